From an optimization exercise on the open Yosys and OpenROAD flow, aimed at small area; shortcuts taken in it are not production practice. RTL that was checked went through simulation tests only; none was proved equivalent to the original. The runs stand in the order in which they began. Some may have run side by side, so a run need not build on the results above it, and the first need not be the original design. Not every run is shown, and edits may drop behaviour that the tests do not exercise. Function not checked in run 1: the RTL went through the layout flow alone. Power is estimated from default activity; no workload was simulated.

<file path="design/flow/design.v">
module counter(out,clk,clr);
input clk,clr;
output reg[3:0] out;
always @(posedge clk) begin
    if(clr)out<=4'b0000;
    else out<=out+1;
end
endmodule
module Processing_Element(A,B,Aout,Bout,clk,clr,read,write);
parameter N=16;
input[N-1:0] A,B;
output reg[N-1:0] Aout,Bout;
reg[N-1:0] Acc;
input clk,clr,read,write;
always @(posedge clk)begin
    if(clr & ~read & ~write)begin
        Acc<=0;
        Aout<=0;
        Bout<=0;
    end
    else if(~clr & read & ~write)begin
      Bout<=Acc;
    end
    else if(~clr & ~read & write )begin
      Bout<=B;
    end
    else begin
        Acc<=Acc+A*B;
        Aout<=A;
        Bout<=B;
    end
end
endmodule
module PE_layer(A0,B0,B1,B2,B3,B4,A0_out,B0_out,B1_out,B2_out,B3_out,B4_out,clk,clr,read,write);
parameter N=16;
parameter M=5;
input[N-1:0] A0,B0,B1,B2,B3,B4;
output[N-1:0] A0_out,B0_out,B1_out,B2_out,B3_out,B4_out;
input clk;
input[M-1:0] clr,read,write;
wire[N-1:0] A0_temp0,A0_temp1,A0_temp2,A0_temp3;
Processing_Element PE0(A0,B0,A0_temp0,B0_out,clk,clr[0],read[0],write[0]);
Processing_Element PE1(A0_temp0,B1,A0_temp1,B1_out,clk,clr[1],read[1],write[1]);
Processing_Element PE2(A0_temp1,B2,A0_temp2,B2_out,clk,clr[2],read[2],write[2]);
Processing_Element PE3(A0_temp2,B3,A0_temp3,B3_out,clk,clr[3],read[3],write[3]);
Processing_Element PE4(A0_temp3,B4,A0_out,B4_out,clk,clr[4],read[4],write[4]);
endmodule
module Systolic_Array(A0,A1,A2,A3,A4,B0,B1,B2,B3,B4,A0_out,A1_out,A2_out,A3_out,A4_out,B0_out,B1_out,B2_out,B3_out,B4_out,clk,clr,clr_C,read,write);
parameter N=16;
parameter M=25;
input[N-1:0] A0,A1,A2,A3,A4,B0,B1,B2,B3,B4;
output[N-1:0] A0_out,A1_out,A2_out,A3_out,A4_out,B0_out,B1_out,B2_out,B3_out,B4_out;
input clk,clr_C;
input[M-1:0] clr,read,write;
wire[3:0] cout;
wire[N-1:0] B0_temp0,B1_temp0,B2_temp0,B3_temp0,B4_temp0;
wire[N-1:0] B0_temp1,B1_temp1,B2_temp1,B3_temp1,B4_temp1;
wire[N-1:0] B0_temp2,B1_temp2,B2_temp2,B3_temp2,B4_temp2;
wire[N-1:0] B0_temp3,B1_temp3,B2_temp3,B3_temp3,B4_temp3;
counter C0(cout,clk,clr_C);
PE_layer PE_layer0(A0,B0,B1,B2,B3,B4,A0_out,B0_temp0,B1_temp0,B2_temp0,B3_temp0,B4_temp0,clk,clr[4:0],read[4:0],write[4:0]);
PE_layer PE_layer1(A1,B0_temp0,B1_temp0,B2_temp0,B3_temp0,B4_temp0,A1_out,B0_temp1,B1_temp1,B2_temp1,B3_temp1,B4_temp1,clk,clr[9:5],read[9:5],write[9:5]);
PE_layer PE_layer2(A2,B0_temp1,B1_temp1,B2_temp1,B3_temp1,B4_temp1,A2_out,B0_temp2,B1_temp2,B2_temp2,B3_temp2,B4_temp2,clk,clr[14:10],read[14:10],write[14:10]);
PE_layer PE_layer3(A3,B0_temp2,B1_temp2,B2_temp2,B3_temp2,B4_temp2,A3_out,B0_temp3,B1_temp3,B2_temp3,B3_temp3,B4_temp3,clk,clr[19:15],read[19:15],write[19:15]);
PE_layer PE_layer4(A4,B0_temp3,B1_temp3,B2_temp3,B3_temp3,B4_temp3,A4_out,B0_out,B1_out,B2_out,B3_out,B4_out,clk,clr[24:20],read[24:20],write[24:20]);
endmodule
module Controller(init,C,read,write,clr,clr_C,clk);
input init,clk;
input[3:0] C;
output reg[24:0] read,write,clr;
output reg clr_C;
reg[1:0] state;
parameter Sinit=2'b00,S1=2'b01,S2=2'b10,S3=2'b11;
always @(posedge clk) begin
    case (state)
        Sinit:state<=init?S1:Sinit;
        S1:state<=(C==4'b1101)?S2:S1;
        S2:state<=S3;
        S3:state<=(C==4'b0110)?Sinit:S3;
    endcase
end
always @(state) begin
    case(state)
    Sinit:begin read<=25'b0;write<=25'b0;clr={25{1'b1}};clr_C=1'b1; end
    S1:begin read<=25'b0;write<=25'b0;clr=25'b0;clr_C=1'b0; end
    S2:begin read<={25{1'b1}};write<=25'b0;clr=25'b0;clr_C=1'b1; end
    S3:begin read<=25'b0;write<={25{1'b1}};clr=25'b0;clr_C=1'b0; end
    endcase
end
endmodule
module Systolic_Array_Controller(init,read,write,clr,clr_C,clk);
input init,clk;
output[24:0] read,write,clr;
output clr_C;
wire[3:0] C;
Controller C1(init,C,read,write,clr,clr_C,clk);
counter co(C,clk,clr_C);
endmodule
module Systolic_Array_with_Controller(init,clk,A0,A1,A2,A3,A4,B0,B1,B2,B3,B4,A0_out,A1_out,A2_out,A3_out,A4_out,B0_out,B1_out,B2_out,B3_out,B4_out);
parameter N=16;
parameter M=25;
input[N-1:0] A0,A1,A2,A3,A4,B0,B1,B2,B3,B4;
output[N-1:0] A0_out,A1_out,A2_out,A3_out,A4_out,B0_out,B1_out,B2_out,B3_out,B4_out;
input init,clk;
wire[24:0] read,write,clr;
wire clr_C;
Systolic_Array_Controller SAC(init,read,write,clr,clr_C,clk);
Systolic_Array SA(A0,A1,A2,A3,A4,B0,B1,B2,B3,B4,A0_out,A1_out,A2_out,A3_out,A4_out,B0_out,B1_out,B2_out,B3_out,B4_out,clk,clr,clr_C,read,write);
endmodule
</file>
<file path="design/flow/run.sh">
#!/bin/bash
# synth_recipe.tcl (not shown) runs the flow's synth.tcl, then flattens the netlist and writes it again
# the make line also repeats each setting of config.mk as NAME=value (left out here)
make -C /OpenROAD-flow-scripts/flow DESIGN_CONFIG=/design/flow/config.mk WORK_HOME=/design/flow/orfs CLKGATE_MAP_FILE= SYNTH_SCRIPT=/design/flow/synth_recipe.tcl finish
</file>
<file path="design/flow/config.mk">
export PLATFORM = sky130hd
export DESIGN_NAME = Systolic_Array_with_Controller
export DESIGN_NICKNAME = Systolic_Array_with_Controller
export VERILOG_FILES = /design/flow/design.v
export SDC_FILE = /design/flow/constraint.sdc
export NUM_CORES = 4
export LEC_CHECK = 0
export CAP_MARGIN = 20
export CORE_MARGIN = 2
export CORE_UTILIZATION = 40
export SLEW_MARGIN = 20
</file>
<file path="design/flow/constraint.sdc">
create_clock -name core_clock -period 10.0 [get_ports {clk}]
set_input_delay 2.0000 -clock core_clock [delete_from_list [all_inputs] [get_ports {clk}]]
set_output_delay 2.0000 -clock core_clock [all_outputs]
set_load 0.01 [all_outputs]
</file>
==> qor.json, run 1 <==
{
  "die": {
    "floorplan.initialDensity_pct": 40.2,
    "die_height_um": 613,
    "fp.coreArea_um2": 369000,
    "dieArea_um2": 376000,
    "fp.dieW_um": 613,
    "io_pins": 322,
    "core.rowCount": 223
  },
  "clock_tree": {
    "tritoncts": "yes",
    "cts_buffer_depth": 4,
    "cts.clk_slew.worst_paths_ns": 0.06,
    "clk_latency_ns": 0.92,
    "postCtsResizedCells": 0,
    "cts_buffers": 160,
    "ctsHoldBuffers": 0,
    "cts.htree.levels": 4,
    "clock_sink_count": 1206,
    "postCtsSetupBuffers": 0,
    "clk_root_buffer_cell": "sky130_fd_sc_hd__clkbuf_16"
  },
  "worst_setup_path": {
    "crit_path_max_fo": 16,
    "timing.rr.start": "SA.PE_layer2.PE2.Bout[1]$_SDFF_PP0_",
    "cp_data_required_time_ns": 10.69,
    "endpoint_kind": "flip-flop",
    "worstSetupStartpointType": "primary input",
    "critPathKind": "primary input to flip-flop",
    "setup.worst_path.start": "B4[1]",
    "timing.critical_path.arrival_ns": 7.68,
    "setup.reg_to_reg.worst_slack_ns": 4.09
  },
  "timing": {
    "fin_worst_hold_slack_ns": 0.442,
    "final_max_slew_viol_count": 0,
    "slew_headroom_pct": 32.9,
    "rsz_0062_raised_after_global_routing": "false",
    "finalSetupTns_ns": 0,
    "worstMarginPinSlew_ns": 1.01,
    "setup-violations-final": 0,
    "final_period_minus_worst_setup_slack_ns": 6.99,
    "worst_slack_ns": 3.01,
    "final.period_utilization_pct": 69.9,
    "setup_skew_after_layout_ns": 0.0871,
    "final_hold_viol_count": 0,
    "max_clock_freq_ghz": 0.143
  },
  "cells_and_area": {
    "commonest_cells_after_routing_fill_and_taps_aside": "4047 x sky130_fd_sc_hd__nand2_1, 3940 x sky130_fd_sc_hd__inv_1, 2350 x sky130_fd_sc_hd__fa_1",
    "layout-drive-gt1-share_pct": 1.90,
    "most_frequent_standard_cell_in_the_layout_excluding_fill_and_tap_cells": "sky130_fd_sc_hd__nand2_1",
    "final_nets": 21461,
    "area_added_between_synthesis_and_finish_pct": 8.37,
    "finish.cell_count_without_fillers": 22728
  },
  "place": {
    "dpl_worst_slack_ns": 2.17,
    "portBuffers": 321,
    "placedCellCount": 22434,
    "dp.final_hpwl_um": 299000,
    "finalWeightedCongestion": 0.863
  },
  "yosys": {
    "synthesis.area_per_instance_um2": 8.28,
    "area_of_the_mapped_netlist_um2": 148000,
    "syn-instance-count": 17933,
    "synth-edff-count": 0,
    "synth_cell_type_count": 48,
    "netlist_top_cells_area": "sky130_fd_sc_hd__fa_1 32%, sky130_fd_sc_hd__dfxtp_1 16%, sky130_fd_sc_hd__ha_1 11%",
    "synth_top_cell_by_area": "sky130_fd_sc_hd__fa_1",
    "asyncSetResetFlopFracSynth_pct": 0,
    "synth_sequential_area_ratio_pct": 16.3,
    "synth_nets": 21748,
    "share_of_the_synthesized_area_in_the_top_cell_type_pct": 31.7,
    "yosys_register_bits": 1206,
    "synth_top_flop_cell": "sky130_fd_sc_hd__dfxtp_1",
    "synth.yosys.warnings": 3
  },
  "global_route": {
    "grt.overflow.total": 0,
    "first_global_vias": 115005,
    "grtUsageTotal_pct": 21.4,
    "largest_net_degree_at_the_start_of_global_routing": 195,
    "antenna_found_initial": 10,
    "grt_pass1_wl_um": 640000
  },
  "route": {
    "drt-vias-per-instance": 4.83,
    "drt-wirelength-per-cell_um": 17.4,
    "drt_iter0_markers": 5728,
    "drc": 0,
    "drt_first_pass_iters": 6,
    "vias": 109796,
    "routed_wl_um": 395000,
    "detail-route-antenna-nets": 0
  },
  "hold_path": {
    "timing.hold.worst.start": "SA.PE_layer0.PE3.Acc[6]$_SDFFE_PP0P_",
    "holdCritPathClass": "flip-flop to flip-flop"
  },
  "status": {
    "outcome": "no timing/DRC/antenna violations"
  },
  "run": {
    "cap_violations": 0
  }
}
[synth_stat cells (all sizes together) (3+ instances only)]
library cell	number
a2111oi	24
a211o	3
a211oi	28
a21boi	46
a21o	74
a21oi	76
a311oi	8
a31oi	3
a41o	11
and2	1319
and3	5
buf	32
clkbuf	796
dfxtp	1206
fa	2350
ha	1303
inv	3940
nand2	4047
nand2b	31
nand3	37
nand3b	9
nand4	4
nor2	116
nor2b	30
nor3	56
nor4	13
o2111ai	3
o211ai	7
o21a	81
o21ai	1138
o21bai	45
o31a	20
o31ai	63
o41ai	3
or2	9
or3	3
xnor2	746
xor2	238
[critical path: stages]
cell and delay (ns):
sky130_fd_sc_hd__clkdlybuf4s50_1 0.74, sky130_fd_sc_hd__and2_1 0.35, sky130_fd_sc_hd__fa_1 0.53, sky130_fd_sc_hd__inv_1 0.05
sky130_fd_sc_hd__fa_1 0.55, sky130_fd_sc_hd__fa_1 0.45, sky130_fd_sc_hd__fa_1 0.54, sky130_fd_sc_hd__inv_1 0.05
sky130_fd_sc_hd__fa_1 0.47, sky130_fd_sc_hd__inv_1 0.05, sky130_fd_sc_hd__fa_1 0.47, sky130_fd_sc_hd__inv_1 0.04
sky130_fd_sc_hd__ha_1 0.32, sky130_fd_sc_hd__a21oi_1 0.37, sky130_fd_sc_hd__o21ai_0 0.15, sky130_fd_sc_hd__a211oi_1 0.26
sky130_fd_sc_hd__xor2_1 0.18, sky130_fd_sc_hd__o21ai_1 0.08
[cell families (layout without fill, tap and decap cells)]
kind of cell,count (synthesis),count (layout),share of synthesized area (%)
multiplexers,2,2,0.0135
XOR/XNOR,984,984,5.80
buffers and inverters,4768,4605,12.1
AND/OR/NAND/NOR,5681,5681,16.9
other,0,8,0
flip-flops,1206,1206,16.3
AO/OA/AOI/OAI,1639,1639,6.34
adder cells (fa/ha/maj),3653,3653,42.7
[worst paths after layout]
kind         cells after the start                                    end
max                             18  SA.PE_layer0.PE4.Acc[14]$_SDFFE_PP0P_
min reg2reg                      2    SA.PE_layer0.PE3.Bout[6]$_SDFF_PP0_
max reg2reg                     17  SA.PE_layer3.PE2.Acc[15]$_SDFFE_PP0P_
min                              2    SA.PE_layer0.PE3.Bout[6]$_SDFF_PP0_
[final cells by class]
type	instances	area, um^2
clock buffers	202	4450
repair buffers	379	3720
well taps	4950	6190
multi-input cells	11959	106000
diodes	8	20.0
fillers	36807	208000
inverters	3940	14800
clock inverters	84	1140
flip-flops and latches	1206	24200
[routing by layer]
| metal | vias to the layer above | GRT usage (%) | share of wire [%] |
|---|---|---|---|
| met4 | 10 | 5.61 | 2.7 |
| met2 | 2377 | 36.0 | 47 |
| met5 | - | 0 | 0.016 |
| met1 | 54625 | 29.1 | 45 |
| met3 | 579 | 2.46 | 4.6 |
| li1 | 52205 | - | - |
[metrics by stage]
stage          utilization (%)  area (um^2)
2_1_floorplan                -       148000
3_3_place_gp              42.1       155000
3_5_place_dp              42.1       155000
4_1_cts                   43.6       161000
5_1_grt                   43.6       161000
6_report                  43.6       161000
Power of run 1 is left out: the tool's default activity adds up to more than one toggle a clock period on the data nets, which glitch-free logic cannot reach.
==> run 2, diff against run 1 <==
==> design/flow/design.v (replaced) <==
module Systolic_Array_with_Controller(init,clk,A0,A1,A2,A3,A4,B0,B1,B2,B3,B4,
  A0_out,A1_out,A2_out,A3_out,A4_out,B0_out,B1_out,B2_out,B3_out,B4_out);
parameter N=16;
input [N-1:0] A0,A1,A2,A3,A4,B0,B1,B2,B3,B4;
output [N-1:0] A0_out,A1_out,A2_out,A3_out,A4_out,B0_out,B1_out,B2_out,B3_out,B4_out;
input init,clk;
reg [4:0] k;
always @(posedge clk) begin
  if (k == 5'd31) k <= init ? 5'd0 : 5'd31;
  else if (k >= 5'd21) k <= 5'd31;
  else k <= k + 5'd1;
end
wire [4:0] v;
assign v[0] = (k >= 5'd1) & (k <= 5'd14);
assign v[1] = (k >= 5'd2) & (k <= 5'd14);
assign v[2] = (k >= 5'd3) & (k <= 5'd14);
assign v[3] = (k >= 5'd4) & (k <= 5'd14);
assign v[4] = (k >= 5'd5) & (k <= 5'd14);
wire sh   = (k >= 5'd15) & (k <= 5'd17);    
wire ra_s = (k == 5'd14);                    
wire ra_3 = (k >= 5'd15) & (k <= 5'd18);    
wire rb   = ((k >= 5'd4) & (k <= 5'd13)) | ((k >= 5'd19) & (k <= 5'd21));
wire oa   = (k >= 5'd4) & (k <= 5'd13);     
wire oh   = (k >= 5'd14) & (k <= 5'd21);    
wire [5*N-1:0] Ain = {A4,A3,A2,A1,A0};
wire [5*N-1:0] Bin = {B4,B3,B2,B1,B0};
reg  [20*N-1:0] as;     
reg  [20*N-1:0] bs;     
reg  [5*N-1:0]  ao;
reg  [5*N-1:0]  bo;
reg  [25*N-1:0] acc;    
wire [25*N-1:0] sum;
genvar i, j;
generate
  for (i = 0; i < 5; i = i + 1) begin : row
    always @(posedge clk) begin
      as[(i*4+0)*N +: N] <= Ain[i*N +: N];
      as[(i*4+1)*N +: N] <= as[(i*4+0)*N +: N];
      as[(i*4+2)*N +: N] <= as[(i*4+1)*N +: N];
      as[(i*4+3)*N +: N] <= as[(i*4+2)*N +: N];
      ao[i*N +: N] <= ({N{oa}} & as[(i*4+3)*N +: N]) | ({N{oh}} & ao[i*N +: N]);
    end
  end
  for (j = 0; j < 5; j = j + 1) begin : col
    always @(posedge clk) begin
      bs[(0*5+j)*N +: N] <= Bin[j*N +: N];
      bs[(1*5+j)*N +: N] <= bs[(0*5+j)*N +: N];
      bs[(2*5+j)*N +: N] <= bs[(1*5+j)*N +: N];
      bs[(3*5+j)*N +: N] <= bs[(2*5+j)*N +: N];
      bo[j*N +: N] <= ({N{ra_s}} & sum[(4*5+j)*N +: N]) | ({N{ra_3}} & acc[(3*5+j)*N +: N])
                    | ({N{rb}} & bs[(3*5+j)*N +: N]);
    end
  end
  for (i = 0; i < 5; i = i + 1) begin : pr
    for (j = 0; j < 5; j = j + 1) begin : pc
      wire [N-1:0] a_op;
      wire [N-1:0] b_op;
      if (j < 4) begin : ai
        assign a_op = as[(i*4+j)*N +: N];
      end else begin : ao4
        assign a_op = ao[i*N +: N];
      end
      if (i < 4) begin : bi
        assign b_op = bs[(i*5+j)*N +: N];
      end else begin : bo4
        assign b_op = bo[j*N +: N];
      end
      wire en = v[(i > j) ? i : j];
      mac16 m (.a(a_op), .b(b_op), .c(acc[(i*5+j)*N +: N]), .y(sum[(i*5+j)*N +: N]));
      if (i >= 1 && i <= 3) begin : mid
        always @(posedge clk)
          acc[(i*5+j)*N +: N] <= ({N{en}} & sum[(i*5+j)*N +: N]) | ({N{sh}} & acc[((i-1)*5+j)*N +: N]);
      end else begin : rim
        always @(posedge clk)
          acc[(i*5+j)*N +: N] <= {N{en}} & sum[(i*5+j)*N +: N];
      end
    end
  end
endgenerate
assign {A4_out,A3_out,A2_out,A1_out,A0_out} = ao;
assign {B4_out,B3_out,B2_out,B1_out,B0_out} = bo;
endmodule
module mac16(input [15:0] a, input [15:0] b, input [15:0] c, output [15:0] y);
  wire n1 = a[0] & b[0];
  wire n2 = a[1] & b[0];
  wire n3 = a[2] & b[0];
  wire n4 = a[3] & b[0];
  wire n5 = a[4] & b[0];
  wire n6 = a[5] & b[0];
  wire n7 = a[6] & b[0];
  wire n8 = a[7] & b[0];
  wire n9 = a[8] & b[0];
  wire n10 = a[9] & b[0];
  wire n11 = a[10] & b[0];
  wire n12 = a[11] & b[0];
  wire n13 = a[12] & b[0];
  wire n14 = a[13] & b[0];
  wire n15 = a[14] & b[0];
  wire n16 = a[15] & b[0];
  wire n17 = a[0] & b[1];
  wire n18 = a[1] & b[1];
  wire n19 = a[2] & b[1];
  wire n20 = a[3] & b[1];
  wire n21 = a[4] & b[1];
  wire n22 = a[5] & b[1];
  wire n23 = a[6] & b[1];
  wire n24 = a[7] & b[1];
  wire n25 = a[8] & b[1];
  wire n26 = a[9] & b[1];
  wire n27 = a[10] & b[1];
  wire n28 = a[11] & b[1];
  wire n29 = a[12] & b[1];
  wire n30 = a[13] & b[1];
  wire n31 = a[14] & b[1];
  wire n32 = a[0] & b[2];
  wire n33 = a[1] & b[2];
  wire n34 = a[2] & b[2];
  wire n35 = a[3] & b[2];
  wire n36 = a[4] & b[2];
  wire n37 = a[5] & b[2];
  wire n38 = a[6] & b[2];
  wire n39 = a[7] & b[2];
  wire n40 = a[8] & b[2];
  wire n41 = a[9] & b[2];
  wire n42 = a[10] & b[2];
  wire n43 = a[11] & b[2];
  wire n44 = a[12] & b[2];
  wire n45 = a[13] & b[2];
  wire n46 = a[0] & b[3];
  wire n47 = a[1] & b[3];
  wire n48 = a[2] & b[3];
  wire n49 = a[3] & b[3];
  wire n50 = a[4] & b[3];
  wire n51 = a[5] & b[3];
  wire n52 = a[6] & b[3];
  wire n53 = a[7] & b[3];
  wire n54 = a[8] & b[3];
  wire n55 = a[9] & b[3];
  wire n56 = a[10] & b[3];
  wire n57 = a[11] & b[3];
  wire n58 = a[12] & b[3];
  wire n59 = a[0] & b[4];
  wire n60 = a[1] & b[4];
  wire n61 = a[2] & b[4];
  wire n62 = a[3] & b[4];
  wire n63 = a[4] & b[4];
  wire n64 = a[5] & b[4];
  wire n65 = a[6] & b[4];
  wire n66 = a[7] & b[4];
  wire n67 = a[8] & b[4];
  wire n68 = a[9] & b[4];
  wire n69 = a[10] & b[4];
  wire n70 = a[11] & b[4];
  wire n71 = a[0] & b[5];
  wire n72 = a[1] & b[5];
  wire n73 = a[2] & b[5];
  wire n74 = a[3] & b[5];
  wire n75 = a[4] & b[5];
  wire n76 = a[5] & b[5];
  wire n77 = a[6] & b[5];
  wire n78 = a[7] & b[5];
  wire n79 = a[8] & b[5];
  wire n80 = a[9] & b[5];
  wire n81 = a[10] & b[5];
  wire n82 = a[0] & b[6];
  wire n83 = a[1] & b[6];
  wire n84 = a[2] & b[6];
  wire n85 = a[3] & b[6];
  wire n86 = a[4] & b[6];
  wire n87 = a[5] & b[6];
  wire n88 = a[6] & b[6];
  wire n89 = a[7] & b[6];
  wire n90 = a[8] & b[6];
  wire n91 = a[9] & b[6];
  wire n92 = a[0] & b[7];
  wire n93 = a[1] & b[7];
  wire n94 = a[2] & b[7];
  wire n95 = a[3] & b[7];
  wire n96 = a[4] & b[7];
  wire n97 = a[5] & b[7];
  wire n98 = a[6] & b[7];
  wire n99 = a[7] & b[7];
  wire n100 = a[8] & b[7];
  wire n101 = a[0] & b[8];
  wire n102 = a[1] & b[8];
  wire n103 = a[2] & b[8];
  wire n104 = a[3] & b[8];
  wire n105 = a[4] & b[8];
  wire n106 = a[5] & b[8];
  wire n107 = a[6] & b[8];
  wire n108 = a[7] & b[8];
  wire n109 = a[0] & b[9];
  wire n110 = a[1] & b[9];
  wire n111 = a[2] & b[9];
  wire n112 = a[3] & b[9];
  wire n113 = a[4] & b[9];
  wire n114 = a[5] & b[9];
  wire n115 = a[6] & b[9];
  wire n116 = a[0] & b[10];
  wire n117 = a[1] & b[10];
  wire n118 = a[2] & b[10];
  wire n119 = a[3] & b[10];
  wire n120 = a[4] & b[10];
  wire n121 = a[5] & b[10];
  wire n122 = a[0] & b[11];
  wire n123 = a[1] & b[11];
  wire n124 = a[2] & b[11];
  wire n125 = a[3] & b[11];
  wire n126 = a[4] & b[11];
  wire n127 = a[0] & b[12];
  wire n128 = a[1] & b[12];
  wire n129 = a[2] & b[12];
  wire n130 = a[3] & b[12];
  wire n131 = a[0] & b[13];
  wire n132 = a[1] & b[13];
  wire n133 = a[2] & b[13];
  wire n134 = a[0] & b[14];
  wire n135 = a[1] & b[14];
  wire n136 = a[0] & b[15];
  wire n137 = n13 ^ n28;
  wire n138 = n13 & n28;
  wire n139 = n14 ^ n29 ^ n43;
  wire n140 = (n14 & n29) | (n14 & n43) | (n29 & n43);
  wire n141 = n56 ^ n68;
  wire n142 = n56 & n68;
  wire n143 = n15 ^ n30 ^ n44;
  wire n144 = (n15 & n30) | (n15 & n44) | (n30 & n44);
  wire n145 = n57 ^ n69 ^ n80;
  wire n146 = (n57 & n69) | (n57 & n80) | (n69 & n80);
  wire n147 = n90 ^ n99;
  wire n148 = n90 & n99;
  wire n149 = n16 ^ n31 ^ n45;
  wire n150 = n58 ^ n70 ^ n81;
  wire n151 = n91 ^ n100 ^ n108;
  wire n152 = n115 ^ n121;
  wire n153 = n9 ^ n24;
  wire n154 = n9 & n24;
  wire n155 = n10 ^ n25 ^ n39;
  wire n156 = (n10 & n25) | (n10 & n39) | (n25 & n39);
  wire n157 = n52 ^ n64;
  wire n158 = n52 & n64;
  wire n159 = n11 ^ n26 ^ n40;
  wire n160 = (n11 & n26) | (n11 & n40) | (n26 & n40);
  wire n161 = n53 ^ n65 ^ n76;
  wire n162 = (n53 & n65) | (n53 & n76) | (n65 & n76);
  wire n163 = n86 ^ n95;
  wire n164 = n86 & n95;
  wire n165 = n12 ^ n27 ^ n41;
  wire n166 = (n12 & n27) | (n12 & n41) | (n27 & n41);
  wire n167 = n54 ^ n66 ^ n77;
  wire n168 = (n54 & n66) | (n54 & n77) | (n66 & n77);
  wire n169 = n87 ^ n96 ^ n104;
  wire n170 = (n87 & n96) | (n87 & n104) | (n96 & n104);
  wire n171 = n111 ^ n117;
  wire n172 = n111 & n117;
  wire n173 = n42 ^ n55 ^ n67;
  wire n174 = (n42 & n55) | (n42 & n67) | (n55 & n67);
  wire n175 = n78 ^ n88 ^ n97;
  wire n176 = (n78 & n88) | (n78 & n97) | (n88 & n97);
  wire n177 = n105 ^ n112 ^ n118;
  wire n178 = (n105 & n112) | (n105 & n118) | (n112 & n118);
  wire n179 = n123 ^ n127 ^ c[12];
  wire n180 = (n123 & n127) | (n123 & c[12]) | (n127 & c[12]);
  wire n181 = n79 ^ n89 ^ n98;
  wire n182 = (n79 & n89) | (n79 & n98) | (n89 & n98);
  wire n183 = n106 ^ n113 ^ n119;
  wire n184 = (n106 & n113) | (n106 & n119) | (n113 & n119);
  wire n185 = n124 ^ n128 ^ n131;
  wire n186 = (n124 & n128) | (n124 & n131) | (n128 & n131);
  wire n187 = c[13] ^ n139 ^ n141;
  wire n188 = (c[13] & n139) | (c[13] & n141) | (n139 & n141);
  wire n189 = n107 ^ n114 ^ n120;
  wire n190 = (n107 & n114) | (n107 & n120) | (n114 & n120);
  wire n191 = n125 ^ n129 ^ n132;
  wire n192 = (n125 & n129) | (n125 & n132) | (n129 & n132);
  wire n193 = n134 ^ c[14] ^ n143;
  wire n194 = (n134 & c[14]) | (n134 & n143) | (c[14] & n143);
  wire n195 = n145 ^ n147 ^ n140;
  wire n196 = (n145 & n147) | (n145 & n140) | (n147 & n140);
  wire n197 = n126 ^ n130 ^ n133;
  wire n198 = n135 ^ n136 ^ c[15];
  wire n199 = n149 ^ n150 ^ n151;
  wire n200 = n152 ^ n144 ^ n146;
  wire n201 = n6 ^ n21;
  wire n202 = n6 & n21;
  wire n203 = n7 ^ n22 ^ n36;
  wire n204 = (n7 & n22) | (n7 & n36) | (n22 & n36);
  wire n205 = n49 ^ n61;
  wire n206 = n49 & n61;
  wire n207 = n8 ^ n23 ^ n37;
  wire n208 = (n8 & n23) | (n8 & n37) | (n23 & n37);
  wire n209 = n50 ^ n62 ^ n73;
  wire n210 = (n50 & n62) | (n50 & n73) | (n62 & n73);
  wire n211 = n83 ^ n92;
  wire n212 = n83 & n92;
  wire n213 = n38 ^ n51 ^ n63;
  wire n214 = (n38 & n51) | (n38 & n63) | (n51 & n63);
  wire n215 = n74 ^ n84 ^ n93;
  wire n216 = (n74 & n84) | (n74 & n93) | (n84 & n93);
  wire n217 = n101 ^ c[8] ^ n153;
  wire n218 = (n101 & c[8]) | (n101 & n153) | (c[8] & n153);
  wire n219 = n75 ^ n85 ^ n94;
  wire n220 = (n75 & n85) | (n75 & n94) | (n85 & n94);
  wire n221 = n102 ^ n109 ^ c[9];
  wire n222 = (n102 & n109) | (n102 & c[9]) | (n109 & c[9]);
  wire n223 = n155 ^ n157 ^ n154;
  wire n224 = (n155 & n157) | (n155 & n154) | (n157 & n154);
  wire n225 = n103 ^ n110 ^ n116;
  wire n226 = (n103 & n110) | (n103 & n116) | (n110 & n116);
  wire n227 = c[10] ^ n159 ^ n161;
  wire n228 = (c[10] & n159) | (c[10] & n161) | (n159 & n161);
  wire n229 = n163 ^ n156 ^ n158;
  wire n230 = (n163 & n156) | (n163 & n158) | (n156 & n158);
  wire n231 = n122 ^ c[11] ^ n165;
  wire n232 = (n122 & c[11]) | (n122 & n165) | (c[11] & n165);
  wire n233 = n167 ^ n169 ^ n171;
  wire n234 = (n167 & n169) | (n167 & n171) | (n169 & n171);
  wire n235 = n160 ^ n162 ^ n164;
  wire n236 = (n160 & n162) | (n160 & n164) | (n162 & n164);
  wire n237 = n137 ^ n173 ^ n175;
  wire n238 = (n137 & n173) | (n137 & n175) | (n173 & n175);
  wire n239 = n177 ^ n179 ^ n166;
  wire n240 = (n177 & n179) | (n177 & n166) | (n179 & n166);
  wire n241 = n168 ^ n170 ^ n172;
  wire n242 = (n168 & n170) | (n168 & n172) | (n170 & n172);
  wire n243 = n138 ^ n181 ^ n183;
  wire n244 = (n138 & n181) | (n138 & n183) | (n181 & n183);
  wire n245 = n185 ^ n187 ^ n174;
  wire n246 = (n185 & n187) | (n185 & n174) | (n187 & n174);
  wire n247 = n176 ^ n178 ^ n180;
  wire n248 = (n176 & n178) | (n176 & n180) | (n178 & n180);
  wire n249 = n142 ^ n189 ^ n191;
  wire n250 = (n142 & n189) | (n142 & n191) | (n189 & n191);
  wire n251 = n193 ^ n195 ^ n182;
  wire n252 = (n193 & n195) | (n193 & n182) | (n195 & n182);
  wire n253 = n184 ^ n186 ^ n188;
  wire n254 = (n184 & n186) | (n184 & n188) | (n186 & n188);
  wire n255 = n148 ^ n197 ^ n198;
  wire n256 = n199 ^ n200 ^ n190;
  wire n257 = n192 ^ n194 ^ n196;
  wire n258 = n4 ^ n19;
  wire n259 = n4 & n19;
  wire n260 = n5 ^ n20 ^ n34;
  wire n261 = (n5 & n20) | (n5 & n34) | (n20 & n34);
  wire n262 = n47 ^ n59;
  wire n263 = n47 & n59;
  wire n264 = n35 ^ n48 ^ n60;
  wire n265 = (n35 & n48) | (n35 & n60) | (n48 & n60);
  wire n266 = n71 ^ c[5] ^ n201;
  wire n267 = (n71 & c[5]) | (n71 & n201) | (c[5] & n201);
  wire n268 = n72 ^ n82 ^ c[6];
  wire n269 = (n72 & n82) | (n72 & c[6]) | (n82 & c[6]);
  wire n270 = n203 ^ n205 ^ n202;
  wire n271 = (n203 & n205) | (n203 & n202) | (n205 & n202);
  wire n272 = c[7] ^ n207 ^ n209;
  wire n273 = (c[7] & n207) | (c[7] & n209) | (n207 & n209);
  wire n274 = n211 ^ n204 ^ n206;
  wire n275 = (n211 & n204) | (n211 & n206) | (n204 & n206);
  wire n276 = n213 ^ n215 ^ n217;
  wire n277 = (n213 & n215) | (n213 & n217) | (n215 & n217);
  wire n278 = n208 ^ n210 ^ n212;
  wire n279 = (n208 & n210) | (n208 & n212) | (n210 & n212);
  wire n280 = n219 ^ n221 ^ n223;
  wire n281 = (n219 & n221) | (n219 & n223) | (n221 & n223);
  wire n282 = n214 ^ n216 ^ n218;
  wire n283 = (n214 & n216) | (n214 & n218) | (n216 & n218);
  wire n284 = n225 ^ n227 ^ n229;
  wire n285 = (n225 & n227) | (n225 & n229) | (n227 & n229);
  wire n286 = n220 ^ n222 ^ n224;
  wire n287 = (n220 & n222) | (n220 & n224) | (n222 & n224);
  wire n288 = n231 ^ n233 ^ n235;
  wire n289 = (n231 & n233) | (n231 & n235) | (n233 & n235);
  wire n290 = n226 ^ n228 ^ n230;
  wire n291 = (n226 & n228) | (n226 & n230) | (n228 & n230);
  wire n292 = n237 ^ n239 ^ n241;
  wire n293 = (n237 & n239) | (n237 & n241) | (n239 & n241);
  wire n294 = n232 ^ n234 ^ n236;
  wire n295 = (n232 & n234) | (n232 & n236) | (n234 & n236);
  wire n296 = n243 ^ n245 ^ n247;
  wire n297 = (n243 & n245) | (n243 & n247) | (n245 & n247);
  wire n298 = n238 ^ n240 ^ n242;
  wire n299 = (n238 & n240) | (n238 & n242) | (n240 & n242);
  wire n300 = n249 ^ n251 ^ n253;
  wire n301 = (n249 & n251) | (n249 & n253) | (n251 & n253);
  wire n302 = n244 ^ n246 ^ n248;
  wire n303 = (n244 & n246) | (n244 & n248) | (n246 & n248);
  wire n304 = n255 ^ n256 ^ n257;
  wire n305 = n250 ^ n252 ^ n254;
  wire n306 = n3 ^ n18;
  wire n307 = n3 & n18;
  wire n308 = n33 ^ n46 ^ c[3];
  wire n309 = (n33 & n46) | (n33 & c[3]) | (n46 & c[3]);
  wire n310 = c[4] ^ n260 ^ n262;
  wire n311 = (c[4] & n260) | (c[4] & n262) | (n260 & n262);
  wire n312 = n264 ^ n266 ^ n261;
  wire n313 = (n264 & n266) | (n264 & n261) | (n266 & n261);
  wire n314 = n268 ^ n270 ^ n265;
  wire n315 = (n268 & n270) | (n268 & n265) | (n270 & n265);
  wire n316 = n272 ^ n274 ^ n269;
  wire n317 = (n272 & n274) | (n272 & n269) | (n274 & n269);
  wire n318 = n276 ^ n278 ^ n273;
  wire n319 = (n276 & n278) | (n276 & n273) | (n278 & n273);
  wire n320 = n280 ^ n282 ^ n277;
  wire n321 = (n280 & n282) | (n280 & n277) | (n282 & n277);
  wire n322 = n284 ^ n286 ^ n281;
  wire n323 = (n284 & n286) | (n284 & n281) | (n286 & n281);
  wire n324 = n288 ^ n290 ^ n285;
  wire n325 = (n288 & n290) | (n288 & n285) | (n290 & n285);
  wire n326 = n292 ^ n294 ^ n289;
  wire n327 = (n292 & n294) | (n292 & n289) | (n294 & n289);
  wire n328 = n296 ^ n298 ^ n293;
  wire n329 = (n296 & n298) | (n296 & n293) | (n298 & n293);
  wire n330 = n300 ^ n302 ^ n297;
  wire n331 = (n300 & n302) | (n300 & n297) | (n302 & n297);
  wire n332 = n304 ^ n305 ^ n301;
  wire n333 = n2 ^ n17;
  wire n334 = n2 & n17;
  wire n335 = n32 ^ c[2] ^ n306;
  wire n336 = (n32 & c[2]) | (n32 & n306) | (c[2] & n306);
  wire n337 = n258 ^ n308 ^ n307;
  wire n338 = (n258 & n308) | (n258 & n307) | (n308 & n307);
  wire n339 = n259 ^ n310 ^ n309;
  wire n340 = (n259 & n310) | (n259 & n309) | (n310 & n309);
  wire n341 = n263 ^ n312 ^ n311;
  wire n342 = (n263 & n312) | (n263 & n311) | (n312 & n311);
  wire n343 = n267 ^ n314 ^ n313;
  wire n344 = (n267 & n314) | (n267 & n313) | (n314 & n313);
  wire n345 = n271 ^ n316 ^ n315;
  wire n346 = (n271 & n316) | (n271 & n315) | (n316 & n315);
  wire n347 = n275 ^ n318 ^ n317;
  wire n348 = (n275 & n318) | (n275 & n317) | (n318 & n317);
  wire n349 = n279 ^ n320 ^ n319;
  wire n350 = (n279 & n320) | (n279 & n319) | (n320 & n319);
  wire n351 = n283 ^ n322 ^ n321;
  wire n352 = (n283 & n322) | (n283 & n321) | (n322 & n321);
  wire n353 = n287 ^ n324 ^ n323;
  wire n354 = (n287 & n324) | (n287 & n323) | (n324 & n323);
  wire n355 = n291 ^ n326 ^ n325;
  wire n356 = (n291 & n326) | (n291 & n325) | (n326 & n325);
  wire n357 = n295 ^ n328 ^ n327;
  wire n358 = (n295 & n328) | (n295 & n327) | (n328 & n327);
  wire n359 = n299 ^ n330 ^ n329;
  wire n360 = (n299 & n330) | (n299 & n329) | (n330 & n329);
  wire n361 = n303 ^ n332 ^ n331;
  wire n362 = n1 ^ c[0];
  wire n363 = n1 & c[0];
  wire n364 = c[1] ^ n333 ^ n363;
  wire n365 = (c[1] & n333) | (c[1] & n363) | (n333 & n363);
  wire n366 = n335 ^ n334 ^ n365;
  wire n367 = (n335 & n334) | (n335 & n365) | (n334 & n365);
  wire n368 = n337 ^ n336 ^ n367;
  wire n369 = (n337 & n336) | (n337 & n367) | (n336 & n367);
  wire n370 = n339 ^ n338 ^ n369;
  wire n371 = (n339 & n338) | (n339 & n369) | (n338 & n369);
  wire n372 = n341 ^ n340 ^ n371;
  wire n373 = (n341 & n340) | (n341 & n371) | (n340 & n371);
  wire n374 = n343 ^ n342 ^ n373;
  wire n375 = (n343 & n342) | (n343 & n373) | (n342 & n373);
  wire n376 = n345 ^ n344 ^ n375;
  wire n377 = (n345 & n344) | (n345 & n375) | (n344 & n375);
  wire n378 = n347 ^ n346 ^ n377;
  wire n379 = (n347 & n346) | (n347 & n377) | (n346 & n377);
  wire n380 = n349 ^ n348 ^ n379;
  wire n381 = (n349 & n348) | (n349 & n379) | (n348 & n379);
  wire n382 = n351 ^ n350 ^ n381;
  wire n383 = (n351 & n350) | (n351 & n381) | (n350 & n381);
  wire n384 = n353 ^ n352 ^ n383;
  wire n385 = (n353 & n352) | (n353 & n383) | (n352 & n383);
  wire n386 = n355 ^ n354 ^ n385;
  wire n387 = (n355 & n354) | (n355 & n385) | (n354 & n385);
  wire n388 = n357 ^ n356 ^ n387;
  wire n389 = (n357 & n356) | (n357 & n387) | (n356 & n387);
  wire n390 = n359 ^ n358 ^ n389;
  wire n391 = (n359 & n358) | (n359 & n389) | (n358 & n389);
  wire n392 = n361 ^ n360 ^ n391;
  assign y = {n392, n390, n388, n386, n384, n382, n380, n378, n376, n374, n372, n370, n368, n366, n364, n362};
endmodule
==> qor.json, run 2 <==
{
  "status": {
    "outcome": "no timing/DRC/antenna violations"
  },
  "global_route": {
    "largest_net_degree_at_the_start_of_global_routing": 125,
    "grtUsageTotal_pct": 23.6,
    "grt_pass1_wl_um": 558000,
    "first_global_vias": 87585,
    "grt.overflow.total": 0,
    "antenna_found_initial": 18
  },
  "yosys": {
    "synth_sequential_area_ratio_pct": 19.6,
    "post_synth_most_frequent_cells": "2625 x sky130_fd_sc_hd__fa_1, 2532 x sky130_fd_sc_hd__inv_1, 2314 x sky130_fd_sc_hd__and2_1, 1205 x sky130_fd_sc_hd__dfxtp_1, 1187 x sky130_fd_sc_hd__nand2_1",
    "asyncSetResetFlopFracSynth_pct": 0,
    "synth_nets": 15184,
    "share_of_the_synthesized_area_in_the_top_cell_type_pct": 42.8,
    "synth_top_flop_cell": "sky130_fd_sc_hd__dfxtp_1",
    "netlist_top_cells_area": "sky130_fd_sc_hd__fa_1 43%, sky130_fd_sc_hd__dfxtp_1 20%, sky130_fd_sc_hd__and2_1 12%",
    "synth.most_common_cell": "sky130_fd_sc_hd__fa_1",
    "area_of_the_mapped_netlist_um2": 123000,
    "synthesis.area_per_instance_um2": 10.2,
    "syn-instance-count": 12017,
    "synth-edff-count": 0,
    "synth_top_cell_by_area": "sky130_fd_sc_hd__fa_1",
    "synth.yosys.warnings": 1,
    "yosys_register_bits": 1205,
    "synth_cell_type_count": 34
  },
  "clock_tree": {
    "postCtsSetupBuffers": 0,
    "clock_sink_count": 1205,
    "postCtsResizedCells": 0,
    "clk_root_buffer_cell": "sky130_fd_sc_hd__clkbuf_16",
    "clk_latency_ns": 0.85,
    "cts.clk_slew.worst_paths_ns": 0.07,
    "cts.htree.levels": 4,
    "cts_buffers": 154,
    "tritoncts": "yes",
    "cts_buffer_depth": 4,
    "ctsHoldBuffers": 0
  },
  "worst_setup_path": {
    "critPathKind": "flip-flop to flip-flop",
    "setup.reg_to_reg.worst_slack_ns": 1.23,
    "endpoint_kind": "flip-flop",
    "worstReg2RegEnd": "bo[47]$_DFF_P_",
    "r2r_cells": 25,
    "cp_data_required_time_ns": 10.78,
    "worstSetupStartpointType": "flip-flop",
    "timing.critical_path.arrival_ns": 9.55,
    "timing.rr.start": "as[289]$_DFF_P_",
    "crit_path_max_fo": 16
  },
  "place": {
    "dp.final_hpwl_um": 274000,
    "placed_area_um2": 131000,
    "portBuffers": 321,
    "finalWeightedCongestion": 0.907,
    "placedCellCount": 16168
  },
  "die": {
    "fp.coreArea_um2": 306000,
    "die_height_um": 558,
    "fp.dieW_um": 558,
    "core.rowCount": 203,
    "floorplan.initialDensity_pct": 40.2,
    "dieArea_um2": 312000,
    "io_pins": 322
  },
  "route": {
    "drc": 0,
    "drt_iter0_markers": 5948,
    "drt-wirelength-per-cell_um": 21.7,
    "drt_first_pass_iters": 8,
    "dr.max_layer_used": "met5",
    "drt-vias-per-instance": 4.89,
    "wl_met3_um": 24200,
    "met2WireLength_um": 164000,
    "vias": 80464,
    "detail-route-antenna-nets": 0,
    "m1WireLength_um": 160000,
    "routed_wl_um": 357000
  },
  "timing": {
    "fin_worst_hold_slack_ns": 0.378,
    "finalSetupTns_ns": 0,
    "max_clock_freq_ghz": 0.114,
    "worstMarginPinSlew_ns": 1.13,
    "slew_headroom_pct": 24.7,
    "final_hold_viol_count": 0,
    "setup_skew_after_layout_ns": 0.0478,
    "final_max_slew_viol_count": 0,
    "final.period_utilization_pct": 87.7,
    "rsz_0062_raised_after_global_routing": "false",
    "final_period_minus_worst_setup_slack_ns": 8.77,
    "setup-violations-final": 0
  },
  "cells_and_area": {
    "biggestRegsByFlops": "acc (400), as (320), bs (320)",
    "number_of_flip_flops_under_the_largest_register_name": 400,
    "final_nets": 15392,
    "most_frequent_standard_cell_in_the_layout_excluding_fill_and_tap_cells": "sky130_fd_sc_hd__fa_1",
    "final_area_um2": 136000,
    "layout-drive-gt1-share_pct": 3.82,
    "finish.cell_count_without_fillers": 16454,
    "registers.top_by_ff_count": "acc",
    "area_added_between_synthesis_and_finish_pct": 10.9,
    "commonest_cells_after_routing_fill_and_taps_aside": "2625 x sky130_fd_sc_hd__fa_1, 2532 x sky130_fd_sc_hd__inv_1, 2314 x sky130_fd_sc_hd__and2_1"
  },
  "power_and_ir_drop": {
    "total_leakage_power_nw": 58.8,
    "power_per_cell_area_nw_per_um2": 278,
    "vdd_drop_max_uv": 183
  },
  "hold_path": {
    "holdCritPathClass": "flip-flop to flip-flop",
    "timing.hold.worst.start": "as[143]$_DFF_P_",
    "holdPathStages": 0,
    "holdPathEnd": "as[159]$_DFF_P_"
  },
  "run": {
    "cap_violations": 0
  }
}
## run 2: report_power, final
group	switching, mW	total, mW	internal (mW)
Clock	2.43	5.94	3.51
Sequential	1.60	7.18	5.58
Combinational	13.0	24.7	11.7
Total	17.1	37.9	20.8
## run 2: logic make-up after synthesis
| logic type | Yosys count | share of synthesized area, % |
|---|---|---|
| compound gates | 435 | 2.93 |
| fa+ha+maj | 3005 | 46.6 |
| buf+inv | 2994 | 9.20 |
| flops | 1205 | 19.6 |
| xor+xnor | 751 | 5.63 |
| simple gates | 3627 | 16.0 |
## run 2: routing by layer
metal	GRT usage, %	up-vias
met5	0.293	-
met4	5.34	8
met3	3.50	485
met2	37.5	2562
met1	34.1	42221
li1	-	35188
## run 2: worst max-delay path: stages (launching register included)
cell and delay (ns):
sky130_fd_sc_hd__dfxtp_1 0.69, sky130_fd_sc_hd__and2_1 0.22, sky130_fd_sc_hd__ha_1 0.13, sky130_fd_sc_hd__inv_1 0.05, sky130_fd_sc_hd__fa_1 0.50, sky130_fd_sc_hd__inv_1 0.05, sky130_fd_sc_hd__fa_1 0.39, sky130_fd_sc_hd__fa_1 0.46
sky130_fd_sc_hd__fa_1 0.46, sky130_fd_sc_hd__fa_1 0.46, sky130_fd_sc_hd__fa_1 0.47, sky130_fd_sc_hd__fa_1 0.46, sky130_fd_sc_hd__fa_1 0.47, sky130_fd_sc_hd__fa_1 0.47, sky130_fd_sc_hd__fa_1 0.48, sky130_fd_sc_hd__fa_1 0.48
sky130_fd_sc_hd__fa_1 0.55, sky130_fd_sc_hd__fa_1 0.45, sky130_fd_sc_hd__inv_1 0.09, sky130_fd_sc_hd__fa_1 0.19, sky130_fd_sc_hd__xor2_1 0.17, sky130_fd_sc_hd__xnor2_1 0.15, sky130_fd_sc_hd__xnor2_1 0.10, sky130_fd_sc_hd__xnor2_1 0.24
sky130_fd_sc_hd__xnor3_1 0.37, sky130_fd_sc_hd__o21ai_0 0.15
## run 2: per-stage QoR
step                total power [mW]  worst slack, ns  util (%)
CTS                             38.4             1.13      44.6
floorplan                       24.5             1.75         -
detailed placement              32.1             1.16      42.8
global placement                31.9             1.33      42.8
global route                    41.8            0.806      44.6
finish                          37.9             1.23      44.6
## run 2: layout make-up
class                           instances  area [um^2]
Antenna cell                            9         22.5
Clock buffer                          195         4300
Clock inverter                         81          995
Fill cell                           29195       169000
Inverter                             2533         9510
Multi-Input combinational cell       7818        87600
Sequential cell                      1205        24100
Tap cell                             4100         5130
Timing Repair Buffer                  513         4690
## run 2: worst max-delay path by stage
| stage | cells past startpoint | endpoint | startpoint |
|---|---|---|---|
| 2_1_floorplan | 26 | bo[15]$_DFF_P_ | bo[0]$_DFF_P_ |
| 3_3_place_gp | 25 | acc[15]$_DFF_P_ | bs[0]$_DFF_P_ |
| 3_5_place_dp | 25 | bo[47]$_DFF_P_ | as[289]$_DFF_P_ |
| 4_1_cts | 25 | bo[47]$_DFF_P_ | as[289]$_DFF_P_ |
| 5_1_grt | 25 | bo[47]$_DFF_P_ | as[289]$_DFF_P_ |
| 6_report | 25 | bo[47]$_DFF_P_ | as[289]$_DFF_P_ |
==> run 3, diff against run 2 <==
==> design/flow/flow/run.sh (new file) <==
#!/bin/bash
# Standard ORFS layout, with one extra step between synthesis and floorplan: polopt.py
# re-chooses the polarity of full adders and simple gates in the synthesized netlist to
# drop needless inverters (registers untouched).  Each tool's output goes to its own log.
set -euo pipefail
W=$(pwd)
R=$W/orfs/results/${FLOW_PLATFORM}/Systolic_Array_with_Controller/base
bash standard.sh synth > "$W/log_synth.txt" 2>&1
cp "$R/1_2_yosys.v" "$W/1_2_yosys.standard.v"
python3 "$W/flow/polopt.py" "$W/1_2_yosys.standard.v" "$R/1_2_yosys.v" > "$W/log_polopt.txt" 2>&1
touch "$R/1_2_yosys.v"
bash standard.sh finish > "$W/log_layout.txt" 2>&1
==> design/flow/flow/polopt.py (new file) <==
#!/usr/bin/env python3
"""Polarity optimisation of a Yosys-written sky130hd gate netlist.

Full adders are self-dual: FA(~a,~b,~c) = (~sum, ~cout).  Yosys' extract_fa picks each
adder's polarity on its own, which leaves inverters between adders.  This pass chooses, for
every fa_1, whether it works on true or complemented signals; re-types 2-input AND/OR-type
gates (and2 nand2 or2 nor2 and2b nor2b nand2b or2b), xor/xnor gates and half adders so that
they take their inputs at whatever polarity is at hand and give the output polarity that is
wanted; and drops the inverters this makes needless.  Registers and all other cells are kept.

usage: polopt.py in.v out.v
"""
import re
import sys
import math
import random
from collections import defaultdict

OUTPINS = {"X", "Y", "Q", "Q_N", "SUM", "COUT", "HI", "LO"}
INV = 3.7536
A_AND = 6.256
A_NAND = 3.7536
A_XOR = 8.7584
A_HA = 12.5120

cell_re = re.compile(r"^\s*(sky130_fd_sc_hd__\w+)\s+(\S+)\s*\((.*?)\);", re.S | re.M)
pin_re = re.compile(r"\.(\w+)\(\s*((?:\\\S+)|[^()\s]+(?:\s*\[[^\]]*\])?)\s*\)")

# 2-input and-type gates: (pin1, pin2, out, inv1, inv2, invout): out = (p1^i1 & p2^i2) ^ io
ANDTYPE = {
    "and2_1": ("A", "B", "X", 0, 0, 0),
    "nand2_1": ("A", "B", "Y", 0, 0, 1),
    "or2_1": ("A", "B", "X", 1, 1, 1),
    "nor2_1": ("A", "B", "Y", 1, 1, 0),
    "and2b_1": ("A_N", "B", "X", 1, 0, 0),
    "nor2b_1": ("A", "B_N", "Y", 1, 0, 0),
    "nand2b_1": ("A_N", "B", "Y", 1, 0, 1),
    "or2b_1": ("B_N", "A", "X", 1, 0, 1),
}


def and_cell(i1, i2, io):
    """cheapest cell for out = (x1^i1 & x2^i2) ^ io: (type, cost, pins for x1, x2, out)"""
    if (i1, i2) == (0, 0):
        return ("nand2_1", A_NAND, "A", "B", "Y") if io else ("and2_1", A_AND, "A", "B", "X")
    if (i1, i2) == (1, 1):
        return ("or2_1", A_AND, "A", "B", "X") if io else ("nor2_1", A_NAND, "A", "B", "Y")
    if (i1, i2) == (1, 0):
        return ("nand2b_1", A_AND, "A_N", "B", "Y") if io else ("nor2b_1", A_AND, "A", "B_N", "Y")
    return ("nand2b_1", A_AND, "B", "A_N", "Y") if io else ("nor2b_1", A_AND, "B_N", "A", "Y")


def main(inp, outp):
    text = open(inp).read()
    first = text.index("sky130_fd_sc_hd__")
    first = text.rfind("\n", 0, first) + 1
    endm = text.rindex("endmodule")
    header, body, footer = text[:first], text[first:endm], text[endm:]
    cells = []
    pos = 0
    rest = []
    for m in cell_re.finditer(body):
        gap = body[pos:m.start()]
        if gap.strip():
            rest.append(gap)
        pos = m.end()
        typ = m.group(1)[len("sky130_fd_sc_hd__"):]
        pins = [(p, n.strip()) for p, n in pin_re.findall(m.group(3))]
        cells.append([typ, m.group(2), pins])
    if body[pos:].strip():
        rest.append(body[pos:])
    for r in rest:
        print("polopt: warning: unparsed text kept:", r.strip()[:200], file=sys.stderr)

    ports = set()
    for m in re.finditer(r"^\s*(input|output)\s+(\[[^\]]*\])?\s*(\S+);", header, re.M):
        name = m.group(3)
        if m.group(2):
            hi, lo = [int(x) for x in m.group(2)[1:-1].split(":")]
            for b in range(min(hi, lo), max(hi, lo) + 1):
                ports.add(f"{name}[{b}]")
        else:
            ports.add(name)

    driver = {}
    for ci, (typ, name, pins) in enumerate(cells):
        for p, n in pins:
            if p in OUTPINS:
                driver[n] = (ci, p)

    inv = set()
    for ci, (typ, name, pins) in enumerate(cells):
        if typ in ("inv_1", "inv_2", "clkinv_1") and dict(pins)["Y"] not in ports:
            inv.add(ci)

    def root(n):
        par = 0
        while n in driver and driver[n][0] in inv:
            n = dict(cells[driver[n][0]][2])["A"]
            par ^= 1
        return n, par

    # kinds: FA (var = flip), AND (var = out flip), XOR (var = out flip), HA (vars on sum/cout)
    kind = {}
    for ci, (typ, name, pins) in enumerate(cells):
        if ci in inv:
            continue
        if typ == "fa_1":
            kind[ci] = "fa"
        elif typ in ANDTYPE:
            kind[ci] = "and"
        elif typ in ("xor2_1", "xnor2_1"):
            kind[ci] = "xor"
        elif typ == "ha_1":
            kind[ci] = "ha"
    # a cell that drives a port keeps its output polarity (the port net keeps its name)
    fixedout = set()
    for n in ports:
        if n in driver and driver[n][0] in kind:
            fixedout.add(driver[n][0])

    # output-net variable: provided polarity of each root net relative to its original signal
    prov = defaultdict(int)
    # per-cell data
    ins = {}      # ci -> list of (pin, root, par)
    for ci, (typ, name, pins) in enumerate(cells):
        if ci in inv:
            continue
        ins[ci] = [(p,) + root(n) for p, n in pins if p not in OUTPINS]
    outs = {ci: [(p, n) for p, n in cells[ci][2] if p in OUTPINS] for ci in ins}

    # consumers of each root: (ci, pin, par); ci None for a port
    cons = defaultdict(list)
    for ci in ins:
        for p, r, par in ins[ci]:
            cons[r].append((ci, p, par))
    for n in ports:
        if n in driver:
            r, par = root(n)
            if r != n or True:
                cons[r].append((None, None, par))

    fa_flip = {ci: 0 for ci, k in kind.items() if k == "fa"}

    def need(ci, par):
        if ci is None:
            return par
        k = kind.get(ci)
        if k == "fa":
            return par ^ fa_flip[ci]
        if k in ("and", "xor", "ha"):
            return None
        return par

    def root_cost(r):
        pv = prov[r]
        for ci, p, par in cons[r]:
            q = need(ci, par)
            if q is not None and q != pv:
                return INV
        return 0.0

    def in_inv(ci, p, r, par):
        # inversion a cell input must apply, relative to the cell's original input net
        return par ^ prov[r]

    def cell_cost(ci):
        k = kind.get(ci)
        typ = cells[ci][0]
        if k == "and":
            p1, p2, po, i1, i2, io = ANDTYPE[typ]
            d = {p: (r, par) for p, r, par in ins[ci]}
            (r1, a1), (r2, a2) = d[p1], d[p2]
            out_n = dict(outs[ci])[po]
            return and_cell(i1 ^ a1 ^ prov[r1], i2 ^ a2 ^ prov[r2], io ^ prov[out_n])[1]
        if k == "ha":
            d = {p: (r, par) for p, r, par in ins[ci]}
            o = dict(outs[ci])
            a = d["A"][1] ^ prov[d["A"][0]]
            b = d["B"][1] ^ prov[d["B"][0]]
            if a == 0 and b == 0 and prov[o["COUT"]] == 0 and prov[o["SUM"]] == 0:
                return A_HA
            return A_XOR + and_cell(a, b, prov[o["COUT"]])[1]
        return 0.0

    # variables: list of (name, cells whose output polarity flips together)
    var_out = {}   # var id -> list of output root nets
    var_kind = {}
    for ci, k in kind.items():
        if ci in fixedout:
            continue
        if k == "fa":
            var_out[("fa", ci)] = [n for p, n in outs[ci]]
            var_kind[("fa", ci)] = ci
        elif k in ("and", "xor"):
            var_out[("o", ci)] = [n for p, n in outs[ci]]
        elif k == "ha":
            for p, n in outs[ci]:
                var_out[("o", ci, p)] = [n]

    def affected(v):
        rs = set(var_out[v])
        cs = set()
        if v[0] == "fa":
            ci = v[1]
            rs |= {r for p, r, par in ins[ci]}
        for r in var_out[v]:
            for ci, p, par in cons[r]:
                if ci is not None and kind.get(ci) in ("and", "ha"):
                    cs.add(ci)
        return rs, cs

    aff = {v: affected(v) for v in var_out}

    def local(v):
        rs, cs = aff[v]
        c = sum(root_cost(r) for r in rs) + sum(cell_cost(ci) for ci in cs)
        if v[0] == "o":
            c += cell_cost(v[1])
        return c

    def flip(v):
        for n in var_out[v]:
            prov[n] ^= 1
        if v[0] == "fa":
            fa_flip[v[1]] ^= 1

    def total():
        return sum(root_cost(r) for r in list(cons.keys())) + sum(cell_cost(ci) for ci in kind)

    start = total()
    vars_ = list(var_out.keys())
    rnd = random.Random(1)
    # neighbours for compound moves: vars whose outputs feed an FA
    feeders = defaultdict(list)
    for v in vars_:
        if v[0] == "fa":
            for p, r, par in ins[v[1]]:
                for w in (("o", driver[r][0]) if r in driver else None,
                          ("fa", driver[r][0]) if r in driver else None,
                          ("o", driver[r][0], driver[r][1]) if r in driver else None):
                    if w in var_out:
                        feeders[v].append(w)
    T = 2.0
    cur = start
    for it in range(60):
        rnd.shuffle(vars_)
        changed = 0
        for v in vars_:
            grp = [v]
            before = local(v)
            flip(v)
            after = local(v)
            d = after - before
            # compound: also re-choose the feeders of a flipped FA
            if v[0] == "fa":
                for w in feeders[v]:
                    b2 = local(w)
                    flip(w)
                    a2 = local(w)
                    if a2 < b2 - 1e-9:
                        d += a2 - b2
                        grp.append(w)
                    else:
                        flip(w)
            if d < -1e-9 or (T > 0.05 and rnd.random() < math.exp(-d / T) and d > 0):
                cur += d
                changed += 1
            else:
                for w in reversed(grp):
                    flip(w)
        T *= 0.85
        if T < 0.05 and changed == 0:
            break
    # final greedy polish
    for _ in range(10):
        ch = 0
        for v in vars_:
            b = local(v)
            flip(v)
            if local(v) < b - 1e-9:
                ch += 1
            else:
                flip(v)
        if not ch:
            break
    end = total()
    print(f"polopt: polarity-dependent area {start:.1f} -> {end:.1f}", file=sys.stderr)

    # rebuild
    newwires = []
    invnet = {}
    out_cells = []

    def comp(r):
        if r not in invnet:
            nm = f"_polinv{len(invnet)}_"
            invnet[r] = nm
            newwires.append(nm)
            out_cells.append(("inv_1", f"_polinvc{len(invnet)}_", [("A", r), ("Y", nm)]))
        return invnet[r]

    def pick(r, want):
        return r if prov[r] == want else comp(r)

    for ci, (typ, name, pins) in enumerate(cells):
        if ci in inv:
            continue
        k = kind.get(ci)
        o = dict(outs[ci])
        d = {p: (r, par) for p, r, par in ins[ci]}
        if k == "and":
            p1, p2, po, i1, i2, io = ANDTYPE[typ]
            (r1, a1), (r2, a2) = d[p1], d[p2]
            t, c, q1, q2, qo = and_cell(i1 ^ a1 ^ prov[r1], i2 ^ a2 ^ prov[r2], io ^ prov[o[po]])
            out_cells.append((t, name, [(q1, r1), (q2, r2), (qo, o[po])]))
            continue
        if k == "xor":
            (ra, aa), (rb, ab) = d["A"], d["B"]
            po = "X" if "X" in o else "Y"
            x = (1 if typ.startswith("xnor") else 0) ^ aa ^ prov[ra] ^ ab ^ prov[rb] ^ prov[o[po]]
            out_cells.append(("xnor2_1", name, [("A", ra), ("B", rb), ("Y", o[po])]) if x else
                             ("xor2_1", name, [("A", ra), ("B", rb), ("X", o[po])]))
            continue
        if k == "ha":
            (ra, aa), (rb, ab) = d["A"], d["B"]
            a = aa ^ prov[ra]
            b = ab ^ prov[rb]
            if a == 0 and b == 0 and prov[o["COUT"]] == 0 and prov[o["SUM"]] == 0:
                out_cells.append(("ha_1", name, [("A", ra), ("B", rb), ("COUT", o["COUT"]), ("SUM", o["SUM"])]))
            else:
                x = a ^ b ^ prov[o["SUM"]]
                out_cells.append(("xnor2_1", name + "_s", [("A", ra), ("B", rb), ("Y", o["SUM"])]) if x else
                                 ("xor2_1", name + "_s", [("A", ra), ("B", rb), ("X", o["SUM"])]))
                t, c, q1, q2, qo = and_cell(a, b, prov[o["COUT"]])
                out_cells.append((t, name + "_c", [(q1, ra), (q2, rb), (qo, o["COUT"])]))
            continue
        newpins = []
        for p, n in pins:
            if p in OUTPINS:
                newpins.append((p, n))
            else:
                r, par = root(n)
                newpins.append((p, pick(r, need(ci, par))))
        out_cells.append((typ, name, newpins))
    # ports driven through absorbed inverters keep their polarity via root consumers: a port
    # net that was the output of an absorbed inverter must still be driven
    for n in ports:
        if n in driver and driver[n][0] in inv:
            raise SystemExit("polopt: port driven by absorbed inverter")

    lines = [header.rstrip("\n") + "\n"]
    for w in newwires:
        lines.append(f"  wire {w};\n")
    for typ, name, pins in out_cells:
        conn = ",\n".join(f"    .{p}({n}{' ' if n.startswith(chr(92)) else ''})" for p, n in pins)
        lines.append(f"  sky130_fd_sc_hd__{typ} {name} (\n{conn}\n  );\n")
    for r in rest:
        lines.append(r)
    lines.append(footer)
    open(outp, "w").write("".join(lines))
    cnt = defaultdict(int)
    for typ, _, _ in out_cells:
        cnt[typ] += 1
    print("polopt: " + " ".join(f"{k} {v}" for k, v in sorted(cnt.items()) if v > 50), file=sys.stderr)


if __name__ == "__main__":
    main(sys.argv[1], sys.argv[2])
==> design/flow/standard.sh (new file) <==
#!/bin/bash
# synth_recipe.tcl (not shown) runs the flow's synth.tcl, then flattens the netlist and writes it again
# the make line also repeats each setting of config.mk as NAME=value (left out here)
make -C /OpenROAD-flow-scripts/flow DESIGN_CONFIG=/design/flow/config.mk WORK_HOME=/design/flow/orfs CLKGATE_MAP_FILE= SYNTH_SCRIPT=/design/flow/synth_recipe.tcl "${@:-finish}"
removed: design/flow/run.sh
==> qor.json, run 3 <==
{
  "status": {
    "outcome": "no timing/DRC/antenna violations"
  },
  "timing": {
    "finalSetupTns_ns": 0,
    "setup-violations-final": 0,
    "setup_skew_after_layout_ns": 0.0527,
    "final_max_slew_viol_count": 0,
    "final_period_minus_worst_setup_slack_ns": 8.44,
    "slew_headroom_pct": 34.3,
    "final_hold_viol_count": 0,
    "max_clock_freq_ghz": 0.119,
    "rsz_0062_raised_after_global_routing": "false",
    "worstMarginPinSlew_ns": 0.985,
    "final.period_utilization_pct": 84.4
  },
  "hold_path": {
    "holdPathEnd": "bs[95]$_DFF_P_",
    "timing.hold.worst.start": "bs[15]$_DFF_P_",
    "holdPathStages": 0,
    "holdCritPathClass": "flip-flop to flip-flop"
  },
  "global_route": {
    "grt.overflow.total": 0,
    "grtUsageTotal_pct": 24.4,
    "largest_net_degree_at_the_start_of_global_routing": 137,
    "first_global_vias": 86588,
    "antenna_found_initial": 24,
    "grt_pass1_wl_um": 533000
  },
  "clock_tree": {
    "cts_buffer_depth": 4,
    "clk_root_buffer_cell": "sky130_fd_sc_hd__clkbuf_16",
    "ctsHoldBuffers": 0,
    "tritoncts": "yes",
    "cts_buffers": 153,
    "postCtsSetupBuffers": 0,
    "clk_latency_ns": 0.86,
    "postCtsResizedCells": 0,
    "clock_sink_count": 1205,
    "cts.htree.levels": 4,
    "cts.clk_slew.worst_paths_ns": 0.06
  },
  "cells_and_area": {
    "biggestRegsByFlops": "acc (400), as (320), bs (320)",
    "multi_input_comb_area_um2": 83600,
    "ff_latch_area_um2": 24100,
    "fraction_of_the_core_area_covered_by_cells_at_the_end_of_the_flow_pct": 44.4,
    "area_added_between_synthesis_and_finish_pct": 10.8,
    "number_of_flip_flops_under_the_largest_register_name": 400,
    "fillerInstances": 25882,
    "layout-drive-gt1-share_pct": 3.44,
    "commonest_cells_after_routing_fill_and_taps_aside": "2993 x sky130_fd_sc_hd__nand2_1, 2625 x sky130_fd_sc_hd__fa_1, 1205 x sky130_fd_sc_hd__dfxtp_1",
    "final_area_um2": 124000,
    "most_frequent_standard_cell_in_the_layout_excluding_fill_and_tap_cells": "sky130_fd_sc_hd__nand2_1",
    "finish.cell_count_without_fillers": 14336,
    "registers.top_by_ff_count": "acc",
    "final_nets": 13388
  },
  "worst_setup_path": {
    "worstReg2RegEnd": "acc[15]$_DFF_P_",
    "r2r_cells": 23,
    "slowest_delay_ns": 0.66,
    "cp_data_required_time_ns": 10.73,
    "timing.critical_path.arrival_ns": 9.17,
    "crit_path_frequent_cell": "sky130_fd_sc_hd__fa_1",
    "timing.critical_path.cells": "nand2_1 > xnor2_1 > fa_1 > fa_1 > inv_1 > fa_1 > fa_1 > inv_1 > fa_1 > fa_1 > fa_1 > fa_1 > fa_1 > fa_1 > fa_1 > fa_1 > fa_1 > xor2_1 > xnor2_1 > xnor2_1 > xnor2_1 > xnor3_1 > and2_1",
    "setup.reg_to_reg.worst_slack_ns": 1.56,
    "endpoint_kind": "flip-flop",
    "timing.rr.start": "bs[1]$_DFF_P_",
    "worstSetupStartpointType": "flip-flop",
    "worst_path_max_delay_cell": "sky130_fd_sc_hd__dfxtp_1",
    "crit_path_max_fo": 16,
    "critPathKind": "flip-flop to flip-flop"
  },
  "route": {
    "routed_wl_um": 339000,
    "drt_first_pass_iters": 8,
    "detail-route-antenna-nets": 0,
    "drt-vias-per-instance": 5.33,
    "vias": 76455,
    "drc": 0,
    "drt_iter0_markers": 6728,
    "drt-wirelength-per-cell_um": 23.6
  },
  "power_and_ir_drop": {
    "total_leakage_power_nw": 43.4,
    "power_per_cell_area_nw_per_um2": 302,
    "vdd_drop_max_uv": 181
  },
  "place": {
    "placed_area_um2": 119000,
    "dp.final_hpwl_um": 255000,
    "portBuffers": 321,
    "placedCellCount": 14063,
    "finalWeightedCongestion": 0.909
  },
  "run": {
    "cap_violations": 0
  },
  "die": {
    "fp.coreArea_um2": 279000,
    "core.rowCount": 194,
    "dieArea_um2": 284000,
    "fp.dieW_um": 533,
    "floorplan.initialDensity_pct": 40.1,
    "io_pins": 322,
    "die_height_um": 533
  },
  "yosys": {
    "synthesis.area_per_instance_um2": 10.8,
    "syn-instance-count": 10382,
    "synth.yosys.warnings": 1,
    "area_of_the_mapped_netlist_um2": 112000,
    "synth_nets": 13276
  }
}
-- run 3: cell types whose count changed in the layout (fill, tap and decap cells not counted), sizes merged, moves of 49 or more --
cell,before,now
and2,2314,634
buf,192,97
ha,380,107
inv,2545,638
nand2,1187,2994
nor2,35,84
or2,2,58
xnor2,592,788
xor2,134,210
-- run 3: per-layer routing --
metal / up-vias / part of all wire, % / GRT usage (%)
met3: 790 / 9.3 / 5.32
met5: - / 0.061 / 0
li1: 31750 / - / -
met4: 32 / 3.5 / 8.06
met1: 40213 / 41 / 33.6
met2: 3670 / 46 / 38.3
-- run 3: worst max-delay path by stage --
stage | from | end | slack, ns
6_report | bs[1]$_DFF_P_ | acc[15]$_DFF_P_ | 1.56
5_1_grt | bs[0]$_DFF_P_ | acc[15]$_DFF_P_ | 1.12
4_1_cts | bs[1]$_DFF_P_ | acc[15]$_DFF_P_ | 1.48
3_5_place_dp | bs[1]$_DFF_P_ | acc[15]$_DFF_P_ | 1.47
3_3_place_gp | bs[1]$_DFF_P_ | acc[15]$_DFF_P_ | 1.51
2_1_floorplan | bs[1]$_DFF_P_ | acc[15]$_DFF_P_ | 2.03
-- run 3: power by group --
| group | total (mW) | leakage (nW) | internal [mW] | switching [mW] |
|---|---|---|---|---|
| sequential | 7.36 | 10.0 | 5.59 | 1.78 |
| clock | 5.74 | 2.49 | 3.41 | 2.33 |
| combinational | 24.3 | 30.9 | 11.8 | 12.5 |
-- run 3: cell type report --
| type | instances | area share [%] |
|---|---|---|
| Antenna cell | 6 | 0.0121 |
| Inverter | 626 | 1.90 |
| Clock buffer | 194 | 3.46 |
| Tap cell | 3724 | 3.76 |
| Clock inverter | 73 | 0.695 |
| Multi-Input combinational cell | 8090 | 67.5 |
| Sequential cell | 1205 | 19.5 |
| Timing Repair Buffer | 418 | 3.19 |
-- run 3: worst max-delay path: cells and delay by family (launching register included) --
family	cells	cell delay, ns
xor+xnor	6	1.35
fa+ha+maj	13	5.86
buf+inv	2	0.12
flops	1	0.66
simple gates	2	0.31
-- run 3: metrics by stage --
step,power [mW],setup WS (ns),hold WS (ns)
floorplan,24.6,2.03,0.326
global placement,31.4,1.51,0.366
detailed placement,31.7,1.47,0.372
CTS,37.9,1.48,0.373
global route,41.1,1.12,0.373
finish,37.5,1.56,0.363
==> run 4, diff against run 3 <==
==> design/flow/run.sh (new file) <==
#!/bin/bash
# synth_recipe.tcl (not shown) runs the flow's synth.tcl, then flattens the netlist and writes it again
# the make line also repeats each setting of config.mk as NAME=value (left out here)
make -C /OpenROAD-flow-scripts/flow DESIGN_CONFIG=/design/flow/config.mk WORK_HOME=/design/flow/orfs CLKGATE_MAP_FILE= SYNTH_SCRIPT=/design/flow/synth_recipe.tcl finish
--- a/design/flow/config.mk
+++ b/design/flow/config.mk
@@ -8,4 +8,5 @@
 export CAP_MARGIN = 20
 export CORE_MARGIN = 2
 export CORE_UTILIZATION = 40
+export CTS_BUF_LIST = sky130_fd_sc_hd__clkbuf_4
 export SLEW_MARGIN = 20
removed: design/flow/flow/run.sh
removed: design/flow/flow/polopt.py
removed: design/flow/standard.sh
==> qor.json, run 4 <==
{
  "cells_and_area": {
    "ff_latch_area_um2": 24100,
    "area_added_between_synthesis_and_finish_pct": 10.4,
    "number_of_flip_flops_under_the_largest_register_name": 400,
    "commonest_cells_after_routing_fill_and_taps_aside": "2625 x sky130_fd_sc_hd__fa_1, 2532 x sky130_fd_sc_hd__inv_1, 2314 x sky130_fd_sc_hd__and2_1",
    "final_nets": 15594,
    "layout-drive-gt1-share_pct": 5.98,
    "fillerInstances": 29512,
    "finish.cell_count_without_fillers": 16821,
    "most_frequent_standard_cell_in_the_layout_excluding_fill_and_tap_cells": "sky130_fd_sc_hd__fa_1",
    "biggestRegsByFlops": "acc (400), as (320), bs (320)",
    "registers.top_by_ff_count": "acc",
    "multi_input_comb_area_um2": 87600
  },
  "clock_tree": {
    "postCtsResizedCells": 0,
    "clk_root_buffer_cell": "sky130_fd_sc_hd__clkbuf_4",
    "postCtsSetupBuffers": 0,
    "cts.clk_slew.worst_paths_ns": 0.07,
    "ctsHoldBuffers": 0,
    "cts_buffer_depth": 4,
    "clock_sink_count": 1205,
    "tritoncts": "yes",
    "cts.htree.levels": 5,
    "cts_buffers": 356,
    "clk_latency_ns": 1.36
  },
  "die": {
    "floorplan.initialDensity_pct": 40.2,
    "core.rowCount": 203,
    "io_pins": 322,
    "dieArea_um2": 312000,
    "die_height_um": 558,
    "fp.dieW_um": 558,
    "fp.coreArea_um2": 306000
  },
  "global_route": {
    "first_global_vias": 89216,
    "grtUsageTotal_pct": 23.7,
    "largest_net_degree_at_the_start_of_global_routing": 125,
    "grt.overflow.total": 0,
    "grt_pass1_wl_um": 560000,
    "antenna_found_initial": 27
  },
  "worst_setup_path": {
    "endpoint_kind": "flip-flop",
    "worstSetupStartpointType": "flip-flop",
    "crit_path_max_fo": 15,
    "timing.critical_path.arrival_ns": 9.96,
    "timing.rr.start": "bo[66]$_DFF_P_",
    "setup.reg_to_reg.worst_slack_ns": 1.25,
    "worstReg2RegEnd": "bo[79]$_DFF_P_",
    "critPathKind": "flip-flop to flip-flop",
    "cp_data_required_time_ns": 11.21,
    "r2r_cells": 25
  },
  "power_and_ir_drop": {
    "vdd_drop_max_uv": 184,
    "power_per_cell_area_nw_per_um2": 272,
    "fin_total_pwr_mw": 36.8,
    "total_leakage_power_nw": 58.9
  },
  "yosys": {
    "synthesis.area_per_instance_um2": 10.2,
    "synth-edff-count": 0,
    "synth_top_cell_by_area": "sky130_fd_sc_hd__fa_1",
    "synth_top_flop_cell": "sky130_fd_sc_hd__dfxtp_1",
    "syn-instance-count": 12017,
    "synth_nets": 15184,
    "synth_cell_type_count": 34,
    "yosys_register_bits": 1205,
    "synth_sequential_area_ratio_pct": 19.6,
    "asyncSetResetFlopFracSynth_pct": 0,
    "netlist_top_cells_area": "sky130_fd_sc_hd__fa_1 43%, sky130_fd_sc_hd__dfxtp_1 20%, sky130_fd_sc_hd__and2_1 12%",
    "synth.most_common_cell": "sky130_fd_sc_hd__fa_1",
    "share_of_the_synthesized_area_in_the_top_cell_type_pct": 42.8,
    "post_synth_most_frequent_cells": "2625 x sky130_fd_sc_hd__fa_1, 2532 x sky130_fd_sc_hd__inv_1, 2314 x sky130_fd_sc_hd__and2_1, 1205 x sky130_fd_sc_hd__dfxtp_1, 1187 x sky130_fd_sc_hd__nand2_1",
    "area_of_the_mapped_netlist_um2": 123000,
    "synth.yosys.warnings": 1
  },
  "hold_path": {
    "holdCritPathClass": "flip-flop to flip-flop",
    "timing.hold.worst.start": "as[303]$_DFF_P_",
    "holdPathStages": 0,
    "holdPathEnd": "as[319]$_DFF_P_"
  },
  "route": {
    "drt_iter0_markers": 5762,
    "detail-route-antenna-nets": 0,
    "drt-wirelength-per-cell_um": 21.3,
    "vias": 81951,
    "drc": 0,
    "drt_first_pass_iters": 9,
    "drt-vias-per-instance": 4.87,
    "routed_wl_um": 358000
  },
  "status": {
    "outcome": "no timing/DRC/antenna violations"
  },
  "timing": {
    "setup_skew_after_layout_ns": 0.112,
    "final_max_slew_viol_count": 0,
    "worst_slack_ns": 1.25,
    "final_period_minus_worst_setup_slack_ns": 8.75,
    "max_clock_freq_ghz": 0.114,
    "worstMarginPinSlew_ns": 1.14,
    "setup-violations-final": 0,
    "fin_worst_hold_slack_ns": 0.325,
    "final.period_utilization_pct": 87.5,
    "rsz_0062_raised_after_global_routing": "false",
    "slew_headroom_pct": 24.0,
    "finalSetupTns_ns": 0,
    "final_hold_viol_count": 0
  },
  "place": {
    "dpl_worst_slack_ns": 1.16,
    "finalWeightedCongestion": 0.907,
    "placedCellCount": 16168,
    "portBuffers": 321,
    "dp.final_hpwl_um": 274000
  },
  "run": {
    "cap_violations": 0
  }
}
run 4: metrics by stage:
step	utilization (%)	instance area [um^2]
detailed placement	42.8	131000
CTS	44.3	136000
global route	44.3	136000
global placement	42.8	131000
floorplan	-	123000
finish	44.4	136000
run 4: area by class of cell:
cell class | instances | area share [%]
multi-input cells | 7818 | 64.6
inverters | 2533 | 7.01
diodes | 14 | 0.0258
well taps | 4100 | 3.78
flip-flops and latches | 1205 | 17.8
repair buffers | 513 | 3.46
clock buffers | 480 | 2.66
clock inverters | 158 | 0.731
run 4: where the power goes:
group | switching (mW) | internal (mW)
Sequential | 1.59 | 5.58
Clock | 2.45 | 2.49
Combinational | 13.0 | 11.7
run 4: worst max-delay path: stages (launching register included):
cell and delay [ns]:
sky130_fd_sc_hd__dfxtp_1 0.70, sky130_fd_sc_hd__nand2_1 0.17, sky130_fd_sc_hd__fa_1 0.57, sky130_fd_sc_hd__inv_1 0.07, sky130_fd_sc_hd__fa_1 0.49, sky130_fd_sc_hd__inv_1 0.06
sky130_fd_sc_hd__fa_1 0.49, sky130_fd_sc_hd__inv_1 0.05, sky130_fd_sc_hd__fa_1 0.39, sky130_fd_sc_hd__fa_1 0.47, sky130_fd_sc_hd__fa_1 0.49, sky130_fd_sc_hd__fa_1 0.47
sky130_fd_sc_hd__fa_1 0.47, sky130_fd_sc_hd__fa_1 0.46, sky130_fd_sc_hd__fa_1 0.47, sky130_fd_sc_hd__fa_1 0.48, sky130_fd_sc_hd__fa_1 0.48, sky130_fd_sc_hd__fa_1 0.42
sky130_fd_sc_hd__inv_1 0.08, sky130_fd_sc_hd__fa_1 0.18, sky130_fd_sc_hd__xor2_1 0.18, sky130_fd_sc_hd__xnor2_1 0.11, sky130_fd_sc_hd__xnor2_1 0.21, sky130_fd_sc_hd__xnor2_1 0.17
sky130_fd_sc_hd__xnor3_1 0.36, sky130_fd_sc_hd__o21ai_0 0.15
run 4: worst max path at each step:
| stage | from | end | cells past startpoint |
|---|---|---|---|
| after floorplan | bo[0]$_DFF_P_ | bo[15]$_DFF_P_ | 26 |
| after global placement | bs[0]$_DFF_P_ | acc[15]$_DFF_P_ | 25 |
| after detailed placement | as[289]$_DFF_P_ | bo[47]$_DFF_P_ | 25 |
| after CTS | bo[66]$_DFF_P_ | bo[79]$_DFF_P_ | 25 |
| after global routing | bo[66]$_DFF_P_ | bo[79]$_DFF_P_ | 25 |
| final | bo[66]$_DFF_P_ | bo[79]$_DFF_P_ | 25 |
run 4: layer usage:
layer	share of wire, %	track usage, %	vias to the layer above
li1	-	-	35800
met1	44	33.8	42694
met2	46	37.5	2845
met3	7.3	4.09	590
met4	2.4	5.71	22
met5	0.075	0.293	-
run 4: cells by family after synthesis:
family / Yosys count / synth area share [%]
AND/OR/NAND/NOR: 3627 / 16.0
adder cells (fa/ha/maj): 3005 / 46.6
buffers and inverters: 2994 / 9.20
flip-flops: 1205 / 19.6
XOR/XNOR: 751 / 5.63
AO/OA/AOI/OAI: 435 / 2.93
==> run 5, diff against run 4 <==
--- a/design/flow/design.v
+++ b/design/flow/design.v
@@ -28,7 +28,8 @@
 reg  [20*N-1:0] bs;     
 reg  [5*N-1:0]  ao;
 reg  [5*N-1:0]  bo;
-reg  [25*N-1:0] acc;    
+reg  [25*N-1:0] accn;   
+wire [25*N-1:0] acc = ~accn;
 wire [25*N-1:0] sum;
 genvar i, j;
 generate
@@ -69,10 +70,10 @@
       mac16 m (.a(a_op), .b(b_op), .c(acc[(i*5+j)*N +: N]), .y(sum[(i*5+j)*N +: N]));
       if (i >= 1 && i <= 3) begin : mid
         always @(posedge clk)
-          acc[(i*5+j)*N +: N] <= ({N{en}} & sum[(i*5+j)*N +: N]) | ({N{sh}} & acc[((i-1)*5+j)*N +: N]);
+          accn[(i*5+j)*N +: N] <= ~(({N{en}} & sum[(i*5+j)*N +: N]) | ({N{sh}} & acc[((i-1)*5+j)*N +: N]));
       end else begin : rim
         always @(posedge clk)
-          acc[(i*5+j)*N +: N] <= {N{en}} & sum[(i*5+j)*N +: N];
+          accn[(i*5+j)*N +: N] <= ~({N{en}} & sum[(i*5+j)*N +: N]);
       end
     end
   end
==> design/flow/flow/run.sh (new file) <==
#!/bin/bash
# Standard ORFS layout with these changes:
#  - between synthesis and floorplan, three rounds of: polopt.py re-chooses the polarity of
#    full adders and simple gates to drop needless inverters, then remap.ys re-maps the logic
#    around the adders and flip-flops with ABC (registers untouched);
#  - port buffers are buf_1 cells;
#  - the clock tree uses clkbuf_8 with sink clusters of 12 and no dummy loads.
# Each tool's output goes to a log file of its own in this folder.
set -euo pipefail
W=$(pwd)
R=$W/orfs/results/${FLOW_PLATFORM}/Systolic_Array_with_Controller/base
LIB=$FLOW_HOME/platforms/${FLOW_PLATFORM}/lib/sky130_fd_sc_hd__tt_025C_1v80.lib
YOSYS=$FLOW_HOME/../tools/install/yosys/bin/yosys
export BUFFER_PORTS_ARGS="-buffer_cell sky130_fd_sc_hd__buf_1"
export CTS_ARGS="-sink_clustering_enable -repair_clock_nets -dont_use_dummy_load -buf_list sky130_fd_sc_hd__clkbuf_8 -sink_clustering_size 12 -sink_clustering_max_diameter 60"
bash standard.sh synth > "$W/log_synth.txt" 2>&1
cp "$R/1_2_yosys.v" "$W/net_0.v"
for i in 1 2 3; do
  python3 "$W/flow/polopt.py" "$W/net_$((i-1)).v" "$W/net_${i}_polopt.v" > "$W/log_polopt_$i.txt" 2>&1
  sed -e "s#LIB#$LIB#g" -e "s#IN#$W/net_${i}_polopt.v#" -e "s#OUT#$W/net_$i.v#" \
      -e "s#TOP#$FLOW_TOP#g" "$W/flow/remap.ys" > "$W/remap_$i.ys"
  "$YOSYS" -s "$W/remap_$i.ys" > "$W/log_remap_$i.txt" 2>&1
done
cp "$W/net_3.v" "$R/1_2_yosys.v"
touch "$R/1_2_yosys.v"
bash standard.sh finish > "$W/log_layout.txt" 2>&1
==> design/flow/flow/polopt.py (new file) <==
#!/usr/bin/env python3
"""Polarity optimisation of a Yosys-written sky130hd gate netlist.

Full adders are self-dual: FA(~a,~b,~c) = (~sum, ~cout).  Yosys' extract_fa picks each
adder's polarity on its own, which leaves inverters between adders.  This pass chooses, for
every fa_1, whether it works on true or complemented signals; re-types 2-input AND/OR-type
gates (and2 nand2 or2 nor2 and2b nor2b nand2b or2b), xor/xnor gates and half adders so that
they take their inputs at whatever polarity is at hand and give the output polarity that is
wanted; and drops the inverters this makes needless.  Registers and all other cells are kept.

usage: polopt.py in.v out.v
"""
import re
import sys
import math
import random
from collections import defaultdict

OUTPINS = {"X", "Y", "Q", "Q_N", "SUM", "COUT", "HI", "LO"}
INV = 3.7536
A_AND = 6.256
A_NAND = 3.7536
A_XOR = 8.7584
A_HA = 12.5120

cell_re = re.compile(r"^\s*(sky130_fd_sc_hd__\w+)\s+(\S+)\s*\((.*?)\);", re.S | re.M)
pin_re = re.compile(r"\.(\w+)\(\s*((?:\\\S+)|[^()\s]+(?:\s*\[[^\]]*\])?)\s*\)")

# 2-input and-type gates: (pin1, pin2, out, inv1, inv2, invout): out = (p1^i1 & p2^i2) ^ io
ANDTYPE = {
    "and2_1": ("A", "B", "X", 0, 0, 0),
    "nand2_1": ("A", "B", "Y", 0, 0, 1),
    "or2_1": ("A", "B", "X", 1, 1, 1),
    "nor2_1": ("A", "B", "Y", 1, 1, 0),
    "and2b_1": ("A_N", "B", "X", 1, 0, 0),
    "nor2b_1": ("A", "B_N", "Y", 1, 0, 0),
    "nand2b_1": ("A_N", "B", "Y", 1, 0, 1),
    "or2b_1": ("B_N", "A", "X", 1, 0, 1),
}


def and_cell(i1, i2, io):
    """cheapest cell for out = (x1^i1 & x2^i2) ^ io: (type, cost, pins for x1, x2, out)"""
    if (i1, i2) == (0, 0):
        return ("nand2_1", A_NAND, "A", "B", "Y") if io else ("and2_1", A_AND, "A", "B", "X")
    if (i1, i2) == (1, 1):
        return ("or2_1", A_AND, "A", "B", "X") if io else ("nor2_1", A_NAND, "A", "B", "Y")
    if (i1, i2) == (1, 0):
        return ("nand2b_1", A_AND, "A_N", "B", "Y") if io else ("nor2b_1", A_AND, "A", "B_N", "Y")
    return ("nand2b_1", A_AND, "B", "A_N", "Y") if io else ("nor2b_1", A_AND, "B_N", "A", "Y")


def main(inp, outp):
    text = open(inp).read()
    first = text.index("sky130_fd_sc_hd__")
    first = text.rfind("\n", 0, first) + 1
    endm = text.rindex("endmodule")
    header, body, footer = text[:first], text[first:endm], text[endm:]
    cells = []
    pos = 0
    rest = []
    for m in cell_re.finditer(body):
        gap = body[pos:m.start()]
        if gap.strip():
            rest.append(gap)
        pos = m.end()
        typ = m.group(1)[len("sky130_fd_sc_hd__"):]
        pins = [(p, n.strip()) for p, n in pin_re.findall(m.group(3))]
        cells.append([typ, m.group(2), pins])
    if body[pos:].strip():
        rest.append(body[pos:])
    for r in rest:
        if not re.fullmatch(r"(\s*assign\s[^;]*;)*\s*", r):
            raise SystemExit("polopt: cannot parse: " + r.strip()[:200])

    ports = set()
    for m in re.finditer(r"^\s*(input|output)\s+(\[[^\]]*\])?\s*(\S+);", header, re.M):
        name = m.group(3)
        if m.group(2):
            hi, lo = [int(x) for x in m.group(2)[1:-1].split(":")]
            for b in range(min(hi, lo), max(hi, lo) + 1):
                ports.add(f"{name}[{b}]")
        else:
            ports.add(name)

    # nets named in assign statements keep their polarity, like ports
    widths = {}
    for m in re.finditer(r"^\s*(?:wire|input|output|reg)\s+(?:\[(\d+):(\d+)\]\s*)?(\\\S+|[\w$]+)\s*;", header, re.M):
        if m.group(1) is not None:
            widths[m.group(3)] = (int(m.group(1)), int(m.group(2)))

    def expand(term):
        term = term.strip()
        m = re.match(r"^(\\\S+|[\w$]+)\s*\[(\d+):(\d+)\]$", term)
        if m:
            a, b = int(m.group(2)), int(m.group(3))
            return [f"{m.group(1)}[{i}]" for i in range(min(a, b), max(a, b) + 1)]
        m = re.match(r"^(\\\S+|[\w$]+)\s*\[(\d+)\]$", term)
        if m:
            return [f"{m.group(1)}[{m.group(2)}]"]
        if term in widths:
            a, b = widths[term]
            return [f"{term}[{i}]" for i in range(min(a, b), max(a, b) + 1)]
        return [term]

    for r in rest:
        for m in re.finditer(r"assign\s+(.*?)\s*=\s*(.*?);", r, re.S):
            for side in (m.group(1), m.group(2)):
                side = side.strip()
                if side.startswith("{"):
                    side = side[1:-1]
                for term in re.split(r",(?![^\[]*\])", side):
                    for n in expand(term):
                        ports.add(n)

    driver = {}
    for ci, (typ, name, pins) in enumerate(cells):
        for p, n in pins:
            if p in OUTPINS:
                driver[n] = (ci, p)

    inv = set()
    for ci, (typ, name, pins) in enumerate(cells):
        if typ in ("inv_1", "inv_2", "clkinv_1") and dict(pins)["Y"] not in ports:
            inv.add(ci)

    def root(n):
        par = 0
        while n in driver and driver[n][0] in inv:
            n = dict(cells[driver[n][0]][2])["A"]
            par ^= 1
        return n, par

    # kinds: FA (var = flip), AND (var = out flip), XOR (var = out flip), HA (vars on sum/cout)
    kind = {}
    for ci, (typ, name, pins) in enumerate(cells):
        if ci in inv:
            continue
        if typ == "fa_1":
            kind[ci] = "fa"
        elif typ in ANDTYPE:
            kind[ci] = "and"
        elif typ in ("xor2_1", "xnor2_1"):
            kind[ci] = "xor"
        elif typ == "ha_1":
            kind[ci] = "ha"
    # a cell that drives a port keeps its output polarity (the port net keeps its name)
    fixedout = set()
    for n in ports:
        if n in driver and driver[n][0] in kind:
            fixedout.add(driver[n][0])

    # output-net variable: provided polarity of each root net relative to its original signal
    prov = defaultdict(int)
    # per-cell data
    ins = {}      # ci -> list of (pin, root, par)
    for ci, (typ, name, pins) in enumerate(cells):
        if ci in inv:
            continue
        ins[ci] = [(p,) + root(n) for p, n in pins if p not in OUTPINS]
    outs = {ci: [(p, n) for p, n in cells[ci][2] if p in OUTPINS] for ci in ins}

    # consumers of each root: (ci, pin, par); ci None for a port
    cons = defaultdict(list)
    for ci in ins:
        for p, r, par in ins[ci]:
            cons[r].append((ci, p, par))
    for n in ports:
        if n in driver:
            r, par = root(n)
            if r != n or True:
                cons[r].append((None, None, par))

    fa_flip = {ci: 0 for ci, k in kind.items() if k == "fa"}

    def need(ci, par):
        if ci is None:
            return par
        k = kind.get(ci)
        if k == "fa":
            return par ^ fa_flip[ci]
        if k in ("and", "xor", "ha"):
            return None
        return par

    def root_cost(r):
        pv = prov[r]
        for ci, p, par in cons[r]:
            q = need(ci, par)
            if q is not None and q != pv:
                return INV
        return 0.0

    def in_inv(ci, p, r, par):
        # inversion a cell input must apply, relative to the cell's original input net
        return par ^ prov[r]

    def cell_cost(ci):
        k = kind.get(ci)
        typ = cells[ci][0]
        if k == "and":
            p1, p2, po, i1, i2, io = ANDTYPE[typ]
            d = {p: (r, par) for p, r, par in ins[ci]}
            (r1, a1), (r2, a2) = d[p1], d[p2]
            out_n = dict(outs[ci])[po]
            return and_cell(i1 ^ a1 ^ prov[r1], i2 ^ a2 ^ prov[r2], io ^ prov[out_n])[1]
        if k == "ha":
            d = {p: (r, par) for p, r, par in ins[ci]}
            o = dict(outs[ci])
            a = d["A"][1] ^ prov[d["A"][0]]
            b = d["B"][1] ^ prov[d["B"][0]]
            if a == 0 and b == 0 and prov[o["COUT"]] == 0 and prov[o["SUM"]] == 0:
                return A_HA
            return A_XOR + and_cell(a, b, prov[o["COUT"]])[1]
        return 0.0

    # variables: list of (name, cells whose output polarity flips together)
    var_out = {}   # var id -> list of output root nets
    var_kind = {}
    for ci, k in kind.items():
        if ci in fixedout:
            continue
        if k == "fa":
            var_out[("fa", ci)] = [n for p, n in outs[ci]]
            var_kind[("fa", ci)] = ci
        elif k in ("and", "xor"):
            var_out[("o", ci)] = [n for p, n in outs[ci]]
        elif k == "ha":
            for p, n in outs[ci]:
                var_out[("o", ci, p)] = [n]

    def affected(v):
        rs = set(var_out[v])
        cs = set()
        if v[0] == "fa":
            ci = v[1]
            rs |= {r for p, r, par in ins[ci]}
        for r in var_out[v]:
            for ci, p, par in cons[r]:
                if ci is not None and kind.get(ci) in ("and", "ha"):
                    cs.add(ci)
        return rs, cs

    aff = {v: affected(v) for v in var_out}

    def local(v):
        rs, cs = aff[v]
        c = sum(root_cost(r) for r in rs) + sum(cell_cost(ci) for ci in cs)
        if v[0] == "o":
            c += cell_cost(v[1])
        return c

    def flip(v):
        for n in var_out[v]:
            prov[n] ^= 1
        if v[0] == "fa":
            fa_flip[v[1]] ^= 1

    def total():
        return sum(root_cost(r) for r in list(cons.keys())) + sum(cell_cost(ci) for ci in kind)

    start = total()
    vars_ = list(var_out.keys())
    rnd = random.Random(1)
    # neighbours for compound moves: vars whose outputs feed an FA
    feeders = defaultdict(list)
    for v in vars_:
        if v[0] == "fa":
            for p, r, par in ins[v[1]]:
                for w in (("o", driver[r][0]) if r in driver else None,
                          ("fa", driver[r][0]) if r in driver else None,
                          ("o", driver[r][0], driver[r][1]) if r in driver else None):
                    if w in var_out:
                        feeders[v].append(w)
    T = 2.0
    cur = start
    for it in range(60):
        rnd.shuffle(vars_)
        changed = 0
        for v in vars_:
            grp = [v]
            before = local(v)
            flip(v)
            after = local(v)
            d = after - before
            # compound: also re-choose the feeders of a flipped FA
            if v[0] == "fa":
                for w in feeders[v]:
                    b2 = local(w)
                    flip(w)
                    a2 = local(w)
                    if a2 < b2 - 1e-9:
                        d += a2 - b2
                        grp.append(w)
                    else:
                        flip(w)
            if d < -1e-9 or (T > 0.05 and rnd.random() < math.exp(-d / T) and d > 0):
                cur += d
                changed += 1
            else:
                for w in reversed(grp):
                    flip(w)
        T *= 0.85
        if T < 0.05 and changed == 0:
            break
    # final greedy polish
    for _ in range(10):
        ch = 0
        for v in vars_:
            b = local(v)
            flip(v)
            if local(v) < b - 1e-9:
                ch += 1
            else:
                flip(v)
        if not ch:
            break
    end = total()
    print(f"polopt: polarity-dependent area {start:.1f} -> {end:.1f}", file=sys.stderr)

    # rebuild
    newwires = []
    invnet = {}
    out_cells = []

    def comp(r):
        if r not in invnet:
            nm = f"_polinv{len(invnet)}_"
            invnet[r] = nm
            newwires.append(nm)
            out_cells.append(("inv_1", f"_polinvc{len(invnet)}_", [("A", r), ("Y", nm)]))
        return invnet[r]

    def pick(r, want):
        return r if prov[r] == want else comp(r)

    for ci, (typ, name, pins) in enumerate(cells):
        if ci in inv:
            continue
        k = kind.get(ci)
        o = dict(outs[ci])
        d = {p: (r, par) for p, r, par in ins[ci]}
        if k == "and":
            p1, p2, po, i1, i2, io = ANDTYPE[typ]
            (r1, a1), (r2, a2) = d[p1], d[p2]
            t, c, q1, q2, qo = and_cell(i1 ^ a1 ^ prov[r1], i2 ^ a2 ^ prov[r2], io ^ prov[o[po]])
            out_cells.append((t, name, [(q1, r1), (q2, r2), (qo, o[po])]))
            continue
        if k == "xor":
            (ra, aa), (rb, ab) = d["A"], d["B"]
            po = "X" if "X" in o else "Y"
            x = (1 if typ.startswith("xnor") else 0) ^ aa ^ prov[ra] ^ ab ^ prov[rb] ^ prov[o[po]]
            out_cells.append(("xnor2_1", name, [("A", ra), ("B", rb), ("Y", o[po])]) if x else
                             ("xor2_1", name, [("A", ra), ("B", rb), ("X", o[po])]))
            continue
        if k == "ha":
            (ra, aa), (rb, ab) = d["A"], d["B"]
            a = aa ^ prov[ra]
            b = ab ^ prov[rb]
            if a == 0 and b == 0 and prov[o["COUT"]] == 0 and prov[o["SUM"]] == 0:
                out_cells.append(("ha_1", name, [("A", ra), ("B", rb), ("COUT", o["COUT"]), ("SUM", o["SUM"])]))
            else:
                x = a ^ b ^ prov[o["SUM"]]
                out_cells.append(("xnor2_1", name + "_s", [("A", ra), ("B", rb), ("Y", o["SUM"])]) if x else
                                 ("xor2_1", name + "_s", [("A", ra), ("B", rb), ("X", o["SUM"])]))
                t, c, q1, q2, qo = and_cell(a, b, prov[o["COUT"]])
                out_cells.append((t, name + "_c", [(q1, ra), (q2, rb), (qo, o["COUT"])]))
            continue
        newpins = []
        for p, n in pins:
            if p in OUTPINS:
                newpins.append((p, n))
            else:
                r, par = root(n)
                newpins.append((p, pick(r, need(ci, par))))
        out_cells.append((typ, name, newpins))
    # ports driven through absorbed inverters keep their polarity via root consumers: a port
    # net that was the output of an absorbed inverter must still be driven
    for n in ports:
        if n in driver and driver[n][0] in inv:
            raise SystemExit("polopt: port driven by absorbed inverter")

    lines = [header.rstrip("\n") + "\n"]
    for w in newwires:
        lines.append(f"  wire {w};\n")
    for typ, name, pins in out_cells:
        conn = ",\n".join(f"    .{p}({n}{' ' if n.startswith(chr(92)) else ''})" for p, n in pins)
        lines.append(f"  sky130_fd_sc_hd__{typ} {name} (\n{conn}\n  );\n")
    for r in rest:
        lines.append(r)
    lines.append(footer)
    open(outp, "w").write("".join(lines))
    cnt = defaultdict(int)
    for typ, _, _ in out_cells:
        cnt[typ] += 1
    print("polopt: " + " ".join(f"{k} {v}" for k, v in sorted(cnt.items()) if v > 50), file=sys.stderr)


if __name__ == "__main__":
    main(sys.argv[1], sys.argv[2])
==> design/flow/flow/remap.ys (new file) <==
# Re-map the logic around the full adders, half adders and flip-flops (kept as they are)
# after polopt.py has fixed the adders' polarities, so inverters fold into other gates.
read_liberty -ignore_miss_func LIB
read_verilog -sv IN
hierarchy -top TOP
setattr -mod -set keep_hierarchy 1 sky130_fd_sc_hd__fa_1 sky130_fd_sc_hd__ha_1 sky130_fd_sc_hd__dfxtp_1
flatten
rename -hide w:*.*
opt_clean -purge
abc -liberty LIB -dont_use *lpflow* -dont_use *probe* -dont_use *clk* -D 10000
opt_clean -purge
splitnets
opt_clean -purge
insbuf -buf sky130_fd_sc_hd__buf_1 A X
opt_clean -purge
select -module TOP
write_verilog -noattr -noexpr -selected OUT
==> design/flow/standard.sh (new file) <==
#!/bin/bash
# synth_recipe.tcl (not shown) runs the flow's synth.tcl, then flattens the netlist and writes it again
# the make line also repeats each setting of config.mk as NAME=value (left out here)
make -C /OpenROAD-flow-scripts/flow DESIGN_CONFIG=/design/flow/config.mk WORK_HOME=/design/flow/orfs CLKGATE_MAP_FILE= SYNTH_SCRIPT=/design/flow/synth_recipe.tcl "${@:-finish}"
--- a/design/flow/config.mk
+++ b/design/flow/config.mk
@@ -8,5 +8,4 @@
 export CAP_MARGIN = 20
 export CORE_MARGIN = 2
 export CORE_UTILIZATION = 40
-export CTS_BUF_LIST = sky130_fd_sc_hd__clkbuf_4
 export SLEW_MARGIN = 20
removed: design/flow/run.sh
==> qor.json, run 5 <==
{
  "status": {
    "outcome": "no timing/DRC/antenna violations"
  },
  "route": {
    "drc": 0,
    "routed_wl_um": 323000,
    "drt-vias-per-instance": 5.66,
    "drt-wirelength-per-cell_um": 24.0,
    "vias": 76103,
    "drt_first_pass_iters": 6,
    "detail-route-antenna-nets": 0,
    "drt_iter0_markers": 6117
  },
  "clock_tree": {
    "clk_latency_ns": 0.98,
    "ctsHoldBuffers": 0,
    "postCtsResizedCells": 0,
    "cts.clk_slew.worst_paths_ns": 0.08,
    "clock_sink_count": 1205,
    "clk_root_buffer_cell": "sky130_fd_sc_hd__clkbuf_8",
    "cts_buffer_depth": 4,
    "postCtsSetupBuffers": 0,
    "cts_buffers": 167,
    "tritoncts": "yes",
    "cts.htree.levels": 4
  },
  "die": {
    "fp.dieW_um": 519,
    "fp.coreArea_um2": 264000,
    "core.rowCount": 189,
    "die_height_um": 519,
    "io_pins": 322,
    "floorplan.initialDensity_pct": 40.1,
    "dieArea_um2": 269000
  },
  "yosys": {
    "area_of_the_mapped_netlist_um2": 106000,
    "synthesis.area_per_instance_um2": 11.4,
    "synth.yosys.warnings": 1,
    "syn-instance-count": 9275,
    "synth_nets": 12073
  },
  "place": {
    "placedCellCount": 13273,
    "finalWeightedCongestion": 0.925,
    "portBuffers": 321,
    "dp.final_hpwl_um": 247000
  },
  "worst_setup_path": {
    "cp_data_required_time_ns": 10.88,
    "critPathKind": "flip-flop to flip-flop",
    "endpoint_kind": "flip-flop",
    "timing.critical_path.arrival_ns": 9.98,
    "worstSetupStartpointType": "flip-flop",
    "setup.worst_path.start": "bs[144]$_DFF_P_",
    "timing.rr.start": "bs[144]$_DFF_P_",
    "crit_path_max_fo": 23
  },
  "timing": {
    "final_hold_viol_count": 0,
    "rsz_0062_raised_after_global_routing": "false",
    "setup_skew_after_layout_ns": 0.0931,
    "setup-violations-final": 0,
    "max_clock_freq_ghz": 0.110,
    "final.period_utilization_pct": 91.0,
    "slew_headroom_pct": 30.1,
    "final_period_minus_worst_setup_slack_ns": 9.10,
    "final_max_slew_viol_count": 0,
    "worstMarginPinSlew_ns": 1.05,
    "finalSetupTns_ns": 0
  },
  "hold_path": {
    "timing.hold.worst.start": "as[15]$_DFF_P_",
    "holdCritPathClass": "flip-flop to flip-flop"
  },
  "cells_and_area": {
    "final_nets": 12708,
    "multi_input_comb_area_um2": 81500,
    "biggestRegsByFlops": "accn (400), as (320), bs (320)",
    "most_frequent_standard_cell_in_the_layout_excluding_fill_and_tap_cells": "sky130_fd_sc_hd__nand2_1",
    "ff_latch_area_um2": 24100,
    "commonest_cells_after_routing_fill_and_taps_aside": "3136 x sky130_fd_sc_hd__nand2_1, 2625 x sky130_fd_sc_hd__fa_1, 1205 x sky130_fd_sc_hd__dfxtp_1",
    "finish.cell_count_without_fillers": 13447,
    "layout-drive-gt1-share_pct": 4.01,
    "registers.top_by_ff_count": "accn",
    "number_of_flip_flops_under_the_largest_register_name": 400,
    "area_added_between_synthesis_and_finish_pct": 8.89,
    "fillerInstances": 24830
  },
  "power_and_ir_drop": {
    "netSwitchingFraction_pct": 46.6,
    "power_per_cell_area_nw_per_um2": 321,
    "fin_total_pwr_mw": 37.1,
    "clock_power_share_pct": 9.0,
    "vdd_drop_max_uv": 264,
    "combPwrFrac_pct": 70.8,
    "p_sw_mw": 17.3,
    "part_of_the_power_in_registers_pct": 20.2,
    "total_leakage_power_nw": 35.4,
    "power.internal_mw": 19.8
  },
  "global_route": {
    "grt_pass1_wl_um": 515000,
    "grt.overflow.total": 0,
    "first_global_vias": 84516,
    "antenna_found_initial": 15,
    "largest_net_degree_at_the_start_of_global_routing": 130,
    "grtUsageTotal_pct": 24.6
  },
  "run": {
    "cap_violations": 0
  }
}
## run 5: cell count changes in the layout (fill, tap and decap cells not counted), sizes merged, moves of 199 or more
cell	before	now
nand2	1187	3138
inv	2547	59
clkbuf	480	167
o22a	0	199
clkdlybuf4s50	321	0
ha	380	11
nand4	0	325
buf	192	536
and2	2314	31
## run 5: layout make-up
class | count | area share [%]
multi-input combinational | 7941 | 70.6
sequential | 1205 | 20.9
tap | 3533 | 3.83
timing repair buffer | 536 | 2.47
clock buffer | 167 | 1.99
inverter | 59 | 0.192
antenna | 6 | 0.0130
## run 5: power by group through the flow
| stage | Combinational (mW) | Sequential (mW) | Clock, mW |
|---|---|---|---|
| 2_1_floorplan | 19.6 | 6.90 | 0 |
| 3_3_place_gp | 26.0 | 7.55 | 0 |
| 3_5_place_dp | 26.4 | 7.57 | 0 |
| 4_1_cts | 26.7 | 7.46 | 3.47 |
| 5_1_grt | 29.9 | 7.59 | 3.63 |
| 6_report | 26.3 | 7.49 | 3.33 |
## run 5: path summary, 6_finish.rpt
check                      endpoint  slack (ns)  depth (start not counted)
setup reg to reg  accn[159]$_DFF_P_        0.90                         23
setup / recovery  accn[159]$_DFF_P_        0.90                         23
hold reg to reg      as[31]$_DFF_P_        0.36                          0
hold / removal       as[31]$_DFF_P_        0.36                          0
## run 5: worst max-delay path, cell delays in order, from the launching register on
cell                      delay [ns]
sky130_fd_sc_hd__dfxtp_1        0.87
sky130_fd_sc_hd__nand2_1        0.17
sky130_fd_sc_hd__or2_0          0.29
sky130_fd_sc_hd__fa_1           0.44
sky130_fd_sc_hd__fa_1           0.48
sky130_fd_sc_hd__fa_1           0.48
sky130_fd_sc_hd__fa_1           0.48
sky130_fd_sc_hd__fa_1           0.48
sky130_fd_sc_hd__fa_1           0.48
sky130_fd_sc_hd__fa_1           0.46
sky130_fd_sc_hd__fa_1           0.47
sky130_fd_sc_hd__fa_1           0.46
sky130_fd_sc_hd__fa_1           0.46
sky130_fd_sc_hd__fa_1           0.48
sky130_fd_sc_hd__fa_1           0.47
sky130_fd_sc_hd__fa_1           0.46
sky130_fd_sc_hd__fa_1           0.44
sky130_fd_sc_hd__xnor2_1        0.23
sky130_fd_sc_hd__xnor2_1        0.17
sky130_fd_sc_hd__xnor2_1        0.16
sky130_fd_sc_hd__xnor2_1        0.16
sky130_fd_sc_hd__xnor2_1        0.11
sky130_fd_sc_hd__o21a_1         0.17
sky130_fd_sc_hd__a21oi_1        0.12
## run 5: per-stage QoR
stage / hold WS, ns / instance area [um^2] / util, % / worst slack (ns)
after floorplan: 0.331 / 106000 / - / 1.59
after global placement: 0.356 / 113000 / 42.8 / 1.09
after detailed placement: 0.361 / 113000 / 42.8 / 0.979
after CTS: 0.353 / 115000 / 43.7 / 0.905
after global routing: 0.350 / 115000 / 43.7 / 0.430
final: 0.365 / 115000 / 43.7 / 0.901
## run 5: layer usage
| layer | routed length (um) | GRT usage, % |
|---|---|---|
| met5 | 86 | 0 |
| met4 | 13800 | 9.29 |
| met3 | 26900 | 4.62 |
| met2 | 156000 | 40.2 |
| met1 | 126000 | 32.6 |
==> run 6, diff against run 5 <==
==> design/flow/flow/run.sh (replaced) <==
#!/bin/bash
# Standard ORFS layout with these changes:
#  - between synthesis and floorplan, polopt.py re-chooses the polarity of full adders and
#    simple gates in the synthesized netlist to drop needless inverters, and remap.ys then
#    re-maps the logic around the adders and flip-flops with ABC (registers untouched);
#  - port buffers are buf_1 cells;
#  - the clock tree uses clkbuf_8 with sink clusters of 12 and no dummy loads.
# Each tool's output goes to a log file of its own in this folder.
set -euo pipefail
W=$(pwd)
R=$W/orfs/results/${FLOW_PLATFORM}/Systolic_Array_with_Controller/base
LIB=$FLOW_HOME/platforms/${FLOW_PLATFORM}/lib/sky130_fd_sc_hd__tt_025C_1v80.lib
YOSYS=$FLOW_HOME/../tools/install/yosys/bin/yosys
export BUFFER_PORTS_ARGS="-buffer_cell sky130_fd_sc_hd__buf_1"
export CTS_ARGS="-sink_clustering_enable -repair_clock_nets -dont_use_dummy_load -buf_list sky130_fd_sc_hd__clkbuf_8 -sink_clustering_size 12 -sink_clustering_max_diameter 60"
bash standard.sh synth > "$W/log_synth.txt" 2>&1
cp "$R/1_2_yosys.v" "$W/1_2_yosys.standard.v"
python3 "$W/flow/polopt.py" "$W/1_2_yosys.standard.v" "$W/1_2_yosys.polopt.v" > "$W/log_polopt.txt" 2>&1
sed -e "s#LIB#$LIB#g" -e "s#IN#$W/1_2_yosys.polopt.v#" -e "s#OUT#$W/1_2_yosys.remap.v#" \
    -e "s#TOP#$FLOW_TOP#g" "$W/flow/remap.ys" > "$W/remap_run.ys"
"$YOSYS" -s "$W/remap_run.ys" > "$W/log_remap.txt" 2>&1
cp "$W/1_2_yosys.remap.v" "$R/1_2_yosys.v"
touch "$R/1_2_yosys.v"
bash standard.sh finish > "$W/log_layout.txt" 2>&1
==> qor.json, run 6 <==
{
  "cells_and_area": {
    "fillerInstances": 24692,
    "registers.top_by_ff_count": "accn",
    "final_nets": 12765,
    "most_frequent_standard_cell_in_the_layout_excluding_fill_and_tap_cells": "sky130_fd_sc_hd__nand2_1",
    "area_added_between_synthesis_and_finish_pct": 8.49,
    "biggestRegsByFlops": "accn (400), as (320), bs (320)",
    "commonest_cells_after_routing_fill_and_taps_aside": "3120 x sky130_fd_sc_hd__nand2_1, 2625 x sky130_fd_sc_hd__fa_1, 1205 x sky130_fd_sc_hd__dfxtp_1",
    "fraction_of_the_core_area_covered_by_cells_at_the_end_of_the_flow_pct": 43.6,
    "layout-drive-gt1-share_pct": 3.54,
    "number_of_flip_flops_under_the_largest_register_name": 400,
    "finish.cell_count_without_fillers": 13495
  },
  "yosys": {
    "syn-instance-count": 9369,
    "synth.yosys.warnings": 1,
    "area_of_the_mapped_netlist_um2": 106000,
    "synth_nets": 12175,
    "synthesis.area_per_instance_um2": 11.3
  },
  "power_and_ir_drop": {
    "power_per_cell_area_nw_per_um2": 255,
    "total_leakage_power_nw": 34.7,
    "vdd_drop_max_uv": 210
  },
  "route": {
    "drt_first_pass_iters": 6,
    "drt_iter0_markers": 6327,
    "detail-route-antenna-nets": 0,
    "vias": 76249,
    "drt-vias-per-instance": 5.65,
    "drt-wirelength-per-cell_um": 24.0,
    "routed_wl_um": 324000,
    "drc": 0
  },
  "status": {
    "outcome": "no timing/DRC/antenna violations"
  },
  "die": {
    "io_pins": 322,
    "core.rowCount": 189,
    "fp.coreArea_um2": 265000,
    "die_height_um": 519,
    "dieArea_um2": 270000,
    "floorplan.initialDensity_pct": 40.2,
    "fp.dieW_um": 519
  },
  "worst_setup_path": {
    "setup.worst_path.start": "as[240]$_DFF_P_",
    "timing.rr.start": "as[240]$_DFF_P_",
    "r2r_cells": 23,
    "critPathKind": "flip-flop to flip-flop",
    "worstSetupStartpointType": "flip-flop",
    "endpoint_kind": "flip-flop",
    "cp_data_required_time_ns": 10.87,
    "timing.critical_path.arrival_ns": 10.07,
    "worstReg2RegEnd": "accn[303]$_DFF_P_",
    "setup.reg_to_reg.worst_slack_ns": 0.80,
    "crit_path_max_fo": 20
  },
  "global_route": {
    "antenna_found_initial": 15,
    "largest_net_degree_at_the_start_of_global_routing": 149,
    "grtUsageTotal_pct": 24.5,
    "grt.overflow.total": 0,
    "first_global_vias": 84747,
    "grt_pass1_wl_um": 513000
  },
  "timing": {
    "final.period_utilization_pct": 92.0,
    "final_period_minus_worst_setup_slack_ns": 9.20,
    "worstMarginPinSlew_ns": 1.07,
    "setup-violations-final": 0,
    "final_hold_viol_count": 0,
    "rsz_0062_raised_after_global_routing": "false",
    "max_clock_freq_ghz": 0.109,
    "finalSetupTns_ns": 0,
    "final_max_slew_viol_count": 0,
    "slew_headroom_pct": 28.5,
    "setup_skew_after_layout_ns": 0.109
  },
  "clock_tree": {
    "cts_buffer_depth": 4,
    "clk_root_buffer_cell": "sky130_fd_sc_hd__clkbuf_8",
    "postCtsSetupBuffers": 0,
    "cts.clk_slew.worst_paths_ns": 0.10,
    "postCtsResizedCells": 0,
    "cts_buffers": 162,
    "clk_latency_ns": 1.00,
    "ctsHoldBuffers": 0,
    "tritoncts": "yes",
    "cts.htree.levels": 4,
    "clock_sink_count": 1205
  },
  "place": {
    "placedCellCount": 13328,
    "portBuffers": 321,
    "dp.final_hpwl_um": 245000,
    "finalWeightedCongestion": 0.902
  },
  "hold_path": {
    "holdPathStages": 0,
    "holdPathEnd": "as[31]$_DFF_P_",
    "timing.hold.worst.start": "as[15]$_DFF_P_",
    "holdCritPathClass": "flip-flop to flip-flop"
  },
  "run": {
    "cap_violations": 0
  }
}
run 6: where the power goes:
group | leakage [nW] | internal (mW) | switching (mW)
registers | 10.0 | 5.42 | 1.40
clock network | 1.16 | 1.43 | 1.82
logic | 23.6 | 9.29 | 9.99
run 6: per-stage QoR:
| stage | instance area [um^2] | power, mW | hold WS [ns] | worst slack [ns] |
|---|---|---|---|---|
| floorplan | 106000 | 20.7 | 0.331 | 1.58 |
| global placement | 113000 | 26.0 | 0.343 | 0.992 |
| detailed placement | 113000 | 26.3 | 0.344 | 0.915 |
| CTS | 115000 | 29.8 | 0.344 | 0.811 |
| global route | 115000 | 32.4 | 0.356 | 0.411 |
| finish | 115000 | 29.4 | 0.349 | 0.799 |
run 6: worst max path at each step:
| stage | cells past startpoint | slack (ns) | endpoint |
|---|---|---|---|
| floorplan | 23 | 1.58 | accn[303]$_DFF_P_ |
| global placement | 23 | 0.99 | accn[303]$_DFF_P_ |
| detailed placement | 23 | 0.92 | accn[303]$_DFF_P_ |
| CTS | 23 | 0.81 | accn[303]$_DFF_P_ |
| global route | 23 | 0.41 | accn[303]$_DFF_P_ |
| finish | 23 | 0.80 | accn[303]$_DFF_P_ |
run 6: critical path, cell delays in order (launching register included):
cell,delay (ns)
sky130_fd_sc_hd__dfxtp_1,0.91
sky130_fd_sc_hd__nand2_1,0.17
sky130_fd_sc_hd__or2_0,0.30
sky130_fd_sc_hd__fa_1,0.43
sky130_fd_sc_hd__fa_1,0.47
sky130_fd_sc_hd__fa_1,0.49
sky130_fd_sc_hd__fa_1,0.46
sky130_fd_sc_hd__fa_1,0.48
sky130_fd_sc_hd__fa_1,0.47
sky130_fd_sc_hd__fa_1,0.48
sky130_fd_sc_hd__fa_1,0.48
sky130_fd_sc_hd__fa_1,0.47
sky130_fd_sc_hd__fa_1,0.46
sky130_fd_sc_hd__fa_1,0.46
sky130_fd_sc_hd__fa_1,0.48
sky130_fd_sc_hd__fa_1,0.47
sky130_fd_sc_hd__fa_1,0.45
sky130_fd_sc_hd__xor2_1,0.19
sky130_fd_sc_hd__xnor2_1,0.19
sky130_fd_sc_hd__xnor2_1,0.16
sky130_fd_sc_hd__xnor2_1,0.16
sky130_fd_sc_hd__xnor2_1,0.12
sky130_fd_sc_hd__o21a_1,0.20
sky130_fd_sc_hd__a21oi_1,0.13
run 6: per-layer routing:
| layer | vias up | part of all wire (%) | track usage [%] |
|---|---|---|---|
| met2 | 4022 | 48 | 40.2 |
| met1 | 39854 | 39 | 32.2 |
| li1 | 31544 | - | - |
| met3 | 815 | 8.5 | 4.53 |
| met4 | 14 | 4.3 | 9.71 |
| met5 | - | 0.027 | 0 |
run 6: area by class of cell:
class | count | area (um^2) | share of cell area, %
Antenna cell | 5 | 12.5 | 0.0109
Clock buffer | 162 | 2230 | 1.93
Inverter | 120 | 450 | 0.391
Multi-Input combinational cell | 7974 | 81500 | 70.7
Sequential cell | 1205 | 24100 | 20.9
Tap cell | 3533 | 4420 | 3.83
Timing Repair Buffer | 496 | 2530 | 2.20
==> run 7, diff against run 6 <==
==> design/flow/design.v (replaced) <==
module Systolic_Array_with_Controller(init,clk,A0,A1,A2,A3,A4,B0,B1,B2,B3,B4,
  A0_out,A1_out,A2_out,A3_out,A4_out,B0_out,B1_out,B2_out,B3_out,B4_out);
parameter N=16;
input [N-1:0] A0,A1,A2,A3,A4,B0,B1,B2,B3,B4;
output [N-1:0] A0_out,A1_out,A2_out,A3_out,A4_out,B0_out,B1_out,B2_out,B3_out,B4_out;
input init,clk;
reg [4:0] k;
always @(posedge clk) begin
  if (k == 5'd31) k <= init ? 5'd0 : 5'd31;
  else if (k >= 5'd21) k <= 5'd31;
  else k <= k + 5'd1;
end
wire [4:0] v;
assign v[0] = (k >= 5'd1) & (k <= 5'd14);
assign v[1] = (k >= 5'd2) & (k <= 5'd14);
assign v[2] = (k >= 5'd3) & (k <= 5'd14);
assign v[3] = (k >= 5'd4) & (k <= 5'd14);
assign v[4] = (k >= 5'd5) & (k <= 5'd14);
wire sh   = (k >= 5'd15) & (k <= 5'd17);    
wire ra_s = (k == 5'd14);                    
wire ra_3 = (k >= 5'd15) & (k <= 5'd18);    
wire rb   = ((k >= 5'd4) & (k <= 5'd13)) | ((k >= 5'd19) & (k <= 5'd21));
wire oa   = (k >= 5'd4) & (k <= 5'd13);     
wire oh   = (k >= 5'd14) & (k <= 5'd21);    
wire [5*N-1:0] Ain = {A4,A3,A2,A1,A0};
wire [5*N-1:0] Bin = {B4,B3,B2,B1,B0};
reg  [20*N-1:0] as;     
reg  [20*N-1:0] bs;     
reg  [5*N-1:0]  ao;
reg  [5*N-1:0]  bo;
reg  [25*N-1:0] accn;   
wire [25*N-1:0] acc = ~accn;
wire [25*N-1:0] sum;
genvar i, j;
generate
  for (i = 0; i < 5; i = i + 1) begin : row
    always @(posedge clk) begin
      as[(i*4+0)*N +: N] <= Ain[i*N +: N];
      as[(i*4+1)*N +: N] <= as[(i*4+0)*N +: N];
      as[(i*4+2)*N +: N] <= as[(i*4+1)*N +: N];
      as[(i*4+3)*N +: N] <= as[(i*4+2)*N +: N];
      ao[i*N +: N] <= ({N{oa}} & as[(i*4+3)*N +: N]) | ({N{oh}} & ao[i*N +: N]);
    end
  end
  for (j = 0; j < 5; j = j + 1) begin : col
    always @(posedge clk) begin
      bs[(0*5+j)*N +: N] <= Bin[j*N +: N];
      bs[(1*5+j)*N +: N] <= bs[(0*5+j)*N +: N];
      bs[(2*5+j)*N +: N] <= bs[(1*5+j)*N +: N];
      bs[(3*5+j)*N +: N] <= bs[(2*5+j)*N +: N];
      bo[j*N +: N] <= ({N{ra_s}} & sum[(4*5+j)*N +: N]) | ({N{ra_3}} & acc[(3*5+j)*N +: N])
                    | ({N{rb}} & bs[(3*5+j)*N +: N]);
    end
  end
  for (i = 0; i < 5; i = i + 1) begin : pr
    for (j = 0; j < 5; j = j + 1) begin : pc
      wire [N-1:0] a_op;
      wire [N-1:0] b_op;
      if (j < 4) begin : ai
        assign a_op = as[(i*4+j)*N +: N];
      end else begin : ao4
        assign a_op = ao[i*N +: N];
      end
      if (i < 4) begin : bi
        assign b_op = bs[(i*5+j)*N +: N];
      end else begin : bo4
        assign b_op = bo[j*N +: N];
      end
      wire en = v[(i > j) ? i : j];
      mac16 m (.a(a_op), .b(b_op), .c(acc[(i*5+j)*N +: N]), .y(sum[(i*5+j)*N +: N]));
      if (i >= 1 && i <= 3) begin : mid
        always @(posedge clk)
          accn[(i*5+j)*N +: N] <= ~(({N{en}} & sum[(i*5+j)*N +: N]) | ({N{sh}} & acc[((i-1)*5+j)*N +: N]));
      end else begin : rim
        always @(posedge clk)
          accn[(i*5+j)*N +: N] <= ~({N{en}} & sum[(i*5+j)*N +: N]);
      end
    end
  end
endgenerate
assign {A4_out,A3_out,A2_out,A1_out,A0_out} = ao;
assign {B4_out,B3_out,B2_out,B1_out,B0_out} = bo;
endmodule
module mac_fa(input x, input y, input z, output s, output co);
  assign s = x ^ y ^ z;
  assign co = (x & y) | (x & z) | (y & z);
endmodule
module mac_ha(input x, input y, output s, output co);
  assign s = x ^ y;
  assign co = x & y;
endmodule
module mac_bsel(input a1, input a0, input one, input two, input neg, output p);
  assign p = ((a1 & one) | (a0 & two)) ^ neg;
endmodule
module mac16(input [15:0] a, input [15:0] b, input [15:0] c, output [15:0] y);
  wire n1 = b[0] ^ 1'b0;
  wire n2 = (b[1] & ~b[0] & ~1'b0) | (~b[1] & b[0] & 1'b0);
  wire n3;
  mac_bsel u1 (a[0], 1'b0, n1, n2, b[1], n3);
  wire n4;
  mac_bsel u2 (a[1], a[0], n1, n2, b[1], n4);
  wire n5;
  mac_bsel u3 (a[2], a[1], n1, n2, b[1], n5);
  wire n6;
  mac_bsel u4 (a[3], a[2], n1, n2, b[1], n6);
  wire n7;
  mac_bsel u5 (a[4], a[3], n1, n2, b[1], n7);
  wire n8;
  mac_bsel u6 (a[5], a[4], n1, n2, b[1], n8);
  wire n9;
  mac_bsel u7 (a[6], a[5], n1, n2, b[1], n9);
  wire n10;
  mac_bsel u8 (a[7], a[6], n1, n2, b[1], n10);
  wire n11;
  mac_bsel u9 (a[8], a[7], n1, n2, b[1], n11);
  wire n12;
  mac_bsel u10 (a[9], a[8], n1, n2, b[1], n12);
  wire n13;
  mac_bsel u11 (a[10], a[9], n1, n2, b[1], n13);
  wire n14;
  mac_bsel u12 (a[11], a[10], n1, n2, b[1], n14);
  wire n15;
  mac_bsel u13 (a[12], a[11], n1, n2, b[1], n15);
  wire n16;
  mac_bsel u14 (a[13], a[12], n1, n2, b[1], n16);
  wire n17;
  mac_bsel u15 (a[14], a[13], n1, n2, b[1], n17);
  wire n18;
  mac_bsel u16 (a[15], a[14], n1, n2, b[1], n18);
  wire n19 = b[2] ^ b[1];
  wire n20 = (b[3] & ~b[2] & ~b[1]) | (~b[3] & b[2] & b[1]);
  wire n21;
  mac_bsel u17 (a[0], 1'b0, n19, n20, b[3], n21);
  wire n22;
  mac_bsel u18 (a[1], a[0], n19, n20, b[3], n22);
  wire n23;
  mac_bsel u19 (a[2], a[1], n19, n20, b[3], n23);
  wire n24;
  mac_bsel u20 (a[3], a[2], n19, n20, b[3], n24);
  wire n25;
  mac_bsel u21 (a[4], a[3], n19, n20, b[3], n25);
  wire n26;
  mac_bsel u22 (a[5], a[4], n19, n20, b[3], n26);
  wire n27;
  mac_bsel u23 (a[6], a[5], n19, n20, b[3], n27);
  wire n28;
  mac_bsel u24 (a[7], a[6], n19, n20, b[3], n28);
  wire n29;
  mac_bsel u25 (a[8], a[7], n19, n20, b[3], n29);
  wire n30;
  mac_bsel u26 (a[9], a[8], n19, n20, b[3], n30);
  wire n31;
  mac_bsel u27 (a[10], a[9], n19, n20, b[3], n31);
  wire n32;
  mac_bsel u28 (a[11], a[10], n19, n20, b[3], n32);
  wire n33;
  mac_bsel u29 (a[12], a[11], n19, n20, b[3], n33);
  wire n34;
  mac_bsel u30 (a[13], a[12], n19, n20, b[3], n34);
  wire n35 = b[4] ^ b[3];
  wire n36 = (b[5] & ~b[4] & ~b[3]) | (~b[5] & b[4] & b[3]);
  wire n37;
  mac_bsel u31 (a[0], 1'b0, n35, n36, b[5], n37);
  wire n38;
  mac_bsel u32 (a[1], a[0], n35, n36, b[5], n38);
  wire n39;
  mac_bsel u33 (a[2], a[1], n35, n36, b[5], n39);
  wire n40;
  mac_bsel u34 (a[3], a[2], n35, n36, b[5], n40);
  wire n41;
  mac_bsel u35 (a[4], a[3], n35, n36, b[5], n41);
  wire n42;
  mac_bsel u36 (a[5], a[4], n35, n36, b[5], n42);
  wire n43;
  mac_bsel u37 (a[6], a[5], n35, n36, b[5], n43);
  wire n44;
  mac_bsel u38 (a[7], a[6], n35, n36, b[5], n44);
  wire n45;
  mac_bsel u39 (a[8], a[7], n35, n36, b[5], n45);
  wire n46;
  mac_bsel u40 (a[9], a[8], n35, n36, b[5], n46);
  wire n47;
  mac_bsel u41 (a[10], a[9], n35, n36, b[5], n47);
  wire n48;
  mac_bsel u42 (a[11], a[10], n35, n36, b[5], n48);
  wire n49 = b[6] ^ b[5];
  wire n50 = (b[7] & ~b[6] & ~b[5]) | (~b[7] & b[6] & b[5]);
  wire n51;
  mac_bsel u43 (a[0], 1'b0, n49, n50, b[7], n51);
  wire n52;
  mac_bsel u44 (a[1], a[0], n49, n50, b[7], n52);
  wire n53;
  mac_bsel u45 (a[2], a[1], n49, n50, b[7], n53);
  wire n54;
  mac_bsel u46 (a[3], a[2], n49, n50, b[7], n54);
  wire n55;
  mac_bsel u47 (a[4], a[3], n49, n50, b[7], n55);
  wire n56;
  mac_bsel u48 (a[5], a[4], n49, n50, b[7], n56);
  wire n57;
  mac_bsel u49 (a[6], a[5], n49, n50, b[7], n57);
  wire n58;
  mac_bsel u50 (a[7], a[6], n49, n50, b[7], n58);
  wire n59;
  mac_bsel u51 (a[8], a[7], n49, n50, b[7], n59);
  wire n60;
  mac_bsel u52 (a[9], a[8], n49, n50, b[7], n60);
  wire n61 = b[8] ^ b[7];
  wire n62 = (b[9] & ~b[8] & ~b[7]) | (~b[9] & b[8] & b[7]);
  wire n63;
  mac_bsel u53 (a[0], 1'b0, n61, n62, b[9], n63);
  wire n64;
  mac_bsel u54 (a[1], a[0], n61, n62, b[9], n64);
  wire n65;
  mac_bsel u55 (a[2], a[1], n61, n62, b[9], n65);
  wire n66;
  mac_bsel u56 (a[3], a[2], n61, n62, b[9], n66);
  wire n67;
  mac_bsel u57 (a[4], a[3], n61, n62, b[9], n67);
  wire n68;
  mac_bsel u58 (a[5], a[4], n61, n62, b[9], n68);
  wire n69;
  mac_bsel u59 (a[6], a[5], n61, n62, b[9], n69);
  wire n70;
  mac_bsel u60 (a[7], a[6], n61, n62, b[9], n70);
  wire n71 = b[10] ^ b[9];
  wire n72 = (b[11] & ~b[10] & ~b[9]) | (~b[11] & b[10] & b[9]);
  wire n73;
  mac_bsel u61 (a[0], 1'b0, n71, n72, b[11], n73);
  wire n74;
  mac_bsel u62 (a[1], a[0], n71, n72, b[11], n74);
  wire n75;
  mac_bsel u63 (a[2], a[1], n71, n72, b[11], n75);
  wire n76;
  mac_bsel u64 (a[3], a[2], n71, n72, b[11], n76);
  wire n77;
  mac_bsel u65 (a[4], a[3], n71, n72, b[11], n77);
  wire n78;
  mac_bsel u66 (a[5], a[4], n71, n72, b[11], n78);
  wire n79 = b[12] ^ b[11];
  wire n80 = (b[13] & ~b[12] & ~b[11]) | (~b[13] & b[12] & b[11]);
  wire n81;
  mac_bsel u67 (a[0], 1'b0, n79, n80, b[13], n81);
  wire n82;
  mac_bsel u68 (a[1], a[0], n79, n80, b[13], n82);
  wire n83;
  mac_bsel u69 (a[2], a[1], n79, n80, b[13], n83);
  wire n84;
  mac_bsel u70 (a[3], a[2], n79, n80, b[13], n84);
  wire n85 = b[14] ^ b[13];
  wire n86 = (b[15] & ~b[14] & ~b[13]) | (~b[15] & b[14] & b[13]);
  wire n87;
  mac_bsel u71 (a[0], 1'b0, n85, n86, b[15], n87);
  wire n88;
  mac_bsel u72 (a[1], a[0], n85, n86, b[15], n88);
  wire n89, n90;
  mac_ha u73 (n17, n33, n89, n90);
  wire n91 = n18 ^ n34;
  wire n92, n93;
  mac_ha u74 (n11, n27, n92, n93);
  wire n94, n95;
  mac_ha u75 (n12, n28, n94, n95);
  wire n96, n97;
  mac_fa u76 (n13, n29, n43, n96, n97);
  wire n98, n99;
  mac_ha u77 (n55, n65, n98, n99);
  wire n100, n101;
  mac_fa u78 (n14, n30, n44, n100, n101);
  wire n102, n103;
  mac_ha u79 (n56, n66, n102, n103);
  wire n104, n105;
  mac_fa u80 (n15, n31, n45, n104, n105);
  wire n106, n107;
  mac_fa u81 (n57, n67, n75, n106, n107);
  wire n108, n109;
  mac_ha u82 (n81, b[13], n108, n109);
  wire n110, n111;
  mac_fa u83 (n16, n32, n46, n110, n111);
  wire n112, n113;
  mac_fa u84 (n58, n68, n76, n112, n113);
  wire n114, n115;
  mac_ha u85 (n82, c[13], n114, n115);
  wire n116, n117;
  mac_fa u86 (n47, n59, n69, n116, n117);
  wire n118, n119;
  mac_fa u87 (n77, n83, n87, n118, n119);
  wire n120, n121;
  mac_fa u88 (b[15], c[14], n89, n120, n121);
  wire n122 = n48 ^ n60 ^ n70;
  wire n123 = n78 ^ n84 ^ n88;
  wire n124 = c[15] ^ n91 ^ n90;
  wire n125, n126;
  mac_ha u89 (n7, n23, n125, n126);
  wire n127, n128;
  mac_ha u90 (n8, n24, n127, n128);
  wire n129, n130;
  mac_fa u91 (n9, n25, n39, n129, n130);
  wire n131, n132;
  mac_ha u92 (n51, b[7], n131, n132);
  wire n133, n134;
  mac_fa u93 (n10, n26, n40, n133, n134);
  wire n135, n136;
  mac_ha u94 (n52, c[7], n135, n136);
  wire n137, n138;
  mac_fa u95 (n41, n53, n63, n137, n138);
  wire n139, n140;
  mac_fa u96 (b[9], c[8], n92, n139, n140);
  wire n141, n142;
  mac_fa u97 (n42, n54, n64, n141, n142);
  wire n143, n144;
  mac_fa u98 (c[9], n94, n93, n143, n144);
  wire n145, n146;
  mac_fa u99 (n73, b[11], c[10], n145, n146);
  wire n147, n148;
  mac_fa u100 (n96, n98, n95, n147, n148);
  wire n149, n150;
  mac_fa u101 (n74, c[11], n100, n149, n150);
  wire n151, n152;
  mac_fa u102 (n102, n97, n99, n151, n152);
  wire n153, n154;
  mac_fa u103 (c[12], n104, n106, n153, n154);
  wire n155, n156;
  mac_fa u104 (n108, n101, n103, n155, n156);
  wire n157, n158;
  mac_fa u105 (n110, n112, n114, n157, n158);
  wire n159, n160;
  mac_fa u106 (n105, n107, n109, n159, n160);
  wire n161, n162;
  mac_fa u107 (n116, n118, n120, n161, n162);
  wire n163, n164;
  mac_fa u108 (n111, n113, n115, n163, n164);
  wire n165 = n122 ^ n123 ^ n124;
  wire n166 = n117 ^ n119 ^ n121;
  wire n167, n168;
  mac_ha u109 (n5, n21, n167, n168);
  wire n169, n170;
  mac_ha u110 (n6, n22, n169, n170);
  wire n171, n172;
  mac_fa u111 (n37, b[5], c[4], n171, n172);
  wire n173, n174;
  mac_fa u112 (n38, c[5], n127, n173, n174);
  wire n175, n176;
  mac_fa u113 (c[6], n129, n131, n175, n176);
  wire n177, n178;
  mac_fa u114 (n133, n135, n130, n177, n178);
  wire n179, n180;
  mac_fa u115 (n137, n139, n134, n179, n180);
  wire n181, n182;
  mac_fa u116 (n141, n143, n138, n181, n182);
  wire n183, n184;
  mac_fa u117 (n145, n147, n142, n183, n184);
  wire n185, n186;
  mac_fa u118 (n149, n151, n146, n185, n186);
  wire n187, n188;
  mac_fa u119 (n153, n155, n150, n187, n188);
  wire n189, n190;
  mac_fa u120 (n157, n159, n154, n189, n190);
  wire n191, n192;
  mac_fa u121 (n161, n163, n158, n191, n192);
  wire n193 = n165 ^ n166 ^ n162;
  wire n194, n195;
  mac_ha u122 (n3, b[1], n194, n195);
  wire n196, n197;
  mac_ha u123 (n4, c[1], n196, n197);
  wire n198, n199;
  mac_fa u124 (b[3], c[2], n167, n198, n199);
  wire n200, n201;
  mac_fa u125 (c[3], n169, n168, n200, n201);
  wire n202, n203;
  mac_fa u126 (n125, n171, n170, n202, n203);
  wire n204, n205;
  mac_fa u127 (n126, n173, n172, n204, n205);
  wire n206, n207;
  mac_fa u128 (n128, n175, n174, n206, n207);
  wire n208, n209;
  mac_fa u129 (n132, n177, n176, n208, n209);
  wire n210, n211;
  mac_fa u130 (n136, n179, n178, n210, n211);
  wire n212, n213;
  mac_fa u131 (n140, n181, n180, n212, n213);
  wire n214, n215;
  mac_fa u132 (n144, n183, n182, n214, n215);
  wire n216, n217;
  mac_fa u133 (n148, n185, n184, n216, n217);
  wire n218, n219;
  mac_fa u134 (n152, n187, n186, n218, n219);
  wire n220, n221;
  mac_fa u135 (n156, n189, n188, n220, n221);
  wire n222, n223;
  mac_fa u136 (n160, n191, n190, n222, n223);
  wire n224 = n164 ^ n193 ^ n192;
  wire n225, n226;
  mac_ha u137 (c[0], n194, n225, n226);
  wire n227, n228;
  mac_fa u138 (n196, n195, n226, n227, n228);
  wire n229, n230;
  mac_fa u139 (n198, n197, n228, n229, n230);
  wire n231, n232;
  mac_fa u140 (n200, n199, n230, n231, n232);
  wire n233, n234;
  mac_fa u141 (n202, n201, n232, n233, n234);
  wire n235, n236;
  mac_fa u142 (n204, n203, n234, n235, n236);
  wire n237, n238;
  mac_fa u143 (n206, n205, n236, n237, n238);
  wire n239, n240;
  mac_fa u144 (n208, n207, n238, n239, n240);
  wire n241, n242;
  mac_fa u145 (n210, n209, n240, n241, n242);
  wire n243, n244;
  mac_fa u146 (n212, n211, n242, n243, n244);
  wire n245, n246;
  mac_fa u147 (n214, n213, n244, n245, n246);
  wire n247, n248;
  mac_fa u148 (n216, n215, n246, n247, n248);
  wire n249, n250;
  mac_fa u149 (n218, n217, n248, n249, n250);
  wire n251, n252;
  mac_fa u150 (n220, n219, n250, n251, n252);
  wire n253, n254;
  mac_fa u151 (n222, n221, n252, n253, n254);
  wire n255 = n224 ^ n223 ^ n254;
  assign y = {n255, n253, n251, n249, n247, n245, n243, n241, n239, n237, n235, n233, n231, n229, n227, n225};
endmodule
==> design/flow/flow/run.sh (replaced) <==
#!/bin/bash
set -euo pipefail
W=$(pwd)
R=$W/orfs/results/${FLOW_PLATFORM}/Systolic_Array_with_Controller/base
LIB=$FLOW_HOME/platforms/${FLOW_PLATFORM}/lib/sky130_fd_sc_hd__tt_025C_1v80.lib
YOSYS=$FLOW_HOME/../tools/install/yosys/bin/yosys
export BUFFER_PORTS_ARGS="-buffer_cell sky130_fd_sc_hd__buf_1"
export CTS_ARGS="-sink_clustering_enable -repair_clock_nets -dont_use_dummy_load -buf_list sky130_fd_sc_hd__clkbuf_8 -sink_clustering_size 12 -sink_clustering_max_diameter 60"
bash standard.sh synth > "$W/log_synth.txt" 2>&1
cp "$R/1_2_yosys.v" "$W/net_standard.v"
python3 "$W/flow/polopt.py" "$W/net_standard.v" "$W/net_polopt.v" > "$W/log_polopt.txt" 2>&1
sed -e "s#LIB#$LIB#g" -e "s#IN#$W/net_polopt.v#" -e "s#OUT#$W/net_remap.v#" \
    -e "s#TOP#$FLOW_TOP#g" -e "s#ABCSCRIPT#$W/flow/amap.abc#" "$W/flow/remap.ys" > "$W/remap_run.ys"
"$YOSYS" -s "$W/remap_run.ys" > "$W/log_remap.txt" 2>&1
cp "$W/net_remap.v" "$R/1_2_yosys.v"
touch "$R/1_2_yosys.v"
bash standard.sh finish > "$W/log_layout.txt" 2>&1
==> design/flow/flow/amap.abc (new file) <==
strash
dch
amap
--- a/design/flow/flow/remap.ys
+++ b/design/flow/flow/remap.ys
@@ -7,7 +7,7 @@
 flatten
 rename -hide w:*.*
 opt_clean -purge
-abc -liberty LIB -dont_use *lpflow* -dont_use *probe* -dont_use *clk* -D 10000
+abc -liberty LIB -dont_use *lpflow* -dont_use *probe* -dont_use *clk* -script ABCSCRIPT
 opt_clean -purge
 splitnets
 opt_clean -purge
--- a/design/flow/config.mk
+++ b/design/flow/config.mk
@@ -7,5 +7,7 @@
 export LEC_CHECK = 0
 export CAP_MARGIN = 20
 export CORE_MARGIN = 2
-export CORE_UTILIZATION = 40
+export CORE_UTILIZATION = 60
 export SLEW_MARGIN = 20
+export SYNTH_HIERARCHICAL = 1
+export SYNTH_MINIMUM_KEEP_SIZE = 0
==> qor.json, run 7 <==
{
  "worst_setup_path": {
    "timing.critical_path.arrival_ns": 10.09,
    "cpLargestDelayFamily": "adder cells",
    "r2r_cells": 34,
    "timing.rr.start": "bs[49]$_DFF_P_",
    "worstSetupStartpointType": "flip-flop",
    "crit_path_max_fo": 14,
    "worstReg2RegEnd": "accn[63]$_DFF_P_",
    "cp_data_required_time_ns": 10.76,
    "endpoint_kind": "flip-flop",
    "setup.reg_to_reg.worst_slack_ns": 0.67,
    "critPathKind": "flip-flop to flip-flop",
    "worst_path_max_delay_cell": "sky130_fd_sc_hd__dfxtp_1",
    "crit_path_frequent_cell": "sky130_fd_sc_hd__fa_1",
    "timing.critical_path.depth": 34,
    "slowest_delay_ns": 0.56,
    "cp_num_buf_inv": 1
  },
  "route": {
    "vias": 92928,
    "drt_iter0_markers": 10016,
    "drt-vias-per-instance": 6.33,
    "detail-route-antenna-nets": 0,
    "routed_wl_um": 317000,
    "drc": 0,
    "drt_first_pass_iters": 8,
    "drt-wirelength-per-cell_um": 21.6
  },
  "power_and_ir_drop": {
    "combPwrFrac_pct": 76.4,
    "part_of_the_power_in_registers_pct": 16.0,
    "clock_power_share_pct": 7.6,
    "vdd_drop_max_uv": 1120,
    "power_per_cell_area_nw_per_um2": 361,
    "p_sw_mw": 19.7,
    "power.internal_mw": 19.9,
    "fin_total_pwr_mw": 39.6,
    "total_leakage_power_nw": 45.1,
    "netSwitchingFraction_pct": 49.8
  },
  "yosys": {
    "synthesis.area_per_instance_um2": 8.67,
    "synth_nets": 13637,
    "area_of_the_mapped_netlist_um2": 102000,
    "syn-instance-count": 11728,
    "synth.yosys.warnings": 7
  },
  "cells_and_area": {
    "biggestRegsByFlops": "accn (400), as (320), bs (320)",
    "most_frequent_standard_cell_in_the_layout_excluding_fill_and_tap_cells": "sky130_fd_sc_hd__nor2_1",
    "fillerInstances": 14528,
    "registers.top_by_ff_count": "accn",
    "number_of_flip_flops_under_the_largest_register_name": 400,
    "layout-drive-gt1-share_pct": 3.29,
    "commonest_cells_after_routing_fill_and_taps_aside": "2090 x sky130_fd_sc_hd__nor2_1, 1612 x sky130_fd_sc_hd__a21oi_1, 1575 x sky130_fd_sc_hd__fa_1",
    "final_nets": 14357,
    "final_area_um2": 110000,
    "area_added_between_synthesis_and_finish_pct": 7.88,
    "ff_latch_area_um2": 24100,
    "multi_input_comb_area_um2": 74200
  },
  "timing": {
    "final_period_minus_worst_setup_slack_ns": 9.33,
    "fin_worst_hold_slack_ns": 0.332,
    "worstMarginPinSlew_ns": 1.08,
    "final_max_slew_viol_count": 0,
    "finalSetupTns_ns": 0,
    "rsz_0062_raised_after_global_routing": "false",
    "worst_slack_ns": 0.668,
    "final_hold_viol_count": 0,
    "max_clock_freq_ghz": 0.107,
    "setup-violations-final": 0,
    "final.period_utilization_pct": 93.3,
    "setup_skew_after_layout_ns": 0.0897,
    "slew_headroom_pct": 27.6
  },
  "die": {
    "fp.dieW_um": 416,
    "die_height_um": 416,
    "io_pins": 322,
    "fp.coreArea_um2": 169000,
    "dieArea_um2": 173000,
    "core.rowCount": 151,
    "floorplan.initialDensity_pct": 60.2
  },
  "hold_path": {
    "holdPathStages": 0,
    "holdCritPathClass": "flip-flop to flip-flop",
    "timing.hold.worst.start": "as[82]$_DFF_P_",
    "holdPathEnd": "as[98]$_DFF_P_"
  },
  "place": {
    "dp.final_hpwl_um": 251000,
    "dpl_worst_slack_ns": 0.643,
    "finalWeightedCongestion": 0.971,
    "portBuffers": 321,
    "placed_area_um2": 108000
  },
  "global_route": {
    "grt_pass1_wl_um": 498000,
    "largest_net_degree_at_the_start_of_global_routing": 81,
    "grtUsageTotal_pct": 36.5,
    "first_global_vias": 88006,
    "antenna_found_initial": 3,
    "grt.overflow.total": 0
  },
  "status": {
    "outcome": "no timing/DRC/antenna violations"
  },
  "clock_tree": {
    "cts_buffers": 146,
    "clk_latency_ns": 0.94,
    "postCtsResizedCells": 0,
    "ctsHoldBuffers": 0,
    "clock_sink_count": 1205,
    "clk_root_buffer_cell": "sky130_fd_sc_hd__clkbuf_8",
    "postCtsSetupBuffers": 0,
    "cts.htree.levels": 4,
    "tritoncts": "yes",
    "cts.clk_slew.worst_paths_ns": 0.08,
    "cts_buffer_depth": 3
  },
  "run": {
    "cap_violations": 0
  }
}
## run 7: layout make-up
cell class | count | share of cell area, %
flip-flops and latches | 1205 | 22.0
inverters | 924 | 3.17
well taps | 2218 | 2.53
repair buffers | 572 | 2.82
diodes | 8 | 0.0182
clock buffers | 146 | 1.83
multi-input cells | 9599 | 67.7
## run 7: power groups by stage
| stage | Sequential (mW) | Combinational (mW) | Clock (mW) |
|---|---|---|---|
| floorplan | 6.36 | 21.9 | 0 |
| global placement | 6.42 | 29.3 | 0 |
| detailed placement | 6.43 | 30.2 | 0 |
| CTS | 6.33 | 30.5 | 3.08 |
| global route | 6.41 | 34.4 | 3.26 |
| finish | 6.34 | 30.2 | 3.02 |
## run 7: metal layers
| layer | track usage (%) | up-vias | part of all wire (%) |
|---|---|---|---|
| li1 | - | 43730 | - |
| met1 | 48.2 | 44003 | 39 |
| met2 | 59.4 | 4397 | 47 |
| met3 | 4.94 | 796 | 7.8 |
| met4 | 18.4 | 2 | 5.8 |
| met5 | 0 | - | 0.0047 |
## run 7: worst max-delay path by stage
stage	from	to	slack [ns]
floorplan	bs[129]$_DFF_P_	accn[143]$_DFF_P_	0.48
global placement	bs[193]$_DFF_P_	accn[207]$_DFF_P_	0.78
detailed placement	bo[32]$_DFF_P_	bo[47]$_DFF_P_	0.64
CTS	bs[193]$_DFF_P_	accn[207]$_DFF_P_	0.64
global route	bs[193]$_DFF_P_	accn[207]$_DFF_P_	0.05
finish	bs[49]$_DFF_P_	accn[63]$_DFF_P_	0.67
## run 7: stage by stage
step	utilization [%]	cells
2_1_floorplan	-	11728
3_3_place_gp	63.8	14518
3_5_place_dp	63.8	14518
4_1_cts	64.9	14664
5_1_grt	65.0	14665
6_report	65.0	14672
==> run 8, diff against run 7 <==
==> design/flow/flow/run.sh (replaced) <==
#!/bin/bash
set -euo pipefail
W=$(pwd)
R=$W/orfs/results/${FLOW_PLATFORM}/Systolic_Array_with_Controller/base
LIB=$FLOW_HOME/platforms/${FLOW_PLATFORM}/lib/sky130_fd_sc_hd__tt_025C_1v80.lib
YOSYS=$FLOW_HOME/../tools/install/yosys/bin/yosys
export BUFFER_PORTS_ARGS="-buffer_cell sky130_fd_sc_hd__buf_1"
export CTS_ARGS="-sink_clustering_enable -repair_clock_nets -dont_use_dummy_load -buf_list sky130_fd_sc_hd__clkbuf_8 -sink_clustering_size 12 -sink_clustering_max_diameter 60"
bash standard.sh synth > "$W/log_synth.txt" 2>&1
cp "$R/1_2_yosys.v" "$W/net_standard.v"
if python3 "$W/flow/polopt.py" "$W/net_standard.v" "$W/net_polopt.v" > "$W/log_polopt.txt" 2>&1 &&
   sed -e "s#LIB#$LIB#g" -e "s#IN#$W/net_polopt.v#" -e "s#OUT#$W/net_remap.v#" \
       -e "s#TOP#$FLOW_TOP#g" -e "s#ABCSCRIPT#$W/flow/amap.abc#" "$W/flow/remap.ys" > "$W/remap_run.ys" &&
   "$YOSYS" -s "$W/remap_run.ys" > "$W/log_remap.txt" 2>&1 &&
   python3 "$W/flow/check.py" "$W/net_standard.v" "$W/net_remap.v" "$LIB" > "$W/log_check.txt" 2>&1; then
  cp "$W/net_remap.v" "$R/1_2_yosys.v"
  touch "$R/1_2_yosys.v"
fi
bash standard.sh finish > "$W/log_layout.txt" 2>&1
==> design/flow/flow/amap.abc (replaced) <==
strash
dch
amap
strash
dch
amap
==> design/flow/flow/check.py (new file) <==
#!/usr/bin/env python3
"""check.py standard.v candidate.v lib: exit 1 unless the candidate netlist uses only
library cells (none lpflow/probe) and holds exactly the standard netlist's flip-flops
(same instance names and cell types)."""
import re
import sys

inst = re.compile(r"^[ \t]*([A-Za-z_$\\][\w$]*)[ \t]+(\\\S+|[\w$]+)[ \t]*\(", re.M)


def cells(path):
    text = open(path).read()
    body = text[text.index(");") + 2:]
    out = []
    for m in inst.finditer(body):
        t, n = m.group(1), m.group(2)
        if t in ("wire", "input", "output", "assign", "module", "endmodule", "reg"):
            continue
        out.append((t, n))
    return out


std, cand, lib = sys.argv[1:4]
libcells = set(re.findall(r"cell\s*\(\s*\"?(\w+)\"?\s*\)", open(lib).read()))
c = cells(cand)
if re.search(r"^\s*\\\$|#\(", open(cand).read(), re.M):
    sys.exit("check: internal or parameterized cells left")
bad = [t for t, n in c if t not in libcells or "lpflow" in t or "probe" in t]
if bad:
    sys.exit(f"check: unexpected cells {sorted(set(bad))[:10]}")
ff = lambda cs: sorted((n, t) for t, n in cs if "df" in t or "dl" in t)
if ff(cells(std)) != ff(c):
    sys.exit("check: flip-flops differ from the standard synthesis")
print(f"check: ok, {len(c)} cells, {len(ff(c))} flip-flops")
==> design/flow/flow/remap.ys (replaced) <==
# Re-map the logic around the full adders and flip-flops (kept as they are)
# after polopt.py has fixed the adders' polarities, so inverters fold into other gates.
read_liberty -ignore_miss_func LIB
read_verilog -sv IN
hierarchy -top TOP
setattr -mod -set keep_hierarchy 1 sky130_fd_sc_hd__fa_1 sky130_fd_sc_hd__dfxtp_1
flatten
rename -hide w:*.*
opt_clean -purge
abc -liberty LIB -dont_use *lpflow* -dont_use *probe* -dont_use *clk* -script ABCSCRIPT
opt_clean -purge
splitnets
opt_clean -purge
insbuf -buf sky130_fd_sc_hd__buf_1 A X
opt_clean -purge
select -module TOP
write_verilog -noattr -noexpr -selected OUT
==> qor.json, run 8 <==
{
  "cells_and_area": {
    "fraction_of_the_core_area_covered_by_cells_at_the_end_of_the_flow_pct": 65.2,
    "registers.top_by_ff_count": "accn",
    "number_of_flip_flops_under_the_largest_register_name": 400,
    "final_nets": 14448,
    "area_added_between_synthesis_and_finish_pct": 8.08,
    "commonest_cells_after_routing_fill_and_taps_aside": "2142 x sky130_fd_sc_hd__nor2_1, 1575 x sky130_fd_sc_hd__fa_1, 1378 x sky130_fd_sc_hd__o22ai_1",
    "most_frequent_standard_cell_in_the_layout_excluding_fill_and_tap_cells": "sky130_fd_sc_hd__nor2_1",
    "biggestRegsByFlops": "accn (400), as (320), bs (320)",
    "layout-drive-gt1-share_pct": 3.40
  },
  "power_and_ir_drop": {
    "total_leakage_power_nw": 44.1,
    "power_per_cell_area_nw_per_um2": 347,
    "vdd_drop_max_uv": 322,
    "fin_total_pwr_mw": 37.7
  },
  "global_route": {
    "first_global_vias": 89928,
    "grt.overflow.total": 0,
    "grtUsageMet2_pct": 62.0,
    "globalRoute.busiestLayer": "met2",
    "antenna_found_initial": 12,
    "grt_pass1_wl_um": 535000,
    "grtUsageTotal_pct": 40.9,
    "globalRouteMet1Util_pct": 54.6,
    "gr-usage-met3_pct": 9.68,
    "largest_net_degree_at_the_start_of_global_routing": 143
  },
  "place": {
    "dpl_worst_slack_ns": 0.232,
    "portBuffers": 321,
    "dp.final_hpwl_um": 278000,
    "finalWeightedCongestion": 1.02
  },
  "timing": {
    "final_hold_viol_count": 0,
    "final_max_slew_viol_count": 0,
    "rsz_0062_raised_after_global_routing": "false",
    "finalSetupTns_ns": 0,
    "final.period_utilization_pct": 95.1,
    "setup-violations-final": 0,
    "worstMarginPinSlew_ns": 1.11,
    "worst_slack_ns": 0.491,
    "max_clock_freq_ghz": 0.105,
    "final_period_minus_worst_setup_slack_ns": 9.51,
    "slew_headroom_pct": 25.2,
    "setup_skew_after_layout_ns": 0.0958
  },
  "route": {
    "routed_wl_um": 349000,
    "vias": 95508,
    "drt-vias-per-instance": 6.40,
    "drt_iter0_markers": 11973,
    "drt-wirelength-per-cell_um": 23.4,
    "drc": 0,
    "detail-route-antenna-nets": 0,
    "drt_first_pass_iters": 9
  },
  "die": {
    "floorplan.initialDensity_pct": 60.3,
    "fp.dieW_um": 413,
    "dieArea_um2": 171000,
    "io_pins": 322,
    "fp.coreArea_um2": 167000,
    "die_height_um": 413,
    "core.rowCount": 150
  },
  "clock_tree": {
    "clk_root_buffer_cell": "sky130_fd_sc_hd__clkbuf_8",
    "clock_sink_count": 1205,
    "cts.clk_slew.worst_paths_ns": 0.08,
    "clk_latency_ns": 0.96,
    "cts_buffers": 146,
    "cts.htree.levels": 4,
    "ctsHoldBuffers": 0,
    "tritoncts": "yes",
    "cts_buffer_depth": 3
  },
  "hold_path": {
    "holdCritPathClass": "flip-flop to flip-flop"
  },
  "worst_setup_path": {
    "worst_path_max_delay_cell": "sky130_fd_sc_hd__fa_1",
    "timing.critical_path.arrival_ns": 10.36,
    "endpoint_kind": "flip-flop",
    "critPathKind": "flip-flop to flip-flop",
    "crit_path_frequent_cell": "sky130_fd_sc_hd__fa_1",
    "worstSetupStartpointType": "flip-flop",
    "crit_path_max_fo": 14,
    "cp_data_required_time_ns": 10.85,
    "slowest_delay_ns": 0.48
  },
  "yosys": {
    "area_of_the_mapped_netlist_um2": 100000,
    "synth_nets": 13716,
    "synthesis.area_per_instance_um2": 8.39,
    "synth.yosys.warnings": 7,
    "syn-instance-count": 11979
  },
  "run": {
    "cap_violations": 0
  },
  "status": {
    "outcome": "no timing/DRC/antenna violations"
  }
}
run 8: changes by cell type in the layout (fill, tap and decap cells not counted), moves of 52 or more:
cell and delta:
sky130_fd_sc_hd__nand2_1 +592, sky130_fd_sc_hd__o221ai_1 -80, sky130_fd_sc_hd__xor2_1 -53, sky130_fd_sc_hd__a22oi_1 -163, sky130_fd_sc_hd__a31oi_1 -183, sky130_fd_sc_hd__a211oi_1 +72, sky130_fd_sc_hd__ha_1 -172, sky130_fd_sc_hd__o32a_1 +79
sky130_fd_sc_hd__nor3_1 -84, sky130_fd_sc_hd__nor2_1 +52, sky130_fd_sc_hd__a21oi_1 -304, sky130_fd_sc_hd__o31ai_1 -78, sky130_fd_sc_hd__o21ai_0 +454, sky130_fd_sc_hd__a221oi_1 +74
run 8: layout make-up:
| cell class | instances | area (um^2) |
|---|---|---|
| multi-input cells | 9857 | 73000 |
| fillers | 14364 | 58100 |
| flip-flops and latches | 1205 | 24100 |
| inverters | 917 | 3450 |
| repair buffers | 583 | 3180 |
| well taps | 2204 | 2760 |
| clock buffers | 146 | 2010 |
| diodes | 12 | 30.0 |
| repair inverters | 1 | 5.00 |
run 8: report_power, final:
part | leakage [nW] | internal [mW] | switching, mW
clock network | 1.05 | 1.29 | 1.77
logic | 33.1 | 11.8 | 16.2
registers | 10.0 | 5.58 | 1.04
run 8: repair_timing:
| item | in CTS | in global routing |
|---|---|---|
| setup endpoints to repair | 0 | 7 |
| gates resized for setup | 0 | 16 |
| setup buffers | 0 | 6 |
run 8: worst max-delay path: cells and delay by family, from the launching register on:
kind | cells | cell delay (ns)
xor+xnor | 2 | 0.34
buf+inv | 1 | 0.43
flops | 1 | 0.33
compound gates | 7 | 1.31
fa+ha+maj | 14 | 6.21
simple gates | 8 | 0.77
run 8: through the flow:
step                      area, um^2  std cells  hold WS, ns
after floorplan               100000      11979        0.331
after global placement        106000      14759        0.337
after detailed placement      106000      14760        0.343
after CTS                     108000      14906        0.347
after global routing          109000      14917        0.339
final                         109000      14925        0.348
run 8: final timing paths:
path | start | end | slack [ns] | cells after the start
worst max register to register | ao[34]$_DFF_P_ | accn[239]$_DFF_P_ | 0.49 | 32
worst min register to register | bs[88]$_DFF_P_ | bs[168]$_DFF_P_ | 0.35 | 0
worst min-delay path | bs[88]$_DFF_P_ | bs[168]$_DFF_P_ | 0.35 | 0
worst max-delay path | ao[34]$_DFF_P_ | accn[239]$_DFF_P_ | 0.49 | 32
run 8: metal layers:
layer | share of wire, % | wire length [um]
met3 | 11 | 38300
met1 | 39 | 135000
met4 | 6.1 | 21200
met2 | 44 | 154000
met5 | 0.0029 | 10
==> run 9, diff against run 8 <==
==> design/flow/flow/run.sh (replaced) <==
#!/bin/bash
set -euo pipefail
W=$(pwd)
R=$W/orfs/results/${FLOW_PLATFORM}/Systolic_Array_with_Controller/base
LIB=$FLOW_HOME/platforms/${FLOW_PLATFORM}/lib/sky130_fd_sc_hd__tt_025C_1v80.lib
YOSYS=$FLOW_HOME/../tools/install/yosys/bin/yosys
export BUFFER_PORTS_ARGS="-buffer_cell sky130_fd_sc_hd__buf_1"
export CTS_ARGS="-sink_clustering_enable -repair_clock_nets -dont_use_dummy_load -buf_list sky130_fd_sc_hd__clkbuf_16 -sink_clustering_size 30 -sink_clustering_max_diameter 120"
bash standard.sh synth > "$W/log_synth.txt" 2>&1
cp "$R/1_2_yosys.v" "$W/net_standard.v"
python3 "$W/flow/polopt.py" "$W/net_standard.v" "$W/net_polopt.v" > "$W/log_polopt.txt" 2>&1
sed -e "s#LIB#$LIB#g" -e "s#IN#$W/net_polopt.v#" -e "s#OUT#$W/net_remap.v#" \
    -e "s#TOP#$FLOW_TOP#g" -e "s#ABCSCRIPT#$W/flow/amap.abc#" "$W/flow/remap.ys" > "$W/remap_run.ys"
"$YOSYS" -s "$W/remap_run.ys" > "$W/log_remap.txt" 2>&1
cp "$W/net_remap.v" "$R/1_2_yosys.v"
touch "$R/1_2_yosys.v"
bash standard.sh finish > "$W/log_layout.txt" 2>&1
==> design/flow/flow/amap.abc (replaced) <==
strash
dch
amap
--- a/design/flow/flow/remap.ys
+++ b/design/flow/flow/remap.ys
@@ -1,9 +1,9 @@
-# Re-map the logic around the full adders and flip-flops (kept as they are)
+# Re-map the logic around the full adders, half adders and flip-flops (kept as they are)
 # after polopt.py has fixed the adders' polarities, so inverters fold into other gates.
 read_liberty -ignore_miss_func LIB
 read_verilog -sv IN
 hierarchy -top TOP
-setattr -mod -set keep_hierarchy 1 sky130_fd_sc_hd__fa_1 sky130_fd_sc_hd__dfxtp_1
+setattr -mod -set keep_hierarchy 1 sky130_fd_sc_hd__fa_1 sky130_fd_sc_hd__ha_1 sky130_fd_sc_hd__dfxtp_1
 flatten
 rename -hide w:*.*
 opt_clean -purge
--- a/design/flow/config.mk
+++ b/design/flow/config.mk
@@ -5,9 +5,9 @@
 export SDC_FILE = /design/flow/constraint.sdc
 export NUM_CORES = 4
 export LEC_CHECK = 0
-export CAP_MARGIN = 20
+export CAP_MARGIN = 0
 export CORE_MARGIN = 2
 export CORE_UTILIZATION = 60
-export SLEW_MARGIN = 20
+export SLEW_MARGIN = 0
 export SYNTH_HIERARCHICAL = 1
 export SYNTH_MINIMUM_KEEP_SIZE = 0
removed: design/flow/flow/check.py
==> qor.json, run 9 <==
{
  "status": {
    "outcome": "no timing/DRC/antenna violations"
  },
  "place": {
    "finalWeightedCongestion": 0.971,
    "placedCellCount": 14518,
    "placed_area_um2": 108000,
    "portBuffers": 321,
    "dp.final_hpwl_um": 251000
  },
  "route": {
    "drt-vias-per-instance": 6.35,
    "drt_iter0_markers": 10185,
    "drc": 0,
    "drt_first_pass_iters": 7,
    "drt-wirelength-per-cell_um": 21.7,
    "detail-route-antenna-nets": 0,
    "routed_wl_um": 316000,
    "vias": 92537
  },
  "power_and_ir_drop": {
    "vdd_drop_max_uv": 1160,
    "power_per_cell_area_nw_per_um2": 358,
    "netSwitchingFraction_pct": 50.1,
    "power.internal_mw": 19.5,
    "p_sw_mw": 19.6,
    "combPwrFrac_pct": 77.4,
    "clock_power_share_pct": 6.4,
    "fin_total_pwr_mw": 39.0,
    "total_leakage_power_nw": 44.7,
    "part_of_the_power_in_registers_pct": 16.2
  },
  "clock_tree": {
    "clock_sink_count": 1205,
    "postCtsResizedCells": 0,
    "ctsHoldBuffers": 0,
    "tritoncts": "yes",
    "clk_root_buffer_cell": "sky130_fd_sc_hd__clkbuf_16",
    "clk_latency_ns": 0.76,
    "cts_buffers": 51,
    "postCtsSetupBuffers": 0,
    "cts.clk_slew.worst_paths_ns": 0.11,
    "cts_buffer_depth": 3,
    "cts.htree.levels": 2
  },
  "timing": {
    "rsz_0062_raised_after_global_routing": "false",
    "final_hold_viol_count": 0,
    "final_max_slew_viol_count": 0,
    "worstMarginPinSlew_ns": 1.19,
    "slew_headroom_pct": 19.6,
    "final.period_utilization_pct": 93.9,
    "finalSetupTns_ns": 0,
    "setup_skew_after_layout_ns": 0.0508,
    "setup-violations-final": 0,
    "final_period_minus_worst_setup_slack_ns": 9.39,
    "max_clock_freq_ghz": 0.107
  },
  "cells_and_area": {
    "registers.top_by_ff_count": "accn",
    "finish.cell_count_without_fillers": 14570,
    "layout-drive-gt1-share_pct": 2.53,
    "biggestRegsByFlops": "accn (400), as (320), bs (320)",
    "commonest_cells_after_routing_fill_and_taps_aside": "2090 x sky130_fd_sc_hd__nor2_1, 1612 x sky130_fd_sc_hd__a21oi_1, 1575 x sky130_fd_sc_hd__fa_1",
    "fillerInstances": 14569,
    "area_added_between_synthesis_and_finish_pct": 7.13,
    "most_frequent_standard_cell_in_the_layout_excluding_fill_and_tap_cells": "sky130_fd_sc_hd__nor2_1",
    "final_nets": 14262,
    "fraction_of_the_core_area_covered_by_cells_at_the_end_of_the_flow_pct": 64.5,
    "number_of_flip_flops_under_the_largest_register_name": 400,
    "final_area_um2": 109000
  },
  "die": {
    "io_pins": 322,
    "fp.coreArea_um2": 169000,
    "fp.dieW_um": 416,
    "floorplan.initialDensity_pct": 60.2,
    "dieArea_um2": 173000,
    "core.rowCount": 151,
    "die_height_um": 416
  },
  "hold_path": {
    "timing.hold.worst.start": "as[65]$_DFF_P_",
    "holdCritPathClass": "flip-flop to flip-flop"
  },
  "global_route": {
    "antenna_found_initial": 4,
    "grtUsageTotal_pct": 36.3,
    "largest_net_degree_at_the_start_of_global_routing": 81,
    "grt_pass1_wl_um": 497000,
    "first_global_vias": 87032,
    "grt.overflow.total": 0
  },
  "worst_setup_path": {
    "r2r_cells": 33,
    "crit_path_max_fo": 27,
    "endpoint_kind": "flip-flop",
    "timing.rr.start": "bs[208]$_DFF_P_",
    "worstReg2RegEnd": "accn[223]$_DFF_P_",
    "setup.worst_path.start": "bs[208]$_DFF_P_",
    "critical_path.endpoint": "accn[223]$_DFF_P_",
    "critPathKind": "flip-flop to flip-flop",
    "slowest_delay_ns": 0.47,
    "timing.critical_path.arrival_ns": 9.95,
    "setup.reg_to_reg.worst_slack_ns": 0.61,
    "worst_path_max_delay_cell": "sky130_fd_sc_hd__fa_1",
    "cp_data_required_time_ns": 10.56,
    "crit_path_frequent_cell": "sky130_fd_sc_hd__fa_1",
    "worstSetupStartpointType": "flip-flop"
  },
  "run": {
    "cap_violations": 0
  },
  "yosys": {
    "synth_nets": 13637,
    "syn-instance-count": 11728,
    "synth.yosys.warnings": 7,
    "synthesis.area_per_instance_um2": 8.67,
    "area_of_the_mapped_netlist_um2": 102000
  }
}
-- run 9: how the worst min path moves through the flow --
stage / to / slack, ns / cells past startpoint
2_1_floorplan: as[100]$_DFF_P_ / 0.33 / 0
3_5_place_dp: as[209]$_DFF_P_ / 0.34 / 0
6_report: as[81]$_DFF_P_ / 0.36 / 0
4_1_cts: as[81]$_DFF_P_ / 0.35 / 0
5_1_grt: as[81]$_DFF_P_ / 0.35 / 0
3_3_place_gp: as[241]$_DFF_P_ / 0.33 / 0
-- run 9: power groups by stage --
stage               clock, mW  combinational, mW  sequential (mW)
floorplan                   0               21.9             6.36
global placement            0               29.3             6.42
detailed placement          0               30.2             6.43
CTS                      2.55               30.5             6.32
global route             2.70               34.4             6.41
finish                   2.49               30.2             6.34
-- run 9: routing by layer --
| metal | part of all wire (%) | GRT usage (%) | up-vias |
|---|---|---|---|
| met5 | 0.0048 | 0 | - |
| met4 | 5.7 | 16.7 | 2 |
| met3 | 7.3 | 4.09 | 744 |
| met2 | 48 | 59.8 | 4315 |
| met1 | 39 | 48.4 | 43966 |
| li1 | - | - | 43510 |
-- run 9: layout make-up --
| type | instances | area (um^2) | share of cell area [%] |
|---|---|---|---|
| Clock buffer | 51 | 1280 | 1.17 |
| Timing Repair Buffer | 572 | 3090 | 2.83 |
| Tap cell | 2218 | 2780 | 2.55 |
| Multi-Input combinational cell | 9599 | 74200 | 68.1 |
| Antenna cell | 1 | 2.50 | 0.00230 |
| Inverter | 924 | 3470 | 3.19 |
| Sequential cell | 1205 | 24100 | 22.1 |
-- run 9: critical path: cells and delay by family (launching register included) --
| family | cells | cell delay (ns) |
|---|---|---|
| adders and majority gates | 15 | 6.38 |
| AOI/OAI and AO/OA | 10 | 1.50 |
| buffers and inverters | 2 | 0.52 |
| and+or+nand+nor | 5 | 0.33 |
| DFF | 1 | 0.32 |
| xor gates and xnor gates | 1 | 0.16 |
-- run 9: stage by stage --
stage / setup WS (ns) / hold WS, ns
after floorplan: 0.481 / 0.331
after global placement: 0.781 / 0.333
after detailed placement: 0.643 / 0.336
after CTS: 0.600 / 0.350
after global routing: 0.0571 / 0.353
final: 0.612 / 0.355
==> run 10, diff against run 9 <==
==> design/flow/design.v (replaced) <==
module Systolic_Array_with_Controller(init,clk,A0,A1,A2,A3,A4,B0,B1,B2,B3,B4,
  A0_out,A1_out,A2_out,A3_out,A4_out,B0_out,B1_out,B2_out,B3_out,B4_out);
parameter N=16;
input [N-1:0] A0,A1,A2,A3,A4,B0,B1,B2,B3,B4;
output [N-1:0] A0_out,A1_out,A2_out,A3_out,A4_out,B0_out,B1_out,B2_out,B3_out,B4_out;
input init,clk;
reg [4:0] k;
always @(posedge clk) begin
  if (k == 5'd31) k <= init ? 5'd0 : 5'd31;
  else if (k >= 5'd21) k <= 5'd31;
  else k <= k + 5'd1;
end
wire [4:0] v;
assign v[0] = (k >= 5'd1) & (k <= 5'd14);
assign v[1] = (k >= 5'd2) & (k <= 5'd14);
assign v[2] = (k >= 5'd3) & (k <= 5'd14);
assign v[3] = (k >= 5'd4) & (k <= 5'd14);
assign v[4] = (k >= 5'd5) & (k <= 5'd14);
wire sh   = (k >= 5'd15) & (k <= 5'd17);    
wire ra_s = (k == 5'd14);                    
wire ra_3 = (k >= 5'd15) & (k <= 5'd18);    
wire rb   = ((k >= 5'd4) & (k <= 5'd13)) | ((k >= 5'd19) & (k <= 5'd21));
wire oa   = (k >= 5'd4) & (k <= 5'd13);     
wire oh   = (k >= 5'd14) & (k <= 5'd21);    
wire [5*N-1:0] Ain = {A4,A3,A2,A1,A0};
wire [5*N-1:0] Bin = {B4,B3,B2,B1,B0};
reg  [20*N-1:0] as;     
reg  [20*N-1:0] bs;     
reg  [5*N-1:0]  ao;
reg  [5*N-1:0]  bo;
reg  [25*N-1:0] accn;   
wire [25*N-1:0] acc = ~accn;
wire [25*N-1:0] sum;
genvar i, j;
generate
  for (i = 0; i < 5; i = i + 1) begin : row
    always @(posedge clk) begin
      as[(i*4+0)*N +: N] <= Ain[i*N +: N];
      as[(i*4+1)*N +: N] <= as[(i*4+0)*N +: N];
      as[(i*4+2)*N +: N] <= as[(i*4+1)*N +: N];
      as[(i*4+3)*N +: N] <= as[(i*4+2)*N +: N];
      ao[i*N +: N] <= ({N{oa}} & as[(i*4+3)*N +: N]) | ({N{oh}} & ao[i*N +: N]);
    end
  end
  for (j = 0; j < 5; j = j + 1) begin : col
    always @(posedge clk) begin
      bs[(0*5+j)*N +: N] <= Bin[j*N +: N];
      bs[(1*5+j)*N +: N] <= bs[(0*5+j)*N +: N];
      bs[(2*5+j)*N +: N] <= bs[(1*5+j)*N +: N];
      bs[(3*5+j)*N +: N] <= bs[(2*5+j)*N +: N];
      bo[j*N +: N] <= ({N{ra_s}} & sum[(4*5+j)*N +: N]) | ({N{ra_3}} & acc[(3*5+j)*N +: N])
                    | ({N{rb}} & bs[(3*5+j)*N +: N]);
    end
  end
  for (i = 0; i < 5; i = i + 1) begin : pr
    for (j = 0; j < 5; j = j + 1) begin : pc
      wire [N-1:0] a_op;
      wire [N-1:0] b_op;
      if (j < 4) begin : ai
        assign a_op = as[(i*4+j)*N +: N];
      end else begin : ao4
        assign a_op = ao[i*N +: N];
      end
      if (i < 4) begin : bi
        assign b_op = bs[(i*5+j)*N +: N];
      end else begin : bo4
        assign b_op = bo[j*N +: N];
      end
      wire en = v[(i > j) ? i : j];
      mac16 m (.a(a_op), .b(b_op), .c(acc[(i*5+j)*N +: N]), .y(sum[(i*5+j)*N +: N]));
      if (i >= 1 && i <= 3) begin : mid
        always @(posedge clk)
          accn[(i*5+j)*N +: N] <= ~(({N{en}} & sum[(i*5+j)*N +: N]) | ({N{sh}} & acc[((i-1)*5+j)*N +: N]));
      end else begin : rim
        always @(posedge clk)
          accn[(i*5+j)*N +: N] <= ~({N{en}} & sum[(i*5+j)*N +: N]);
      end
    end
  end
endgenerate
assign {A4_out,A3_out,A2_out,A1_out,A0_out} = ao;
assign {B4_out,B3_out,B2_out,B1_out,B0_out} = bo;
endmodule
module mac_fa(input x, input y, input z, output s, output co);
  assign s = x ^ y ^ z;
  assign co = (x & y) | (x & z) | (y & z);
endmodule
module mac_ha(input x, input y, output s, output co);
  assign s = x ^ y;
  assign co = x & y;
endmodule
module mac_bsel(input a1, input a0, input one, input two, input neg, output p);
  assign p = ((a1 & one) | (a0 & two)) ^ neg;
endmodule
module mac16(input [15:0] a, input [15:0] b, input [15:0] c, output [15:0] y);
  wire n1 = b[0] ^ 1'b0;
  wire n2 = (b[1] & ~b[0] & ~1'b0) | (~b[1] & b[0] & 1'b0);
  wire n3 = a[0] & n1;
  wire n4 = b[1] & ~n3;
  wire n5;
  mac_bsel u1 (a[1], a[0], n1, n2, b[1], n5);
  wire n6;
  mac_bsel u2 (a[2], a[1], n1, n2, b[1], n6);
  wire n7;
  mac_bsel u3 (a[3], a[2], n1, n2, b[1], n7);
  wire n8;
  mac_bsel u4 (a[4], a[3], n1, n2, b[1], n8);
  wire n9;
  mac_bsel u5 (a[5], a[4], n1, n2, b[1], n9);
  wire n10;
  mac_bsel u6 (a[6], a[5], n1, n2, b[1], n10);
  wire n11;
  mac_bsel u7 (a[7], a[6], n1, n2, b[1], n11);
  wire n12;
  mac_bsel u8 (a[8], a[7], n1, n2, b[1], n12);
  wire n13;
  mac_bsel u9 (a[9], a[8], n1, n2, b[1], n13);
  wire n14;
  mac_bsel u10 (a[10], a[9], n1, n2, b[1], n14);
  wire n15;
  mac_bsel u11 (a[11], a[10], n1, n2, b[1], n15);
  wire n16;
  mac_bsel u12 (a[12], a[11], n1, n2, b[1], n16);
  wire n17;
  mac_bsel u13 (a[13], a[12], n1, n2, b[1], n17);
  wire n18;
  mac_bsel u14 (a[14], a[13], n1, n2, b[1], n18);
  wire n19;
  mac_bsel u15 (a[15], a[14], n1, n2, b[1], n19);
  wire n20 = b[2] ^ b[1];
  wire n21 = (b[3] & ~b[2] & ~b[1]) | (~b[3] & b[2] & b[1]);
  wire n22 = a[0] & n20;
  wire n23 = b[3] & ~n22;
  wire n24;
  mac_bsel u16 (a[1], a[0], n20, n21, b[3], n24);
  wire n25;
  mac_bsel u17 (a[2], a[1], n20, n21, b[3], n25);
  wire n26;
  mac_bsel u18 (a[3], a[2], n20, n21, b[3], n26);
  wire n27;
  mac_bsel u19 (a[4], a[3], n20, n21, b[3], n27);
  wire n28;
  mac_bsel u20 (a[5], a[4], n20, n21, b[3], n28);
  wire n29;
  mac_bsel u21 (a[6], a[5], n20, n21, b[3], n29);
  wire n30;
  mac_bsel u22 (a[7], a[6], n20, n21, b[3], n30);
  wire n31;
  mac_bsel u23 (a[8], a[7], n20, n21, b[3], n31);
  wire n32;
  mac_bsel u24 (a[9], a[8], n20, n21, b[3], n32);
  wire n33;
  mac_bsel u25 (a[10], a[9], n20, n21, b[3], n33);
  wire n34;
  mac_bsel u26 (a[11], a[10], n20, n21, b[3], n34);
  wire n35;
  mac_bsel u27 (a[12], a[11], n20, n21, b[3], n35);
  wire n36;
  mac_bsel u28 (a[13], a[12], n20, n21, b[3], n36);
  wire n37 = b[4] ^ b[3];
  wire n38 = (b[5] & ~b[4] & ~b[3]) | (~b[5] & b[4] & b[3]);
  wire n39 = a[0] & n37;
  wire n40 = b[5] & ~n39;
  wire n41;
  mac_bsel u29 (a[1], a[0], n37, n38, b[5], n41);
  wire n42;
  mac_bsel u30 (a[2], a[1], n37, n38, b[5], n42);
  wire n43;
  mac_bsel u31 (a[3], a[2], n37, n38, b[5], n43);
  wire n44;
  mac_bsel u32 (a[4], a[3], n37, n38, b[5], n44);
  wire n45;
  mac_bsel u33 (a[5], a[4], n37, n38, b[5], n45);
  wire n46;
  mac_bsel u34 (a[6], a[5], n37, n38, b[5], n46);
  wire n47;
  mac_bsel u35 (a[7], a[6], n37, n38, b[5], n47);
  wire n48;
  mac_bsel u36 (a[8], a[7], n37, n38, b[5], n48);
  wire n49;
  mac_bsel u37 (a[9], a[8], n37, n38, b[5], n49);
  wire n50;
  mac_bsel u38 (a[10], a[9], n37, n38, b[5], n50);
  wire n51;
  mac_bsel u39 (a[11], a[10], n37, n38, b[5], n51);
  wire n52 = b[6] ^ b[5];
  wire n53 = (b[7] & ~b[6] & ~b[5]) | (~b[7] & b[6] & b[5]);
  wire n54 = a[0] & n52;
  wire n55 = b[7] & ~n54;
  wire n56;
  mac_bsel u40 (a[1], a[0], n52, n53, b[7], n56);
  wire n57;
  mac_bsel u41 (a[2], a[1], n52, n53, b[7], n57);
  wire n58;
  mac_bsel u42 (a[3], a[2], n52, n53, b[7], n58);
  wire n59;
  mac_bsel u43 (a[4], a[3], n52, n53, b[7], n59);
  wire n60;
  mac_bsel u44 (a[5], a[4], n52, n53, b[7], n60);
  wire n61;
  mac_bsel u45 (a[6], a[5], n52, n53, b[7], n61);
  wire n62;
  mac_bsel u46 (a[7], a[6], n52, n53, b[7], n62);
  wire n63;
  mac_bsel u47 (a[8], a[7], n52, n53, b[7], n63);
  wire n64;
  mac_bsel u48 (a[9], a[8], n52, n53, b[7], n64);
  wire n65 = b[8] ^ b[7];
  wire n66 = (b[9] & ~b[8] & ~b[7]) | (~b[9] & b[8] & b[7]);
  wire n67 = a[0] & n65;
  wire n68 = b[9] & ~n67;
  wire n69;
  mac_bsel u49 (a[1], a[0], n65, n66, b[9], n69);
  wire n70;
  mac_bsel u50 (a[2], a[1], n65, n66, b[9], n70);
  wire n71;
  mac_bsel u51 (a[3], a[2], n65, n66, b[9], n71);
  wire n72;
  mac_bsel u52 (a[4], a[3], n65, n66, b[9], n72);
  wire n73;
  mac_bsel u53 (a[5], a[4], n65, n66, b[9], n73);
  wire n74;
  mac_bsel u54 (a[6], a[5], n65, n66, b[9], n74);
  wire n75;
  mac_bsel u55 (a[7], a[6], n65, n66, b[9], n75);
  wire n76 = b[10] ^ b[9];
  wire n77 = (b[11] & ~b[10] & ~b[9]) | (~b[11] & b[10] & b[9]);
  wire n78 = a[0] & n76;
  wire n79 = b[11] & ~n78;
  wire n80;
  mac_bsel u56 (a[1], a[0], n76, n77, b[11], n80);
  wire n81;
  mac_bsel u57 (a[2], a[1], n76, n77, b[11], n81);
  wire n82;
  mac_bsel u58 (a[3], a[2], n76, n77, b[11], n82);
  wire n83;
  mac_bsel u59 (a[4], a[3], n76, n77, b[11], n83);
  wire n84;
  mac_bsel u60 (a[5], a[4], n76, n77, b[11], n84);
  wire n85 = b[12] ^ b[11];
  wire n86 = (b[13] & ~b[12] & ~b[11]) | (~b[13] & b[12] & b[11]);
  wire n87 = a[0] & n85;
  wire n88 = b[13] & ~n87;
  wire n89;
  mac_bsel u61 (a[1], a[0], n85, n86, b[13], n89);
  wire n90;
  mac_bsel u62 (a[2], a[1], n85, n86, b[13], n90);
  wire n91;
  mac_bsel u63 (a[3], a[2], n85, n86, b[13], n91);
  wire n92 = b[14] ^ b[13];
  wire n93 = (b[15] & ~b[14] & ~b[13]) | (~b[15] & b[14] & b[13]);
  wire n94 = a[0] & n92;
  wire n95 = b[15] & ~n94;
  wire n96;
  mac_bsel u64 (a[1], a[0], n92, n93, b[15], n96);
  wire n97 = n19 ^ n36;
  wire n98, n99;
  mac_ha u65 (n13, n30, n98, n99);
  wire n100, n101;
  mac_fa u66 (n14, n31, n46, n100, n101);
  wire n102, n103;
  mac_fa u67 (n15, n32, n47, n102, n103);
  wire n104, n105;
  mac_ha u68 (n60, n71, n104, n105);
  wire n106, n107;
  mac_fa u69 (n16, n33, n48, n106, n107);
  wire n108, n109;
  mac_fa u70 (n61, n72, n81, n108, n109);
  wire n110, n111;
  mac_fa u71 (n17, n34, n49, n110, n111);
  wire n112, n113;
  mac_fa u72 (n62, n73, n82, n112, n113);
  wire n114, n115;
  mac_ha u73 (n88, n89, n114, n115);
  wire n116, n117;
  mac_fa u74 (n18, n35, n50, n116, n117);
  wire n118, n119;
  mac_fa u75 (n63, n74, n83, n118, n119);
  wire n120, n121;
  mac_fa u76 (n90, n94, c[14], n120, n121);
  wire n122 = n51 ^ n64 ^ n75;
  wire n123 = n84 ^ n91 ^ n95;
  wire n124 = n96 ^ c[15] ^ n97;
  wire n125, n126;
  mac_ha u77 (n9, n26, n125, n126);
  wire n127, n128;
  mac_fa u78 (n10, n27, n42, n127, n128);
  wire n129, n130;
  mac_fa u79 (n11, n28, n43, n129, n130);
  wire n131, n132;
  mac_ha u80 (n55, n56, n131, n132);
  wire n133, n134;
  mac_fa u81 (n12, n29, n44, n133, n134);
  wire n135, n136;
  mac_fa u82 (n57, n67, c[8], n135, n136);
  wire n137, n138;
  mac_fa u83 (n45, n58, n68, n137, n138);
  wire n139, n140;
  mac_fa u84 (n69, c[9], n98, n139, n140);
  wire n141, n142;
  mac_fa u85 (n59, n70, n78, n141, n142);
  wire n143, n144;
  mac_fa u86 (c[10], n100, n99, n143, n144);
  wire n145, n146;
  mac_fa u87 (n79, n80, c[11], n145, n146);
  wire n147, n148;
  mac_fa u88 (n102, n104, n101, n147, n148);
  wire n149, n150;
  mac_fa u89 (n87, c[12], n106, n149, n150);
  wire n151, n152;
  mac_fa u90 (n108, n103, n105, n151, n152);
  wire n153, n154;
  mac_fa u91 (c[13], n110, n112, n153, n154);
  wire n155, n156;
  mac_fa u92 (n114, n107, n109, n155, n156);
  wire n157, n158;
  mac_fa u93 (n116, n118, n120, n157, n158);
  wire n159, n160;
  mac_fa u94 (n111, n113, n115, n159, n160);
  wire n161 = n122 ^ n123 ^ n124;
  wire n162 = n117 ^ n119 ^ n121;
  wire n163, n164;
  mac_ha u95 (n7, n23, n163, n164);
  wire n165, n166;
  mac_fa u96 (n8, n25, n39, n165, n166);
  wire n167, n168;
  mac_fa u97 (n40, n41, c[5], n167, n168);
  wire n169, n170;
  mac_fa u98 (n54, c[6], n127, n169, n170);
  wire n171, n172;
  mac_fa u99 (c[7], n129, n131, n171, n172);
  wire n173, n174;
  mac_fa u100 (n133, n135, n130, n173, n174);
  wire n175, n176;
  mac_fa u101 (n137, n139, n134, n175, n176);
  wire n177, n178;
  mac_fa u102 (n141, n143, n138, n177, n178);
  wire n179, n180;
  mac_fa u103 (n145, n147, n142, n179, n180);
  wire n181, n182;
  mac_fa u104 (n149, n151, n146, n181, n182);
  wire n183, n184;
  mac_fa u105 (n153, n155, n150, n183, n184);
  wire n185, n186;
  mac_fa u106 (n157, n159, n154, n185, n186);
  wire n187 = n161 ^ n162 ^ n158;
  wire n188, n189;
  mac_ha u107 (n4, n5, n188, n189);
  wire n190, n191;
  mac_fa u108 (n6, n22, c[2], n190, n191);
  wire n192, n193;
  mac_fa u109 (n24, c[3], n163, n192, n193);
  wire n194, n195;
  mac_fa u110 (c[4], n165, n164, n194, n195);
  wire n196, n197;
  mac_fa u111 (n125, n167, n166, n196, n197);
  wire n198, n199;
  mac_fa u112 (n126, n169, n168, n198, n199);
  wire n200, n201;
  mac_fa u113 (n128, n171, n170, n200, n201);
  wire n202, n203;
  mac_fa u114 (n132, n173, n172, n202, n203);
  wire n204, n205;
  mac_fa u115 (n136, n175, n174, n204, n205);
  wire n206, n207;
  mac_fa u116 (n140, n177, n176, n206, n207);
  wire n208, n209;
  mac_fa u117 (n144, n179, n178, n208, n209);
  wire n210, n211;
  mac_fa u118 (n148, n181, n180, n210, n211);
  wire n212, n213;
  mac_fa u119 (n152, n183, n182, n212, n213);
  wire n214, n215;
  mac_fa u120 (n156, n185, n184, n214, n215);
  wire n216 = n160 ^ n187 ^ n186;
  wire n217, n218;
  mac_ha u121 (n3, c[0], n217, n218);
  wire n219, n220;
  mac_fa u122 (c[1], n188, n218, n219, n220);
  wire n221, n222;
  mac_fa u123 (n190, n189, n220, n221, n222);
  wire n223, n224;
  mac_fa u124 (n192, n191, n222, n223, n224);
  wire n225, n226;
  mac_fa u125 (n194, n193, n224, n225, n226);
  wire n227, n228;
  mac_fa u126 (n196, n195, n226, n227, n228);
  wire n229, n230;
  mac_fa u127 (n198, n197, n228, n229, n230);
  wire n231, n232;
  mac_fa u128 (n200, n199, n230, n231, n232);
  wire n233, n234;
  mac_fa u129 (n202, n201, n232, n233, n234);
  wire n235, n236;
  mac_fa u130 (n204, n203, n234, n235, n236);
  wire n237, n238;
  mac_fa u131 (n206, n205, n236, n237, n238);
  wire n239, n240;
  mac_fa u132 (n208, n207, n238, n239, n240);
  wire n241, n242;
  mac_fa u133 (n210, n209, n240, n241, n242);
  wire n243, n244;
  mac_fa u134 (n212, n211, n242, n243, n244);
  wire n245, n246;
  mac_fa u135 (n214, n213, n244, n245, n246);
  wire n247 = n216 ^ n215 ^ n246;
  assign y = {n247, n245, n243, n241, n239, n237, n235, n233, n231, n229, n227, n225, n223, n221, n219, n217};
endmodule
==> design/flow/flow/run.sh (replaced) <==
#!/bin/bash
set -euo pipefail
W=$(pwd)
R=$W/orfs/results/${FLOW_PLATFORM}/Systolic_Array_with_Controller/base
LIB=$FLOW_HOME/platforms/${FLOW_PLATFORM}/lib/sky130_fd_sc_hd__tt_025C_1v80.lib
YOSYS=$FLOW_HOME/../tools/install/yosys/bin/yosys
export BUFFER_PORTS_ARGS="-buffer_cell sky130_fd_sc_hd__buf_1"
export CTS_ARGS="-sink_clustering_enable -repair_clock_nets -dont_use_dummy_load -buf_list sky130_fd_sc_hd__clkbuf_16 -sink_clustering_size 25 -sink_clustering_max_diameter 100"
bash standard.sh synth > "$W/log_synth.txt" 2>&1
cp "$R/1_2_yosys.v" "$W/net_standard.v"
if python3 "$W/flow/polopt.py" "$W/net_standard.v" "$W/net_polopt.v" > "$W/log_polopt.txt" 2>&1 &&
   sed -e "s#LIB#$LIB#g" -e "s#IN#$W/net_polopt.v#" -e "s#OUT#$W/net_remap.v#" \
       -e "s#TOP#$FLOW_TOP#g" -e "s#ABCSCRIPT#$W/flow/amap.abc#" "$W/flow/remap.ys" > "$W/remap_run.ys" &&
   "$YOSYS" -s "$W/remap_run.ys" > "$W/log_remap.txt" 2>&1 &&
   python3 "$W/flow/check.py" "$W/net_standard.v" "$W/net_remap.v" "$LIB" > "$W/log_check.txt" 2>&1; then
  cp "$W/net_remap.v" "$R/1_2_yosys.v"
  touch "$R/1_2_yosys.v"
fi
bash standard.sh finish > "$W/log_layout.txt" 2>&1
==> design/flow/flow/amap.abc (replaced) <==
strash
dch
amap
strash
dch
amap
==> design/flow/flow/check.py (new file) <==
#!/usr/bin/env python3
"""check.py standard.v candidate.v lib: exit 1 unless the candidate netlist uses only
library cells (none lpflow/probe) and holds exactly the standard netlist's flip-flops
(same instance names and cell types)."""
import re
import sys

inst = re.compile(r"^[ \t]*([A-Za-z_$\\][\w$]*)[ \t]+(\\\S+|[\w$]+)[ \t]*\(", re.M)


def cells(path):
    text = open(path).read()
    body = text[text.index(");") + 2:]
    out = []
    for m in inst.finditer(body):
        t, n = m.group(1), m.group(2)
        if t in ("wire", "input", "output", "assign", "module", "endmodule", "reg"):
            continue
        out.append((t, n))
    return out


std, cand, lib = sys.argv[1:4]
libcells = set(re.findall(r"cell\s*\(\s*\"?(\w+)\"?\s*\)", open(lib).read()))
c = cells(cand)
if re.search(r"^\s*\\\$|#\(", open(cand).read(), re.M):
    sys.exit("check: internal or parameterized cells left")
bad = [t for t, n in c if t not in libcells or "lpflow" in t or "probe" in t]
if bad:
    sys.exit(f"check: unexpected cells {sorted(set(bad))[:10]}")
ff = lambda cs: sorted((n, t) for t, n in cs if "df" in t or "dl" in t)
if ff(cells(std)) != ff(c):
    sys.exit("check: flip-flops differ from the standard synthesis")
print(f"check: ok, {len(c)} cells, {len(ff(c))} flip-flops")
==> design/flow/flow/remap.ys (replaced) <==
# Re-map the logic around the full adders and flip-flops (kept as they are)
# after polopt.py has fixed the adders' polarities, so inverters fold into other gates.
read_liberty -ignore_miss_func LIB
read_verilog -sv IN
hierarchy -top TOP
setattr -mod -set keep_hierarchy 1 sky130_fd_sc_hd__fa_1 sky130_fd_sc_hd__dfxtp_1
flatten
rename -hide w:*.*
opt_clean -purge
abc -liberty LIB -dont_use *lpflow* -dont_use *probe* -dont_use *clk* -script ABCSCRIPT
opt_clean -purge
splitnets
opt_clean -purge
insbuf -buf sky130_fd_sc_hd__buf_1 A X
opt_clean -purge
select -module TOP
write_verilog -noattr -noexpr -selected OUT
--- a/design/flow/config.mk
+++ b/design/flow/config.mk
@@ -5,9 +5,10 @@
 export SDC_FILE = /design/flow/constraint.sdc
 export NUM_CORES = 4
 export LEC_CHECK = 0
-export CAP_MARGIN = 0
+export CAP_MARGIN = 20
 export CORE_MARGIN = 2
 export CORE_UTILIZATION = 60
-export SLEW_MARGIN = 0
+export GPL_TIMING_DRIVEN = 0
+export SLEW_MARGIN = 20
 export SYNTH_HIERARCHICAL = 1
 export SYNTH_MINIMUM_KEEP_SIZE = 0
==> qor.json, run 10 <==
{
  "status": {
    "outcome": "no timing/DRC/antenna violations"
  },
  "clock_tree": {
    "cts_buffers": 66,
    "ctsHoldBuffers": 0,
    "clock_sink_count": 1205,
    "clk_latency_ns": 0.75,
    "cts.htree.levels": 3,
    "clk_root_buffer_cell": "sky130_fd_sc_hd__clkbuf_16",
    "cts_buffer_depth": 3,
    "tritoncts": "yes",
    "cts.clk_slew.worst_paths_ns": 0.10
  },
  "worst_setup_path": {
    "worst_path_max_delay_cell": "sky130_fd_sc_hd__dfxtp_2",
    "critPathKind": "flip-flop to flip-flop",
    "crit_path_frequent_cell": "sky130_fd_sc_hd__fa_1",
    "setup.reg_to_reg.worst_slack_ns": 0.46,
    "timing.rr.start": "bs[144]$_DFF_P_",
    "r2r_cells": 30,
    "timing.critical_path.arrival_ns": 10.16,
    "worstReg2RegEnd": "accn[159]$_DFF_P_",
    "endpoint_kind": "flip-flop",
    "worstSetupStartpointType": "flip-flop",
    "crit_path_max_fo": 24,
    "slowest_delay_ns": 0.65,
    "cp_data_required_time_ns": 10.62
  },
  "power_and_ir_drop": {
    "p_sw_mw": 17.8,
    "combPwrFrac_pct": 73.5,
    "netSwitchingFraction_pct": 49.8,
    "part_of_the_power_in_registers_pct": 18.6,
    "power.internal_mw": 18.0,
    "clock_power_share_pct": 7.9,
    "vdd_drop_max_uv": 605,
    "total_leakage_power_nw": 43.3,
    "fin_total_pwr_mw": 35.8,
    "power_per_cell_area_nw_per_um2": 338
  },
  "place": {
    "dp.final_hpwl_um": 259000,
    "placed_area_um2": 104000,
    "finalWeightedCongestion": 0.982,
    "portBuffers": 321
  },
  "route": {
    "routed_wl_um": 326000,
    "drc": 0,
    "detail-route-antenna-nets": 0,
    "drt_iter0_markers": 10908,
    "drt-wirelength-per-cell_um": 23.1,
    "drt-vias-per-instance": 6.46,
    "drt_first_pass_iters": 11,
    "vias": 91313
  },
  "cells_and_area": {
    "commonest_cells_after_routing_fill_and_taps_aside": "1575 x sky130_fd_sc_hd__fa_1, 1529 x sky130_fd_sc_hd__o21ai_0, 1439 x sky130_fd_sc_hd__nor2_1",
    "registers.top_by_ff_count": "accn",
    "biggestRegsByFlops": "accn (400), as (320), bs (320)",
    "fraction_of_the_core_area_covered_by_cells_at_the_end_of_the_flow_pct": 64.9,
    "number_of_flip_flops_under_the_largest_register_name": 400,
    "area_added_between_synthesis_and_finish_pct": 7.28,
    "most_frequent_standard_cell_in_the_layout_excluding_fill_and_tap_cells": "sky130_fd_sc_hd__fa_1",
    "final_nets": 13690,
    "final_area_um2": 106000,
    "layout-drive-gt1-share_pct": 1.92
  },
  "timing": {
    "final_period_minus_worst_setup_slack_ns": 9.54,
    "setup_skew_after_layout_ns": 0.0920,
    "setup-violations-final": 0,
    "worstMarginPinSlew_ns": 1.20,
    "final.period_utilization_pct": 95.4,
    "final_max_slew_viol_count": 0,
    "final_hold_viol_count": 0,
    "slew_headroom_pct": 19.0,
    "max_clock_freq_ghz": 0.105
  },
  "yosys": {
    "synth.yosys.warnings": 7,
    "synthesis.area_per_instance_um2": 8.59,
    "syn-instance-count": 11486,
    "area_of_the_mapped_netlist_um2": 98700,
    "synth_nets": 13223
  },
  "die": {
    "core.rowCount": 148,
    "floorplan.initialDensity_pct": 60.5,
    "fp.dieW_um": 410,
    "die_height_um": 410,
    "io_pins": 322,
    "fp.coreArea_um2": 163000,
    "dieArea_um2": 168000
  },
  "hold_path": {
    "holdCritPathClass": "flip-flop to flip-flop",
    "holdPathStages": 0,
    "timing.hold.worst.start": "as[21]$_DFF_P_",
    "holdPathEnd": "as[37]$_DFF_P_"
  },
  "global_route": {
    "antenna_found_initial": 5,
    "first_global_vias": 85679,
    "largest_net_degree_at_the_start_of_global_routing": 66,
    "grt.overflow.total": 0,
    "grtUsageTotal_pct": 38.6,
    "grt_pass1_wl_um": 503000
  },
  "run": {
    "cap_violations": 0
  }
}
-- run 10: cell count changes in the layout (fill, tap and decap cells not counted), sizes merged, moves of 86 or more --
cell / delta
nor2: -648
o21ai: +692
o31ai: -86
buf: -183
inv: +129
nand2: +661
o221ai: -95
o32a: +107
ha: -172
a22oi: -167
a21oi: -774
-- run 10: what timing repair did --
item | 4_1_cts | 5_1_grt
cloned | 0 | 9
pin swaps | 0 | 1
endpoints found under the setup margin | 3 | 28
buffers inserted | 0 | 12
resized for setup | 2 | 81
-- run 10: how the worst max path moves through the flow --
| stage | endpoint | depth (start not counted) | start |
|---|---|---|---|
| after floorplan | accn[64]$_DFF_P_ | 9 | k[1]$_DFF_P_ |
| after global routing | accn[191]$_DFF_P_ | 31 | bs[176]$_DFF_P_ |
| after global placement | accn[304]$_DFF_P_ | 9 | k[1]$_DFF_P_ |
| after detailed placement | bo[47]$_DFF_P_ | 27 | bo[33]$_DFF_P_ |
| after CTS | accn[319]$_DFF_P_ | 30 | bs[305]$_DFF_P_ |
| final | accn[159]$_DFF_P_ | 30 | bs[144]$_DFF_P_ |
-- run 10: power by group through the flow --
| stage | Sequential [mW] | Clock, mW | Combinational, mW |
|---|---|---|---|
| 2_1_floorplan | 6.22 | 0 | 19.0 |
| 3_5_place_dp | 6.71 | 0 | 26.1 |
| 6_report | 6.65 | 2.84 | 26.3 |
| 3_3_place_gp | 6.70 | 0 | 25.1 |
| 5_1_grt | 6.69 | 3.01 | 29.9 |
| 4_1_cts | 6.60 | 2.87 | 26.4 |
-- run 10: per-stage QoR --
step	cells	hold slack, ns	setup TNS (ns)	setup WS, ns
CTS	14103	0.322	0	0.00777
floorplan	11486	0.331	0	0.631
detailed placement	14037	0.341	-0.144	-0.0971
global route	14126	0.324	-0.0221	-0.0210
finish	14132	0.324	0	0.459
global placement	13982	0.340	-2352.34	-11.80
-- run 10: area by class of cell --
cell class | count | area [um^2]
well taps | 2175 | 2720
diodes | 6 | 15.0
fillers | 14045 | 57200
repair buffers | 390 | 2470
multi-input cells | 9217 | 70700
flip-flops and latches | 1205 | 24200
clock buffers | 66 | 1650
inverters | 1064 | 4040
repair inverters | 9 | 45.0
-- run 10: per-layer routing --
layer / wire [um] / GRT usage, % / up-vias
li1: - / - / 41950
met1: 127000 / 51.9 / 43538
met2: 153000 / 62.1 / 4955
met3: 28300 / 5.45 / 866
met4: 17900 / 17.7 / 4
met5: 27 / 0 / -
-- run 10: critical path: cells and delay by family, from the launching register on --
family	cells	cell delay, ns
adder cells (fa/ha/maj)	14	6.14
XOR/XNOR	2	0.38
buffers and inverters	2	0.49
AO/OA/AOI/OAI	6	1.18
AND/OR/NAND/NOR	6	0.58
flip-flops	1	0.65
==> run 11, diff against run 10 <==
--- a/design/flow/design.v
+++ b/design/flow/design.v
@@ -28,8 +28,7 @@
 reg  [20*N-1:0] bs;     
 reg  [5*N-1:0]  ao;
 reg  [5*N-1:0]  bo;
-reg  [25*N-1:0] accn;   
-wire [25*N-1:0] acc = ~accn;
+reg  [25*N-1:0] acc;    
 wire [25*N-1:0] sum;
 genvar i, j;
 generate
@@ -70,10 +69,10 @@
       mac16 m (.a(a_op), .b(b_op), .c(acc[(i*5+j)*N +: N]), .y(sum[(i*5+j)*N +: N]));
       if (i >= 1 && i <= 3) begin : mid
         always @(posedge clk)
-          accn[(i*5+j)*N +: N] <= ~(({N{en}} & sum[(i*5+j)*N +: N]) | ({N{sh}} & acc[((i-1)*5+j)*N +: N]));
+          acc[(i*5+j)*N +: N] <= ({N{en}} & sum[(i*5+j)*N +: N]) | ({N{sh}} & acc[((i-1)*5+j)*N +: N]);
       end else begin : rim
         always @(posedge clk)
-          accn[(i*5+j)*N +: N] <= ~({N{en}} & sum[(i*5+j)*N +: N]);
+          acc[(i*5+j)*N +: N] <= {N{en}} & sum[(i*5+j)*N +: N];
       end
     end
   end
--- a/design/flow/flow/run.sh
+++ b/design/flow/flow/run.sh
@@ -5,7 +5,7 @@
 LIB=$FLOW_HOME/platforms/${FLOW_PLATFORM}/lib/sky130_fd_sc_hd__tt_025C_1v80.lib
 YOSYS=$FLOW_HOME/../tools/install/yosys/bin/yosys
 export BUFFER_PORTS_ARGS="-buffer_cell sky130_fd_sc_hd__buf_1"
-export CTS_ARGS="-sink_clustering_enable -repair_clock_nets -dont_use_dummy_load -buf_list sky130_fd_sc_hd__clkbuf_16 -sink_clustering_size 25 -sink_clustering_max_diameter 100"
+export CTS_ARGS="-sink_clustering_enable -repair_clock_nets -dont_use_dummy_load -buf_list sky130_fd_sc_hd__clkbuf_16 -sink_clustering_size 28 -sink_clustering_max_diameter 110"
 bash standard.sh synth > "$W/log_synth.txt" 2>&1
 cp "$R/1_2_yosys.v" "$W/net_standard.v"
 if python3 "$W/flow/polopt.py" "$W/net_standard.v" "$W/net_polopt.v" > "$W/log_polopt.txt" 2>&1 &&
==> qor.json, run 11 <==
{
  "status": {
    "outcome": "no timing/DRC/antenna violations"
  },
  "die": {
    "floorplan.initialDensity_pct": 60.5,
    "core.rowCount": 148,
    "io_pins": 322,
    "die_height_um": 409,
    "fp.dieW_um": 409,
    "fp.coreArea_um2": 163000,
    "dieArea_um2": 168000
  },
  "cells_and_area": {
    "area_added_between_synthesis_and_finish_pct": 6.85,
    "final_nets": 13595,
    "commonest_cells_after_routing_fill_and_taps_aside": "1622 x sky130_fd_sc_hd__o22ai_1, 1575 x sky130_fd_sc_hd__fa_1, 1554 x sky130_fd_sc_hd__o21ai_0",
    "most_frequent_standard_cell_in_the_layout_excluding_fill_and_tap_cells": "sky130_fd_sc_hd__o22ai_1",
    "registers.top_by_ff_count": "acc",
    "number_of_flip_flops_under_the_largest_register_name": 400,
    "layout-drive-gt1-share_pct": 2.19,
    "biggestRegsByFlops": "acc (400), as (320), bs (320)"
  },
  "clock_tree": {
    "clock_sink_count": 1205,
    "cts_buffers": 57,
    "cts.clk_slew.worst_paths_ns": 0.12,
    "cts_buffer_depth": 3,
    "ctsHoldBuffers": 0,
    "cts.htree.levels": 2,
    "clk_root_buffer_cell": "sky130_fd_sc_hd__clkbuf_16",
    "clk_latency_ns": 0.75,
    "tritoncts": "yes"
  },
  "worst_setup_path": {
    "slowest_delay_ns": 0.62,
    "worstSetupStartpointType": "flip-flop",
    "cp_data_required_time_ns": 10.66,
    "critPathKind": "flip-flop to flip-flop",
    "worst_path_max_delay_cell": "sky130_fd_sc_hd__dfxtp_1",
    "crit_path_max_fo": 14,
    "timing.critical_path.arrival_ns": 10.25,
    "crit_path_frequent_cell": "sky130_fd_sc_hd__fa_1",
    "endpoint_kind": "flip-flop"
  },
  "timing": {
    "setup-violations-final": 0,
    "rsz_0062_raised_after_global_routing": "true",
    "worstMarginPinSlew_ns": 1.12,
    "fin_worst_hold_slack_ns": 0.348,
    "slew_headroom_pct": 24.2,
    "max_clock_freq_ghz": 0.104,
    "final.period_utilization_pct": 96.0,
    "final_hold_viol_count": 0,
    "final_period_minus_worst_setup_slack_ns": 9.60,
    "final_max_slew_viol_count": 0,
    "setup_skew_after_layout_ns": 0.0898
  },
  "global_route": {
    "antenna_found_initial": 8,
    "grtUsageTotal_pct": 37.8,
    "grt_pass1_wl_um": 496000,
    "first_global_vias": 84762,
    "largest_net_degree_at_the_start_of_global_routing": 74,
    "grt.overflow.total": 0
  },
  "yosys": {
    "synth_nets": 13122,
    "area_of_the_mapped_netlist_um2": 98600,
    "syn-instance-count": 11385,
    "synth.yosys.warnings": 7,
    "synthesis.area_per_instance_um2": 8.66
  },
  "route": {
    "wl_met3_um": 27200,
    "m1WireLength_um": 127000,
    "drt-vias-per-instance": 6.42,
    "drt_iter0_markers": 11278,
    "drt_first_pass_iters": 12,
    "drt-wirelength-per-cell_um": 22.8,
    "drc": 0,
    "dr.max_layer_used": "met5",
    "met2WireLength_um": 147000,
    "vias": 90063,
    "detail-route-antenna-nets": 0,
    "routed_wl_um": 320000
  },
  "power_and_ir_drop": {
    "total_leakage_power_nw": 41.1,
    "fin_total_pwr_mw": 36.5,
    "power_per_cell_area_nw_per_um2": 347,
    "vdd_drop_max_uv": 582
  },
  "place": {
    "finalWeightedCongestion": 0.976,
    "portBuffers": 321,
    "dp.final_hpwl_um": 254000
  },
  "run": {
    "cap_violations": 0
  },
  "hold_path": {
    "holdCritPathClass": "flip-flop to flip-flop"
  }
}
[run 11: layout make-up]
cell class / instances / area, um^2
multi-input combinational: 8975 / 70100
timing repair inverter: 18 / 90.1
antenna: 6 / 15.0
timing repair buffer: 396 / 2180
inverter: 1205 / 4630
sequential: 1205 / 24200
fill: 13928 / 57600
clock buffer: 57 / 1430
tap: 2175 / 2720
[run 11: metrics by stage]
step / cells / util [%] / worst slack [ns] / instance area [um^2] / setup TNS, ns
5_1_grt: 14031 / 64.7 / -0.130 / 105000 / -0.137
2_1_floorplan: 11385 / - / 0.856 / 98600 / 0
3_5_place_dp: 13925 / 63.5 / -0.0219 / 103000 / -0.0219
6_report: 14037 / 64.7 / 0.403 / 105000 / 0
3_3_place_gp: 13881 / 62.9 / -11.45 / 103000 / -1727.07
4_1_cts: 13982 / 64.3 / 0.0231 / 105000 / 0
[run 11: report_power, final]
group	internal [mW]	switching, mW	total (mW)
registers	5.58	1.13	6.70
logic	11.6	15.6	27.2
clock network	1.01	1.63	2.65
[run 11: critical path, delay by kind of cell, from the launching register on]
kind	cells	cell delay [ns]
adders and majority gates	13	5.85
AOI/OAI and AO/OA	9	2.10
DFF	1	0.62
buffers and inverters	1	0.38
and+or+nand+nor	5	0.37
xor gates and xnor gates	1	0.16
[run 11: worst paths after layout]
| check | from | endpoint | slack, ns | depth (start not counted) |
|---|---|---|---|---|
| worst max-delay path | bs[51]$_DFF_P_ | acc[63]$_DFF_P_ | 0.40 | 29 |
| worst min-delay path | as[14]$_DFF_P_ | as[30]$_DFF_P_ | 0.35 | 0 |
| worst max register to register | bs[51]$_DFF_P_ | acc[63]$_DFF_P_ | 0.40 | 29 |
| worst min register to register | as[14]$_DFF_P_ | as[30]$_DFF_P_ | 0.35 | 0 |
[run 11: layer usage]
| metal | track usage [%] | vias to the layer above |
|---|---|---|
| met5 | 0 | - |
| met4 | 18.6 | 8 |
| met3 | 5.27 | 831 |
| met2 | 60.0 | 4779 |
| met1 | 51.2 | 42729 |
| li1 | - | 41716 |
[run 11: what timing repair did]
action / 4_1_cts / 5_1_grt
gates resized for setup: 1 / 100
cloned: 0 / 18
setup endpoints to repair: 1 / 27
buffers inserted: 0 / 28
==> run 12, diff against run 11 <==
--- a/design/flow/design.v
+++ b/design/flow/design.v
@@ -24,6 +24,20 @@
 wire oh   = (k >= 5'd14) & (k <= 5'd21);    
 wire [5*N-1:0] Ain = {A4,A3,A2,A1,A0};
 wire [5*N-1:0] Bin = {B4,B3,B2,B1,B0};
+function [N-1:0] to_e(input [N-1:0] x);
+  integer q;
+  begin
+    for (q = 0; q < N; q = q + 1)
+      to_e[q] = (q % 2 == 0 && q > 0) ? x[q] ^ x[q-1] : x[q];
+  end
+endfunction
+function [N-1:0] from_e(input [N-1:0] x);
+  integer q;
+  begin
+    for (q = 0; q < N; q = q + 1)
+      from_e[q] = (q % 2 == 0 && q > 0) ? x[q] ^ x[q-1] : x[q];
+  end
+endfunction
 reg  [20*N-1:0] as;     
 reg  [20*N-1:0] bs;     
 reg  [5*N-1:0]  ao;
@@ -43,12 +57,12 @@
   end
   for (j = 0; j < 5; j = j + 1) begin : col
     always @(posedge clk) begin
-      bs[(0*5+j)*N +: N] <= Bin[j*N +: N];
+      bs[(0*5+j)*N +: N] <= to_e(Bin[j*N +: N]);
       bs[(1*5+j)*N +: N] <= bs[(0*5+j)*N +: N];
       bs[(2*5+j)*N +: N] <= bs[(1*5+j)*N +: N];
       bs[(3*5+j)*N +: N] <= bs[(2*5+j)*N +: N];
       bo[j*N +: N] <= ({N{ra_s}} & sum[(4*5+j)*N +: N]) | ({N{ra_3}} & acc[(3*5+j)*N +: N])
-                    | ({N{rb}} & bs[(3*5+j)*N +: N]);
+                    | ({N{rb}} & from_e(bs[(3*5+j)*N +: N]));
     end
   end
   for (i = 0; i < 5; i = i + 1) begin : pr
@@ -66,7 +80,11 @@
         assign b_op = bo[j*N +: N];
       end
       wire en = v[(i > j) ? i : j];
-      mac16 m (.a(a_op), .b(b_op), .c(acc[(i*5+j)*N +: N]), .y(sum[(i*5+j)*N +: N]));
+      if (i < 4) begin : me
+        mac16e m (.a(a_op), .b(b_op), .c(acc[(i*5+j)*N +: N]), .y(sum[(i*5+j)*N +: N]));
+      end else begin : mr
+        mac16 m (.a(a_op), .b(b_op), .c(acc[(i*5+j)*N +: N]), .y(sum[(i*5+j)*N +: N]));
+      end
       if (i >= 1 && i <= 3) begin : mid
         always @(posedge clk)
           acc[(i*5+j)*N +: N] <= ({N{en}} & sum[(i*5+j)*N +: N]) | ({N{sh}} & acc[((i-1)*5+j)*N +: N]);
@@ -405,3 +423,309 @@
   wire n247 = n216 ^ n215 ^ n246;
   assign y = {n247, n245, n243, n241, n239, n237, n235, n233, n231, n229, n227, n225, n223, n221, n219, n217};
 endmodule
+module mac16e(input [15:0] a, input [15:0] b, input [15:0] c, output [15:0] y);
+  wire n1 = ~b[0] & (b[1] ^ 1'b0);
+  wire n2 = a[0] & b[0];
+  wire n3 = b[1] & ~n2;
+  wire n4;
+  mac_bsel u1 (a[1], a[0], b[0], n1, b[1], n4);
+  wire n5;
+  mac_bsel u2 (a[2], a[1], b[0], n1, b[1], n5);
+  wire n6;
+  mac_bsel u3 (a[3], a[2], b[0], n1, b[1], n6);
+  wire n7;
+  mac_bsel u4 (a[4], a[3], b[0], n1, b[1], n7);
+  wire n8;
+  mac_bsel u5 (a[5], a[4], b[0], n1, b[1], n8);
+  wire n9;
+  mac_bsel u6 (a[6], a[5], b[0], n1, b[1], n9);
+  wire n10;
+  mac_bsel u7 (a[7], a[6], b[0], n1, b[1], n10);
+  wire n11;
+  mac_bsel u8 (a[8], a[7], b[0], n1, b[1], n11);
+  wire n12;
+  mac_bsel u9 (a[9], a[8], b[0], n1, b[1], n12);
+  wire n13;
+  mac_bsel u10 (a[10], a[9], b[0], n1, b[1], n13);
+  wire n14;
+  mac_bsel u11 (a[11], a[10], b[0], n1, b[1], n14);
+  wire n15;
+  mac_bsel u12 (a[12], a[11], b[0], n1, b[1], n15);
+  wire n16;
+  mac_bsel u13 (a[13], a[12], b[0], n1, b[1], n16);
+  wire n17;
+  mac_bsel u14 (a[14], a[13], b[0], n1, b[1], n17);
+  wire n18;
+  mac_bsel u15 (a[15], a[14], b[0], n1, b[1], n18);
+  wire n19 = ~b[2] & (b[3] ^ b[1]);
+  wire n20 = a[0] & b[2];
+  wire n21 = b[3] & ~n20;
+  wire n22;
+  mac_bsel u16 (a[1], a[0], b[2], n19, b[3], n22);
+  wire n23;
+  mac_bsel u17 (a[2], a[1], b[2], n19, b[3], n23);
+  wire n24;
+  mac_bsel u18 (a[3], a[2], b[2], n19, b[3], n24);
+  wire n25;
+  mac_bsel u19 (a[4], a[3], b[2], n19, b[3], n25);
+  wire n26;
+  mac_bsel u20 (a[5], a[4], b[2], n19, b[3], n26);
+  wire n27;
+  mac_bsel u21 (a[6], a[5], b[2], n19, b[3], n27);
+  wire n28;
+  mac_bsel u22 (a[7], a[6], b[2], n19, b[3], n28);
+  wire n29;
+  mac_bsel u23 (a[8], a[7], b[2], n19, b[3], n29);
+  wire n30;
+  mac_bsel u24 (a[9], a[8], b[2], n19, b[3], n30);
+  wire n31;
+  mac_bsel u25 (a[10], a[9], b[2], n19, b[3], n31);
+  wire n32;
+  mac_bsel u26 (a[11], a[10], b[2], n19, b[3], n32);
+  wire n33;
+  mac_bsel u27 (a[12], a[11], b[2], n19, b[3], n33);
+  wire n34;
+  mac_bsel u28 (a[13], a[12], b[2], n19, b[3], n34);
+  wire n35 = ~b[4] & (b[5] ^ b[3]);
+  wire n36 = a[0] & b[4];
+  wire n37 = b[5] & ~n36;
+  wire n38;
+  mac_bsel u29 (a[1], a[0], b[4], n35, b[5], n38);
+  wire n39;
+  mac_bsel u30 (a[2], a[1], b[4], n35, b[5], n39);
+  wire n40;
+  mac_bsel u31 (a[3], a[2], b[4], n35, b[5], n40);
+  wire n41;
+  mac_bsel u32 (a[4], a[3], b[4], n35, b[5], n41);
+  wire n42;
+  mac_bsel u33 (a[5], a[4], b[4], n35, b[5], n42);
+  wire n43;
+  mac_bsel u34 (a[6], a[5], b[4], n35, b[5], n43);
+  wire n44;
+  mac_bsel u35 (a[7], a[6], b[4], n35, b[5], n44);
+  wire n45;
+  mac_bsel u36 (a[8], a[7], b[4], n35, b[5], n45);
+  wire n46;
+  mac_bsel u37 (a[9], a[8], b[4], n35, b[5], n46);
+  wire n47;
+  mac_bsel u38 (a[10], a[9], b[4], n35, b[5], n47);
+  wire n48;
+  mac_bsel u39 (a[11], a[10], b[4], n35, b[5], n48);
+  wire n49 = ~b[6] & (b[7] ^ b[5]);
+  wire n50 = a[0] & b[6];
+  wire n51 = b[7] & ~n50;
+  wire n52;
+  mac_bsel u40 (a[1], a[0], b[6], n49, b[7], n52);
+  wire n53;
+  mac_bsel u41 (a[2], a[1], b[6], n49, b[7], n53);
+  wire n54;
+  mac_bsel u42 (a[3], a[2], b[6], n49, b[7], n54);
+  wire n55;
+  mac_bsel u43 (a[4], a[3], b[6], n49, b[7], n55);
+  wire n56;
+  mac_bsel u44 (a[5], a[4], b[6], n49, b[7], n56);
+  wire n57;
+  mac_bsel u45 (a[6], a[5], b[6], n49, b[7], n57);
+  wire n58;
+  mac_bsel u46 (a[7], a[6], b[6], n49, b[7], n58);
+  wire n59;
+  mac_bsel u47 (a[8], a[7], b[6], n49, b[7], n59);
+  wire n60;
+  mac_bsel u48 (a[9], a[8], b[6], n49, b[7], n60);
+  wire n61 = ~b[8] & (b[9] ^ b[7]);
+  wire n62 = a[0] & b[8];
+  wire n63 = b[9] & ~n62;
+  wire n64;
+  mac_bsel u49 (a[1], a[0], b[8], n61, b[9], n64);
+  wire n65;
+  mac_bsel u50 (a[2], a[1], b[8], n61, b[9], n65);
+  wire n66;
+  mac_bsel u51 (a[3], a[2], b[8], n61, b[9], n66);
+  wire n67;
+  mac_bsel u52 (a[4], a[3], b[8], n61, b[9], n67);
+  wire n68;
+  mac_bsel u53 (a[5], a[4], b[8], n61, b[9], n68);
+  wire n69;
+  mac_bsel u54 (a[6], a[5], b[8], n61, b[9], n69);
+  wire n70;
+  mac_bsel u55 (a[7], a[6], b[8], n61, b[9], n70);
+  wire n71 = ~b[10] & (b[11] ^ b[9]);
+  wire n72 = a[0] & b[10];
+  wire n73 = b[11] & ~n72;
+  wire n74;
+  mac_bsel u56 (a[1], a[0], b[10], n71, b[11], n74);
+  wire n75;
+  mac_bsel u57 (a[2], a[1], b[10], n71, b[11], n75);
+  wire n76;
+  mac_bsel u58 (a[3], a[2], b[10], n71, b[11], n76);
+  wire n77;
+  mac_bsel u59 (a[4], a[3], b[10], n71, b[11], n77);
+  wire n78;
+  mac_bsel u60 (a[5], a[4], b[10], n71, b[11], n78);
+  wire n79 = ~b[12] & (b[13] ^ b[11]);
+  wire n80 = a[0] & b[12];
+  wire n81 = b[13] & ~n80;
+  wire n82;
+  mac_bsel u61 (a[1], a[0], b[12], n79, b[13], n82);
+  wire n83;
+  mac_bsel u62 (a[2], a[1], b[12], n79, b[13], n83);
+  wire n84;
+  mac_bsel u63 (a[3], a[2], b[12], n79, b[13], n84);
+  wire n85 = ~b[14] & (b[15] ^ b[13]);
+  wire n86 = a[0] & b[14];
+  wire n87 = b[15] & ~n86;
+  wire n88;
+  mac_bsel u64 (a[1], a[0], b[14], n85, b[15], n88);
+  wire n89 = n18 ^ n34;
+  wire n90, n91;
+  mac_ha u65 (n12, n28, n90, n91);
+  wire n92, n93;
+  mac_fa u66 (n13, n29, n43, n92, n93);
+  wire n94, n95;
+  mac_fa u67 (n14, n30, n44, n94, n95);
+  wire n96, n97;
+  mac_ha u68 (n56, n66, n96, n97);
+  wire n98, n99;
+  mac_fa u69 (n15, n31, n45, n98, n99);
+  wire n100, n101;
+  mac_fa u70 (n57, n67, n75, n100, n101);
+  wire n102, n103;
+  mac_fa u71 (n16, n32, n46, n102, n103);
+  wire n104, n105;
+  mac_fa u72 (n58, n68, n76, n104, n105);
+  wire n106, n107;
+  mac_ha u73 (n81, n82, n106, n107);
+  wire n108, n109;
+  mac_fa u74 (n17, n33, n47, n108, n109);
+  wire n110, n111;
+  mac_fa u75 (n59, n69, n77, n110, n111);
+  wire n112, n113;
+  mac_fa u76 (n83, n86, c[14], n112, n113);
+  wire n114 = n48 ^ n60 ^ n70;
+  wire n115 = n78 ^ n84 ^ n87;
+  wire n116 = n88 ^ c[15] ^ n89;
+  wire n117, n118;
+  mac_ha u77 (n8, n24, n117, n118);
+  wire n119, n120;
+  mac_fa u78 (n9, n25, n39, n119, n120);
+  wire n121, n122;
+  mac_fa u79 (n10, n26, n40, n121, n122);
+  wire n123, n124;
+  mac_ha u80 (n51, n52, n123, n124);
+  wire n125, n126;
+  mac_fa u81 (n11, n27, n41, n125, n126);
+  wire n127, n128;
+  mac_fa u82 (n53, n62, c[8], n127, n128);
+  wire n129, n130;
+  mac_fa u83 (n42, n54, n63, n129, n130);
+  wire n131, n132;
+  mac_fa u84 (n64, c[9], n90, n131, n132);
+  wire n133, n134;
+  mac_fa u85 (n55, n65, n72, n133, n134);
+  wire n135, n136;
+  mac_fa u86 (c[10], n92, n91, n135, n136);
+  wire n137, n138;
+  mac_fa u87 (n73, n74, c[11], n137, n138);
+  wire n139, n140;
+  mac_fa u88 (n94, n96, n93, n139, n140);
+  wire n141, n142;
+  mac_fa u89 (n80, c[12], n98, n141, n142);
+  wire n143, n144;
+  mac_fa u90 (n100, n95, n97, n143, n144);
+  wire n145, n146;
+  mac_fa u91 (c[13], n102, n104, n145, n146);
+  wire n147, n148;
+  mac_fa u92 (n106, n99, n101, n147, n148);
+  wire n149, n150;
+  mac_fa u93 (n108, n110, n112, n149, n150);
+  wire n151, n152;
+  mac_fa u94 (n103, n105, n107, n151, n152);
+  wire n153 = n114 ^ n115 ^ n116;
+  wire n154 = n109 ^ n111 ^ n113;
+  wire n155, n156;
+  mac_ha u95 (n6, n21, n155, n156);
+  wire n157, n158;
+  mac_fa u96 (n7, n23, n36, n157, n158);
+  wire n159, n160;
+  mac_fa u97 (n37, n38, c[5], n159, n160);
+  wire n161, n162;
+  mac_fa u98 (n50, c[6], n119, n161, n162);
+  wire n163, n164;
+  mac_fa u99 (c[7], n121, n123, n163, n164);
+  wire n165, n166;
+  mac_fa u100 (n125, n127, n122, n165, n166);
+  wire n167, n168;
+  mac_fa u101 (n129, n131, n126, n167, n168);
+  wire n169, n170;
+  mac_fa u102 (n133, n135, n130, n169, n170);
+  wire n171, n172;
+  mac_fa u103 (n137, n139, n134, n171, n172);
+  wire n173, n174;
+  mac_fa u104 (n141, n143, n138, n173, n174);
+  wire n175, n176;
+  mac_fa u105 (n145, n147, n142, n175, n176);
+  wire n177, n178;
+  mac_fa u106 (n149, n151, n146, n177, n178);
+  wire n179 = n153 ^ n154 ^ n150;
+  wire n180, n181;
+  mac_ha u107 (n3, n4, n180, n181);
+  wire n182, n183;
+  mac_fa u108 (n5, n20, c[2], n182, n183);
+  wire n184, n185;
+  mac_fa u109 (n22, c[3], n155, n184, n185);
+  wire n186, n187;
+  mac_fa u110 (c[4], n157, n156, n186, n187);
+  wire n188, n189;
+  mac_fa u111 (n117, n159, n158, n188, n189);
+  wire n190, n191;
+  mac_fa u112 (n118, n161, n160, n190, n191);
+  wire n192, n193;
+  mac_fa u113 (n120, n163, n162, n192, n193);
+  wire n194, n195;
+  mac_fa u114 (n124, n165, n164, n194, n195);
+  wire n196, n197;
+  mac_fa u115 (n128, n167, n166, n196, n197);
+  wire n198, n199;
+  mac_fa u116 (n132, n169, n168, n198, n199);
+  wire n200, n201;
+  mac_fa u117 (n136, n171, n170, n200, n201);
+  wire n202, n203;
+  mac_fa u118 (n140, n173, n172, n202, n203);
+  wire n204, n205;
+  mac_fa u119 (n144, n175, n174, n204, n205);
+  wire n206, n207;
+  mac_fa u120 (n148, n177, n176, n206, n207);
+  wire n208 = n152 ^ n179 ^ n178;
+  wire n209, n210;
+  mac_ha u121 (n2, c[0], n209, n210);
+  wire n211, n212;
+  mac_fa u122 (c[1], n180, n210, n211, n212);
+  wire n213, n214;
+  mac_fa u123 (n182, n181, n212, n213, n214);
+  wire n215, n216;
+  mac_fa u124 (n184, n183, n214, n215, n216);
+  wire n217, n218;
+  mac_fa u125 (n186, n185, n216, n217, n218);
+  wire n219, n220;
+  mac_fa u126 (n188, n187, n218, n219, n220);
+  wire n221, n222;
+  mac_fa u127 (n190, n189, n220, n221, n222);
+  wire n223, n224;
+  mac_fa u128 (n192, n191, n222, n223, n224);
+  wire n225, n226;
+  mac_fa u129 (n194, n193, n224, n225, n226);
+  wire n227, n228;
+  mac_fa u130 (n196, n195, n226, n227, n228);
+  wire n229, n230;
+  mac_fa u131 (n198, n197, n228, n229, n230);
+  wire n231, n232;
+  mac_fa u132 (n200, n199, n230, n231, n232);
+  wire n233, n234;
+  mac_fa u133 (n202, n201, n232, n233, n234);
+  wire n235, n236;
+  mac_fa u134 (n204, n203, n234, n235, n236);
+  wire n237, n238;
+  mac_fa u135 (n206, n205, n236, n237, n238);
+  wire n239 = n208 ^ n207 ^ n238;
+  assign y = {n239, n237, n235, n233, n231, n229, n227, n225, n223, n221, n219, n217, n215, n213, n211, n209};
+endmodule
==> qor.json, run 12 <==
{
  "global_route": {
    "antenna_found_initial": 14,
    "first_global_vias": 83921,
    "grt_pass1_wl_um": 499000,
    "grtUsageTotal_pct": 38.4,
    "grt.overflow.total": 0,
    "largest_net_degree_at_the_start_of_global_routing": 63
  },
  "timing": {
    "final.period_utilization_pct": 95.5,
    "final_period_minus_worst_setup_slack_ns": 9.55,
    "slew_headroom_pct": 27.2,
    "worstMarginPinSlew_ns": 1.09,
    "fin_worst_hold_slack_ns": 0.355,
    "final_hold_viol_count": 0,
    "max_clock_freq_ghz": 0.105,
    "finalSetupTns_ns": 0,
    "final_max_slew_viol_count": 0,
    "setup_skew_after_layout_ns": 0.0829,
    "setup-violations-final": 0
  },
  "route": {
    "detail-route-antenna-nets": 0,
    "drt_iter0_markers": 11351,
    "drt-vias-per-instance": 6.47,
    "routed_wl_um": 322000,
    "drt-wirelength-per-cell_um": 23.2,
    "drc": 0,
    "vias": 89792,
    "drt_first_pass_iters": 9
  },
  "die": {
    "io_pins": 322,
    "die_height_um": 408,
    "fp.dieW_um": 408,
    "core.rowCount": 148,
    "dieArea_um2": 166000,
    "floorplan.initialDensity_pct": 60.3,
    "fp.coreArea_um2": 162000
  },
  "worst_setup_path": {
    "endpoint_kind": "flip-flop",
    "cpLargestDelayFamily": "adder cells",
    "crit_path_max_fo": 18,
    "cp_data_required_time_ns": 10.62,
    "crit_path_frequent_cell": "sky130_fd_sc_hd__fa_1",
    "slowest_delay_ns": 0.83,
    "worstSetupStartpointType": "flip-flop",
    "cp_num_buf_inv": 1,
    "timing.critical_path.arrival_ns": 10.17,
    "critPathKind": "flip-flop to flip-flop",
    "worst_path_max_delay_cell": "sky130_fd_sc_hd__dfxtp_1"
  },
  "cells_and_area": {
    "most_frequent_standard_cell_in_the_layout_excluding_fill_and_tap_cells": "sky130_fd_sc_hd__o22ai_1",
    "number_of_flip_flops_under_the_largest_register_name": 400,
    "final_area_um2": 105000,
    "layout-drive-gt1-share_pct": 2.11,
    "biggestRegsByFlops": "acc (400), as (320), bs (320)",
    "finish.cell_count_without_fillers": 13883,
    "final_nets": 13444,
    "commonest_cells_after_routing_fill_and_taps_aside": "1591 x sky130_fd_sc_hd__o22ai_1, 1575 x sky130_fd_sc_hd__fa_1, 1460 x sky130_fd_sc_hd__o21ai_0",
    "registers.top_by_ff_count": "acc",
    "area_added_between_synthesis_and_finish_pct": 7.22
  },
  "status": {
    "outcome": "no timing/DRC/antenna violations"
  },
  "clock_tree": {
    "cts_buffer_depth": 3,
    "clk_latency_ns": 0.75,
    "cts.htree.levels": 2,
    "tritoncts": "yes",
    "ctsHoldBuffers": 0,
    "cts_buffers": 53,
    "clk_root_buffer_cell": "sky130_fd_sc_hd__clkbuf_16",
    "clock_sink_count": 1205,
    "cts.clk_slew.worst_paths_ns": 0.12
  },
  "place": {
    "placed_area_um2": 103000,
    "finalWeightedCongestion": 1.01,
    "placedCellCount": 13787,
    "portBuffers": 321,
    "dp.final_hpwl_um": 258000
  },
  "power_and_ir_drop": {
    "power_per_cell_area_nw_per_um2": 329,
    "vdd_drop_max_uv": 348,
    "fin_total_pwr_mw": 34.5,
    "total_leakage_power_nw": 41.2
  },
  "yosys": {
    "synth_nets": 12980,
    "synthesis.area_per_instance_um2": 8.71,
    "area_of_the_mapped_netlist_um2": 97900,
    "syn-instance-count": 11243,
    "synth.yosys.warnings": 7
  },
  "hold_path": {
    "holdCritPathClass": "flip-flop to flip-flop"
  },
  "run": {
    "cap_violations": 0
  }
}
[run 12: changes by cell type in the layout (fill, tap and decap cells not counted), sizes merged, moves of 12 or more]
cell      before   now
o32ai         71    33
inv         1177  1228
nand2       1098  1110
o221ai         1   149
a221o          0    18
a221oi        51    85
o21ai       1620  1481
a21oi        761   696
o22ai       1622  1593
o32a         121    26
clkinvlp      46    32
nor2        1276  1259
a22oi         41    27
[run 12: power by group]
part	internal [mW]	switching (mW)	total [mW]
combinational	10.9	14.4	25.3
clock	0.948	1.59	2.54
sequential	5.56	1.08	6.65
[run 12: cell type report]
class | instances | area [um^2]
clock buffers | 53 | 1330
multi-input cells | 8791 | 69600
inverters | 1247 | 4750
fillers | 13970 | 57400
flip-flops and latches | 1205 | 24200
repair buffers | 396 | 2350
well taps | 2175 | 2720
repair inverters | 13 | 65.1
diodes | 3 | 7.51
[run 12: through the flow]
step                      worst slack [ns]  util [%]
final                                0.447      64.6
after global routing              -0.00644      64.6
after CTS                           0.0358      64.2
after detailed placement            -0.424      63.3
after global placement               -9.91      62.7
after floorplan                      0.158         -
[run 12: routing by layer]
layer / GRT usage, % / part of all wire (%) / routed length (um)
met4: 18.2 / 5.8 / 18800
met2: 59.6 / 45 / 145000
met3: 6.91 / 9.9 / 31900
met5: 0 / 0.0087 / 28
met1: 52.4 / 39 / 126000
[run 12: path summary, 6_finish.rpt]
kind	slack [ns]	startpoint	end	cells past startpoint
max	0.45	bs[81]$_DFF_P_	acc[95]$_DFF_P_	26
min	0.35	as[133]$_DFF_P_	as[149]$_DFF_P_	0
max reg2reg	0.45	bs[81]$_DFF_P_	acc[95]$_DFF_P_	26
min reg2reg	0.35	as[133]$_DFF_P_	as[149]$_DFF_P_	0
[run 12: what timing repair did]
item,4_1_cts,5_1_grt
pin swaps,0,2
endpoints found under the setup margin,5,28
cloned,1,12
resized for setup,7,108
buffers inserted,0,25

[re-timing with driven ports]
The flow's constraints put no driver on any port. The routed layouts listed below were extracted and timed again, unchanged, in two steps.
Step 1 (the two cells are an assumption about what drives the block):
set clk [get_ports {clk}]
set_driving_cell -lib_cell sky130_fd_sc_hd__clkbuf_16 $clk
set_driving_cell -lib_cell sky130_fd_sc_hd__buf_2 [delete_from_list [all_inputs] $clk]
Step 2 times the ports against the registers' clock, not the clock port: input delays grow and output delays shrink by t, the midpoint of the rising clock arrivals with the driver on.
Slacks: ideal ports / drivers / drivers and shift; pairs: ideal ports / drivers.
run	t, ns	setup slack, ns	worst hold slack (ns)	clock arrival spread, ns	cell pins on the clock port's net
run 1	0.981	3.014 / 3.064 / 2.083	0.442 / 0.442 / 0.442	0.095 / 0.096	1
run 2	0.926	1.227 / 1.227 / 1.227	0.378 / 0.378 / 0.378	0.062 / 0.062	1
run 3	0.924	1.562 / 1.562 / 1.562	0.363 / 0.363 / 0.363	0.066 / 0.067	1
run 4	1.401	1.248 / 1.248 / 1.248	0.325 / 0.325 / 0.325	0.126 / 0.126	1
run 5	1.018	0.901 / 0.901 / 0.901	0.365 / 0.365 / 0.365	0.110 / 0.109	1
run 6	1.042	0.799 / 0.799 / 0.799	0.349 / 0.349 / 0.349	0.113 / 0.113	1
run 7	0.979	0.668 / 0.668 / 0.668	0.332 / 0.332 / 0.332	0.096 / 0.095	1
run 8	1.013	0.491 / 0.491 / 0.491	0.348 / 0.348 / 0.348	0.116 / 0.116	1
run 9	0.826	0.612 / 0.612 / 0.612	0.355 / 0.355 / 0.355	0.063 / 0.063	1
run 10	0.801	0.459 / 0.459 / 0.459	0.324 / 0.324 / 0.324	0.092 / 0.092	1
run 11	0.794	0.403 / 0.403 / 0.403	0.348 / 0.348 / 0.348	0.100 / 0.100	1
run 12	0.797	0.447 / 0.447 / 0.447	0.355 / 0.355 / 0.355	0.089 / 0.090	1
After both steps every run listed still meets setup and hold. For run 1, which loses most, drivers alone change the setup slack by +0.050 ns; drivers and shift together by -0.931 ns.
